This is an optimization exercise on Yosys and OpenROAD, whose aim is small area, not a production implementation.
RTL that was checked went through simulation tests only; none was proved equivalent to the original.
Order is by start time. A run may have started before the one above it ended, and the first run may already hold edits.
Not every run is shown, and edits may drop behaviour that the tests do not exercise.
Only the layout flow was run in runs 16 and 21; the RTL was not checked for function there.
The clock cells of runs 11 to 23 come from the design's own scripts or RTL, not from TritonCTS.
The flow treats the clock pin as an ideal source. Dropping or thinning the clock tree relies on that and would not hold on a real chip.
No activity file was given, so power comes from the tool's default toggle rates.

[flow/run.sh]
#!/bin/bash
# synth_recipe.tcl (not shown) runs the flow's synth.tcl, then flattens the netlist and writes it again
# the make line also repeats each setting of config.mk as NAME=value (left out here)
make -C /OpenROAD-flow-scripts/flow DESIGN_CONFIG=/design/flow/config.mk WORK_HOME=/design/flow/orfs CLKGATE_MAP_FILE= SYNTH_SCRIPT=/design/flow/synth_recipe.tcl finish
[flow/config.mk]
export PLATFORM = sky130hd
export DESIGN_NAME = user_logic
export DESIGN_NICKNAME = user_logic
export VERILOG_FILES = /design/flow/design.v
export SDC_FILE = /design/flow/constraint.sdc
export NUM_CORES = 4
export LEC_CHECK = 0
export CAP_MARGIN = 20
export CORE_MARGIN = 2
export CORE_UTILIZATION = 40
export SLEW_MARGIN = 20
[flow/design.v]
module user_logic
(
  IR_signal,
  Interrupt,
  Bus2IP_Clk,                      
  Bus2IP_Reset,                    
  Bus2IP_Data,                     
  Bus2IP_BE,                       
  Bus2IP_RdCE,                     
  Bus2IP_WrCE,                     
  IP2Bus_Data,                     
  IP2Bus_RdAck,                    
  IP2Bus_WrAck,                    
  IP2Bus_Error                     
);  
  parameter high = 2'b11;
  parameter low  = 2'b00;
  parameter rise = 2'b01;
  parameter fall = 2'b10;
parameter C_SLV_DWIDTH                   = 32;
parameter C_NUM_REG                      = 3;
input					  IR_signal;
output reg				  Interrupt;
input                                     Bus2IP_Clk;
input                                     Bus2IP_Reset;
input      [0 : C_SLV_DWIDTH-1]           Bus2IP_Data;
input      [0 : C_SLV_DWIDTH/8-1]         Bus2IP_BE;
input      [0 : C_NUM_REG-1]              Bus2IP_RdCE;
input      [0 : C_NUM_REG-1]              Bus2IP_WrCE;
output     [0 : C_SLV_DWIDTH-1]           IP2Bus_Data;
output                                    IP2Bus_RdAck;
output                                    IP2Bus_WrAck;
output                                    IP2Bus_Error;
  reg clk_div_16; 	 
  reg [15:0] clk_div_cnt;  
  wire div_tick;           
  reg input_state;	 
  reg current_state;	 
  reg previous_state;	 
  reg [1:0] state;	 
  reg [11:0] data;	 
  reg [3:0] data_bit;	 
  reg rd_flag;		 
  reg send_flag;	 
  reg start_flag;	 
  integer cnt_low;	 
  reg data_write_flag; 	 
  reg        [0 : C_SLV_DWIDTH-1]           slv_reg0;
  reg        [0 : C_SLV_DWIDTH-1]           slv_reg1;
  reg        [0 : C_SLV_DWIDTH-1]           slv_reg2;
  wire       [0 : 2]                        slv_reg_write_sel;
  wire       [0 : 2]                        slv_reg_read_sel;
  reg        [0 : C_SLV_DWIDTH-1]           slv_ip2bus_data;
  wire                                      slv_read_ack;
  wire                                      slv_write_ack;
  integer                                   byte_index, bit_index;
  always @(posedge Bus2IP_Clk)
  begin
	if(Bus2IP_Reset)  
	begin
		clk_div_16 <= 1'b0;
		clk_div_cnt <= 16'b0;
	end
	else if(clk_div_cnt == 16'd1406)  
	begin
		clk_div_16 <= ~clk_div_16;
		clk_div_cnt <= 16'b0;
	end
	else	 
		clk_div_cnt <= clk_div_cnt + 1'b1;
  end
  assign div_tick = (clk_div_cnt == 16'd1406) && ~clk_div_16;
  always @(posedge Bus2IP_Clk)
  begin
	if(Bus2IP_Reset) 
	begin   
		input_state <= 1'b1;
		current_state <= 1'b1;
		previous_state <= 1'b1;
	end
	else
	begin   
		input_state <= IR_signal; 
		current_state <= input_state;
		previous_state <= current_state;
	end
  end
  always @(posedge Bus2IP_Clk)
  begin
	if(Bus2IP_Reset)
	begin
		state <= high;	 
		rd_flag <= 1'b0;
	end
	else if(~previous_state && ~current_state)  
	begin
		state <= low;
		rd_flag <= 1'b1; 
	end
	else if(previous_state && current_state)    
	begin
		state <= high;
		rd_flag <= 1'b0; 
	end
	else if(~previous_state && current_state)  
	begin
		state <= rise;
		rd_flag <= 1'b0; 
	end
	else if(previous_state && ~current_state)  
	begin
		state <= fall;
		rd_flag <= 1'b1; 
	end
	else 
		state <= state;
  end	
  always @(posedge Bus2IP_Clk)
  begin
	if(Bus2IP_Reset)
	begin
		cnt_low <= 0;
		data_write_flag <= 1'b0;
		data_bit <= 4'b0;
		data <= 12'b0;
		start_flag <= 1'b0;
		send_flag <= 1'b0;
		slv_reg0 <= 32'b0;
		slv_reg1 <= 32'b0;
	end
	else if(div_tick)
	begin
	if(rd_flag)
		cnt_low <= cnt_low + 1;	
	else	
		cnt_low <= 0;
	if(state == low)
		data_write_flag <= 1;  	 
	else if(state == high)
	begin
		if((cnt_low > 62) && (cnt_low < 66))  
		begin
			data_bit <= 4'b0;  	 
			data <= 12'b0;		 
			cnt_low <= 0;		 
			start_flag <= 1; 	 
		end
		if((cnt_low > 30) && (cnt_low < 34) && data_write_flag && start_flag)
		begin    
			data <= {1'b1,data[11:1]};   
			data_bit <= data_bit + 1;    
			data_write_flag <= 0;        
			cnt_low <= 0;                
			send_flag <= 0;              
		end
		if((cnt_low > 14) && (cnt_low < 18) && data_write_flag && start_flag)
		begin    
			data <= {1'b0,data[11:1]};   
			data_bit <= data_bit + 1;    
			data_write_flag <= 0;        
			cnt_low <= 0;                
			send_flag <= 0;              
		end
	end
	if(data_bit == 12 && send_flag == 0)
	begin
		slv_reg0   <= data;
		slv_reg1   <= slv_reg1 + 1'b1;
		send_flag  <= 1;  
		start_flag <= 0; 
	end
	end
  end
  reg [0 : C_SLV_DWIDTH-1] slv_reg1_previous, slv_reg1_current;
  reg interrupt_rst_flag;
  always @(posedge Bus2IP_Clk)
  begin
	if(Bus2IP_Reset)
	begin
		slv_reg1_previous <= 0;
		slv_reg1_current <= 0;
		Interrupt <= 1'b0;
		slv_reg2 <= 32'b0;
	end
        else
	begin
		slv_reg1_current  <= slv_reg1;
		slv_reg1_previous <= slv_reg1_current;
  		if(slv_reg1_previous < slv_reg1_current)  
		begin	
			Interrupt  <= 1'b1;
			slv_reg2 <= 32'h00008000;
		end
		if(slv_reg2 == 32'h10008000)  
		begin
			Interrupt <= 1'b0;
			slv_reg2 <= 32'b0;	
		end
		if ( slv_reg_write_sel == 3'b001 )
		begin
            		for (byte_index=0;byte_index<=(C_SLV_DWIDTH/8)-3;byte_index=byte_index+1 ) 
     	      		  if ( Bus2IP_BE[byte_index] == 1 ) 
                	    for ( bit_index = byte_index*8; bit_index <= byte_index*8+7; bit_index = bit_index+1 )
                  		slv_reg2[bit_index] <= Bus2IP_Data[bit_index];
		end
	end
  end	
  assign
    slv_reg_write_sel = Bus2IP_WrCE[0:2],
    slv_reg_read_sel  = Bus2IP_RdCE[0:2],
    slv_write_ack     = Bus2IP_WrCE[0] || Bus2IP_WrCE[1] || Bus2IP_WrCE[2],
    slv_read_ack      = Bus2IP_RdCE[0] || Bus2IP_RdCE[1] || Bus2IP_RdCE[2];
  always @( slv_reg_read_sel or slv_reg0 or slv_reg1 or slv_reg2 )
    begin: SLAVE_REG_READ_PROC
      case ( slv_reg_read_sel )
        3'b100 : slv_ip2bus_data <= slv_reg0;
        3'b010 : slv_ip2bus_data <= slv_reg1;
        3'b001 : slv_ip2bus_data <= slv_reg2;
        default : slv_ip2bus_data <= 0;
      endcase
    end  
  assign IP2Bus_Data    = slv_ip2bus_data;
  assign IP2Bus_WrAck   = slv_write_ack;
  assign IP2Bus_RdAck   = slv_read_ack;
  assign IP2Bus_Error   = 0;
endmodule
[flow/constraint.sdc]
create_clock -name core_clock -period 10.0 [get_ports {Bus2IP_Clk}]
set_input_delay 2.0000 -clock core_clock [delete_from_list [all_inputs] [get_ports {Bus2IP_Clk}]]
set_output_delay 2.0000 -clock core_clock [all_outputs]
set_load 0.01 [all_outputs]
==> notes.md, run 1 <==
Synth Flop Type dfxtp_1; actual slew at the worst max-slew pin 1.05 ns; worst hold endpoint current_state; Leak 0.00367 µW; Wirelength per Cell 14.2 µm; fillers 2043; CP required 8.00 ns; Port Buffer Count 61; Die Area 22900 µm²; worst slack, placed 3.52 ns; hold path cells 1; flop-to-flop setup slack 6.96 ns; CP arrival 4.49 ns; Non-Filler Instances 1322; synth top area cells dfxtp_1, ha_1, nor2_1; GR Layer Usage met3 2.93%; detailed-route wire length 18.8 mm; min-delay worst type reg -> reg; ANT cells 0; Reg2Reg Capture Point slv_reg1[5]; global route overflow 0; layout overhead on the synthesized area 16.9%; worst setup path category in -> out; setup_tns 0 ns; Routability Congestion 0.775; ANT nets after route 0; outcome complete, no violations; Synth Instances 995; relative slew slack 29.6%; Clock Pin Slew Worst Setup and Hold Paths 0.08 ns; cts hold-fix bufs 0; Inst Count DP 1290; CP bufs+invs 3; first-pass GRT wire length 31.1 mm; initial antenna violation count 0; yosys warns 1; # IOs 81; gr busiest metal met2; Critical Path Fanout Max 20; Synth Register Bits 199; achievable frequency 0.154 GHz; peak supply drop 0.000108 V; Crit. End Element output pin; RSZ-0062 raised after global routing false; most frequent CP cell clkdlybuf4s50_1; Max clock buf depth 2; Final Hold Vio Count 0; CP max stage cell nor3b_2; vias in the first global route 6246; Crit path largest cell delay 0.84 ns; CTS Sinks 199; Worst Clk Skew 0.0163 ns; Core Footprint 21200 µm²; Synth top area share 45.8%; Power Total 1580 µW; Layout Nets 1123; largest net degree at the start of global routing 76; Setup WS post-layout 3.51 ns; total of max-cap violations 0; post-CTS setup buffers 0; CTS resizes 0; DRC Markers 0; detailed router's first-iteration violation count 268; Worst R2R Path Depth 7; Root Buffer clkbuf_16; # setup viols final 0; DIE HEIGHT 151 µm; Final min period 6.49 ns; Yosys top cell by area dfxtp_1; Reg2Reg Launch Point clk_div_cnt[1]; Netlist cell types 56; HPWL after DPL 13.3 mm; met2 Use GR 27.5%; CTS tree yes; M1 GR Usage 23.2%; post-synthesis sequential area ratio 45.8%; via density per instance 5.10; via count 6744; initial core utilization 41.1%; type of origin of the critical path input pin; FP Rows 53; final slew viol count 0; EDFF count, synth 0; GRT Resource Usage Total 17.1%; asr flop ratio synth 0%; die width 151 µm; clk latency of the worst-skew pair 0.44 ns; Largest delay share family, worst path buffers and inverters; CTS H-tree lvls 4; cell area after synthesis 8700 µm²; total CTS buffers 17; fin crit share 64.9%; share of layout cells above drive strength 1 5.25%; Avg Inst Size Synth 8.74 µm²; crit path cell chain clkdlybuf4s50_1 > nor3b_2 > buf_4 > a22o_1 > clkdlybuf4s50_1; pwr dens 156 nW/µm²; min-delay src input_state; first-pass detailed-route iteration total 4
[report_power, final]
part           switching, µW  internal (µW)
Clock                    367            377
Combinational           26.2           16.6
Sequential              3.19            795
[cells by family (layout without fill, tap and decap cells)]
family          count (synthesis)  count (layout)  synth area share (%)
xor+xnor                       67              67                  6.75
mux                             1               1                 0.115
other cells                     1               1                0.0431
flops                         199             199                  45.8
buf+inv                       120             172                  5.42
compound gates                134             134                  11.0
simple gates                  429             429                  24.6
fa+ha+maj                      44              44                  6.33
[metal layers]
layer	wire length, µm	up-vias	part of all wire, %
met2	8730	84	46
li1	-	3503	-
met5	0	-	0
met3	490	20	2.6
met1	9300	3137	49
met4	296	0	1.6
[cells in the final DEF (no fill, tap or decap), types with 17 or more instances in the layout]
master,instances
a22o_1,41
xor2_1,21
clkbuf_16,17
xnor2_1,46
a21oi_1,37
inv_1,74
nor4_1,19
nor2b_1,24
nand2_1,88
ha_1,44
nor3_1,33
nor2_1,136
nand3_1,38
clkdlybuf4s50_1,60
o21ai_0,19
dfxtp_1,199
nand4_1,25
[Yosys cell counts (all sizes together), types with 2 or more instances]
master  number
and3        10
nor2       136
nor3        33
o41ai       14
clkbuf      26
nor3b        7
xor2        21
or3         12
o31ai        2
o211ai       2
o21ai       19
o21ba        2
nor2b       24
a21o         3
nand2       89
a221oi       3
nor4        22
or4b         2
inv         74
nand4       26
buf         20
and2        10
xnor2       46
a32oi        3
a41oi        2
and4         5
a22o        41
nand3       39
or4          2
or2          5
a21oi       37
ha          44
dfxtp      199
[how the worst max path moves through the flow]
stage | startpoint | end | slack [ns] | cells after the start
final | Bus2IP_RdCE[1] | IP2Bus_Data[12] | 3.51 | 5
after global routing | Bus2IP_RdCE[1] | IP2Bus_Data[12] | 3.40 | 5
after CTS | Bus2IP_RdCE[1] | IP2Bus_Data[12] | 3.51 | 5
after detailed placement | Bus2IP_RdCE[1] | IP2Bus_Data[0] | 3.52 | 5
after global placement | Bus2IP_RdCE[1] | IP2Bus_Data[0] | 3.51 | 5
after floorplan | Bus2IP_RdCE[1] | IP2Bus_Data[0] | 4.92 | 3
[cell type report]
type	count	area, µm²	share of cell area [%]
inverter	74	278	2.73
sequential	199	3980	39.2
timing repair buffer	66	646	6.35
tap	275	344	3.38
clock buffer	17	425	4.18
multi-input combinational	676	4260	41.9
clock inverter	15	231	2.28
[state kept, by name, indices dropped and copies added (netlist names), 2 cells and up]
| register | cells |
|---|---|
| clk_div_cnt | 16 |
| cnt_low | 32 |
| data | 12 |
| data_bit | 4 |
| slv_reg0 | 12 |
| slv_reg1 | 32 |
| slv_reg1_current | 32 |
| slv_reg1_previous | 32 |
| slv_reg2 | 17 |
| state | 2 |
[per-stage QoR]
stage / hold slack (ns) / instance area [µm²] / utilization (%)
3_3_place_gp: 0.400 / 9510 / 44.9
3_5_place_dp: 0.402 / 9510 / 45.0
5_1_grt: 0.434 / 10200 / 48.1
4_1_cts: 0.419 / 10200 / 48.1
6_report: 0.418 / 10200 / 48.1
2_1_floorplan: 0.389 / 8700 / -
==> inputs of run 2 (changes only) <==
==> flow/design.v (replaced) <==
module user_logic
(
  IR_signal,
  Interrupt,
  Bus2IP_Clk,
  Bus2IP_Reset,
  Bus2IP_Data,
  Bus2IP_BE,
  Bus2IP_RdCE,
  Bus2IP_WrCE,
  IP2Bus_Data,
  IP2Bus_RdAck,
  IP2Bus_WrAck,
  IP2Bus_Error
);
parameter C_SLV_DWIDTH                   = 32;
parameter C_NUM_REG                      = 3;
input                                     IR_signal;
output                                    Interrupt;
input                                     Bus2IP_Clk;
input                                     Bus2IP_Reset;
input      [0 : C_SLV_DWIDTH-1]           Bus2IP_Data;
input      [0 : C_SLV_DWIDTH/8-1]         Bus2IP_BE;
input      [0 : C_NUM_REG-1]              Bus2IP_RdCE;
input      [0 : C_NUM_REG-1]              Bus2IP_WrCE;
output     [0 : C_SLV_DWIDTH-1]           IP2Bus_Data;
output                                    IP2Bus_RdAck;
output                                    IP2Bus_WrAck;
output                                    IP2Bus_Error;
  localparam [11:0] Y_RST  = 12'b100110100010;
  localparam [11:0] Y_A    = 12'b111011101000;
  localparam [11:0] Y_E    = 12'b000101110111;
  localparam [11:0] M_E    = 12'b111101111011;
  localparam [11:0] Y_T    = 12'b101110111000;
  localparam [11:0] M_T    = 12'b111111011100;
  localparam [11:0] Y_W    = 12'b111011100010;
  localparam [11:0] M_W    = 12'b111101110011;
  reg  [11:0] y;
  wire te = ((y & M_E) == (Y_E & M_E));
  wire tt = ((y & M_T) == (Y_T & M_T));
  wire tw = ((y & M_W) == (Y_W & M_W));
  always @(posedge Bus2IP_Clk)
    if (Bus2IP_Reset)  y <= Y_RST;
    else if (tw)       y <= Y_A;
    else               y <= {y[10:0], y[11] ^ y[10] ^ y[9] ^ y[3]};
  reg ir_d;
  always @(posedge Bus2IP_Clk)
    ir_d <= IR_signal;
  wire lvl_low  = ~ir_d & ~IR_signal;
  wire lvl_high =  ir_d &  IR_signal;
  reg  [6:0]  n1;      
  reg         wflag;   
  reg         sflag;   
  reg  [12:0] sr;      
  reg         pend;    
  wire lo_ok  = ~n1[3] & ~n1[2] & ~(n1[1] & n1[0]);
  wire r_zero = lo_ok & (n1[6:4] == 3'b001);
  wire r_one  = lo_ok & (n1[6:4] == 3'b010);
  wire r_strt = lo_ok & (n1[6:4] == 3'b100);
  wire send   = sflag & sr[0];
  wire dec    = lvl_high & wflag & sflag & (r_zero | r_one);
  wire ld     = lvl_high & r_strt & ~send;
  always @(posedge Bus2IP_Clk)
    if (Bus2IP_Reset) begin
      n1    <= 7'd1;
      wflag <= 1'b0;
      sflag <= 1'b0;
    end else if (te) begin
      if (IR_signal)             n1 <= 7'd1;
      else if (~(n1[6] & n1[5])) n1 <= n1 + 7'd1;
      if (lvl_low)               wflag <= 1'b1;
      else if (dec)              wflag <= 1'b0;
      if (send)                  sflag <= 1'b0;
      else if (ld)               sflag <= 1'b1;
    end
  always @(posedge Bus2IP_Clk)
    if (te & ld)       sr <= 13'h1000;
    else if (te & dec) sr <= {r_one, sr[12:1]};
  reg  [0:11] reg0;
  reg  [31:0] reg1;
  reg  [0:15] reg2_hi;
  reg         irq;
  wire do_send = tt & pend;
  wire set_irq = tw & pend;
  wire clr_irq = irq & (reg2_hi == 16'h1000);
  wire wr2     = (Bus2IP_WrCE == 3'b001);
  always @(posedge Bus2IP_Clk)
    if (Bus2IP_Reset)               pend <= 1'b0;
    else if (te & send)             pend <= 1'b1;
    else if (do_send & (&reg1))     pend <= 1'b0;
    else if (tw)                    pend <= 1'b0;
  always @(posedge Bus2IP_Clk)
    if (Bus2IP_Reset) begin
      reg0 <= 12'b0;
      reg1 <= 32'b0;
    end else if (do_send) begin
      reg0 <= sr[12:1];
      reg1 <= reg1 + 32'd1;
    end
  always @(posedge Bus2IP_Clk)
    if (Bus2IP_Reset) begin
      irq     <= 1'b0;
      reg2_hi <= 16'b0;
    end else begin
      if (clr_irq)      irq <= 1'b0;
      else if (set_irq) irq <= 1'b1;
      if (wr2 & Bus2IP_BE[0])         reg2_hi[0:7]  <= Bus2IP_Data[0:7];
      else if (clr_irq | set_irq)     reg2_hi[0:7]  <= 8'b0;
      if (wr2 & Bus2IP_BE[1])         reg2_hi[8:15] <= Bus2IP_Data[8:15];
      else if (clr_irq | set_irq)     reg2_hi[8:15] <= 8'b0;
    end
  assign Interrupt = irq;
  wire rd0 = (Bus2IP_RdCE == 3'b100);
  wire rd1 = (Bus2IP_RdCE == 3'b010);
  wire rd2 = (Bus2IP_RdCE == 3'b001);
  assign IP2Bus_Data  = ({32{rd0}} & {20'b0, reg0})
                      | ({32{rd1}} & reg1)
                      | ({32{rd2}} & {reg2_hi, irq, 15'b0});
  assign IP2Bus_WrAck = Bus2IP_WrCE[0] | Bus2IP_WrCE[1] | Bus2IP_WrCE[2];
  assign IP2Bus_RdAck = Bus2IP_RdCE[0] | Bus2IP_RdCE[1] | Bus2IP_RdCE[2];
  assign IP2Bus_Error = 1'b0;
endmodule
==> run 2 against run 1 <==
Effect of this change:
- flip-flop and latch count is 102 lower
- largest cell class unchanged
- via count is 37% lower
- clock power fell by 53%
- maximum frequency rose by 4.2%
- still clean on timing, DRC and antenna
- area after synthesis decreased by 47%
- critical path type unchanged
- first-iteration DRC count down 4.1%
- critical endpoint is now IP2Bus_Data[14]
- count of clock-buffer cells in the layout is 8 lower
- sequential power is about 50% lower
- highest routed layer unchanged
- non-clock buffer count increased by 2
- combinational power fell by about 10%
- global-route usage rose by 2.4 points
==> notes.md, run 2 <==
pwr dens 140 nW/µm²; type of origin of the critical path input pin; Wirelength per Cell 16.5 µm; total of max-cap violations 0; CP max stage cell nor3b_2; CTS Sinks 97; cell area after synthesis 4610 µm²; Crit path largest cell delay 0.88 ns; detailed router's first-iteration violation count 257; Core Footprint 11300 µm²; initial antenna violation count 0; CTS tree yes; peak supply drop 0.0000763 V; post-CTS setup buffers 0; most frequent CP cell clkdlybuf4s50_1; Synth Flop Type dfxtp_1; Setup WS post-layout 3.76 ns; Reg2Reg Capture Point reg1[15]; Crit. End Element output pin; met2 routed WL 6.02 mm; most common cell after layout, fill and taps aside dfxtp_1; vias in the first global route 4119; # IOs 81; Synth Instances 544; DRC Markers 0; Max clock buf depth 2; initial core utilization 40.7%; cts hold-fix bufs 0; GRT Resource Usage Total 19.5%; FP Rows 39; CP required 8.00 ns; Final Hold Vio Count 0; largest net degree at the start of global routing 91; first-pass GRT wire length 20.3 mm; Critical Path Sink IP2Bus_Data[14]; biggest regs reg1: 32 flops, reg2_hi: 16 flops, sr: 13 flops; share of layout cells above drive strength 1 7.85%; worst setup path startpoint Bus2IP_RdCE[2]; Die Area 12400 µm²; fin crit share 62.4%; Root Buffer clkbuf_16; CP arrival 4.24 ns; Power Total 783 µW; # setup viols final 0; HPWL after DPL 8.31 mm; Post-synth top cells dfxtp_1, a21oi_1, nor2_1; Reg2Reg Launch Point y[9]; RSZ-0062 raised after global routing false; actual slew at the worst max-slew pin 1.07 ns; worst setup path category in -> out; routed wl met3 364 µm; outcome complete, no violations; die width 111 µm; Avg Inst Size Synth 8.48 µm²; Netlist cell types 52; asr flop ratio synth 0%; post-synthesis sequential area ratio 42.1%; DIE HEIGHT 111 µm; Worst Clk Skew 0.00689 ns; Top reg by flops reg1; global route overflow 0; ANT cells 0; crit path cell chain clkdlybuf4s50_1 > nor3b_2 > a22o_1 > clkdlybuf4s50_1; Clock Pin Slew Worst Setup and Hold Paths 0.06 ns; yosys warns 1; Critical Path Fanout Max 17; Hold Slack 0.444 ns; most frequent cells in the layout dfxtp_1, clkdlybuf4s50_1, a21oi_1; detailed-route wire length 12.0 mm; relative slew slack 28.2%; achievable frequency 0.160 GHz; total CTS buffers 9; Final min period 6.24 ns; EDFF count, synth 0; Layout Nets 629; via count 4227; Leak 0.00186 µW; via density per instance 5.80; top-count cell post-synth dfxtp_1; uppermost routed layer met4; min-delay worst type reg -> reg; number of flip-flops in the largest register 32; Non-Filler Instances 729; clk latency of the worst-skew pair 0.33 ns; Port Buffer Count 61; CTS H-tree lvls 3; CTS resizes 0; Inst Count DP 713; Synth top area share 42.1%; flop-to-flop setup slack 7.34 ns; Yosys top cell by area dfxtp_1; layout overhead on the synthesized area 21.3%; first-pass detailed-route iteration total 4; Synth Register Bits 97; worst slack, placed 3.79 ns; synth top area cells dfxtp_1, a21oi_1, a22o_1; fillers 1130; setup_tns 0 ns; ANT nets after route 0; Worst R2R Path Depth 4; Routability Congestion 0.830; final slew viol count 0; wire length on met1 5.58 mm
run 2: cell types whose count changed in the layout (fill, tap and decap cells not counted), sizes merged, moves of 16 or more:
cell	before	now
dfxtp	199	97
or4	2	18
nor3	33	5
nand3	39	18
xnor2	46	3
nor2	136	39
ha	44	3
nand2	89	38
xor2	21	3
inv	84	15
run 2: where the power goes:
part | internal [µW] | switching (µW)
sequential | 391 | 4.79
combinational | 19.1 | 19.3
clock | 197 | 152
run 2: metal layers:
metal | vias up | GRT usage, %
met5 | - | 0
met4 | 0 | 3.13
met3 | 5 | 3.59
met2 | 73 | 33.6
met1 | 2054 | 26.2
li1 | 2095 | -
run 2: cells by family (layout without fill, tap and decap cells):
family / Yosys count / count (layout) / share of synthesized area [%]
buf+inv: 55 / 97 / 4.72
other cells: 1 / 1 / 0.0813
mux: 12 / 12 / 2.90
simple gates: 229 / 229 / 28.4
xor+xnor: 6 / 6 / 1.14
compound gates: 141 / 141 / 19.9
flops: 97 / 97 / 42.1
fa+ha+maj: 3 / 3 / 0.814
run 2: how the worst min path moves through the flow:
stage / start / slack, ns / end / depth (start not counted)
global placement: y[1] / 0.44 / y[2] / 1
CTS: y[1] / 0.45 / y[2] / 1
global route: y[1] / 0.48 / y[2] / 1
finish: y[1] / 0.44 / y[2] / 1
floorplan: y[1] / 0.42 / y[2] / 1
detailed placement: y[1] / 0.43 / y[2] / 1
run 2: metrics by stage:
stage	util (%)	cell area [µm²]
after floorplan	-	4610
after global placement	46.7	5290
after detailed placement	46.7	5290
after CTS	49.4	5590
after global routing	49.4	5590
final	49.4	5590
run 2: critical path, delay by kind of cell:
kind,cells,cell delay (ns)
buf+inv,2,1.06
simple gates,1,0.88
compound gates,1,0.28
run 2: area by class of cell:
class | count | area [µm²] | share of cell area [%]
multi-input cells | 392 | 2460 | 44.0
flip-flops and latches | 97 | 1940 | 34.7
repair buffers | 68 | 658 | 11.8
clock buffers | 9 | 225 | 4.03
well taps | 143 | 179 | 3.20
clock inverters | 7 | 78.8 | 1.41
inverters | 13 | 48.8 | 0.872
==> inputs of run 3 (changes only) <==
--- a/flow/config.mk
+++ b/flow/config.mk
@@ -5,6 +5,7 @@
 export SDC_FILE = /design/flow/constraint.sdc
 export NUM_CORES = 4
 export LEC_CHECK = 0
+export ABC_AREA = 1
 export CAP_MARGIN = 20
 export CORE_MARGIN = 2
 export CORE_UTILIZATION = 40
==> run 3 against run 2 <==
Effect of this change:
- still clean on timing, DRC and antenna
- first-iteration DRC count up 8.9%
- global-route usage up 0.70 points
- largest cell class unchanged
- register-to-register slack gained 0.75 ns
==> notes.md, run 3 <==
outcome complete, no violations; Clock Pin Slew Worst Setup and Hold Paths 0.06 ns; Core Footprint 12000 µm²; Non-Filler Instances 961; first-pass detailed-route iteration total 6; total CTS buffers 9; CP max stage cell clkdlybuf4s50_1; actual slew at the worst max-slew pin 0.729 ns; relative slew slack 51.3%; post-synthesis sequential area ratio 39.3%; Hold Slack 0.442 ns; Netlist cell types 30; flop-to-flop setup slack 8.09 ns; most common cell after layout, fill and taps aside nand2_1; # IOs 81; cell area after synthesis 4940 µm²; worst setup path category in -> out; worst hold endpoint y[6]; setup_tns 0 ns; final slew viol count 0; top-count cell post-synth nand2_1; GRT Resource Usage Total 20.2%; Routability Congestion 0.886; cts hold-fix bufs 0; crit path cell chain clkdlybuf4s50_1 > nor2_1 > nand2_1 > o22ai_1 > clkdlybuf4s50_1; Power Total 815 µW; die width 115 µm; layout overhead on the synthesized area 20.8%; Reg2Reg Launch Point y[9]; Synth Instances 757; most frequent CP cell clkdlybuf4s50_1; total of max-cap violations 0; biggest regs reg1: 32 flops, reg2_hi: 16 flops, sr: 13 flops; Top reg by flops reg1; CTS H-tree lvls 3; largest net degree at the start of global routing 43; post-CTS setup buffers 0; first-pass GRT wire length 21.5 mm; share of layout cells above drive strength 1 3.81%; Reg2Reg Capture Point reg1[27]; clk latency of the worst-skew pair 0.35 ns; Wirelength per Cell 13.2 µm; Max clock buf depth 2; Root Buffer clkbuf_16; fin crit share 61.2%; global route overflow 0; EDFF count, synth 0; achievable frequency 0.163 GHz; detailed router's first-iteration violation count 280; fillers 1219; via count 4886; Worst R2R Path Depth 7; CTS Sinks 97; Worst Clk Skew 0.00542 ns; CTS tree yes; Final Hold Vio Count 0; ANT cells 0; Avg Inst Size Synth 6.53 µm²; # setup viols final 0; Crit path largest cell delay 0.59 ns; Layout Nets 857; yosys warns 1; FP Rows 40; hold path cells 2; min-delay src y[5]; via density per instance 5.08; type of origin of the critical path input pin; CP arrival 4.12 ns; Leak 0.00235 µW; Synth top area share 39.3%; number of flip-flops in the largest register 32; Inst Count DP 945; Post-synth top cells nand2_1, nor2_1, inv_1; Port Buffer Count 61; DIE HEIGHT 115 µm; ANT nets after route 0; Yosys top cell by area dfxtp_1; Synth Flop Type dfxtp_1; Final min period 6.12 ns; initial core utilization 41.1%; asr flop ratio synth 0%; pwr dens 137 nW/µm²; HPWL after DPL 9.17 mm; Crit. End Element output pin; CTS resizes 0; Die Area 13300 µm²; peak supply drop 0.000109 V; DRC Markers 0; most frequent cells in the layout nand2_1, nor2_1, inv_1; min-delay worst type reg -> reg; RSZ-0062 raised after global routing false; CP required 8.00 ns; detailed-route wire length 12.7 mm; vias in the first global route 4649; Synth Register Bits 97; Critical Path Fanout Max 10; initial antenna violation count 0; synth top area cells dfxtp_1, nand2_1, nor2_1
## run 3: through the flow
stage	cell area, µm²	utilization, %	setup WS (ns)
floorplan	4940	-	5.14
global placement	5650	47.0	3.96
detailed placement	5650	47.0	3.94
CTS	5970	49.7	3.93
global route	5970	49.7	3.75
finish	5970	49.7	3.88
## run 3: worst max path at each step
stage / slack (ns) / start / endpoint
global route: 3.75 / Bus2IP_RdCE[1] / IP2Bus_Data[16]
floorplan: 5.14 / Bus2IP_RdCE[1] / IP2Bus_Data[0]
detailed placement: 3.94 / Bus2IP_RdCE[1] / IP2Bus_Data[1]
global placement: 3.96 / Bus2IP_RdCE[1] / IP2Bus_Data[16]
CTS: 3.93 / Bus2IP_RdCE[1] / IP2Bus_Data[16]
finish: 3.88 / Bus2IP_RdCE[1] / IP2Bus_Data[16]
## run 3: logic make-up after synthesis
logic type      after synthesis  share of synthesized area, %
xor+xnor                      9                          1.60
compound gates              102                          11.0
flops                        97                          39.3
buf+inv                     139                          11.1
fa+ha+maj                     3                         0.760
simple gates                406                          36.1
other cells                   1                        0.0759
## run 3: per-layer routing
layer,global-route usage [%],share of wire [%],vias to the layer above
met5,0,0,-
met4,8.84,2.0,0
met1,25.3,47,2234
li1,-,-,2525
met2,34.1,46,109
met3,3.58,5.0,18
## run 3: area by class of cell
cell class / instances / area, µm² / share of cell area [%]
clock buffers: 12 / 246 / 4.13
clock inverters: 4 / 76.3 / 1.28
inverters: 116 / 435 / 7.30
multi-input cells: 521 / 2450 / 41.1
flip-flops and latches: 97 / 1940 / 32.5
well taps: 147 / 184 / 3.08
repair buffers: 64 / 633 / 10.6
## run 3: worst max-delay path: cells and delay by family
family                 cells  cell delay, ns
AND/OR/NAND/NOR            2            0.75
AO/OA/AOI/OAI              1            0.34
buffers and inverters      2            1.04
## run 3: power breakdown
part           internal, µW  total, µW  switching, µW
logic                  17.9       40.8           22.9
registers               391        396           4.66
clock network           227        378            151
total                   636        815            179
==> inputs of run 4 (changes only) <==
==> flow/flow/run.sh (new file) <==
#!/bin/bash
set -euo pipefail
cd "$(dirname "$0")/.."
bash standard.sh \
  BUFFER_PORTS_ARGS="-buffer_cell sky130_fd_sc_hd__buf_1" \
  CTS_ARGS="-sink_clustering_enable -repair_clock_nets -dont_use_dummy_load -buf_list sky130_fd_sc_hd__clkbuf_8" \
  finish > flow_make.log 2>&1
==> flow/standard.sh (new file) <==
#!/bin/bash
# synth_recipe.tcl (not shown) runs the flow's synth.tcl, then flattens the netlist and writes it again
# the make line also repeats each setting of config.mk as NAME=value (left out here)
make -C /OpenROAD-flow-scripts/flow DESIGN_CONFIG=/design/flow/config.mk WORK_HOME=/design/flow/orfs CLKGATE_MAP_FILE= SYNTH_SCRIPT=/design/flow/synth_recipe.tcl "${@:-finish}"
--- a/flow/config.mk
+++ b/flow/config.mk
@@ -5,7 +5,6 @@
 export SDC_FILE = /design/flow/constraint.sdc
 export NUM_CORES = 4
 export LEC_CHECK = 0
-export ABC_AREA = 1
 export CAP_MARGIN = 20
 export CORE_MARGIN = 2
 export CORE_UTILIZATION = 40
removed: flow/run.sh
==> run 4 against run 3 <==
Effect of this change:
- sequential power is essentially flat
- utilization down 5.2 points
- flip-flop and latch count did not move
- total power fell by 23%
- highest routed layer unchanged
- clock power is 46% lower
- via count shrank 14%
- largest power group unchanged
==> notes.md, run 4 <==
outcome complete, no violations; min-delay worst type reg -> reg; relative slew slack 25.8%; post-synthesis adder-cell area fraction 0.814%; min-delay src sr[2]; Crit. End Element output pin; Post-synth top cells dfxtp_1, a21oi_1, nor2_1; post-synthesis sequential area ratio 42.1%; Synth Area in Compound Gates 19.9%; Clock Pin Slew Worst Setup and Hold Paths 0.09 ns; Synth Register Bits 97; Layout Nets 629; CP max stage cell nor3b_2; actual slew at the worst max-slew pin 1.11 ns; Port Buffer Count 61; top-count cell post-synth dfxtp_1; detailed-route wire length 11.6 mm; share of layout cells above drive strength 1 6.74%; Worst Clk Skew 0.0233 ns; Max clock buf depth 2; Synth Instances 544; # setup viols final 0; global route overflow 0; most common cell after layout, fill and taps aside dfxtp_1; Synth top area share 42.1%; Final Hold Vio Count 0; Hold Slack 0.456 ns; synth top area cells dfxtp_1, a21oi_1, a22o_1; biggest regs reg1: 32 flops, reg2_hi: 16 flops, sr: 13 flops; worst hold endpoint reg0[10]; initial antenna violation count 0; worst setup path category in -> out; Reg2Reg Launch Point y[9]; final slew viol count 0; GRT Resource Usage Total 18.6%; Synth Flop Type dfxtp_1; CP required 8.00 ns; yosys warns 1; initial core utilization 40.7%; Avg Inst Size Synth 8.48 µm²; number of flip-flops in the largest register 32; combinational power share 5.0%; EDFF count, synth 0; fillers 1166; total CTS buffers 9; via count 4180; Core Footprint 11300 µm²; crit path cell chain buf_1 > nor3b_2 > a22o_1 > buf_1; sequential power share 62.8%; cts hold-fix bufs 0; # IOs 81; RSZ-0062 raised after global routing false; CTS resizes 0; first-pass GRT wire length 19.2 mm; die width 111 µm; clk latency of the worst-skew pair 0.37 ns; Yosys top cell by area dfxtp_1; DRC Markers 0; CTS H-tree lvls 3; largest net degree at the start of global routing 91; Largest delay share family, worst path simple AND/OR/NAND/NOR gates; Root Buffer clkbuf_8; ANT cells 0; FP Rows 39; largest family of logic cells by synthesized area simple AND/OR/NAND/NOR gates; Psw 146 µW; Clk pwr share 32.2%; Wirelength per Cell 16.1 µm; post-synthesis simple-gate area fraction 28.4%; hold path cells 2; CP arrival 3.51 ns; peak supply drop 0.0000675 V; most frequent CP cell buf_1; Critical Path Fanout Max 17; Switching Share 23.2%; post-synthesis mux area share 2.90%; achievable frequency 0.181 GHz; post-CTS setup buffers 0; fin crit share 55.1%; ANT nets after route 0; most frequent cells in the layout dfxtp_1, buf_1, a21oi_1; CP bufs+invs 2; pwr dens 125 nW/µm²; asr flop ratio synth 0%; Top reg by flops reg1; setup_tns 0 ns; Die Area 12400 µm²; DIE HEIGHT 111 µm; CTS Sinks 97; detailed router's first-iteration violation count 283; Netlist cell types 52; HPWL after DPL 7.89 mm; Worst R2R Path Depth 4; Final min period 5.51 ns; cell-internal power 484 µW; xor/xnor cell area share of the yosys netlist 1.14%; post-layout util 44.5%; vias in the first global route 3922; CTS tree yes; layout overhead on the synthesized area 9.25%; Routability Congestion 0.793; Reg2Reg Capture Point reg1[17]; type of origin of the critical path input pin; total of max-cap violations 0; first-pass detailed-route iteration total 4; via density per instance 5.79; Crit path largest cell delay 0.91 ns; cell area after synthesis 4610 µm²; flop-to-flop setup slack 7.37 ns; Leak 0.00163 µW
==> run 4: changes by cell type after synthesis, sizes merged, moves of 18 or more <==
cell	before	now
nand2	164	38
inv	115	13
nor2	137	39
nand3	54	18
a22o	0	29
clkbuf	13	37
o22ai	22	0
or4	0	18
==> run 4: logic make-up after synthesis <==
kind of cell | after synthesis
AO/OA/AOI/OAI | 141
XOR/XNOR | 6
adder cells (fa/ha/maj) | 3
buffers and inverters | 55
flip-flops | 97
multiplexers | 12
other | 1
AND/OR/NAND/NOR | 229
==> run 4: power by group through the flow <==
stage                     clock (µW)  sequential, µW  combinational (µW)
final                            203             396                31.6
after global routing             222             397                34.9
after CTS                        208             396                31.6
after detailed placement           0             405                31.4
after global placement             0             405                30.4
after floorplan                    0             403                21.6
==> run 4: layer usage <==
metal  part of all wire, %  up-vias  GRT usage [%]
met4                   1.1        0           5.68
met2                    48       73           31.4
met3                   3.6       10           3.59
met1                    48     2001           24.1
li1                      -     2096              -
met5                     0        -              0
==> run 4: worst max-delay path by stage <==
stage / cells after the start / end / startpoint
5_1_grt: 4 / IP2Bus_Data[15] / Bus2IP_RdCE[2]
4_1_cts: 4 / IP2Bus_Data[14] / Bus2IP_RdCE[2]
3_3_place_gp: 4 / IP2Bus_Data[14] / Bus2IP_RdCE[2]
6_report: 4 / IP2Bus_Data[15] / Bus2IP_RdCE[2]
2_1_floorplan: 3 / IP2Bus_Data[10] / Bus2IP_RdCE[1]
3_5_place_dp: 4 / IP2Bus_Data[14] / Bus2IP_RdCE[2]
==> run 4: final cells by class <==
cell class	instances	area (µm²)	area share, %
flip-flops and latches	97	1940	38.5
inverters	13	48.8	0.968
clock buffers	9	124	2.46
well taps	143	179	3.55
multi-input cells	392	2460	48.9
repair buffers	68	283	5.61
==> run 4: through the flow <==
stage | cell area [µm²] | std cells | setup WS [ns] | power (µW)
floorplan | 4610 | 544 | 4.92 | 425
global placement | 4910 | 713 | 4.57 | 435
detailed placement | 4910 | 713 | 4.55 | 436
CTS | 5040 | 722 | 4.54 | 636
global route | 5040 | 722 | 4.35 | 654
finish | 5040 | 722 | 4.49 | 631
==> run 4: worst reg2reg max path, delay by kind of cell (launching register included) <==
family / cells / cell delay [ns]
DFF: 1 / 0.44
and+or+nand+nor: 3 / 1.70
muxes: 1 / 0.38
==> inputs of run 5 (changes only) <==
==> flow/flow/run.sh (replaced) <==
#!/bin/bash
set -euo pipefail
cd "$(dirname "$0")/.."
bash standard.sh \
  BUFFER_PORTS_ARGS="-buffer_cell sky130_fd_sc_hd__buf_1" \
  CTS_ARGS="-sink_clustering_enable -repair_clock_nets -dont_use_dummy_load -root_buf sky130_fd_sc_hd__clkbuf_8 -buf_list sky130_fd_sc_hd__clkbuf_4" \
  finish > flow_make.log 2>&1
==> run 5 against run 4 <==
Effect of this change:
- total power unchanged
- area after synthesis unchanged
- still clean on timing, DRC and antenna
- highest routed layer unchanged
- count of clock-buffer cells in the layout unchanged
- synthesized cell count unchanged
- sequential power about the same
==> notes.md, run 5 <==
outcome complete, no violations; Worst R2R Path Depth 4; # IOs 81; worst setup path category in -> out; Clock Pin Slew Worst Setup and Hold Paths 0.09 ns; EDFF count, synth 0; detailed-route wire length 11.6 mm; Synth Register Bits 97; layout overhead on the synthesized area 9.25%; most common cell after layout, fill and taps aside dfxtp_1; total CTS buffers 9; total of max-cap violations 0; min-delay worst type reg -> reg; CTS Sinks 97; DRC Markers 0; Root Buffer clkbuf_8; Reg2Reg Capture Point reg1[17]; post-CTS setup buffers 0; Worst Clk Skew 0.0233 ns; Final min period 5.51 ns; actual slew at the worst max-slew pin 1.11 ns; most frequent cells in the layout dfxtp_1, buf_1, a21oi_1; fin crit share 55.1%; DIE HEIGHT 111 µm; # setup viols final 0; top-count cell post-synth dfxtp_1; asr flop ratio synth 0%; relative slew slack 25.8%; largest net degree at the start of global routing 91; Die Area 12400 µm²; Avg Inst Size Synth 8.48 µm²; flop-to-flop setup slack 7.37 ns; fillers 1166; Port Buffer Count 61; die width 111 µm; ANT nets after route 0; cts hold-fix bufs 0; number of flip-flops in the largest register 32; cell area after synthesis 4610 µm²; hold path cells 2; FP Rows 39; Reg2Reg Launch Point y[9]; Critical Path Fanout Max 17; Synth top area share 42.1%; RSZ-0062 raised after global routing false; post-synthesis sequential area ratio 42.1%; ANT cells 0; type of origin of the critical path input pin; Netlist cell types 52; worst hold endpoint reg0[10]; flip-flop and latch area 1940 µm²; Inst Count DP 713; pwr dens 125 nW/µm²; clk latency of the worst-skew pair 0.37 ns; Layout Nets 629; vias in the first global route 3922; Routability Congestion 0.793; CTS resizes 0; Hold Slack 0.456 ns; Wirelength per Cell 16.1 µm; CTS tree yes; first-pass detailed-route iteration total 4; via count 4180; CP arrival 3.51 ns; via density per instance 5.79; final slew viol count 0; detailed router's first-iteration violation count 283; CTS H-tree lvls 3; initial antenna violation count 0; Yosys top cell by area dfxtp_1; Non-Filler Instances 722; HPWL after DPL 7.89 mm; achievable frequency 0.181 GHz; Final Hold Vio Count 0; initial core utilization 40.7%; share of layout cells above drive strength 1 6.74%; global route overflow 0; CP required 8.00 ns; setup_tns 0 ns; Max clock buf depth 2; yosys warns 1; synth top area cells dfxtp_1, a21oi_1, a22o_1; Crit. End Element output pin; min-delay src sr[2]; peak supply drop 0.0000675 V; biggest regs reg1: 32 flops, reg2_hi: 16 flops, sr: 13 flops; Leak 0.00163 µW; Core Footprint 11300 µm²; Synth Flop Type dfxtp_1; Synth Instances 544; Multi-input gate area 2460 µm²; GRT Resource Usage Total 18.6%; Post-synth top cells dfxtp_1, a21oi_1, nor2_1; first-pass GRT wire length 19.2 mm; Top reg by flops reg1
==> run 5: cells by family (layout without fill, tap and decap cells) <==
family                     Yosys count  in the layout  synth area share [%]
DFF                                 97             97                  42.1
xor gates and xnor gates             6              6                  1.14
AOI/OAI and AO/OA                  141            141                  19.9
adders and majority gates            3              3                 0.814
other                                1              1                0.0813
muxes                               12             12                  2.90
and+or+nand+nor                    229            229                  28.4
buffers and inverters               55             90                  4.72
==> run 5: metrics by stage <==
stage                     utilization, %  cell area [µm²]  worst slack, ns  total power (µW)
after floorplan                        -             4610             4.92               425
after global placement              43.4             4910             4.57               435
after detailed placement            43.4             4910             4.55               436
after CTS                           44.5             5040             4.54               636
after global routing                44.5             5040             4.35               654
final                               44.5             5040             4.49               631
==> run 5: layer usage <==
layer / GRT usage (%) / vias to the layer above / share of wire (%)
met5: 0 / - / 0
met4: 5.68 / 0 / 1.1
met3: 3.59 / 10 / 3.6
met2: 31.4 / 73 / 48
met1: 24.1 / 2001 / 48
li1: - / 2096 / -
==> run 5: layout make-up <==
cell class / count / share of cell area [%]
sequential: 97 / 38.5
timing repair buffer: 68 / 5.61
tap: 143 / 3.55
inverter: 13 / 0.968
multi-input combinational: 392 / 48.9
clock buffer: 9 / 2.46
==> run 5: how the worst max path moves through the flow <==
stage	to	startpoint	slack (ns)	cells after the start
final	IP2Bus_Data[15]	Bus2IP_RdCE[2]	4.49	4
after global routing	IP2Bus_Data[15]	Bus2IP_RdCE[2]	4.35	4
after CTS	IP2Bus_Data[14]	Bus2IP_RdCE[2]	4.54	4
after global placement	IP2Bus_Data[14]	Bus2IP_RdCE[2]	4.57	4
after floorplan	IP2Bus_Data[10]	Bus2IP_RdCE[1]	4.92	3
after detailed placement	IP2Bus_Data[14]	Bus2IP_RdCE[2]	4.55	4
==> run 5: critical path, stage by stage <==
cell and delay (ns):
buf_1 0.14, nor3b_2 0.91, a22o_1 0.29, buf_1 0.17
==> run 5: report_power, final <==
group	switching [µW]	internal [µW]
sequential	4.90	391
clock	122	81.0
combinational	19.5	12.1
total	146	484
==> inputs of run 6 (changes only) <==
==> flow/flow/run.sh (replaced) <==
#!/bin/bash
set -euo pipefail
cd "$(dirname "$0")/.."
bash standard.sh \
  BUFFER_PORTS_ARGS="-buffer_cell sky130_fd_sc_hd__buf_1" \
  CTS_ARGS="-sink_clustering_enable -repair_clock_nets -dont_use_dummy_load -sink_clustering_size 50 -sink_clustering_max_diameter 300 -buf_list sky130_fd_sc_hd__clkbuf_8" \
  finish > flow_make.log 2>&1
--- a/flow/config.mk
+++ b/flow/config.mk
@@ -8,4 +8,5 @@
 export CAP_MARGIN = 20
 export CORE_MARGIN = 2
 export CORE_UTILIZATION = 40
+export GPL_TIMING_DRIVEN = 0
 export SLEW_MARGIN = 20
==> run 6 against run 5 <==
Effect of this change:
- still clean
- maximum frequency shrank 5.7%
- flip-flop and latch count is the same
- sequential share of layout area shrank 0.76 points
- synthesized cell count is the same
- utilization grew 0.90 points
- die area is the same
- area after synthesis is the same
- clock power grew 2%
- global-route usage grew 1.9 points
- wire length grew 8.8%
- setup slack lost 0.33 ns
- critical path type unchanged
- largest power group unchanged
- highest routed layer unchanged
==> notes.md, run 6 <==
Die Area 12400 µm²; top-count cell post-synth dfxtp_1; crit path cell chain buf_1 > nor3b_1 > clkbuf_1 > a22o_1 > buf_1; ANT cells 0; worst slack, placed 4.20 ns; CTS Sinks 97; Root Buffer clkbuf_8; Clock Pin Slew Worst Setup and Hold Paths 0.09 ns; fin crit share 58.4%; Max clock buf depth 2; # IOs 81; total CTS buffers 9; most frequent cells in the layout dfxtp_1, buf_1, a21oi_1; pwr dens 124 nW/µm²; Routability Congestion 0.846; Crit path largest cell delay 0.90 ns; Synth Instances 544; CP arrival 3.84 ns; ANT nets after route 0; DRC Markers 0; Core Footprint 11300 µm²; clk latency of the worst-skew pair 0.37 ns; first-pass GRT wire length 20.8 mm; CTS H-tree lvls 3; HPWL after DPL 9.26 mm; Leak 0.00164 µW; CP bufs+invs 3; Synth top area share 42.1%; post-CTS setup buffers 0; Yosys top cell by area dfxtp_1; min-delay worst type reg -> reg; total of max-cap violations 0; CTS resizes 0; final slew viol count 0; number of flip-flops in the largest register 32; biggest regs reg1: 32 flops, reg2_hi: 16 flops, sr: 13 flops; worst setup path category in -> out; final instance area 5140 µm²; global route overflow 0; via count 4414; Top reg by flops reg1; most common cell after layout, fill and taps aside dfxtp_1; first-pass detailed-route iteration total 5; post-synthesis sequential area ratio 42.1%; peak supply drop 0.0000731 V; GRT Resource Usage Total 20.5%; Largest delay share family, worst path simple AND/OR/NAND/NOR gates; Synth Register Bits 97; DIE HEIGHT 111 µm; Layout Nets 663; FP Rows 39; type of origin of the critical path input pin; synth top area cells dfxtp_1, a21oi_1, a22o_1; CP required 8.00 ns; cts hold-fix bufs 0; largest net degree at the start of global routing 15; detailed router's first-iteration violation count 318; Crit. End Element output pin; layout overhead on the synthesized area 11.4%; initial core utilization 40.7%; outcome complete, no violations; relative slew slack 27.1%; # setup viols final 0; cell area after synthesis 4610 µm²; RSZ-0062 raised after global routing false; Final min period 5.84 ns; Post-synth top cells dfxtp_1, a21oi_1, nor2_1; detailed-route wire length 12.6 mm; vias in the first global route 4204; Synth Flop Type dfxtp_1; Avg Inst Size Synth 8.48 µm²; setup_tns 0 ns; Worst Clk Skew 0.0171 ns; Post-DP Area 5020 µm²; EDFF count, synth 0; Final Hold Vio Count 0; via density per instance 5.84; initial antenna violation count 0; CTS tree yes; most frequent CP cell buf_1; Wirelength per Cell 16.7 µm; Setup WS post-layout 4.16 ns; Port Buffer Count 60; fillers 1154; Netlist cell types 52; yosys warns 1; asr flop ratio synth 0%; achievable frequency 0.171 GHz; actual slew at the worst max-slew pin 1.09 ns; Power Total 637 µW; share of layout cells above drive strength 1 5.06%; Critical Path Fanout Max 10; CP max stage cell nor3b_1; die width 111 µm
-- run 6: worst register-to-register path: cells and delay by family, from the launching register on --
| family | cells | cell delay [ns] |
|---|---|---|
| buffers and inverters | 2 | 0.38 |
| adder cells (fa/ha/maj) | 1 | 0.34 |
| AND/OR/NAND/NOR | 4 | 1.28 |
| flip-flops | 1 | 0.47 |
-- run 6: layout make-up --
| type | count | area [µm²] | area share (%) |
|---|---|---|---|
| multi-input combinational | 392 | 2450 | 47.7 |
| sequential | 97 | 1940 | 37.8 |
| timing repair buffer | 60 | 225 | 4.38 |
| buffer | 42 | 169 | 3.29 |
| inverter | 13 | 48.8 | 0.949 |
| tap | 143 | 179 | 3.48 |
| clock buffer | 9 | 124 | 2.41 |
-- run 6: per-layer routing --
metal / GRT usage [%] / wire length, µm
met1: 27.3 / 5920
met2: 33.6 / 5900
met3: 4.57 / 594
met4: 5.93 / 194
met5: 0 / 0
-- run 6: path summary, 6_finish.rpt --
kind / start / end / slack (ns) / cells past startpoint
max: Bus2IP_RdCE[2] / IP2Bus_Data[8] / 4.16 / 5
min: y[1] / y[2] / 0.45 / 1
max reg2reg: reg1[1] / pend / 7.39 / 7
min reg2reg: y[1] / y[2] / 0.45 / 1
-- run 6: where the power goes --
| group | internal [µW] | switching (µW) | leakage, µW |
|---|---|---|---|
| clock | 81.1 | 127 | 0.0000647 |
| combinational | 12.5 | 21.0 | 0.000794 |
| sequential | 391 | 5.00 | 0.000785 |
-- run 6: stage by stage --
| step | hold WS, ns | util (%) | cells |
|---|---|---|---|
| 6_report | 0.447 | 45.4 | 756 |
| 4_1_cts | 0.451 | 45.4 | 756 |
| 3_5_place_dp | 0.444 | 44.3 | 747 |
| 2_1_floorplan | 0.421 | - | 544 |
| 3_3_place_gp | 0.440 | 44.3 | 747 |
| 5_1_grt | 0.478 | 45.4 | 756 |
-- run 6: cells by family after synthesis --
kind of cell,Yosys count,synth area share (%)
multiplexers,12,2.90
AO/OA/AOI/OAI,141,19.9
buffers and inverters,55,4.72
XOR/XNOR,6,1.14
adder cells (fa/ha/maj),3,0.814
other,1,0.0813
AND/OR/NAND/NOR,229,28.4
flip-flops,97,42.1
==> inputs of run 7 (changes only) <==
==> flow/flow/run.sh (replaced) <==
#!/bin/bash
set -euo pipefail
cd "$(dirname "$0")/.."
bash standard.sh \
  BUFFER_PORTS_ARGS="-buffer_cell sky130_fd_sc_hd__buf_1" \
  CTS_ARGS="-sink_clustering_enable -repair_clock_nets -dont_use_dummy_load -sink_clustering_size 35 -sink_clustering_max_diameter 150 -buf_list sky130_fd_sc_hd__clkbuf_8" \
  finish > flow_make.log 2>&1
==> run 7 against run 6 <==
Effect of this change:
- final area unchanged
- maximum frequency unchanged
- combinational power hardly changed
- total power stayed put
- setup slack unchanged
- wire length unchanged
- sequential share of layout area unchanged
- clock skew unchanged
- cell count unchanged
- utilization did not move
- worst hold slack is the same
- clock power hardly changed
- critical path type unchanged
- largest power group unchanged
==> notes.md, run 7 <==
vias in the first global route 4204; initial antenna violation count 0; FP Rows 39; outcome complete, no violations; Routability Congestion 0.846; DRC Markers 0; CTS H-tree lvls 3; Die Area 12400 µm²; peak supply drop 0.0000731 V; actual slew at the worst max-slew pin 1.09 ns; Final Hold Vio Count 0; global route overflow 0; pwr dens 124 nW/µm²; Final min period 5.84 ns; detailed-route wire length 12.6 mm; CTS resizes 0; Clock Pin Slew Worst Setup and Hold Paths 0.09 ns; most frequent cells in the layout dfxtp_1, buf_1, a21oi_1; die width 111 µm; clk latency of the worst-skew pair 0.37 ns; Critical Path Fanout Max 10; initial core utilization 40.7%; total of max-cap violations 0; setup_tns 0 ns; Layout Nets 663; min-delay worst type reg -> reg; synth top area cells dfxtp_1, a21oi_1, a22o_1; Yosys top cell by area dfxtp_1; Leak 0.00164 µW; CP required 8.00 ns; Synth top area share 42.1%; HPWL after DPL 9.26 mm; # IOs 81; final slew viol count 0; worst setup path category in -> out; flop-to-flop setup slack 7.39 ns; cts hold-fix bufs 0; first-pass GRT wire length 20.8 mm; Inst Count DP 747; Root Buffer clkbuf_8; type of origin of the critical path input pin; achievable frequency 0.171 GHz; Worst R2R Path Depth 7; ANT nets after route 0; Netlist cell types 52; asr flop ratio synth 0%; Crit. End Element output pin; biggest regs reg1: 32 flops, reg2_hi: 16 flops, sr: 13 flops; number of flip-flops in the largest register 32; Wirelength per Cell 16.7 µm; largest net degree at the start of global routing 15; EDFF count, synth 0; Synth Register Bits 97; CTS Sinks 97; GRT Resource Usage Total 20.5%; total CTS buffers 9; yosys warns 1; fin crit share 58.4%; hold path cells 1; Synth Flop Type dfxtp_1; DIE HEIGHT 111 µm; post-synthesis sequential area ratio 42.1%; Top reg by flops reg1; RSZ-0062 raised after global routing false; Avg Inst Size Synth 8.48 µm²; first-pass detailed-route iteration total 5; post-CTS setup buffers 0; Max clock buf depth 2; cell area after synthesis 4610 µm²; detailed router's first-iteration violation count 318; via density per instance 5.84; Worst Clk Skew 0.0171 ns; layout overhead on the synthesized area 11.4%; CTS tree yes; Power Total 637 µW; via count 4414; relative slew slack 27.1%; Non-Filler Instances 756; ANT cells 0; CP arrival 3.84 ns; share of layout cells above drive strength 1 5.06%; most common cell after layout, fill and taps aside dfxtp_1; Synth Instances 544; Port Buffer Count 60; top-count cell post-synth dfxtp_1; Core Footprint 11300 µm²; # setup viols final 0; Post-synth top cells dfxtp_1, a21oi_1, nor2_1
## run 7: cell counts after synthesis
No cell type changed its count.
## run 7: cell type report
cell class                 count  area, µm²
sequential                    97       1940
multi-input combinational    392       2450
buffer                        42        169
timing repair buffer          60        225
tap                          143        179
inverter                      13       48.8
clock buffer                   9        124
fill                        1154       6180
## run 7: worst max-delay path, stage by stage
cell and delay (ns):
buf_1 0.13, nor3b_1 0.90, clkbuf_1 0.44, a22o_1 0.22, buf_1 0.16
## run 7: cell families after synthesis
group | count (synthesis) | synth area share (%)
other | 1 | 0.0813
AND/OR/NAND/NOR | 229 | 28.4
adder cells (fa/ha/maj) | 3 | 0.814
AO/OA/AOI/OAI | 141 | 19.9
XOR/XNOR | 6 | 1.14
flip-flops | 97 | 42.1
buffers and inverters | 55 | 4.72
multiplexers | 12 | 2.90
## run 7: power by group
group / switching (µW) / internal (µW) / total, µW
Combinational: 21.0 / 12.5 / 33.4
Sequential: 5.00 / 391 / 396
Clock: 127 / 81.1 / 208
## run 7: worst paths after layout
kind	from	to
hold / removal	y[1]	y[2]
hold reg to reg	y[1]	y[2]
setup / recovery	Bus2IP_RdCE[2]	IP2Bus_Data[8]
setup reg to reg	reg1[1]	pend
## run 7: through the flow
stage               hold slack, ns  setup WS [ns]  util (%)  instance area [µm²]
global route                 0.478           4.02      45.4                 5140
detailed placement           0.444           4.20      44.3                 5020
floorplan                    0.421           4.92         -                 4610
CTS                          0.451           4.19      45.4                 5140
finish                       0.447           4.16      45.4                 5140
global placement             0.440           4.19      44.3                 5020
## run 7: per-layer routing
metal | GRT usage (%) | part of all wire, %
met4 | 5.93 | 1.5
met3 | 4.57 | 4.7
met1 | 27.3 | 47
met5 | 0 | 0
met2 | 33.6 | 47
==> inputs of run 8 (changes only) <==
--- a/flow/design.v
+++ b/flow/design.v
@@ -87,28 +87,37 @@
   always @(posedge Bus2IP_Clk)
     if (Bus2IP_Reset)               pend <= 1'b0;
     else if (te & send)             pend <= 1'b1;
-    else if (do_send & (&reg1))     pend <= 1'b0;
+    else if (r1_c[32])              pend <= 1'b0;
     else if (tw)                    pend <= 1'b0;
+  wire r0_ld   = do_send & ~Bus2IP_Reset;
+  wire r0_hold = ~do_send & ~Bus2IP_Reset;
   always @(posedge Bus2IP_Clk)
-    if (Bus2IP_Reset) begin
-      reg0 <= 12'b0;
-      reg1 <= 32'b0;
-    end else if (do_send) begin
-      reg0 <= sr[12:1];
-      reg1 <= reg1 + 32'd1;
+    reg0 <= ({12{r0_ld}} & sr[12:1]) | ({12{r0_hold}} & reg0);
+  wire [32:0] r1_c;
+  assign r1_c[0] = do_send;
+  genvar gi;
+  generate
+    for (gi = 0; gi < 32; gi = gi + 1) begin : g_r1
+      assign r1_c[gi+1] = r1_c[gi] & reg1[gi];
+      always @(posedge Bus2IP_Clk)
+        reg1[gi] <= ~Bus2IP_Reset & (reg1[gi] ^ r1_c[gi]);
     end
+  endgenerate
   always @(posedge Bus2IP_Clk)
     if (Bus2IP_Reset) begin
       irq     <= 1'b0;
-      reg2_hi <= 16'b0;
     end else begin
       if (clr_irq)      irq <= 1'b0;
       else if (set_irq) irq <= 1'b1;
-      if (wr2 & Bus2IP_BE[0])         reg2_hi[0:7]  <= Bus2IP_Data[0:7];
-      else if (clr_irq | set_irq)     reg2_hi[0:7]  <= 8'b0;
-      if (wr2 & Bus2IP_BE[1])         reg2_hi[8:15] <= Bus2IP_Data[8:15];
-      else if (clr_irq | set_irq)     reg2_hi[8:15] <= 8'b0;
     end
+  wire we_b0   = wr2 & Bus2IP_BE[0] & ~Bus2IP_Reset;
+  wire we_b1   = wr2 & Bus2IP_BE[1] & ~Bus2IP_Reset;
+  wire keep_b0 = ~(wr2 & Bus2IP_BE[0]) & ~(clr_irq | set_irq) & ~Bus2IP_Reset;
+  wire keep_b1 = ~(wr2 & Bus2IP_BE[1]) & ~(clr_irq | set_irq) & ~Bus2IP_Reset;
+  always @(posedge Bus2IP_Clk) begin
+    reg2_hi[0:7]  <= ({8{we_b0}} & Bus2IP_Data[0:7])  | ({8{keep_b0}} & reg2_hi[0:7]);
+    reg2_hi[8:15] <= ({8{we_b1}} & Bus2IP_Data[8:15]) | ({8{keep_b1}} & reg2_hi[8:15]);
+  end
   assign Interrupt = irq;
   wire rd0 = (Bus2IP_RdCE == 3'b100);
   wire rd1 = (Bus2IP_RdCE == 3'b010);
==> flow/flow/run.sh (replaced) <==
#!/bin/bash
set -euo pipefail
cd "$(dirname "$0")/.."
bash standard.sh \
  BUFFER_PORTS_ARGS="-buffer_cell sky130_fd_sc_hd__buf_1" \
  CTS_ARGS="-sink_clustering_enable -repair_clock_nets -dont_use_dummy_load -buf_list sky130_fd_sc_hd__clkbuf_8" \
  finish > flow_make.log 2>&1
--- a/flow/config.mk
+++ b/flow/config.mk
@@ -8,5 +8,4 @@
 export CAP_MARGIN = 20
 export CORE_MARGIN = 2
 export CORE_UTILIZATION = 40
-export GPL_TIMING_DRIVEN = 0
 export SLEW_MARGIN = 20
==> run 8 against run 7 <==
Effect of this change:
- combinational power fell by 11%
- critical path depth rose by 32
- non-clock buffer count fell by 37
- setup slack got worse by 1.4 ns
- worst hold slack improved by 0.014 ns
- sequential share of layout area rose by 4.6 points
- first-iteration DRC count fell by 47%
- utilization rose by 1.2 points
- clock power fell by 5%
- critical path type is now reg -> reg
==> notes.md, run 8 <==
Worst Clk Skew 0.0263 ns; via density per instance 5.22; Die Area 11000 µm²; synth top area cells dfxtp_1, a22o_1, ha_1; most frequent CP cell ha_1; Crit. End Element register; Yosys top cell by area dfxtp_1; Power Total 623 µW; cts hold-fix bufs 0; most frequent cells in the layout dfxtp_1, buf_1, a22o_1; detailed-route wire length 8.10 mm; Crit path largest cell delay 0.41 ns; CTS tree yes; ANT nets after route 0; DRC Markers 0; Synth top area share 47.6%; vias in the first global route 2788; Wirelength per Cell 14.3 µm; post-synthesis sequential area ratio 47.6%; total CTS buffers 9; Routability Congestion 0.790; CP bufs+invs 1; Synth Flop Type dfxtp_1; global route overflow 0; final slew viol count 0; GRT Resource Usage Total 14.9%; detailed router's first-iteration violation count 167; achievable frequency 0.138 GHz; CP required 10.28 ns; Setup WS post-layout 2.76 ns; min-delay worst type reg -> reg; total of max-cap violations 0; CTS resizes 0; worst setup path category reg -> reg; Final Hold Vio Count 0; HPWL after DPL 5.69 mm; cell area after synthesis 4080 µm²; FP Rows 36; worst slack, placed 2.70 ns; layout overhead on the synthesized area 12.2%; first-pass GRT wire length 13.5 mm; ANT cells 0; actual slew at the worst max-slew pin 1.11 ns; peak supply drop 0.0000672 V; Clock Pin Slew Worst Setup and Hold Paths 0.07 ns; Largest delay share family, worst path adder cells; pwr dens 136 nW/µm²; setup_tns 0 ns; Avg Inst Size Synth 10.8 µm²; Netlist cell types 47; Post-synth top cells dfxtp_1, a22o_1, nor2b_1; biggest regs reg1: 32 flops, reg2_hi: 16 flops, sr: 13 flops; CP arrival 7.51 ns; number of flip-flops in the largest register 32; RSZ-0062 raised after global routing false; most common cell after layout, fill and taps aside dfxtp_1; Layout Nets 516; CTS H-tree lvls 3; via count 2963; DIE HEIGHT 105 µm; first-pass detailed-route iteration total 4; # setup viols final 0; top-count cell post-synth dfxtp_1; CTS Sinks 97; Final min period 7.24 ns; asr flop ratio synth 0%; yosys warns 1; Root Buffer clkbuf_8; post-CTS setup buffers 0; Max clock buf depth 2; die width 105 µm; initial antenna violation count 0; Core Footprint 9820 µm²; Leak 0.00189 µW; largest net degree at the start of global routing 67; type of origin of the critical path register; share of layout cells above drive strength 1 6.67%; # IOs 81; outcome complete, no violations; EDFF count, synth 0; CP max stage cell dfxtp_1; Synth Register Bits 97; Critical Path Fanout Max 13; Port Buffer Count 61; relative slew slack 26.1%; initial core utilization 41.5%; Synth Instances 379; clk latency of the worst-skew pair 0.36 ns; fin crit share 72.4%; Top reg by flops reg1
-- run 8: cell types whose count changed after synthesis, moves of 13 or more --
cell      before  now
a21oi_1       51    5
ha_1           3   34
nand2_1       38    7
a22o_1        29   56
clkbuf_1      37   13
nand4_1       28    4
nor2b_1       13   37
o21ai_0       23    3
or4_1         17    1
a22oi_1       15    0
nand3_1       18    3
mux2i_1        1   14
-- run 8: final cells by class --
class	count	area, µm²
Clock buffer	9	124
Fill cell	960	5240
Inverter	6	22.5
Multi-Input combinational cell	258	2060
Sequential cell	97	1940
Tap cell	133	166
Timing Repair Buffer	65	260
-- run 8: worst paths after layout --
kind         cells after the start  slack, ns   end  startpoint
min reg2reg                      2       0.46  y[8]        y[7]
min                              2       0.46  y[8]        y[7]
max reg2reg                     37       2.76  pend        pend
max                             37       2.76  pend        pend
-- run 8: worst reg2reg max path, delay by kind of cell (launching register included) --
| family | cells | cell delay (ns) |
|---|---|---|
| flip-flops | 1 | 0.41 |
| buffers and inverters | 1 | 0.21 |
| AND/OR/NAND/NOR | 3 | 0.30 |
| AO/OA/AOI/OAI | 1 | 0.32 |
| adder cells (fa/ha/maj) | 32 | 5.93 |
-- run 8: per-layer routing --
metal  share of wire (%)  GRT usage [%]
met4                 1.4           5.52
met5                   0              0
met1                  50           20.2
met3                 3.4           2.87
met2                  45           23.6
-- run 8: kinds of logic (layout without fill, tap and decap cells) --
group / Yosys count / in the layout / synth area share (%)
mux: 14 / 14 / 3.44
fa+ha+maj: 34 / 34 / 10.4
flops: 97 / 97 / 47.6
xor+xnor: 4 / 4 / 0.859
compound gates: 74 / 74 / 15.6
buf+inv: 24 / 80 / 2.42
other cells: 1 / 1 / 0.0919
simple gates: 131 / 131 / 19.5
-- run 8: report_power, final --
part           internal, µW  switching (µW)
logic                  11.7            18.0
registers               391            4.70
clock network          81.0             116
total                   484             139
-- run 8: per-stage QoR --
stage          hold slack (ns)  util (%)  cell area (µm²)  std cells
5_1_grt                  0.487      46.6             4580        568
4_1_cts                  0.465      46.6             4570        568
2_1_floorplan            0.432         -             4080        379
3_5_place_dp             0.453      45.3             4450        559
3_3_place_gp             0.456      45.3             4450        559
6_report                 0.462      46.6             4580        568
==> inputs of run 9 (changes only) <==
--- a/flow/config.mk
+++ b/flow/config.mk
@@ -7,5 +7,5 @@
 export LEC_CHECK = 0
 export CAP_MARGIN = 20
 export CORE_MARGIN = 2
-export CORE_UTILIZATION = 40
+export CORE_UTILIZATION = 65
 export SLEW_MARGIN = 20
==> run 9 against run 8 <==
Effect of this change:
- still clean on timing, DRC and antenna
- combinational power about the same
- critical path type unchanged
- non-clock buffer count unchanged
- largest cell class unchanged
- critical path depth down 1
- final area down 1.4%
- sequential share of layout area up 0.62 points
- utilization up 29 points
- synthesized cell count unchanged
- global-route usage up 9.3 points
- register-to-register slack better by 0.11 ns
- clock skew down 0.0046 ns
==> notes.md, run 9 <==
Leak 0.00190 µW; Port Buffer Count 61; total of max-cap violations 0; Wirelength per Cell 15.5 µm; Netlist cell types 47; CTS H-tree lvls 3; fin crit share 71.3%; FP Rows 28; Final Hold Vio Count 0; setup_tns 0 ns; first-pass detailed-route iteration total 4; CP required 10.29 ns; Worst Clk Skew 0.0217 ns; min-delay worst type reg -> reg; RSZ-0062 raised after global routing false; detailed-route wire length 7.93 mm; CTS resizes 0; post-CTS setup buffers 0; Routability Congestion 0.811; yosys warns 1; Max clock buf depth 2; Crit path largest cell delay 0.38 ns; Clock Pin Slew Worst Setup and Hold Paths 0.08 ns; via density per instance 5.78; actual slew at the worst max-slew pin 1.05 ns; Synth Flop Type dfxtp_1; DRC Markers 0; # setup viols final 0; pwr dens 138 nW/µm²; CTS tree yes; HPWL after DPL 5.50 mm; worst setup path category reg -> reg; cts hold-fix bufs 0; EDFF count, synth 0; Synth Instances 379; largest net degree at the start of global routing 67; achievable frequency 0.140 GHz; CP max stage cell dfxtp_1; biggest regs reg1: 32 flops, reg2_hi: 16 flops, sr: 13 flops; number of flip-flops in the largest register 32; most frequent cells in the layout dfxtp_1, buf_1, a22o_1; detailed router's first-iteration violation count 132; global route overflow 0; Core Footprint 5990 µm²; first-pass GRT wire length 13.6 mm; layout overhead on the synthesized area 10.6%; Power Total 621 µW; Root Buffer clkbuf_8; most frequent CP cell ha_1; via count 2949; initial antenna violation count 0; # IOs 81; peak supply drop 0.000113 V; Synth Register Bits 97; top-count cell post-synth dfxtp_1; ANT nets after route 0; initial core utilization 68.1%; Layout Nets 516; synth top area cells dfxtp_1, a22o_1, ha_1; type of origin of the critical path register; final slew viol count 0; cell area after synthesis 4080 µm²; Die Area 6920 µm²; outcome complete, no violations; share of layout cells above drive strength 1 6.67%; GRT Resource Usage Total 24.2%; relative slew slack 29.8%; Avg Inst Size Synth 10.8 µm²; ANT cells 0; asr flop ratio synth 0%; total CTS buffers 9; vias in the first global route 2894; Crit. End Element register; clk latency of the worst-skew pair 0.37 ns; Yosys top cell by area dfxtp_1; CTS Sinks 97; most common cell after layout, fill and taps aside dfxtp_1; post-synthesis sequential area ratio 47.6%; Critical Path Fanout Max 7; DIE HEIGHT 83.2 µm; Top reg by flops reg1; Post-synth top cells dfxtp_1, a22o_1, nor2b_1; CP arrival 7.43 ns; Synth top area share 47.6%; die width 83.2 µm; Final min period 7.13 ns
run 9: path summary, 6_finish.rpt:
path | from | depth (start not counted) | end | slack [ns]
max | y[10] | 36 | pend | 2.87
min | y[7] | 2 | y[8] | 0.47
max reg2reg | y[10] | 36 | pend | 2.87
min reg2reg | y[7] | 2 | y[8] | 0.47
run 9: final cells by class:
class	instances	area (µm²)
fillers	440	1480
well taps	75	93.8
clock buffers	9	124
multi-input cells	258	2070
flip-flops and latches	97	1940
inverters	6	22.5
repair buffers	65	264
run 9: kinds of logic after synthesis:
| group | count (synthesis) | synth area share (%) |
|---|---|---|
| xor+xnor | 4 | 0.859 |
| simple gates | 131 | 19.5 |
| mux | 14 | 3.44 |
| compound gates | 74 | 15.6 |
| other cells | 1 | 0.0919 |
| flops | 97 | 47.6 |
| buf+inv | 24 | 2.42 |
| fa+ha+maj | 34 | 10.4 |
run 9: routing by layer:
layer	part of all wire [%]	wire (µm)	GRT usage [%]	vias up
met2	47	3700	39.2	73
met3	4.6	361	5.86	12
met1	47	3730	32.0	1384
met4	1.7	135	7.75	0
li1	-	-	-	1480
met5	0	0	0	-
run 9: through the flow:
step | instances | setup slack [ns] | instance area (µm²) | hold slack (ns) | utilization, %
final | 510 | 2.87 | 4510 | 0.465 | 75.3
after global routing | 510 | 2.53 | 4510 | 0.488 | 75.3
after CTS | 509 | 2.74 | 4490 | 0.466 | 75.0
after detailed placement | 500 | 2.79 | 4370 | 0.455 | 72.9
after global placement | 500 | 2.92 | 4370 | 0.447 | 72.9
after floorplan | 379 | 3.34 | 4080 | 0.432 | -
run 9: report_power, final:
part           leakage [µW]  internal, µW  switching (µW)
sequential         0.000785           391            4.67
combinational       0.00105          11.6            17.9
clock             0.0000647          80.7             115
run 9: critical path, delay by kind of cell, from the launching register on:
family / cells / cell delay [ns]
fa+ha+maj: 32 / 5.96
simple gates: 3 / 0.39
flops: 1 / 0.38
compound gates: 1 / 0.32
==> inputs of run 10 (changes only) <==
==> flow/flow/run.sh (replaced) <==
#!/bin/bash
set -euo pipefail
cd "$(dirname "$0")/.."
bash standard.sh \
  BUFFER_PORTS_ARGS="-buffer_cell sky130_fd_sc_hd__buf_1" \
  CTS_ARGS="-sink_clustering_enable -repair_clock_nets -dont_use_dummy_load -buf_list sky130_fd_sc_hd__clkbuf_8" \
  REMOVE_ABC_BUFFERS=1 RECOVER_POWER=100 \
  finish > flow_make.log 2>&1
--- a/flow/config.mk
+++ b/flow/config.mk
@@ -8,4 +8,5 @@
 export CAP_MARGIN = 20
 export CORE_MARGIN = 2
 export CORE_UTILIZATION = 65
+export GPL_TIMING_DRIVEN = 0
 export SLEW_MARGIN = 20
==> run 10 against run 9 <==
Effect of this change:
- wire length is 1.3% lower
- utilization fell by 0.52 points
- critical path type unchanged
- clock power barely moved
- sequential share of layout area grew 0.30 points
- sequential power is essentially flat
- final area shrank 0.69%
- now fails the layout checks on capacitance limit, slew limit
==> notes.md, run 10 <==
outcome failed layout checks; SO Viols capacitance limit, slew limit; Crit path largest cell delay 1.28 ns; Final Hold Vio Count 0; top-count cell post-synth dfxtp_1; Synth Instances 379; CTS H-tree lvls 3; CP arrival 7.72 ns; number of flip-flops in the largest register 32; worst slack, placed 2.79 ns; min-delay src y[7]; worst hold endpoint y[8]; first-pass detailed-route iteration total 4; wire length on met1 3.65 mm; cell area after synthesis 4080 µm²; Root Buffer clkbuf_8; CP max stage cell nor4_1; CP bufs+invs 1; via density per instance 5.93; Port Buffer Count 61; largest net degree at the start of global routing 38; global route overflow 0; peak supply drop 0.000122 V; ANT nets after route 0; Largest delay share family, worst path adder cells; share of layout cells above drive strength 1 5.49%; Netlist cell types 47; EDFF count, synth 0; hold path cells 2; via count 3034; vias in the first global route 2951; Final min period 7.56 ns; Top reg by flops reg1; fillers 478; Multi-input gate area 2040 µm²; Switching Share 22.0%; Post-synth top cells dfxtp_1, a22o_1, nor2b_1; type of origin of the critical path register; Synth Register Bits 97; DRC Markers 0; min-delay worst type reg -> reg; DIE HEIGHT 83.2 µm; routed wl met3 462 µm; Yosys top cell by area dfxtp_1; Routability Congestion 0.827; die width 83.2 µm; fin crit share 75.6%; Reg2Reg Capture Point pend; detailed-route wire length 7.82 mm; Clock Pin Slew Worst Setup and Hold Paths 0.08 ns; Wirelength per Cell 15.3 µm; CP required 10.17 ns; Crit. End Element register; most frequent cells in the layout dfxtp_1, buf_1, a22o_1; FP Rows 28; Leak 0.00187 µW; initial antenna violation count 0; initial core utilization 68.1%; clk latency of the worst-skew pair 0.35 ns; Critical Path Fanout Max 8; # setup viols final 0; flop-to-flop setup slack 2.44 ns; Max clock buf depth 2; # IOs 81; most common cell after layout, fill and taps aside dfxtp_1; synth top area cells dfxtp_1, a22o_1, ha_1; Synth top area share 47.6%; Synth Flop Type dfxtp_1; achievable frequency 0.132 GHz; actual slew at the worst max-slew pin 1.94 ns; sequential power share 63.9%; asr flop ratio synth 0%; layout overhead on the synthesized area 9.85%; combinational power share 4.7%; CTS Sinks 97; CTS resizes 0; detailed router's first-iteration violation count 107; uppermost routed layer met4; relative slew slack -30.9%; GRT Resource Usage Total 23.5%; first-pass GRT wire length 13.4 mm; worst setup path category reg -> reg; HPWL after DPL 5.64 mm; RSZ-0062 raised after global routing false; total of max-cap violations 3; ANT cells 0; final slew viol count 59; cell-internal power 484 µW; Core Footprint 5990 µm²; Setup WS post-layout 2.44 ns; Avg Inst Size Synth 10.8 µm²; total CTS buffers 9; most frequent CP cell ha_1; Worst Clk Skew 0.0234 ns; post-CTS setup buffers 0; Worst R2R Path Depth 37; CTS tree yes; Reg2Reg Launch Point pend; setup_tns 0 ns; Psw 136 µW; flip-flop and latch area 1940 µm²; yosys warns 1; met2 routed WL 3.58 mm; biggest regs reg1: 32 flops, reg2_hi: 16 flops, sr: 13 flops; Clk pwr share 31.4%; cts hold-fix bufs 0; pwr dens 138 nW/µm²; Hold Slack 0.474 ns; Die Area 6920 µm²; Layout Nets 518; post-synthesis sequential area ratio 47.6%; post-layout util 74.8%
## run 10: power by group through the flow
stage,Combinational (µW),Sequential (µW),Clock (µW)
after CTS,31.0,396,200
final,29.0,396,195
after global routing,32.5,397,212
after global placement,27.3,405,0
after floorplan,15.7,403,0
after detailed placement,30.8,405,0
## run 10: cell type report
type	instances	share of cell area, %
well taps	75	2.09
clock buffers	9	2.76
flip-flops and latches	97	43.3
inverters	6	0.503
repair buffers	67	5.86
multi-input cells	258	45.4
## run 10: how the worst max path moves through the flow
stage | endpoint | start | depth (start not counted) | slack, ns
floorplan | pend | y[9] | 36 | 3.42
global placement | reg1[31] | pend | 35 | 2.58
detailed placement | pend | y[10] | 37 | 2.79
CTS | pend | y[10] | 37 | 2.73
global route | pend | pend | 37 | 1.83
finish | pend | pend | 37 | 2.44
## run 10: worst min-delay path, cell delays in order, from the launching register on
cell      delay, ns
dfxtp_1        0.32
inv_1          0.05
o21bai_1       0.06
## run 10: per-layer routing
layer | vias up | global-route usage (%)
li1 | 1491 | -
met1 | 1431 | 31.2
met2 | 97 | 37.5
met3 | 15 | 5.57
met4 | 0 | 8.64
met5 | - | 0
## run 10: logic make-up after synthesis
family                     share of synthesized area [%]
adders and majority gates                           10.4
muxes                                               3.44
buffers and inverters                               2.42
DFF                                                 47.6
and+or+nand+nor                                     19.5
AOI/OAI and AO/OA                                   15.6
other                                             0.0919
xor gates and xnor gates                           0.859
## run 10: through the flow
stage / std cells / area (µm²) / total power (µW)
6_report: 512 / 4480 / 620
5_1_grt: 512 / 4480 / 642
4_1_cts: 512 / 4550 / 627
3_5_place_dp: 503 / 4420 / 436
3_3_place_gp: 497 / 4330 / 432
2_1_floorplan: 361 / 4000 / 419
==> inputs of run 11 (changes only) <==
==> flow/flow/run.sh (replaced) <==
#!/bin/bash
# The standard layout (standard synthesis unchanged) with three changes:
#  * port buffers are buf_1 instead of the default clkdlybuf4s50_1;
#  * the clock tree is rebuilt after CTS by clock_tree.tcl (POST_CTS hook):
#    CLK_NBUF buffers of type CLK_BUF_CELL, each fed from the clock port;
#  * CTS itself inserts no dummy loads.
# The full make output goes to flow_make.log in the work folder; ORFS's own
# per-step logs are under orfs/logs.
set -euo pipefail
cd "$(dirname "$0")/.."
export CLK_NBUF=3
export CLK_BUF_CELL=sky130_fd_sc_hd__clkbuf_16
bash standard.sh \
  BUFFER_PORTS_ARGS="-buffer_cell sky130_fd_sc_hd__buf_1" \
  CTS_ARGS="-sink_clustering_enable -repair_clock_nets -dont_use_dummy_load -buf_list sky130_fd_sc_hd__clkbuf_8" \
  POST_CTS_TCL="$(pwd)/flow/clock_tree.tcl" \
  finish > flow_make.log 2>&1
==> flow/flow/clock_tree.tcl (new file) <==
set nbuf [expr {[info exists ::env(CLK_NBUF)] ? $::env(CLK_NBUF) : 4}]
set bcell [expr {[info exists ::env(CLK_BUF_CELL)] ? $::env(CLK_BUF_CELL) : "sky130_fd_sc_hd__clkbuf_8"}]
set block [ord::get_db_block]
set clkport [$block findBTerm Bus2IP_Clk]
set clknet [$clkport getNet]
# walk the tree from the port: collect buffers and sinks
set sinks {}
set bufs {}
set todo [list $clknet]
while {[llength $todo]} {
  set net [lindex $todo 0]; set todo [lrange $todo 1 end]
  foreach it [$net getITerms] {
    set inst [$it getInst]
    if {![$it isInputSignal] && [$it getIoType] ne "INPUT"} { continue }
    set m [[$inst getMaster] getName]
    if {[string match "*clkbuf*" $m] || [string match "*clkinv*" $m]} {
      lappend bufs $inst
      lappend todo [[$inst findITerm X] getNet]
    } else {
      lappend sinks $it
    }
  }
}
foreach b $bufs {
  set on [[$b findITerm X] getNet]
  foreach it [$b getITerms] { if {[$it getNet] ne "NULL"} { $it disconnect } }
  odb::dbInst_destroy $b
  if {$on ne "NULL" && $on ne $clknet && [llength [$on getITerms]] == 0} { odb::dbNet_destroy $on }
}
foreach it $sinks { if {[$it getNet] ne "NULL"} { $it disconnect } }
# k-means on sink locations
set pts {}
foreach it $sinks {
  set bb [[$it getInst] getBBox]
  lappend pts [list [expr {([$bb xMin]+[$bb xMax])/2.0}] [expr {([$bb yMin]+[$bb yMax])/2.0}]]
}
set n [llength $pts]
set cents {}
set sorted [lsort -real -index 0 $pts]
for {set k 0} {$k < $nbuf} {incr k} { lappend cents [lindex $sorted [expr {int(($k+0.5)*$n/$nbuf)}]] }
for {set iter 0} {$iter < 50} {incr iter} {
  # balanced assignment: each buffer takes at most cap sinks; the sinks with
  # the most to lose from a second choice pick first
  set cap [expr {($n + $nbuf - 1) / $nbuf}]
  set order {}
  set i 0
  foreach p $pts {
    set ds {}
    for {set k 0} {$k < $nbuf} {incr k} {
      set c [lindex $cents $k]
      lappend ds [expr {abs([lindex $p 0]-[lindex $c 0]) + abs([lindex $p 1]-[lindex $c 1])}]
    }
    set sd [lsort -real $ds]
    lappend order [list $i [expr {[lindex $sd 1] - [lindex $sd 0]}] $ds]
    incr i
  }
  set asg [lrepeat $n 0]
  set used [lrepeat $nbuf 0]
  foreach o [lsort -real -decreasing -index 1 $order] {
    set ds [lindex $o 2]
    set best -1; set bd 1e30
    for {set k 0} {$k < $nbuf} {incr k} {
      if {[lindex $used $k] < $cap && [lindex $ds $k] < $bd} { set bd [lindex $ds $k]; set best $k }
    }
    lset asg [lindex $o 0] $best
    lset used $best [expr {[lindex $used $best] + 1}]
  }
  set nc {}
  for {set k 0} {$k < $nbuf} {incr k} {
    set sx 0; set sy 0; set cnt 0
    foreach p $pts a $asg { if {$a == $k} { set sx [expr {$sx+[lindex $p 0]}]; set sy [expr {$sy+[lindex $p 1]}]; incr cnt } }
    if {$cnt} { lappend nc [list [expr {$sx/$cnt}] [expr {$sy/$cnt}]] } else { lappend nc [lindex $cents $k] }
  }
  set cents $nc
}
set master [[ord::get_db] findMaster $bcell]
for {set k 0} {$k < $nbuf} {incr k} {
  set b [odb::dbInst_create $block $master "clkbuf_leaf_$k"]
  set c [lindex $cents $k]
  $b setLocation [expr {int([lindex $c 0])}] [expr {int([lindex $c 1])}]
  $b setPlacementStatus PLACED
  set net [odb::dbNet_create $block "clknet_leaf_$k"]
  $net setSigType CLOCK
  [$b findITerm A] connect $clknet
  [$b findITerm X] connect $net
  set cnt 0
  foreach it $sinks a $asg { if {$a == $k} { $it connect $net; incr cnt } }
  puts "clk4: buffer $k ($bcell) drives $cnt sinks"
}
puts "clk4: removed [llength $bufs] CTS buffers, [llength $sinks] sinks"
detailed_placement
check_placement -verbose
--- a/flow/config.mk
+++ b/flow/config.mk
@@ -8,5 +8,4 @@
 export CAP_MARGIN = 20
 export CORE_MARGIN = 2
 export CORE_UTILIZATION = 65
-export GPL_TIMING_DRIVEN = 0
 export SLEW_MARGIN = 20
==> run 11 against run 10 <==
Effect of this change:
- now clean on timing, DRC and antenna
- cell count down 1.6%
- register-to-register slack better by 0.37 ns
- synthesized cell count unchanged
- clock power down 23%
- global-route usage down 0.43 points
- combinational power up 2%
- area after synthesis unchanged
- clock skew down 0.011 ns
- largest cell class unchanged
- highest routed layer unchanged
==> notes.md, run 11 <==
ANT nets after route 0; Crit. End Element register; synth top area cells dfxtp_1, a22o_1, ha_1; Synth Register Bits 97; Port Buffer Count 61; most common cell after layout, fill and taps aside dfxtp_1; first-pass detailed-route iteration total 4; Psw 117 µW; largest net degree at the start of global routing 67; GRT Resource Usage Total 23.1%; share of layout cells above drive strength 1 5.36%; vias in the first global route 2860; number of flip-flops in the largest register 32; RSZ-0062 raised after global routing false; CP max stage cell dfxtp_1; via density per instance 5.84; DRC Markers 0; actual slew at the worst max-slew pin 1.08 ns; peak supply drop 0.000165 V; Reg2Reg Launch Point y[10]; worst setup path category reg -> reg; Avg Inst Size Synth 10.8 µm²; Routability Congestion 0.811; cell-internal power 459 µW; min-delay worst type reg -> reg; worst slack, placed 2.79 ns; Power Total 576 µW; Top reg by flops reg1; combinational power share 5.1%; Layout Nets 519; Synth Flop Type dfxtp_1; detailed router's first-iteration violation count 149; yosys warns 1; Switching Share 20.3%; Synth top area share 47.6%; worst hold endpoint y[8]; hold path cells 2; # IOs 81; DIE HEIGHT 83.2 µm; setup_tns 0 ns; relative slew slack 27.4%; sequential power share 68.8%; most frequent CP cell ha_1; post-synthesis sequential area ratio 47.6%; Critical Path Fanout Max 9; detailed-route wire length 7.93 mm; cell area after synthesis 4080 µm²; final instance area 4460 µm²; Core Footprint 5990 µm²; fin crit share 71.9%; Final Hold Vio Count 0; die width 83.2 µm; total of max-cap violations 0; Crit path largest cell delay 0.39 ns; # setup viols final 0; first-pass GRT wire length 13.4 mm; min-delay src y[7]; final slew viol count 0; flip-flop and latch area 1940 µm²; achievable frequency 0.139 GHz; Reg2Reg Capture Point pend; Multi-input gate area 2070 µm²; Die Area 6920 µm²; Wirelength per Cell 15.7 µm; global route overflow 0; biggest regs reg1: 32 flops, reg2_hi: 16 flops, sr: 13 flops; Yosys top cell by area dfxtp_1; most frequent cells in the layout dfxtp_1, buf_1, a22o_1; pwr dens 129 nW/µm²; CP required 10.11 ns; Worst R2R Path Depth 36; Worst Clk Skew 0.0127 ns; flop-to-flop setup slack 2.81 ns; FP Rows 28; Leak 0.00187 µW; Synth Instances 379; Clock Pin Slew Worst Setup and Hold Paths 0.12 ns; Post-synth top cells dfxtp_1, a22o_1, nor2b_1; top-count cell post-synth dfxtp_1; ANT cells 0; Setup WS post-layout 2.81 ns; Netlist cell types 47; clk latency of the worst-skew pair 0.18 ns; layout overhead on the synthesized area 9.42%; Post-DP Area 4370 µm²; CP arrival 7.30 ns; initial antenna violation count 0; HPWL after DPL 5.50 mm; post-layout util 74.5%; EDFF count, synth 0; CTS Sinks 97; Final min period 7.19 ns; via count 2942; outcome complete, no violations; asr flop ratio synth 0%; type of origin of the critical path register; Clk pwr share 26.1%; fillers 442; initial core utilization 68.1%
[run 11: per-layer routing]
metal  part of all wire (%)  vias to the layer above  track usage [%]
li1                       -                     1478                -
met1                     46                     1393             31.2
met2                     49                       66             40.3
met3                    4.5                        5             3.08
met4                   0.66                        0             3.43
met5                      0                        -                0
[run 11: cell type report]
class | instances | share of cell area (%)
plain buffers | 3 | 1.68
inverters | 6 | 0.505
well taps | 75 | 2.10
flip-flops and latches | 97 | 43.5
repair buffers | 65 | 5.92
multi-input cells | 258 | 46.3
[run 11: how the worst max path moves through the flow]
stage | to | startpoint | cells after the start | slack (ns)
after global placement | pend | y[10] | 36 | 2.92
after detailed placement | pend | y[6] | 36 | 2.79
final | pend | y[10] | 36 | 2.81
after global routing | pend | y[6] | 36 | 2.49
after floorplan | pend | y[9] | 37 | 3.34
[run 11: worst max-delay path: cells and delay by family (launching register included)]
family          cells  cell delay, ns
simple gates        3            0.41
compound gates      1            0.33
flops               1            0.39
fa+ha+maj          32            5.98
[run 11: metrics by stage]
step | hold WS [ns] | instances
detailed placement | 0.455 | 500
floorplan | 0.432 | 379
global route | 0.497 | 504
global placement | 0.447 | 500
finish | 0.470 | 504
[run 11: cells by family after synthesis]
| group | Yosys count | share of synthesized area, % |
|---|---|---|
| and+or+nand+nor | 131 | 19.5 |
| DFF | 97 | 47.6 |
| AOI/OAI and AO/OA | 74 | 15.6 |
| adders and majority gates | 34 | 10.4 |
| buffers and inverters | 24 | 2.42 |
| muxes | 14 | 3.44 |
| xor gates and xnor gates | 4 | 0.859 |
| other | 1 | 0.0919 |
[run 11: power groups by stage]
stage	registers, µW	logic (µW)	clock network (µW)
floorplan	403	19.8	0
global placement	405	28.5	0
detailed placement	405	28.8	0
global route	397	32.8	167
finish	396	29.5	151
==> inputs of run 12 (changes only) <==
--- a/flow/design.v
+++ b/flow/design.v
@@ -73,9 +73,14 @@
       if (send)                  sflag <= 1'b0;
       else if (ld)               sflag <= 1'b1;
     end
+  wire sr_ld   = te & ld;
+  wire sr_sh   = te & dec;
+  wire sr_hold = ~(sr_ld | sr_sh);
+  wire [12:0] sr_d;
+  ul_ao22 u_sr [11:0] (.a(sr_sh), .b(sr[12:1]), .c(sr_hold), .d(sr[11:0]), .y(sr_d[11:0]));
+  assign sr_d[12] = (sr_sh & r_one) | (sr_hold & sr[12]) | sr_ld;
   always @(posedge Bus2IP_Clk)
-    if (te & ld)       sr <= 13'h1000;
-    else if (te & dec) sr <= {r_one, sr[12:1]};
+    sr <= sr_d;
   reg  [0:11] reg0;
   reg  [31:0] reg1;
   reg  [0:15] reg2_hi;
@@ -91,16 +96,19 @@
     else if (tw)                    pend <= 1'b0;
   wire r0_ld   = do_send & ~Bus2IP_Reset;
   wire r0_hold = ~do_send & ~Bus2IP_Reset;
+  wire [0:11] reg0_d;
+  ul_ao22 u_r0 [0:11] (.a(r0_ld), .b(sr[12:1]), .c(r0_hold), .d(reg0), .y(reg0_d));
   always @(posedge Bus2IP_Clk)
-    reg0 <= ({12{r0_ld}} & sr[12:1]) | ({12{r0_hold}} & reg0);
+    reg0 <= reg0_d;
   wire [32:0] r1_c;
   assign r1_c[0] = do_send;
   genvar gi;
   generate
     for (gi = 0; gi < 32; gi = gi + 1) begin : g_r1
-      assign r1_c[gi+1] = r1_c[gi] & reg1[gi];
+      wire d;
+      ul_cnt_bit u_c (.q(reg1[gi]), .ci(r1_c[gi]), .rst(Bus2IP_Reset), .d(d), .co(r1_c[gi+1]));
       always @(posedge Bus2IP_Clk)
-        reg1[gi] <= ~Bus2IP_Reset & (reg1[gi] ^ r1_c[gi]);
+        reg1[gi] <= d;
     end
   endgenerate
   always @(posedge Bus2IP_Clk)
@@ -114,10 +122,11 @@
   wire we_b1   = wr2 & Bus2IP_BE[1] & ~Bus2IP_Reset;
   wire keep_b0 = ~(wr2 & Bus2IP_BE[0]) & ~(clr_irq | set_irq) & ~Bus2IP_Reset;
   wire keep_b1 = ~(wr2 & Bus2IP_BE[1]) & ~(clr_irq | set_irq) & ~Bus2IP_Reset;
-  always @(posedge Bus2IP_Clk) begin
-    reg2_hi[0:7]  <= ({8{we_b0}} & Bus2IP_Data[0:7])  | ({8{keep_b0}} & reg2_hi[0:7]);
-    reg2_hi[8:15] <= ({8{we_b1}} & Bus2IP_Data[8:15]) | ({8{keep_b1}} & reg2_hi[8:15]);
-  end
+  wire [0:15] reg2_d;
+  ul_ao22 u_r2a [0:7] (.a(we_b0), .b(Bus2IP_Data[0:7]),  .c(keep_b0), .d(reg2_hi[0:7]),  .y(reg2_d[0:7]));
+  ul_ao22 u_r2b [0:7] (.a(we_b1), .b(Bus2IP_Data[8:15]), .c(keep_b1), .d(reg2_hi[8:15]), .y(reg2_d[8:15]));
+  always @(posedge Bus2IP_Clk)
+    reg2_hi <= reg2_d;
   assign Interrupt = irq;
   wire rd0 = (Bus2IP_RdCE == 3'b100);
   wire rd1 = (Bus2IP_RdCE == 3'b010);
@@ -129,3 +138,10 @@
   assign IP2Bus_RdAck = Bus2IP_RdCE[0] | Bus2IP_RdCE[1] | Bus2IP_RdCE[2];
   assign IP2Bus_Error = 1'b0;
 endmodule
+module ul_ao22 (input a, input b, input c, input d, output y);
+  assign y = (a & b) | (c & d);
+endmodule
+module ul_cnt_bit (input q, input ci, input rst, output d, output co);
+  assign d  = ~rst & (q ^ ci);
+  assign co = q & ci;
+endmodule
==> run 12 against run 11 <==
Effect of this change:
- global-route usage decreased by 1.0 points
- synthesized cell count decreased by 1.1%
- total power decreased by 0.56%
- cell count decreased by 1.4%
- utilization decreased by 1.2 points
- setup slack got worse by 0.62 ns
- first-iteration DRC count decreased by 24%
- sequential share of layout area increased by 0.99 points
- largest cell class unchanged
==> notes.md, run 12 <==
Avg Inst Size Synth 10.7 µm²; DIE HEIGHT 82.5 µm; Worst Clk Skew 0.00792 ns; # setup viols final 0; first-pass GRT wire length 11.8 mm; min-delay worst type reg -> reg; detailed-route wire length 7.64 mm; met2 Use GR 37.6%; DRC Markers 0; Critical Path Fanout Max 13; gr busiest metal met2; Die Area 6810 µm²; Hold Slack 0.471 ns; Synth Flop Type dfxtp_1; Final Hold Vio Count 0; Switching Share 20.1%; Final min period 7.81 ns; most frequent CP cell ha_1; type of origin of the critical path register; pwr dens 131 nW/µm²; yosys warns 1; Core Footprint 5960 µm²; Non-Filler Instances 497; Layout Nets 512; Inst Count DP 494; EDFF count, synth 0; Top reg by flops reg1; # IOs 81; die width 82.5 µm; top-count cell post-synth dfxtp_1; GRT Resource Usage Total 22.1%; first-pass detailed-route iteration total 4; vias in the first global route 2591; via count 2930; CTS Sinks 97; relative slew slack 25.0%; Port Buffer Count 61; most common cell after layout, fill and taps aside dfxtp_1; peak supply drop 0.000155 V; ANT cells 0; Psw 115 µW; CP required 10.11 ns; global route overflow 0; Routability Congestion 0.794; total of max-cap violations 0; RSZ-0062 raised after global routing false; setup_tns 0 ns; Yosys top cell by area dfxtp_1; fin crit share 78.1%; FP Rows 28; detailed router's first-iteration violation count 113; Crit path largest cell delay 0.38 ns; final slew viol count 0; Wirelength per Cell 15.4 µm; CP max stage cell dfxtp_1; M1 GR Usage 29.1%; asr flop ratio synth 0%; number of flip-flops in the largest register 32; most frequent cells in the layout dfxtp_1, buf_1, a22o_1; HPWL after DPL 5.39 mm; combinational power share 4.9%; share of layout cells above drive strength 1 3.55%; layout overhead on the synthesized area 8.86%; Clk pwr share 26.1%; Clock Pin Slew Worst Setup and Hold Paths 0.11 ns; Post-synth top cells dfxtp_1, a22o_1, ha_1, nor2b_1, nor2_1; worst setup path category reg -> reg; post-synthesis sequential area ratio 48.4%; Netlist cell types 46; initial antenna violation count 0; Synth Instances 375; actual slew at the worst max-slew pin 1.12 ns; synth top area cells dfxtp_1, a22o_1, ha_1; achievable frequency 0.128 GHz; flip-flop and latch area 1940 µm²; Leak 0.00181 µW; fillers 453; clk latency of the worst-skew pair 0.17 ns; Synth Register Bits 97; initial core utilization 67.3%; Crit. End Element register; via density per instance 5.90; outcome complete, no violations; Synth top area share 48.4%; largest net degree at the start of global routing 67; Multi-input gate area 1970 µm²; sequential power share 69.0%; biggest regs reg1: 32 flops, reg2_hi: 16 flops, sr: 13 flops; GR Layer Usage met3 4.46%; CP arrival 7.91 ns; cell area after synthesis 4010 µm²; cell-internal power 458 µW; ANT nets after route 0
[run 12: cell types whose count changed in the layout (fill, tap and decap cells not counted), sizes merged, moves of 3 or more]
cell | previous run | this run
nor2 | 27 | 20
a21oi | 5 | 9
nand4 | 4 | 1
nor2b | 37 | 34
o21ai | 3 | 6
or4 | 1 | 4
[run 12: worst max-delay path: cells and delay by family, from the launching register on]
kind / cells / cell delay, ns
and+or+nand+nor: 3 / 0.58
buffers and inverters: 1 / 0.21
DFF: 1 / 0.38
adders and majority gates: 32 / 6.43
AOI/OAI and AO/OA: 1 / 0.13
[run 12: power groups by stage]
| stage | logic, µW | registers, µW | clock network [µW] |
|---|---|---|---|
| after floorplan | 18.2 | 403 | 0 |
| after global placement | 26.9 | 404 | 0 |
| after detailed placement | 27.6 | 404 | 0 |
| after global routing | 30.8 | 396 | 164 |
| final | 27.9 | 395 | 150 |
[run 12: cell families after synthesis]
family,share of synthesized area [%]
adders and majority gates,10.6
muxes,3.00
other,0.0935
AOI/OAI and AO/OA,16.1
DFF,48.4
and+or+nand+nor,18.2
xor gates and xnor gates,0.656
buffers and inverters,2.87
[run 12: per-layer routing]
| layer | vias up | share of wire, % |
|---|---|---|
| met5 | - | 0 |
| met4 | 0 | 0.97 |
| met3 | 8 | 4.4 |
| met2 | 62 | 47 |
| met1 | 1390 | 48 |
| li1 | 1470 | - |
[run 12: final cells by class]
cell class	count	area share [%]
Buffer	3	1.72
Inverter	6	0.516
Multi-Input combinational cell	251	45.2
Sequential cell	97	44.5
Tap cell	75	2.15
Timing Repair Buffer	65	5.96
[run 12: path summary, 6_finish.rpt]
kind | start | to | slack [ns] | depth (start not counted)
min | wflag | wflag | 0.47 | 2
max reg2reg | y[10] | pend | 2.19 | 37
min reg2reg | wflag | wflag | 0.47 | 2
max | y[10] | pend | 2.19 | 37
[run 12: per-stage QoR]
| stage | power [µW] | util (%) | setup slack [ns] | instance area (µm²) |
|---|---|---|---|---|
| after floorplan | 421 | - | 2.71 | 4010 |
| after global placement | 431 | 72.0 | 2.22 | 4290 |
| after detailed placement | 432 | 72.0 | 2.19 | 4290 |
| after global routing | 591 | 73.3 | 1.79 | 4360 |
| final | 573 | 73.3 | 2.19 | 4360 |
==> inputs of run 13 (changes only) <==
--- a/flow/flow/clock_tree.tcl
+++ b/flow/flow/clock_tree.tcl
@@ -1,4 +1,5 @@
 set nbuf [expr {[info exists ::env(CLK_NBUF)] ? $::env(CLK_NBUF) : 4}]
+set balance [expr {[info exists ::env(CLK_BALANCE)] ? $::env(CLK_BALANCE) : 1}]
 set bcell [expr {[info exists ::env(CLK_BUF_CELL)] ? $::env(CLK_BUF_CELL) : "sky130_fd_sc_hd__clkbuf_8"}]
 set block [ord::get_db_block]
 set clkport [$block findBTerm Bus2IP_Clk]
@@ -41,7 +42,7 @@
 for {set iter 0} {$iter < 50} {incr iter} {
   # balanced assignment: each buffer takes at most cap sinks; the sinks with
   # the most to lose from a second choice pick first
-  set cap [expr {($n + $nbuf - 1) / $nbuf}]
+  set cap [expr {$balance ? ($n + $nbuf - 1) / $nbuf : $n}]
   set order {}
   set i 0
   foreach p $pts {
--- a/flow/config.mk
+++ b/flow/config.mk
@@ -7,5 +7,5 @@
 export LEC_CHECK = 0
 export CAP_MARGIN = 20
 export CORE_MARGIN = 2
-export CORE_UTILIZATION = 65
+export CORE_UTILIZATION = 80
 export SLEW_MARGIN = 20
==> run 13 against run 12 <==
Effect of this change:
- largest cell class unchanged
- synthesized cell count is the same
- area after synthesis is the same
- register-to-register slack lost 0.33 ns
- sequential share of layout area grew 0.10 points
- first-iteration DRC count grew 120%
- global-route usage grew 14 points
- final area shrank 0.23%
- still clean
- total power grew 0.33%
- die area shrank 18%
==> notes.md, run 13 <==
outcome complete, no violations; RSZ-0062 raised after global routing false; actual slew at the worst max-slew pin 1.05 ns; routed wl met3 682 µm; CTS Sinks 97; EDFF count, synth 0; yosys warns 1; Final Hold Vio Count 0; Worst Clk Skew 0.0169 ns; type of origin of the critical path register; most frequent cells in the layout dfxtp_1, buf_1, a22o_1; via density per instance 6.77; Routability Congestion 0.821; Yosys top cell by area dfxtp_1; # IOs 81; uppermost routed layer met4; Synth Instances 375; most frequent CP cell ha_1; setup_tns 0 ns; initial core utilization 83.8%; fillers 189; min-delay worst type reg -> reg; final slew viol count 0; Synth top area share 48.4%; global route overflow 0; Multi-input gate area 1970 µm²; DIE HEIGHT 74.8 µm; Netlist cell types 46; largest net degree at the start of global routing 67; clk latency of the worst-skew pair 0.18 ns; share of layout cells above drive strength 1 3.55%; ANT cells 0; cell area after synthesis 4010 µm²; Synth Register Bits 97; Final min period 8.14 ns; Post-synth top cells dfxtp_1, a22o_1, ha_1, nor2b_1, nor2_1; Hold Slack 0.480 ns; min-delay src y[0]; worst setup path startpoint y[10]; initial antenna violation count 0; fin crit share 81.4%; wire length on met1 3.82 mm; achievable frequency 0.123 GHz; Wirelength per Cell 20.8 µm; total of max-cap violations 0; asr flop ratio synth 0%; die width 74.8 µm; Synth Flop Type dfxtp_1; worst setup path category reg -> reg; Crit. End Element register; # setup viols final 0; Port Buffer Count 61; CP max stage cell dfxtp_1; peak supply drop 0.000154 V; first-pass detailed-route iteration total 5; Top reg by flops reg1; HPWL after DPL 6.50 mm; Clock Pin Slew Worst Setup and Hold Paths 0.11 ns; Critical Path Fanout Max 13; via count 3311; Reg2Reg Launch Point y[10]; Layout Nets 512; GRT Resource Usage Total 36.3%; pwr dens 132 nW/µm²; CP arrival 8.24 ns; number of flip-flops in the largest register 32; vias in the first global route 3168; detailed router's first-iteration violation count 252; top-count cell post-synth dfxtp_1; layout overhead on the synthesized area 8.61%; Crit path largest cell delay 0.39 ns; synth top area cells dfxtp_1, a22o_1, ha_1; biggest regs reg1: 32 flops, reg2_hi: 16 flops, sr: 13 flops; Core Footprint 4790 µm²; first-pass GRT wire length 15.3 mm; FP Rows 25; most common cell after layout, fill and taps aside dfxtp_1; Leak 0.00181 µW; met2 routed WL 5.19 mm; DRC Markers 0; Die Area 5590 µm²; detailed-route wire length 10.2 mm; post-synthesis sequential area ratio 48.4%; flip-flop and latch area 1940 µm²; relative slew slack 30.0%; Avg Inst Size Synth 10.7 µm²; ANT nets after route 0; CP required 10.10 ns
## run 13: power breakdown
| part | switching, µW | internal, µW |
|---|---|---|
| sequential | 4.22 | 392 |
| combinational | 19.2 | 10.3 |
| clock | 93.6 | 56.1 |
## run 13: critical path: cells and delay by family, from the launching register on
| family | cells | cell delay (ns) |
|---|---|---|
| fa+ha+maj | 32 | 6.65 |
| simple gates | 3 | 0.65 |
| flops | 1 | 0.39 |
| buf+inv | 1 | 0.22 |
| compound gates | 1 | 0.17 |
## run 13: per-stage QoR
step / utilization [%] / power (µW) / cells / cell area [µm²] / setup WS (ns)
after floorplan: - / 421 / 375 / 4010 / 2.71
after detailed placement: 89.4 / 432 / 486 / 4280 / 2.08
after global routing: 91.0 / 588 / 489 / 4350 / 1.61
final: 91.0 / 575 / 489 / 4350 / 1.86
after global placement: 89.4 / 430 / 486 / 4280 / 2.33
## run 13: cell type report
cell class / instances / area share (%)
multi-input combinational: 251 / 45.3
buffer: 3 / 1.72
timing repair buffer: 65 / 5.98
tap: 67 / 1.93
sequential: 97 / 44.6
inverter: 6 / 0.517
## run 13: cells by family (layout without fill, tap and decap cells)
| logic type | after synthesis | in the layout | share of synthesized area [%] |
|---|---|---|---|
| xor+xnor | 3 | 3 | 0.656 |
| compound gates | 81 | 81 | 16.1 |
| simple gates | 120 | 120 | 18.2 |
| flops | 97 | 97 | 48.4 |
| buf+inv | 27 | 74 | 2.87 |
| mux | 12 | 12 | 3.00 |
| fa+ha+maj | 34 | 34 | 10.6 |
| other cells | 1 | 1 | 0.0935 |
## run 13: per-layer routing
layer | global-route usage, % | vias to the layer above
met5 | 0 | -
met4 | 15.5 | 0
met3 | 5.22 | 60
met2 | 65.7 | 203
met1 | 43.1 | 1581
li1 | - | 1467
## run 13: worst paths after layout
kind / cells after the start / slack [ns] / to
worst max-delay path: 37 / 1.86 / pend
worst min-delay path: 1 / 0.48 / y[1]
worst max register to register: 37 / 1.86 / pend
worst min register to register: 1 / 0.48 / y[1]
==> inputs of run 14 (changes only) <==
==> flow/config.mk (replaced) <==
export PLATFORM = sky130hd
export DESIGN_NAME = user_logic
export DESIGN_NICKNAME = user_logic
export VERILOG_FILES = /design/flow/design.v
export SDC_FILE = /design/flow/constraint.sdc
export NUM_CORES = 4
export LEC_CHECK = 0
export CAP_MARGIN = 0
export CORE_MARGIN = 2
export CORE_UTILIZATION = 65
export SLEW_MARGIN = 0
==> run 14 against run 13 <==
Effect of this change:
- largest power group unchanged
- total power decreased by 0.33%
- setup slack better by 0.33 ns
- utilization shrank 18 points
==> notes.md, run 14 <==
Worst R2R Path Depth 37; ANT nets after route 0; cell area after synthesis 4010 µm²; Avg Inst Size Synth 10.7 µm²; via count 2930; Die Area 6810 µm²; DRC Markers 0; global route overflow 0; Port Buffer Count 61; first-pass GRT wire length 11.8 mm; Final Hold Vio Count 0; die width 82.5 µm; # IOs 81; Critical Path Fanout Max 13; clk latency of the worst-skew pair 0.17 ns; most common cell after layout, fill and taps aside dfxtp_1; fillers 453; relative slew slack 25.0%; CP required 10.11 ns; total of max-cap violations 0; CP arrival 7.91 ns; Final min period 7.81 ns; fin crit share 78.1%; post-synthesis sequential area ratio 48.4%; pwr dens 131 nW/µm²; Post-synth top cells dfxtp_1, a22o_1, ha_1, nor2b_1, nor2_1; worst setup path category reg -> reg; Routability Congestion 0.794; Crit. End Element register; share of layout cells above drive strength 1 3.55%; achievable frequency 0.128 GHz; detailed-route wire length 7.64 mm; Yosys top cell by area dfxtp_1; Clock Pin Slew Worst Setup and Hold Paths 0.11 ns; Leak 0.00181 µW; Hold Slack 0.471 ns; Reg2Reg Capture Point pend; initial antenna violation count 0; # setup viols final 0; initial core utilization 67.3%; most frequent cells in the layout dfxtp_1, buf_1, a22o_1; type of origin of the critical path register; Core Footprint 5960 µm²; largest net degree at the start of global routing 67; final slew viol count 0; synth top area cells dfxtp_1, a22o_1, ha_1; min-delay worst type reg -> reg; first-pass detailed-route iteration total 4; peak supply drop 0.000155 V; number of flip-flops in the largest register 32; ANT cells 0; via density per instance 5.90; Synth Register Bits 97; Worst Clk Skew 0.00792 ns; yosys warns 1; RSZ-0062 raised after global routing false; GRT Resource Usage Total 22.1%; most frequent CP cell ha_1; worst hold endpoint wflag; Synth Flop Type dfxtp_1; top-count cell post-synth dfxtp_1; min-delay src wflag; CP max stage cell dfxtp_1; EDFF count, synth 0; Layout Nets 512; detailed router's first-iteration violation count 113; CTS Sinks 97; actual slew at the worst max-slew pin 1.12 ns; vias in the first global route 2591; Netlist cell types 46; Synth top area share 48.4%; asr flop ratio synth 0%; biggest regs reg1: 32 flops, reg2_hi: 16 flops, sr: 13 flops; layout overhead on the synthesized area 8.86%; Reg2Reg Launch Point y[10]; HPWL after DPL 5.39 mm; Synth Instances 375; setup_tns 0 ns; hold path cells 2; flop-to-flop setup slack 2.19 ns; Power Total 573 µW; DIE HEIGHT 82.5 µm; Crit path largest cell delay 0.38 ns; FP Rows 28; outcome complete, no violations; Top reg by flops reg1; Wirelength per Cell 15.4 µm
==> run 14: where the power goes <==
| group | leakage, µW | switching [µW] | internal, µW |
|---|---|---|---|
| Combinational | 0.000990 | 17.6 | 10.3 |
| Clock | 0.0000370 | 93.8 | 56.1 |
| Sequential | 0.000786 | 3.82 | 392 |
==> run 14: logic make-up after synthesis <==
family	share of synthesized area (%)
AND/OR/NAND/NOR	18.2
flip-flops	48.4
AO/OA/AOI/OAI	16.1
adder cells (fa/ha/maj)	10.6
buffers and inverters	2.87
multiplexers	3.00
XOR/XNOR	0.656
other	0.0935
==> run 14: worst max-delay path by stage <==
stage | start | end | slack [ns] | depth (start not counted)
after detailed placement | y[10] | pend | 2.19 | 37
after global routing | y[8] | pend | 1.79 | 37
after floorplan | y[10] | pend | 2.71 | 37
final | y[10] | pend | 2.19 | 37
after global placement | y[10] | pend | 2.22 | 37
==> run 14: cell type report <==
| class | count | area, µm² | area share, % |
|---|---|---|---|
| multi-input combinational | 251 | 1970 | 45.2 |
| sequential | 97 | 1940 | 44.5 |
| timing repair buffer | 65 | 260 | 5.96 |
| tap | 75 | 93.8 | 2.15 |
| buffer | 3 | 75.1 | 1.72 |
| inverter | 6 | 22.5 | 0.516 |
==> run 14: through the flow <==
step           setup WS (ns)  utilization, %  instance area, µm²  std cells
2_1_floorplan           2.71               -                4010        375
3_3_place_gp            2.22            72.0                4290        494
3_5_place_dp            2.19            72.0                4290        494
5_1_grt                 1.79            73.3                4360        497
6_report                2.19            73.3                4360        497
==> run 14: worst max-delay path, delay by kind of cell (launching register included) <==
family | cells | cell delay (ns)
fa+ha+maj | 32 | 6.43
flops | 1 | 0.38
compound gates | 1 | 0.13
buf+inv | 1 | 0.21
simple gates | 3 | 0.58
==> run 14: metal layers <==
metal,global-route usage (%),up-vias,part of all wire (%),wire length (µm)
li1,-,1470,-,-
met1,29.1,1390,48,3660
met2,37.6,62,47,3570
met3,4.46,8,4.4,336
met4,4.43,0,0.97,74
met5,0,-,0,0
==> inputs of run 15 (changes only) <==
--- a/flow/flow/run.sh
+++ b/flow/flow/run.sh
@@ -13,5 +13,6 @@
 bash standard.sh \
   BUFFER_PORTS_ARGS="-buffer_cell sky130_fd_sc_hd__buf_1" \
   CTS_ARGS="-sink_clustering_enable -repair_clock_nets -dont_use_dummy_load -buf_list sky130_fd_sc_hd__clkbuf_8" \
+  REMOVE_ABC_BUFFERS=1 \
   POST_CTS_TCL="$(pwd)/flow/clock_tree.tcl" \
   finish > flow_make.log 2>&1
--- a/flow/config.mk
+++ b/flow/config.mk
@@ -5,7 +5,8 @@
 export SDC_FILE = /design/flow/constraint.sdc
 export NUM_CORES = 4
 export LEC_CHECK = 0
-export CAP_MARGIN = 0
+export CAP_MARGIN = 20
 export CORE_MARGIN = 2
 export CORE_UTILIZATION = 65
-export SLEW_MARGIN = 0
+export GPL_TIMING_DRIVEN = 0
+export SLEW_MARGIN = 20
==> run 15 against run 14 <==
Effect of this change:
- highest routed layer unchanged
- critical path depth unchanged
- clock skew increased by 0.0028 ns
- area after synthesis did not move
- total power decreased by 0.21%
- clock power barely moved
- worst hold slack worse by 0.0012 ns
- first-iteration DRC count grew 62%
- critical path type unchanged
- utilization up 0.61 points
==> notes.md, run 15 <==
outcome complete, no violations; Synth top area share 48.4%; DIE HEIGHT 82.5 µm; FP Rows 28; Crit path largest cell delay 0.37 ns; global route overflow 0; initial antenna violation count 0; EDFF count, synth 0; Final min period 7.79 ns; number of flip-flops in the largest register 32; Synth Register Bits 97; largest net degree at the start of global routing 37; ANT nets after route 0; layout overhead on the synthesized area 9.77%; share of layout cells above drive strength 1 4.25%; Layout Nets 514; most frequent CP cell ha_1; Leak 0.00183 µW; post-synthesis sequential area ratio 48.4%; detailed router's first-iteration violation count 183; setup_tns 0 ns; CP bufs+invs 1; cell area after synthesis 4010 µm²; asr flop ratio synth 0%; RSZ-0062 raised after global routing false; final slew viol count 0; Setup WS post-layout 2.21 ns; Avg Inst Size Synth 10.7 µm²; Critical Path Fanout Max 7; worst setup path category reg -> reg; Core Footprint 5960 µm²; die width 82.5 µm; Final Hold Vio Count 0; achievable frequency 0.128 GHz; actual slew at the worst max-slew pin 0.938 ns; clk latency of the worst-skew pair 0.17 ns; hold path cells 1; initial core utilization 67.3%; Post-DP Area 4330 µm²; min-delay worst type reg -> reg; CP arrival 7.90 ns; via density per instance 5.87; HPWL after DPL 5.60 mm; first-pass GRT wire length 12.2 mm; WP depth 37; Yosys top cell by area dfxtp_1; synth top area cells dfxtp_1, a22o_1, ha_1; # setup viols final 0; DRC Markers 0; fillers 463; relative slew slack 37.0%; Netlist cell types 46; first-pass detailed-route iteration total 4; Wirelength per Cell 15.3 µm; fin crit share 77.9%; Clock Pin Slew Worst Setup and Hold Paths 0.11 ns; Largest delay share family, worst path adder cells; Port Buffer Count 61; vias in the first global route 2582; Routability Congestion 0.814; CP max stage cell dfxtp_1; via count 2931; Top reg by flops reg1; Worst Clk Skew 0.0107 ns; top-count cell post-synth dfxtp_1; Synth Flop Type dfxtp_1; Hold Slack 0.470 ns; Post-synth top cells dfxtp_1, a22o_1, ha_1, nor2b_1, nor2_1; pwr dens 130 nW/µm²; peak supply drop 0.000142 V; ANT cells 0; Crit. End Element register; biggest regs reg1: 32 flops, reg2_hi: 16 flops, sr: 13 flops; worst slack, placed 2.24 ns; final instance area 4400 µm²; GRT Resource Usage Total 22.7%; # IOs 81; most common cell after layout, fill and taps aside dfxtp_1; Die Area 6810 µm²; CP required 10.12 ns; Synth Instances 375; CTS Sinks 97; type of origin of the critical path register; most frequent cells in the layout dfxtp_1, buf_1, a22o_1; total of max-cap violations 0; detailed-route wire length 7.61 mm; yosys warns 1; Worst R2R Path Depth 37
run 15: cell counts after synthesis:
No cell type changed its count.
run 15: metal layers:
layer / share of wire, % / track usage, %
met5: 0 / 0
met3: 5.1 / 3.70
met2: 47 / 36.9
met1: 47 / 32.1
met4: 1.0 / 4.43
run 15: per-stage QoR:
step	power [µW]	instances	utilization, %
after global routing	593	499	73.9
final	572	499	73.9
after floorplan	417	354	-
after detailed placement	433	496	72.6
after global placement	430	490	71.2
run 15: layout make-up:
type	count	area, µm²	area share [%]
Multi-Input combinational cell	251	1980	44.9
Buffer	3	75.1	1.71
Tap cell	75	93.8	2.13
Inverter	6	22.5	0.512
Sequential cell	97	1940	44.1
Timing Repair Buffer	67	292	6.62
run 15: power by group:
| group | leakage [µW] | internal, µW | switching (µW) |
|---|---|---|---|
| clock | 0.0000370 | 56.0 | 91.5 |
| sequential | 0.000786 | 392 | 3.62 |
| combinational | 0.00101 | 11.3 | 18.0 |
| total | 0.00183 | 459 | 113 |
run 15: worst reg2reg max path: cells and delay by family (launching register included):
kind / cells / cell delay, ns
adder cells (fa/ha/maj): 32 / 6.40
AND/OR/NAND/NOR: 3 / 0.63
flip-flops: 1 / 0.37
buffers and inverters: 1 / 0.17
AO/OA/AOI/OAI: 1 / 0.15
run 15: kinds of logic (layout without fill, tap and decap cells):
family,count (synthesis),in the layout,synth area share (%)
AOI/OAI and AO/OA,81,81,16.1
xor gates and xnor gates,3,3,0.656
adders and majority gates,34,34,10.6
buffers and inverters,27,76,2.87
DFF,97,97,48.4
muxes,12,12,3.00
other,1,1,0.0935
and+or+nand+nor,120,120,18.2
run 15: worst paths after layout:
check	from	end	slack, ns
max	y[10]	pend	2.21
min	y[5]	y[6]	0.47
max reg2reg	y[10]	pend	2.21
min reg2reg	y[5]	y[6]	0.47
==> inputs of run 16 (changes only) <==
--- a/flow/design.v
+++ b/flow/design.v
@@ -105,10 +105,9 @@
   genvar gi;
   generate
     for (gi = 0; gi < 32; gi = gi + 1) begin : g_r1
-      wire d;
-      ul_cnt_bit u_c (.q(reg1[gi]), .ci(r1_c[gi]), .rst(Bus2IP_Reset), .d(d), .co(r1_c[gi+1]));
+      assign r1_c[gi+1] = r1_c[gi] & reg1[gi];
       always @(posedge Bus2IP_Clk)
-        reg1[gi] <= d;
+        reg1[gi] <= ~Bus2IP_Reset & (reg1[gi] ^ r1_c[gi]);
     end
   endgenerate
   always @(posedge Bus2IP_Clk)
--- a/flow/flow/run.sh
+++ b/flow/flow/run.sh
@@ -13,6 +13,5 @@
 bash standard.sh \
   BUFFER_PORTS_ARGS="-buffer_cell sky130_fd_sc_hd__buf_1" \
   CTS_ARGS="-sink_clustering_enable -repair_clock_nets -dont_use_dummy_load -buf_list sky130_fd_sc_hd__clkbuf_8" \
-  REMOVE_ABC_BUFFERS=1 \
   POST_CTS_TCL="$(pwd)/flow/clock_tree.tcl" \
   finish > flow_make.log 2>&1
--- a/flow/config.mk
+++ b/flow/config.mk
@@ -8,5 +8,5 @@
 export CAP_MARGIN = 20
 export CORE_MARGIN = 2
 export CORE_UTILIZATION = 65
-export GPL_TIMING_DRIVEN = 0
 export SLEW_MARGIN = 20
+export SYNTH_HIERARCHICAL = 1
==> run 16 against run 15 <==
Effect of this change:
- maximum frequency is 13% higher
- wire length rose by 2.5%
- clock skew is 0.0039 ns higher
- setup slack gained 0.87 ns
- total power increased by 0.56%
- final area shrank 1.9%
- critical endpoint unchanged
- global-route usage grew 0.45 points
- first-iteration DRC count down 27%
- highest routed layer unchanged
- synthesized cell count decreased by 2.4%
==> notes.md, run 16 <==
Port Buffer Count 61; vias in the first global route 2625; total of max-cap violations 0; CTS Sinks 97; Power Total 575 µW; CP max stage cell dfxtp_1; biggest regs reg1: 32 flops, reg2_hi: 16 flops, sr: 13 flops; post-synthesis sequential area ratio 49.3%; Non-Filler Instances 495; number of flip-flops in the largest register 32; Reg2Reg Capture Point pend; Setup WS post-layout 3.08 ns; ANT cells 0; EDFF count, synth 0; top-count cell post-synth dfxtp_1; initial core utilization 66.9%; die width 81.9 µm; DIE HEIGHT 81.9 µm; peak supply drop 0.000153 V; # IOs 81; Netlist cell types 41; Inst Count DP 492; first-pass GRT wire length 12.2 mm; yosys warns 7; setup_tns 0 ns; most common cell after layout, fill and taps aside dfxtp_1; Synth Register Bits 97; Reg2Reg Launch Point y[9]; post-synthesis adder-cell area fraction 10.8%; post-layout util 73.4%; Worst Clk Skew 0.0146 ns; Final Hold Vio Count 0; worst setup path category reg -> reg; outcome complete, no violations; GRT Resource Usage Total 23.2%; layout overhead on the synthesized area 9.59%; post-synthesis mux area share 0%; Critical Path Fanout Max 5; synth top area cells dfxtp_1, a22o_1, ha_1; Final min period 6.92 ns; Clock Pin Slew Worst Setup and Hold Paths 0.12 ns; via count 2982; type of origin of the critical path register; Worst R2R Path Depth 36; min-delay worst type reg -> reg; xor/xnor cell area share of the yosys netlist 0.889%; largest net degree at the start of global routing 49; CP arrival 7.05 ns; most frequent CP cell ha_1; first-pass detailed-route iteration total 4; CP required 10.14 ns; most frequent cells in the layout dfxtp_1, a22o_1, buf_1; via density per instance 6.02; Crit. End Element register; # setup viols final 0; final slew viol count 0; global route overflow 0; Synth Flop Type dfxtp_1; Leak 0.00182 µW; cell area after synthesis 3940 µm²; worst slack, placed 3.09 ns; Wirelength per Cell 15.8 µm; Yosys top cell by area dfxtp_1; initial antenna violation count 0; asr flop ratio synth 0%; Synth Instances 366; FP Rows 28; RSZ-0062 raised after global routing false; Synth Area in Compound Gates 18.7%; Top reg by flops reg1; flip-flop and latch area 1940 µm²; Die Area 6700 µm²; share of layout cells above drive strength 1 3.33%; min-delay src wflag; Crit path largest cell delay 0.37 ns; Multi-input gate area 1930 µm²; ANT nets after route 0; DRC Markers 0; clk latency of the worst-skew pair 0.18 ns; worst hold endpoint wflag; hold path cells 2; post-synthesis simple-gate area fraction 18.2%; HPWL after DPL 5.60 mm; largest family of logic cells by synthesized area compound AO/OA/AOI/OAI gates; actual slew at the worst max-slew pin 1.02 ns; fillers 445; detailed router's first-iteration violation count 134; Avg Inst Size Synth 10.8 µm²; fin crit share 69.2%; Layout Nets 510; Core Footprint 5890 µm²; Routability Congestion 0.868; Synth top area share 49.3%; Post-synth top cells dfxtp_1, a22o_1, nor2b_1; pwr dens 133 nW/µm²; detailed-route wire length 7.80 mm; flop-to-flop setup slack 3.08 ns; relative slew slack 31.5%; achievable frequency 0.145 GHz
run 16: worst max-delay path by stage:
stage | from | to | cells after the start
after floorplan | y[9] | pend | 36
after global placement | y[9] | pend | 36
final | y[9] | pend | 36
after global routing | y[8] | pend | 36
after detailed placement | y[9] | pend | 36
run 16: Yosys stat by module, one instance, submodules excluded:
module	cell area (µm²)	cells	flops+latches
user_logic	3590	326	97
ul_ao22	8.76	1	0
run 16: where the power goes:
part           total (µW)  internal, µW  switching (µW)
clock network         151          56.1            94.8
registers             396           392            4.56
logic                28.0          10.7            17.4
total                 575           458             117
run 16: per-layer routing:
metal	vias up	GRT usage [%]	wire length, µm
li1	1463	-	-
met1	1453	29.9	3640
met2	59	41.5	3790
met3	7	3.08	306
met4	0	4.67	59
met5	-	0	0
run 16: kinds of logic (layout without fill, tap and decap cells):
logic type                 count (synthesis)  after routing
and+or+nand+nor                          119            119
DFF                                       97             97
adders and majority gates                 34             34
buffers and inverters                     20             74
xor gates and xnor gates                   4              4
other                                      1              1
AOI/OAI and AO/OA                         91             91
run 16: layout make-up:
class	count	area share (%)
Timing Repair Buffer	64	5.85
Sequential cell	97	45.0
Tap cell	75	2.17
Buffer	3	1.74
Multi-Input combinational cell	249	44.7
Inverter	7	0.609
run 16: stage by stage:
step	cell area [µm²]	hold WS (ns)
5_1_grt	4320	0.497
2_1_floorplan	3940	0.423
3_3_place_gp	4240	0.452
3_5_place_dp	4240	0.458
6_report	4320	0.477
run 16: worst max-delay path: cells and delay by family (launching register included):
| family | cells | cell delay (ns) |
|---|---|---|
| AND/OR/NAND/NOR | 3 | 0.41 |
| adder cells (fa/ha/maj) | 32 | 5.92 |
| AO/OA/AOI/OAI | 1 | 0.14 |
| flip-flops | 1 | 0.37 |
==> inputs of run 17 (changes only) <==
--- a/flow/design.v
+++ b/flow/design.v
@@ -85,6 +85,7 @@
   reg  [31:0] reg1;
   reg  [0:15] reg2_hi;
   reg         irq;
+  wire [32:0] r1_c;    
   wire do_send = tt & pend;
   wire set_irq = tw & pend;
   wire clr_irq = irq & (reg2_hi == 16'h1000);
@@ -100,7 +101,6 @@
   ul_ao22 u_r0 [0:11] (.a(r0_ld), .b(sr[12:1]), .c(r0_hold), .d(reg0), .y(reg0_d));
   always @(posedge Bus2IP_Clk)
     reg0 <= reg0_d;
-  wire [32:0] r1_c;
   assign r1_c[0] = do_send;
   genvar gi;
   generate
@@ -140,7 +140,3 @@
 module ul_ao22 (input a, input b, input c, input d, output y);
   assign y = (a & b) | (c & d);
 endmodule
-module ul_cnt_bit (input q, input ci, input rst, output d, output co);
-  assign d  = ~rst & (q ^ ci);
-  assign co = q & ci;
-endmodule
==> run 17 against run 16 <==
Effect of this change:
- critical path type unchanged
- largest cell class unchanged
- setup slack unchanged
- still clean on timing, DRC and antenna
- total power unchanged
- sequential share of layout area unchanged
- utilization unchanged
- die area unchanged
- highest routed layer unchanged
- first-iteration DRC count unchanged
- maximum frequency unchanged
==> notes.md, run 17 <==
biggest regs reg1: 32 flops, reg2_hi: 16 flops, sr: 13 flops; share of layout cells above drive strength 1 3.33%; Hold Slack 0.477 ns; most frequent cells in the layout dfxtp_1, a22o_1, buf_1; Synth Instances 366; post-synthesis sequential area ratio 49.3%; initial core utilization 66.9%; Crit. End Element register; most common cell after layout, fill and taps aside dfxtp_1; cell area after synthesis 3940 µm²; Die Area 6700 µm²; DRC Markers 0; initial antenna violation count 0; post-synthesis simple-gate area fraction 18.2%; Worst Clk Skew 0.0146 ns; first-pass detailed-route iteration total 4; largest family of logic cells by synthesized area compound AO/OA/AOI/OAI gates; Synth Area in Compound Gates 18.7%; via density per instance 6.02; worst setup path category reg -> reg; peak supply drop 0.000153 V; Routability Congestion 0.868; ANT nets after route 0; type of origin of the critical path register; Wirelength per Cell 15.8 µm; achievable frequency 0.145 GHz; top-count cell post-synth dfxtp_1; setup_tns 0 ns; final slew viol count 0; ANT cells 0; CP max stage cell dfxtp_1; yosys warns 7; pwr dens 133 nW/µm²; fillers 445; CP arrival 7.05 ns; Avg Inst Size Synth 10.8 µm²; post-synthesis mux area share 0%; Final min period 6.92 ns; Top reg by flops reg1; HPWL after DPL 5.60 mm; Synth Register Bits 97; most frequent CP cell ha_1; # IOs 81; relative slew slack 31.5%; Final Hold Vio Count 0; Leak 0.00182 µW; GRT Resource Usage Total 23.2%; CTS Sinks 97; Post-synth top cells dfxtp_1, a22o_1, nor2b_1; layout overhead on the synthesized area 9.59%; Multi-input gate area 1930 µm²; die width 81.9 µm; synth top area cells dfxtp_1, a22o_1, ha_1; DIE HEIGHT 81.9 µm; via count 2982; Clock Pin Slew Worst Setup and Hold Paths 0.12 ns; min-delay worst type reg -> reg; Netlist cell types 41; actual slew at the worst max-slew pin 1.02 ns; Crit path largest cell delay 0.37 ns; post-synthesis adder-cell area fraction 10.8%; outcome complete, no violations; Yosys top cell by area dfxtp_1; Critical Path Fanout Max 5; Layout Nets 510; FP Rows 28; first-pass GRT wire length 12.2 mm; Synth top area share 49.3%; Synth Flop Type dfxtp_1; detailed-route wire length 7.80 mm; vias in the first global route 2625; largest net degree at the start of global routing 49; Core Footprint 5890 µm²; fin crit share 69.2%; flip-flop and latch area 1940 µm²; asr flop ratio synth 0%; CP required 10.14 ns; Port Buffer Count 61; detailed router's first-iteration violation count 134; RSZ-0062 raised after global routing false; EDFF count, synth 0; global route overflow 0; clk latency of the worst-skew pair 0.18 ns; total of max-cap violations 0; number of flip-flops in the largest register 32; # setup viols final 0; xor/xnor cell area share of the yosys netlist 0.889%; flop-to-flop setup slack 3.08 ns
## run 17: cell counts in the layout (fill, tap and decap cells not counted)
No cell type changed its count.
## run 17: path summary, 6_finish.rpt
| path | start | end | depth (start not counted) |
|---|---|---|---|
| min | wflag | wflag | 2 |
| max reg2reg | y[9] | pend | 36 |
| min reg2reg | wflag | wflag | 2 |
| max | y[9] | pend | 36 |
## run 17: power breakdown
group          leakage (µW)  switching [µW]  internal, µW
clock network     0.0000370            94.8          56.1
logic              0.000997            17.4          10.7
registers          0.000785            4.56           392
total               0.00182             117           458
## run 17: logic make-up (layout without fill, tap and decap cells)
group | Yosys count | after routing
xor+xnor | 4 | 4
other cells | 1 | 1
buf+inv | 20 | 74
compound gates | 91 | 91
fa+ha+maj | 34 | 34
flops | 97 | 97
simple gates | 119 | 119
## run 17: Yosys stat by module (local to each module, per instance)
module | area (µm²) | cells inside | flip-flops and latches
user_logic | 3590 | 326 | 97
ul_ao22 | 8.76 | 1 | 0
## run 17: routing by layer
layer | vias to the layer above | GRT usage [%] | part of all wire [%]
met5 | - | 0 | 0
met4 | 0 | 4.67 | 0.76
met3 | 7 | 3.08 | 3.9
met2 | 59 | 41.5 | 49
met1 | 1453 | 29.9 | 47
li1 | 1463 | - | -
## run 17: layout make-up
class                      instances  area share (%)
buffer                             3            1.74
inverter                           7           0.609
multi-input combinational        249            44.7
sequential                        97            45.0
tap                               75            2.17
timing repair buffer              64            5.85
## run 17: worst max-delay path, delay by kind of cell (launching register included)
kind / cells / cell delay (ns)
AOI/OAI and AO/OA: 1 / 0.14
DFF: 1 / 0.37
and+or+nand+nor: 3 / 0.41
adders and majority gates: 32 / 5.92
## run 17: metrics by stage
step / util (%) / power, µW / instances / setup WS (ns) / area [µm²]
after floorplan: - / 422 / 366 / 3.65 / 3940
after global placement: 72.1 / 432 / 492 / 3.16 / 4240
after detailed placement: 72.1 / 433 / 492 / 3.09 / 4240
after global routing: 73.4 / 590 / 495 / 2.65 / 4320
final: 73.4 / 575 / 495 / 3.08 / 4320
==> inputs of run 18 (changes only) <==
--- a/flow/design.v
+++ b/flow/design.v
@@ -62,17 +62,28 @@
   wire ld     = lvl_high & r_strt & ~send;
   always @(posedge Bus2IP_Clk)
     if (Bus2IP_Reset) begin
-      n1    <= 7'd1;
       wflag <= 1'b0;
       sflag <= 1'b0;
     end else if (te) begin
-      if (IR_signal)             n1 <= 7'd1;
-      else if (~(n1[6] & n1[5])) n1 <= n1 + 7'd1;
       if (lvl_low)               wflag <= 1'b1;
       else if (dec)              wflag <= 1'b0;
       if (send)                  sflag <= 1'b0;
       else if (ld)               sflag <= 1'b1;
     end
+  wire       n1_clr = Bus2IP_Reset | (te & IR_signal);
+  wire [7:0] n1_c;
+  assign n1_c[0] = te & ~(n1[6] & n1[5]);
+  genvar ni;
+  generate
+    for (ni = 0; ni < 7; ni = ni + 1) begin : g_n1
+      assign n1_c[ni+1] = n1_c[ni] & n1[ni];
+      if (ni == 0) begin : b0
+        always @(posedge Bus2IP_Clk) n1[ni] <= n1_clr | (n1[ni] ^ n1_c[ni]);
+      end else begin : bn
+        always @(posedge Bus2IP_Clk) n1[ni] <= ~n1_clr & (n1[ni] ^ n1_c[ni]);
+      end
+    end
+  endgenerate
   wire sr_ld   = te & ld;
   wire sr_sh   = te & dec;
   wire sr_hold = ~(sr_ld | sr_sh);
==> run 18 against run 17 <==
Effect of this change:
- via count shrank 7.1%
- final area is 0.49% lower
- highest routed layer unchanged
- register-to-register slack got worse by 0.05 ns
- combinational power about the same
==> notes.md, run 18 <==
Synth top area share 49.8%; Psw 115 µW; flip-flop and latch area 1940 µm²; Routability Congestion 0.732; cell area after synthesis 3900 µm²; ANT nets after route 0; cell-internal power 458 µW; most common cell after layout, fill and taps aside dfxtp_1; CTS Sinks 97; RSZ-0062 raised after global routing false; vias in the first global route 2510; detailed router's first-iteration violation count 112; Port Buffer Count 61; fillers 438; fin crit share 69.6%; Wirelength per Cell 15.4 µm; Power Total 573 µW; setup_tns 0 ns; Final Hold Vio Count 0; ANT cells 0; Final min period 6.96 ns; Layout Nets 496; most frequent CP cell ha_1; post-synthesis sequential area ratio 49.8%; Post-synth top cells dfxtp_1, a22o_1, ha_1; Critical Path Fanout Max 3; Synth Instances 345; min-delay worst type reg -> reg; Top reg by flops reg1; Clock Pin Slew Worst Setup and Hold Paths 0.12 ns; Synth Register Bits 97; GRT Resource Usage Total 22.2%; combinational power share 4.9%; Multi-input gate area 1910 µm²; detailed-route wire length 7.31 mm; Netlist cell types 44; clk latency of the worst-skew pair 0.17 ns; achievable frequency 0.144 GHz; Yosys top cell by area dfxtp_1; DRC Markers 0; Worst Clk Skew 0.00914 ns; total of max-cap violations 0; outcome complete, no violations; via density per instance 5.82; Hold Slack 0.454 ns; asr flop ratio synth 0%; Die Area 6640 µm²; worst setup path category reg -> reg; via count 2770; # setup viols final 0; synth top area cells dfxtp_1, a22o_1, ha_1; type of origin of the critical path register; Crit path largest cell delay 0.35 ns; DIE HEIGHT 81.5 µm; layout overhead on the synthesized area 10.1%; top-count cell post-synth dfxtp_1; Clk pwr share 26.1%; Avg Inst Size Synth 11.3 µm²; share of layout cells above drive strength 1 3.99%; largest net degree at the start of global routing 51; actual slew at the worst max-slew pin 1.06 ns; initial antenna violation count 0; global route overflow 0; # IOs 81; post-layout util 73.4%; relative slew slack 29.3%; first-pass GRT wire length 11.6 mm; CP required 10.10 ns; Largest delay share family, worst path adder cells; final slew viol count 0; CP arrival 7.07 ns; Crit. End Element register; pwr dens 133 nW/µm²; CP max stage cell dfxtp_1; peak supply drop 0.000137 V; Switching Share 20.1%; CP bufs+invs 1; initial core utilization 66.7%; FP Rows 28; first-pass detailed-route iteration total 4; Reg2Reg Launch Point y[10]; sequential power share 69.0%; Leak 0.00189 µW; min-delay src y[7]; Core Footprint 5850 µm²; Synth Flop Type dfxtp_1; worst setup path startpoint y[10]; number of flip-flops in the largest register 32; die width 81.5 µm; HPWL after DPL 5.20 mm; biggest regs reg1: 32 flops, reg2_hi: 16 flops, sr: 13 flops; EDFF count, synth 0; most frequent cells in the layout dfxtp_1, a22o_1, buf_1; yosys warns 7
[run 18: power by group through the flow]
stage | Clock, µW | Sequential, µW | Combinational [µW]
3_3_place_gp | 0 | 404 | 27.3
2_1_floorplan | 0 | 403 | 18.3
5_1_grt | 163 | 397 | 31.2
6_report | 150 | 396 | 27.9
3_5_place_dp | 0 | 404 | 27.9
[run 18: logic make-up (layout without fill, tap and decap cells)]
| kind of cell | count (synthesis) | count (layout) | synth area share, % |
|---|---|---|---|
| simple gates | 101 | 101 | 16.1 |
| xor+xnor | 4 | 4 | 0.898 |
| flops | 97 | 97 | 49.8 |
| buf+inv | 18 | 74 | 1.89 |
| fa+ha+maj | 39 | 39 | 12.5 |
| compound gates | 85 | 85 | 18.8 |
| other cells | 1 | 1 | 0.0961 |
[run 18: final timing paths]
kind	to	slack, ns	cells past startpoint
max	pend	3.04	37
max reg2reg	pend	3.04	37
min reg2reg	y[8]	0.45	2
min	y[8]	0.45	2
[run 18: metrics by stage]
| stage | setup WS (ns) | instance area, µm² | std cells |
|---|---|---|---|
| final | 3.04 | 4300 | 476 |
| after floorplan | 3.67 | 3900 | 345 |
| after global placement | 3.18 | 4210 | 473 |
| after global routing | 2.69 | 4300 | 476 |
| after detailed placement | 3.11 | 4210 | 473 |
[run 18: worst min-delay path: cells and delay by family, from the launching register on]
kind	cells	cell delay [ns]
simple gates	2	0.09
flops	1	0.33
[run 18: modules after synthesis, one instance, submodules excluded]
module	cell area, µm²	times used
ul_ao22	8.76	40
user_logic	3550	1
[run 18: per-layer routing]
| layer | track usage [%] | share of wire (%) | vias to the layer above |
|---|---|---|---|
| met5 | 0 | 0 | - |
| met4 | 5.25 | 1.4 | 0 |
| met3 | 2.64 | 4.4 | 10 |
| met2 | 39.5 | 48 | 71 |
| met1 | 28.8 | 47 | 1295 |
| li1 | - | - | 1394 |
[run 18: cell type report]
class                   instances  area share [%]
flip-flops and latches         97            45.2
multi-input cells             230            44.4
repair buffers                 64            5.88
well taps                      75            2.18
plain buffers                   3            1.75
inverters                       7           0.612
==> inputs of run 19 (changes only) <==
==> flow/flow/run.sh (replaced) <==
#!/bin/bash
# The standard layout (standard synthesis unchanged) with three changes:
#  * port buffers are buf_1 instead of the default clkdlybuf4s50_1;
#  * the clock tree is rebuilt after CTS by clock_tree.tcl (POST_CTS hook):
#    one inverter (CLK_ROOT_INV) on the clock port feeding CLK_NBUF
#    inverters (CLK_BUF_CELL), each driving one group of flip-flops;
#  * CTS itself inserts no dummy loads.
# The full make output goes to flow_make.log in the work folder; ORFS's own
# per-step logs are under orfs/logs.
set -euo pipefail
cd "$(dirname "$0")/.."
export CLK_NBUF=3
export CLK_BUF_CELL=sky130_fd_sc_hd__inv_12
export CLK_ROOT_INV=sky130_fd_sc_hd__inv_4
bash standard.sh \
  BUFFER_PORTS_ARGS="-buffer_cell sky130_fd_sc_hd__buf_1" \
  CTS_ARGS="-sink_clustering_enable -repair_clock_nets -dont_use_dummy_load -buf_list sky130_fd_sc_hd__clkbuf_8" \
  POST_CTS_TCL="$(pwd)/flow/clock_tree.tcl" \
  finish > flow_make.log 2>&1
--- a/flow/flow/clock_tree.tcl
+++ b/flow/flow/clock_tree.tcl
@@ -2,6 +2,8 @@
 set balance [expr {[info exists ::env(CLK_BALANCE)] ? $::env(CLK_BALANCE) : 1}]
 set bcell [expr {[info exists ::env(CLK_BUF_CELL)] ? $::env(CLK_BUF_CELL) : "sky130_fd_sc_hd__clkbuf_8"}]
 set block [ord::get_db_block]
+proc uniq_inst {n} { set b [ord::get_db_block]; while {[$b findInst $n] ne "NULL"} { append n "_r" }; return $n }
+proc uniq_net {n} { set b [ord::get_db_block]; while {[$b findNet $n] ne "NULL"} { append n "_r" }; return $n }
 set clkport [$block findBTerm Bus2IP_Clk]
 set clknet [$clkport getNet]
 # walk the tree from the port: collect buffers and sinks
@@ -75,15 +77,31 @@
   set cents $nc
 }
 set master [[ord::get_db] findMaster $bcell]
+set feed $clknet
+if {[info exists ::env(CLK_ROOT_INV)] && $::env(CLK_ROOT_INV) ne ""} {
+  # an inverter pair: one inverter at the centre of the sinks feeds the
+  # leaf inverters, so the sinks see the clock's own polarity
+  set sx 0; set sy 0
+  foreach c $cents { set sx [expr {$sx + [lindex $c 0]}]; set sy [expr {$sy + [lindex $c 1]}] }
+  set r [odb::dbInst_create $block [[ord::get_db] findMaster $::env(CLK_ROOT_INV)] [uniq_inst "clkinv_root"]]
+  $r setLocation [expr {int($sx/$nbuf)}] [expr {int($sy/$nbuf)}]
+  $r setPlacementStatus PLACED
+  set feed [odb::dbNet_create $block [uniq_net "clknet_root_n"]]
+  $feed setSigType CLOCK
+  [$r findITerm A] connect $clknet
+  [$r findITerm Y] connect $feed
+}
 for {set k 0} {$k < $nbuf} {incr k} {
-  set b [odb::dbInst_create $block $master "clkbuf_leaf_$k"]
+  set b [odb::dbInst_create $block $master [uniq_inst "clkbuf_leaf_$k"]]
   set c [lindex $cents $k]
   $b setLocation [expr {int([lindex $c 0])}] [expr {int([lindex $c 1])}]
   $b setPlacementStatus PLACED
-  set net [odb::dbNet_create $block "clknet_leaf_$k"]
+  set net [odb::dbNet_create $block [uniq_net "clknet_leaf_$k"]]
   $net setSigType CLOCK
-  [$b findITerm A] connect $clknet
-  [$b findITerm X] connect $net
+  [$b findITerm A] connect $feed
+  set out [$b findITerm X]
+  if {$out eq "NULL"} { set out [$b findITerm Y] }
+  $out connect $net
   set cnt 0
   foreach it $sinks a $asg { if {$a == $k} { $it connect $net; incr cnt } }
   puts "clk4: buffer $k ($bcell) drives $cnt sinks"
==> run 19 against run 18 <==
Effect of this change:
- sequential power about the same
- worst hold slack worse by 0.00091 ns
- clock skew up 0.0022 ns
- synthesized cell count unchanged
- first-iteration DRC count down 0.89%
- die area unchanged
- final area down 0.47%
- cell count up 0.21%
- wire length down 0.45%
- critical path type unchanged
==> notes.md, run 19 <==
fin crit share 69.5%; clk latency of the worst-skew pair 0.23 ns; Setup WS post-layout 3.05 ns; Critical Path Sink pend; DIE HEIGHT 81.5 µm; pwr dens 132 nW/µm²; worst setup path category reg -> reg; Final min period 6.95 ns; ANT cells 0; worst slack, placed 3.11 ns; Worst Clk Skew 0.0113 ns; Leak 0.00188 µW; first-pass detailed-route iteration total 4; CP arrival 7.10 ns; Core Footprint 5850 µm²; Reg2Reg Capture Point pend; die width 81.5 µm; setup_tns 0 ns; CP required 10.16 ns; ANT nets after route 0; FP Rows 28; CP max stage cell dfxtp_1; post-layout util 73.1%; Synth top area share 49.8%; final slew viol count 0; cell area after synthesis 3900 µm²; Reg2Reg Launch Point y[10]; yosys warns 7; detailed-route wire length 7.28 mm; actual slew at the worst max-slew pin 1.04 ns; layout overhead on the synthesized area 9.59%; worst setup path startpoint y[10]; DRC Markers 0; biggest regs reg1: 32 flops, reg2_hi: 16 flops, sr: 13 flops; RSZ-0062 raised after global routing false; via count 2773; min-delay worst type reg -> reg; Clock Pin Slew Worst Setup and Hold Paths 0.11 ns; Yosys top cell by area dfxtp_1; detailed router's first-iteration violation count 111; # IOs 81; Netlist cell types 44; Synth Flop Type dfxtp_1; achievable frequency 0.144 GHz; largest net degree at the start of global routing 51; Avg Inst Size Synth 11.3 µm²; total of max-cap violations 0; Top reg by flops reg1; peak supply drop 0.0000991 V; CTS Sinks 97; Power Total 564 µW; top-count cell post-synth dfxtp_1; global route overflow 0; initial antenna violation count 0; flop-to-flop setup slack 3.05 ns; Layout Nets 497; Crit. End Element register; first-pass GRT wire length 11.6 mm; most common cell after layout, fill and taps aside dfxtp_1; Worst R2R Path Depth 37; initial core utilization 66.7%; synth top area cells dfxtp_1, a22o_1, ha_1; Synth Instances 345; Wirelength per Cell 15.3 µm; post-synthesis sequential area ratio 49.8%; gr busiest metal met2; Die Area 6640 µm²; most frequent CP cell ha_1; Port Buffer Count 61; # setup viols final 0; Critical Path Fanout Max 3; via density per instance 5.81; vias in the first global route 2544; EDFF count, synth 0; Routability Congestion 0.732; outcome complete, no violations; most frequent cells in the layout dfxtp_1, a22o_1, buf_1; share of layout cells above drive strength 1 4.23%; GR Layer Usage met3 2.20%; met2 Use GR 39.0%; asr flop ratio synth 0%; Post-synth top cells dfxtp_1, a22o_1, ha_1; M1 GR Usage 28.8%; type of origin of the critical path register; Crit path largest cell delay 0.35 ns; number of flip-flops in the largest register 32; Final Hold Vio Count 0; GRT Resource Usage Total 21.9%; Synth Register Bits 97; relative slew slack 30.1%; HPWL after DPL 5.20 mm
## run 19: layout make-up
type / count / area, µm²
sequential: 97 / 1940
multi-input combinational: 230 / 1910
fill: 438 / 1570
timing repair buffer: 64 / 253
tap: 75 / 93.8
inverter: 11 / 81.3
## run 19: worst min path at each step
stage                     start    to  slack, ns  cells past startpoint
after detailed placement   y[7]  y[8]       0.44                      2
after floorplan            y[7]  y[8]       0.42                      2
after global routing       y[7]  y[8]       0.50                      2
final                      y[7]  y[8]       0.45                      2
after global placement     y[7]  y[8]       0.43                      2
## run 19: cells by family after synthesis
group                      after synthesis  synth area share [%]
AOI/OAI and AO/OA                       85                  18.8
xor gates and xnor gates                 4                 0.898
other                                    1                0.0961
buffers and inverters                   18                  1.89
DFF                                     97                  49.8
adders and majority gates               39                  12.5
and+or+nand+nor                        101                  16.1
## run 19: report_power, final
part / switching (µW) / internal (µW) / total [µW]
Combinational: 17.3 / 10.6 / 27.9
Clock: 123 / 17.6 / 140
Sequential: 4.19 / 392 / 396
## run 19: per-module statistics from Yosys, one instance, submodules excluded
module,cells inside,times used,cell area (µm²)
user_logic,305,1,3550
ul_ao22,1,40,8.76
## run 19: critical path, delay by kind of cell (launching register included)
family	cells	cell delay, ns
fa+ha+maj	32	5.91
flops	1	0.35
compound gates	1	0.14
buf+inv	1	0.08
simple gates	3	0.41
## run 19: routing by layer
layer / up-vias / wire length [µm]
li1: 1390 / -
met1: 1308 / 3350
met2: 64 / 3490
met3: 11 / 322
met4: 0 / 110
met5: - / 0
## run 19: per-stage QoR
step / hold slack (ns) / cells / area [µm²]
after floorplan: 0.423 / 345 / 3900
after detailed placement: 0.437 / 473 / 4210
after global routing: 0.499 / 477 / 4280
final: 0.454 / 477 / 4280
after global placement: 0.431 / 473 / 4210
==> inputs of run 20 (changes only) <==
==> flow/flow/run.sh (replaced) <==
#!/bin/bash
# The standard layout (standard synthesis unchanged) with these changes:
#  * port buffers are buf_1 instead of the default clkdlybuf4s50_1;
#  * the clock tree is rebuilt after CTS by clock_tree.tcl (POST_CTS hook):
#    one inverter (CLK_ROOT_INV) on the clock port feeding CLK_NBUF
#    inverters (CLK_BUF_CELL), each driving one group of flip-flops;
#  * CTS itself inserts no dummy loads;
#  * after CTS, downsize.tcl swaps gates that synthesis upsized to smaller
#    cells of the same function where slew, load and timing allow.
# The full make output goes to flow_make.log in the work folder; ORFS's own
# per-step logs are under orfs/logs.
set -euo pipefail
cd "$(dirname "$0")/.."
export CLK_NBUF=3
export CLK_BUF_CELL=sky130_fd_sc_hd__inv_12
export CLK_ROOT_INV=sky130_fd_sc_hd__inv_4
bash standard.sh \
  BUFFER_PORTS_ARGS="-buffer_cell sky130_fd_sc_hd__buf_1" \
  CTS_ARGS="-sink_clustering_enable -repair_clock_nets -dont_use_dummy_load -buf_list sky130_fd_sc_hd__clkbuf_8" \
  POST_CTS_TCL="$(pwd)/flow/post_cts.tcl" \
  finish > flow_make.log 2>&1
==> flow/flow/downsize.tcl (new file) <==
# Gate sizing after CTS: synthesis (ABC) upsizes some gates on its own
# critical paths. For each logic cell with a drive strength above 1, try the
# smaller cells of the same function (_0, _1, _2), smallest first, and keep
# a swap only if, with placement parasitics, there is no max-slew or
# max-capacitance violation, the cell's own output slew stays under 0.6 ns,
# setup slack stays over 1 ns and hold slack over 0.1 ns. Flip-flops, the
# clock tree and inverters are left alone.
set block [ord::get_db_block]
set db [ord::get_db]
set swapped 0
set tried 0
estimate_parasitics -placement
foreach inst [$block getInsts] {
  set m [[$inst getMaster] getName]
  if {![regexp {^sky130_fd_sc_hd__(.*)_([0-9]+)$} $m -> fn drv]} { continue }
  if {$drv <= 1} { continue }
  if {[regexp {^(dfxtp|clkinv|inv|conb|tap|fill|decap|dlygate|clkdly)} $fn]} { continue }
  set on_clock 0
  foreach it [$inst getITerms] {
    set n [$it getNet]
    if {$n ne "NULL" && [$n getSigType] eq "CLOCK"} { set on_clock 1 }
  }
  if {$on_clock} { continue }
  set cands {}
  foreach d {0 1 2} {
    if {$d < $drv && [$db findMaster "sky130_fd_sc_hd__${fn}_$d"] ne "NULL"} {
      lappend cands "sky130_fd_sc_hd__${fn}_$d"
    }
  }
  if {![llength $cands]} { continue }
  incr tried
  foreach c $cands {
    set old [$inst getMaster]
    $inst swapMaster [$db findMaster $c]
    estimate_parasitics -placement
    set ok 1
    if {[sta::max_slew_violation_count] > 0 || [sta::max_capacitance_violation_count] > 0} { set ok 0 }
    if {$ok && ([sta::worst_slack_cmd max] < 1.0e-9 || [sta::worst_slack_cmd min] < 0.1e-9)} { set ok 0 }
    if {$ok} {
      foreach it [$inst getITerms] {
        if {![$it isOutputSignal]} { continue }
        set pin [get_pins "[$inst getName]/[[$it getMTerm] getName]"]
        foreach prop {slew_max_rise slew_max_fall} {
          if {[get_property $pin $prop] > 0.6} { set ok 0 }
        }
      }
    }
    if {$ok} { incr swapped; puts "downsize: [$inst getName] $m -> $c"; break }
    $inst swapMaster $old
  }
}
estimate_parasitics -placement
puts "downsize: tried $tried, swapped $swapped"
==> flow/flow/post_cts.tcl (new file) <==
# POST_CTS hook: rebuild the clock tree, then size gates down where it is safe.
set flow_dir [file dirname [file normalize [info script]]]
source [file join $flow_dir clock_tree.tcl]
source [file join $flow_dir downsize.tcl]
==> run 20 against run 19 <==
Effect of this change:
- still clean on timing, DRC and antenna
- maximum frequency is 0.15% lower
- flip-flop and latch count stayed put
- first-iteration DRC count is 19% lower
- wire length hardly changed
- total power is 0.20% lower
- clock skew is 0.0021 ns lower
- area after synthesis stayed put
- critical path type unchanged
==> notes.md, run 20 <==
total of max-cap violations 0; most frequent cells in the layout dfxtp_1, a22o_1, buf_1; min-delay worst type reg -> reg; HPWL after DPL 5.20 mm; die width 81.5 µm; Synth Area in Compound Gates 18.8%; Die Area 6640 µm²; Yosys top cell by area dfxtp_1; first-pass GRT wire length 11.6 mm; xor/xnor cell area share of the yosys netlist 0.898%; worst hold endpoint y[8]; combinational power share 4.7%; post-synthesis mux area share 0%; asr flop ratio synth 0%; Reg2Reg Launch Point y[10]; Worst Clk Skew 0.00921 ns; relative slew slack 30.3%; vias in the first global route 2543; Final min period 6.96 ns; Non-Filler Instances 477; most frequent CP cell ha_1; Clk pwr share 24.9%; Post-synth top cells dfxtp_1, a22o_1, ha_1; DRC Markers 0; Synth Flop Type dfxtp_1; Synth Register Bits 97; Netlist cell types 44; detailed router's first-iteration violation count 90; share of layout cells above drive strength 1 2.49%; Worst R2R Path Depth 37; via count 2773; Inst Count DP 473; # setup viols final 0; Layout Nets 497; Crit path largest cell delay 0.35 ns; largest net degree at the start of global routing 51; min-delay src y[7]; fillers 443; biggest regs reg1: 32 flops, reg2_hi: 16 flops, sr: 13 flops; via density per instance 5.81; Critical Path Fanout Max 3; Psw 144 µW; cell-internal power 419 µW; CTS Sinks 97; top-count cell post-synth dfxtp_1; Final Hold Vio Count 0; ANT nets after route 0; post-synthesis sequential area ratio 49.8%; DIE HEIGHT 81.5 µm; initial antenna violation count 0; Switching Share 25.5%; Power Total 563 µW; fin crit share 69.6%; CP max stage cell dfxtp_1; largest family of logic cells by synthesized area compound AO/OA/AOI/OAI gates; clk latency of the worst-skew pair 0.23 ns; achievable frequency 0.144 GHz; cell area after synthesis 3900 µm²; sequential power share 70.3%; Synth Instances 345; Leak 0.00186 µW; Routability Congestion 0.732; detailed-route wire length 7.28 mm; FP Rows 28; Crit. End Element register; number of flip-flops in the largest register 32; ANT cells 0; outcome complete, no violations; post-synthesis simple-gate area fraction 16.1%; setup_tns 0 ns; Port Buffer Count 61; Wirelength per Cell 15.3 µm; # IOs 81; synth top area cells dfxtp_1, a22o_1, ha_1; pwr dens 133 nW/µm²; Synth top area share 49.8%; CP arrival 7.11 ns; post-synthesis adder-cell area fraction 12.5%; first-pass detailed-route iteration total 4; Top reg by flops reg1; RSZ-0062 raised after global routing false; GRT Resource Usage Total 22.0%; type of origin of the critical path register; actual slew at the worst max-slew pin 1.04 ns; Avg Inst Size Synth 11.3 µm²; global route overflow 0; worst setup path category reg -> reg; peak supply drop 0.0000980 V; CP required 10.16 ns; layout overhead on the synthesized area 8.75%; final slew viol count 0; hold path cells 2; most common cell after layout, fill and taps aside dfxtp_1; Clock Pin Slew Worst Setup and Hold Paths 0.11 ns; initial core utilization 66.7%; EDFF count, synth 0; yosys warns 7; Reg2Reg Capture Point pend; Core Footprint 5850 µm²; flop-to-flop setup slack 3.04 ns
## run 20: worst max-delay path, delay by kind of cell, from the launching register on
family | cells | cell delay (ns)
adder cells (fa/ha/maj) | 32 | 5.92
AND/OR/NAND/NOR | 3 | 0.41
flip-flops | 1 | 0.35
AO/OA/AOI/OAI | 1 | 0.14
buffers and inverters | 1 | 0.08
## run 20: layer usage
metal	vias up	wire length (µm)	track usage [%]
li1	1396	-	-
met1	1300	3400	29.3
met2	66	3480	39.0
met3	11	295	2.20
met4	0	110	4.75
met5	-	0	0
## run 20: per-module statistics from Yosys (local to each module, per instance)
module / copies in the design / cells / flops+latches
ul_ao22: 40 / 1 / 0
user_logic: 1 / 305 / 97
## run 20: how the worst max path moves through the flow
stage / endpoint / startpoint / slack (ns) / depth (start not counted)
5_1_grt: pend / y[10] / 2.69 / 37
6_report: pend / y[10] / 3.04 / 37
3_5_place_dp: pend / y[6] / 3.11 / 36
2_1_floorplan: reg1[31] / y[6] / 3.67 / 35
3_3_place_gp: pend / y[6] / 3.18 / 36
## run 20: layout make-up
cell class / count / area (µm²) / area share (%)
Timing Repair Buffer: 64 / 249 / 5.87
Inverter: 11 / 81.3 / 1.92
Sequential cell: 97 / 1940 / 45.8
Multi-Input combinational cell: 230 / 1880 / 44.3
Tap cell: 75 / 93.8 / 2.21
## run 20: cells by family after synthesis
family | Yosys count
AO/OA/AOI/OAI | 85
other | 1
AND/OR/NAND/NOR | 101
flip-flops | 97
adder cells (fa/ha/maj) | 39
buffers and inverters | 18
XOR/XNOR | 4
## run 20: metrics by stage
stage                     hold slack [ns]  worst slack, ns  area, µm²  utilization (%)
final                               0.455             3.04       4240             72.5
after global routing                0.499             2.69       4240             72.5
after detailed placement            0.437             3.11       4210             72.0
after global placement              0.431             3.18       4210             72.0
after floorplan                     0.423             3.67       3900                -
## run 20: power groups by stage
stage / clock network [µW] / registers, µW / logic [µW]
2_1_floorplan: 0 / 403 / 18.3
3_3_place_gp: 0 / 404 / 27.3
3_5_place_dp: 0 / 404 / 27.9
5_1_grt: 155 / 397 / 29.9
6_report: 140 / 396 / 26.7
==> inputs of run 21 (changes only) <==
--- a/flow/design.v
+++ b/flow/design.v
@@ -60,16 +60,10 @@
   wire send   = sflag & sr[0];
   wire dec    = lvl_high & wflag & sflag & (r_zero | r_one);
   wire ld     = lvl_high & r_strt & ~send;
-  always @(posedge Bus2IP_Clk)
-    if (Bus2IP_Reset) begin
-      wflag <= 1'b0;
-      sflag <= 1'b0;
-    end else if (te) begin
-      if (lvl_low)               wflag <= 1'b1;
-      else if (dec)              wflag <= 1'b0;
-      if (send)                  sflag <= 1'b0;
-      else if (ld)               sflag <= 1'b1;
-    end
+  always @(posedge Bus2IP_Clk) begin
+    wflag <= ~Bus2IP_Reset & ((te & lvl_low) | (wflag & ~(te & dec)));
+    sflag <= ~Bus2IP_Reset & ~(te & send) & (sflag | (te & ld));
+  end
   wire       n1_clr = Bus2IP_Reset | (te & IR_signal);
   wire [7:0] n1_c;
   assign n1_c[0] = te & ~(n1[6] & n1[5]);
==> run 21 against run 20 <==
Effect of this change:
- utilization increased by 0.33 points
- flip-flop and latch count unchanged
- still clean on timing, DRC and antenna
- wire length increased by 0.91%
- sequential share of layout area increased by 0.068 points
- via count increased by 0.18%
- maximum frequency decreased by 3.1%
- critical path type unchanged
- die area decreased by 0.94%
- sequential power about the same
- setup slack got worse by 0.23 ns
==> notes.md, run 21 <==
CP arrival 7.34 ns; ANT nets after route 0; EDFF count, synth 0; post-synthesis simple-gate area fraction 16.3%; Clock Pin Slew Worst Setup and Hold Paths 0.11 ns; Wirelength per Cell 15.4 µm; Worst Clk Skew 0.00731 ns; xor/xnor cell area share of the yosys netlist 0.907%; relative slew slack 29.1%; min-delay worst type reg -> reg; Top reg by flops reg1; Synth Instances 345; Die Area 6580 µm²; biggest regs reg1: 32 flops, reg2_hi: 16 flops, sr: 13 flops; CTS Sinks 97; min-delay src y[5]; Synth top area share 50.3%; post-synthesis mux area share 0%; Core Footprint 5820 µm²; Setup WS post-layout 2.82 ns; worst slack, placed 2.81 ns; Final Hold Vio Count 0; top-count cell post-synth dfxtp_1; Critical Path Sink pend; Switching Share 25.5%; most common cell after layout, fill and taps aside dfxtp_1; Port Buffer Count 61; worst setup path category reg -> reg; DRC Markers 0; global route overflow 0; fin crit share 71.8%; Worst R2R Path Depth 36; Post-synth top cells dfxtp_1, a22o_1, ha_1; Psw 143 µW; type of origin of the critical path register; fillers 458; post-synthesis sequential area ratio 50.3%; Synth Flop Type dfxtp_1; Routability Congestion 0.793; actual slew at the worst max-slew pin 1.06 ns; CP required 10.16 ns; first-pass GRT wire length 11.3 mm; synth top area cells dfxtp_1, a22o_1, ha_1; initial core utilization 66.4%; Avg Inst Size Synth 11.2 µm²; post-synthesis adder-cell area fraction 12.6%; Clk pwr share 24.9%; share of layout cells above drive strength 1 2.24%; RSZ-0062 raised after global routing false; Synth Area in Compound Gates 18.0%; CP max stage cell dfxtp_1; most frequent CP cell ha_1; Power Total 562 µW; Yosys top cell by area dfxtp_1; asr flop ratio synth 0%; total of max-cap violations 0; most frequent cells in the layout dfxtp_1, a22o_1, buf_1; number of flip-flops in the largest register 32; cell area after synthesis 3860 µm²; pwr dens 133 nW/µm²; HPWL after DPL 5.24 mm; FP Rows 28; GRT Resource Usage Total 21.6%; Crit. End Element register; Netlist cell types 35; Synth Register Bits 97; final slew viol count 0; Reg2Reg Launch Point y[6]; sequential power share 70.4%; largest family of logic cells by synthesized area compound AO/OA/AOI/OAI gates; detailed router's first-iteration violation count 114; clk latency of the worst-skew pair 0.23 ns; DIE HEIGHT 81.1 µm; via count 2778; Reg2Reg Capture Point pend; Final min period 7.18 ns; ANT cells 0; achievable frequency 0.139 GHz; Crit path largest cell delay 0.37 ns; # setup viols final 0; post-layout util 72.9%; yosys warns 7; flop-to-flop setup slack 2.82 ns; Layout Nets 497; largest net degree at the start of global routing 51; # IOs 81; cell-internal power 419 µW; setup_tns 0 ns; layout overhead on the synthesized area 9.68%; detailed-route wire length 7.35 mm; vias in the first global route 2423; combinational power share 4.7%; outcome complete, no violations; worst setup path startpoint y[6]; via density per instance 5.82; Leak 0.00184 µW; Critical Path Fanout Max 3; first-pass detailed-route iteration total 4; peak supply drop 0.000116 V; initial antenna violation count 0; die width 81.1 µm
==> run 21: layout make-up <==
| cell class | instances | area (µm²) | area share (%) |
|---|---|---|---|
| Inverter | 10 | 77.6 | 1.83 |
| Sequential cell | 97 | 1940 | 45.8 |
| Timing Repair Buffer | 65 | 253 | 5.96 |
| Multi-Input combinational cell | 230 | 1870 | 44.2 |
| Tap cell | 75 | 93.8 | 2.21 |
==> run 21: critical path, delay by kind of cell, from the launching register on <==
family | cells | cell delay, ns
fa+ha+maj | 32 | 5.92
simple gates | 3 | 0.68
flops | 1 | 0.37
compound gates | 1 | 0.15
==> run 21: worst min-delay path by stage <==
stage / endpoint / cells after the start / slack [ns]
finish: y[6] / 1 / 0.48
global route: y[2] / 1 / 0.50
detailed placement: y[2] / 1 / 0.45
global placement: y[11] / 2 / 0.45
floorplan: y[2] / 1 / 0.43
==> run 21: power by group through the flow <==
stage                     sequential (µW)  clock (µW)  combinational [µW]
after floorplan                       403           0                16.8
after global placement                404           0                25.6
after detailed placement              404           0                26.4
after global routing                  397         158                29.1
final                                 396         140                26.2
==> run 21: logic make-up (layout without fill, tap and decap cells) <==
group / count (synthesis) / count (layout)
xor+xnor: 4 / 4
compound gates: 84 / 84
flops: 97 / 97
simple gates: 102 / 102
other cells: 1 / 1
buf+inv: 18 / 75
fa+ha+maj: 39 / 39
==> run 21: per-stage QoR <==
stage,hold WS (ns),cell area [µm²],instances
floorplan,0.429,3860,345
global placement,0.450,4180,473
detailed placement,0.449,4180,473
global route,0.502,4240,477
finish,0.478,4240,477
==> run 21: metal layers <==
layer,vias up,GRT usage (%),wire (µm),share of wire [%]
met5,-,0,0,0
li1,1393,-,-,-
met3,5,2.44,354,4.8
met1,1312,28.4,3380,46
met4,0,3.05,62,0.84
met2,68,39.1,3560,48
==> run 21: Yosys stat by module (local to each module, per instance) <==
module | times used | cell area, µm² | cells
user_logic | 1 | 3510 | 305
ul_ao22 | 40 | 8.76 | 1
==> inputs of run 22 (changes only) <==
--- a/flow/design.v
+++ b/flow/design.v
@@ -27,14 +27,14 @@
 output                                    IP2Bus_RdAck;
 output                                    IP2Bus_WrAck;
 output                                    IP2Bus_Error;
-  localparam [11:0] Y_RST  = 12'b100110100010;
-  localparam [11:0] Y_A    = 12'b111011101000;
-  localparam [11:0] Y_E    = 12'b000101110111;
-  localparam [11:0] M_E    = 12'b111101111011;
-  localparam [11:0] Y_T    = 12'b101110111000;
-  localparam [11:0] M_T    = 12'b111111011100;
-  localparam [11:0] Y_W    = 12'b111011100010;
-  localparam [11:0] M_W    = 12'b111101110011;
+  localparam [11:0] Y_RST  = 12'b111010000101;
+  localparam [11:0] Y_A    = 12'b110010001000;
+  localparam [11:0] Y_E    = 12'b000010000100;
+  localparam [11:0] M_E    = 12'b111100110111;
+  localparam [11:0] Y_T    = 12'b010000100000;
+  localparam [11:0] M_T    = 12'b100110111111;
+  localparam [11:0] Y_W    = 12'b000010000001;
+  localparam [11:0] M_W    = 12'b011001111111;
   reg  [11:0] y;
   wire te = ((y & M_E) == (Y_E & M_E));
   wire tt = ((y & M_T) == (Y_T & M_T));
@@ -42,7 +42,7 @@
   always @(posedge Bus2IP_Clk)
     if (Bus2IP_Reset)  y <= Y_RST;
     else if (tw)       y <= Y_A;
-    else               y <= {y[10:0], y[11] ^ y[10] ^ y[9] ^ y[3]};
+    else               y <= {y[10:0], y[11] ^ y[0]};
   reg ir_d;
   always @(posedge Bus2IP_Clk)
     ir_d <= IR_signal;
==> run 22 against run 21 <==
Effect of this change:
- sequential power hardly changed
- maximum frequency is 0.28% higher
- area after synthesis is 0.62% lower
- sequential share of layout area is 0.53 points higher
- global-route usage is 1.7 points higher
- setup slack better by 0.020 ns
- synthesized cell count is 1.2% lower
- register-to-register slack better by 0.02 ns
- clock power hardly changed
- via count is 0.36% lower
- flip-flop and latch count stayed put
- critical path type unchanged
- largest cell class unchanged
==> notes.md, run 22 <==
outcome complete, no violations; CP max stage cell dfxtp_1; initial antenna violation count 0; largest family of logic cells by synthesized area compound AO/OA/AOI/OAI gates; final slew viol count 0; CP bufs+invs 0; post-synthesis adder-cell area fraction 12.4%; ANT cells 0; Layout Nets 491; die width 80.9 µm; HPWL after DPL 5.23 mm; Core Footprint 5610 µm²; xor/xnor cell area share of the yosys netlist 0.684%; fillers 426; post-synthesis simple-gate area fraction 16.3%; Netlist cell types 40; Non-Filler Instances 469; most frequent cells in the layout dfxtp_1, a22o_1, buf_1; achievable frequency 0.140 GHz; fin crit share 71.6%; detailed router's first-iteration violation count 98; most frequent CP cell ha_1; Post-synth top cells dfxtp_1, a22o_1, ha_1; first-pass detailed-route iteration total 4; # IOs 81; post-synthesis sequential area ratio 50.6%; cell area after synthesis 3840 µm²; Avg Inst Size Synth 11.3 µm²; Worst Clk Skew 0.0152 ns; top-count cell post-synth dfxtp_1; vias in the first global route 2615; Synth top area share 50.6%; Synth Flop Type dfxtp_1; yosys warns 7; min-delay worst type reg -> reg; total of max-cap violations 0; via count 2768; most common cell after layout, fill and taps aside dfxtp_1; actual slew at the worst max-slew pin 1.08 ns; global route overflow 0; clk latency of the worst-skew pair 0.23 ns; # setup viols final 0; Post-DP Area 4150 µm²; Yosys top cell by area dfxtp_1; Clock Pin Slew Worst Setup and Hold Paths 0.11 ns; DRC Markers 0; CP arrival 7.30 ns; Hold Slack 0.454 ns; RSZ-0062 raised after global routing false; biggest regs reg1: 32 flops, reg2_hi: 16 flops, sr: 13 flops; Final min period 7.16 ns; asr flop ratio synth 0%; type of origin of the critical path register; Synth Register Bits 97; first-pass GRT wire length 12.2 mm; detailed-route wire length 7.38 mm; Synth Area in Compound Gates 18.3%; Die Area 6540 µm²; via density per instance 5.90; Critical Path Fanout Max 5; relative slew slack 27.6%; synth top area cells dfxtp_1, a22o_1, ha_1; final instance area 4190 µm²; initial core utilization 68.5%; setup_tns 0 ns; post-synthesis mux area share 0%; share of layout cells above drive strength 1 2.52%; Power Total 559 µW; Inst Count DP 465; CTS Sinks 97; Final Hold Vio Count 0; Leak 0.00183 µW; Largest delay share family, worst path adder cells; Crit. End Element register; EDFF count, synth 0; GRT Resource Usage Total 23.3%; peak supply drop 0.000113 V; largest net degree at the start of global routing 48; layout overhead on the synthesized area 9.09%; Port Buffer Count 61; number of flip-flops in the largest register 32; Crit path largest cell delay 0.43 ns; DIE HEIGHT 80.9 µm; Top reg by flops reg1; ANT nets after route 0; FP Rows 27; Routability Congestion 0.811; CP required 10.14 ns; pwr dens 134 nW/µm²; worst setup path category reg -> reg; Wirelength per Cell 15.7 µm; Synth Instances 341
-- run 22: cell families after synthesis --
kind of cell / after synthesis
adder cells (fa/ha/maj): 38
buffers and inverters: 16
other: 1
flip-flops: 97
AO/OA/AOI/OAI: 84
XOR/XNOR: 3
AND/OR/NAND/NOR: 102
-- run 22: per-module statistics from Yosys (local to each module, per instance) --
module,cells,flip-flops and latches
user_logic,301,97
ul_ao22,1,0
-- run 22: cell type report --
type / instances / area (µm²) / area share, %
Inverter: 9 / 73.8 / 1.76
Tap cell: 72 / 90.1 / 2.15
Sequential cell: 97 / 1940 / 46.4
Timing Repair Buffer: 63 / 241 / 5.76
Multi-Input combinational cell: 228 / 1840 / 44.0
-- run 22: final timing paths --
check,start,endpoint,slack [ns],cells after the start
setup / recovery,y[0],pend,2.84,37
hold / removal,y[8],y[9],0.45,2
setup reg to reg,y[0],pend,2.84,37
hold reg to reg,y[8],y[9],0.45,2
-- run 22: worst reg2reg max path: cells and delay by family (launching register included) --
kind / cells / cell delay, ns
AOI/OAI and AO/OA: 1 / 0.17
adders and majority gates: 32 / 5.93
DFF: 1 / 0.43
and+or+nand+nor: 4 / 0.54
-- run 22: stage by stage --
step | util, % | setup slack [ns]
finish | 74.7 | 2.84
global placement | 74.0 | 3.04
floorplan | - | 3.57
detailed placement | 74.0 | 2.89
global route | 74.7 | 2.48
-- run 22: routing by layer --
metal  GRT usage, %  vias up  routed length, µm
met5              0        -                  0
met4           3.73        0                 60
met3           2.44        6                352
met2           41.2       68               3570
met1           31.5     1318               3390
li1               -     1376                  -
-- run 22: power breakdown --
group | internal, µW | total, µW | switching, µW
sequential | 391 | 395 | 3.97
combinational | 8.06 | 24.3 | 16.2
clock | 17.5 | 140 | 123
==> inputs of run 23 (changes only) <==
--- a/flow/design.v
+++ b/flow/design.v
@@ -52,12 +52,13 @@
   reg         wflag;   
   reg         sflag;   
   reg  [12:0] sr;      
-  reg         pend;    
   wire lo_ok  = ~n1[3] & ~n1[2] & ~(n1[1] & n1[0]);
   wire r_zero = lo_ok & (n1[6:4] == 3'b001);
   wire r_one  = lo_ok & (n1[6:4] == 3'b010);
   wire r_strt = lo_ok & (n1[6:4] == 3'b100);
   wire send   = sflag & sr[0];
+  wire pend   = ~sflag & sr[0];    
+  wire [32:0] r1_c;                
   wire dec    = lvl_high & wflag & sflag & (r_zero | r_one);
   wire ld     = lvl_high & r_strt & ~send;
   always @(posedge Bus2IP_Clk) begin
@@ -82,7 +83,10 @@
   wire sr_sh   = te & dec;
   wire sr_hold = ~(sr_ld | sr_sh);
   wire [12:0] sr_d;
-  ul_ao22 u_sr [11:0] (.a(sr_sh), .b(sr[12:1]), .c(sr_hold), .d(sr[11:0]), .y(sr_d[11:0]));
+  wire [11:0] sr_m;
+  ul_ao22 u_sr [11:0] (.a(sr_sh), .b(sr[12:1]), .c(sr_hold), .d(sr[11:0]), .y(sr_m));
+  assign sr_d[11:1] = sr_m[11:1];
+  assign sr_d[0]  = sr_m[0] & ~Bus2IP_Reset & ~(pend & (tw | r1_c[32]));
   assign sr_d[12] = (sr_sh & r_one) | (sr_hold & sr[12]) | sr_ld;
   always @(posedge Bus2IP_Clk)
     sr <= sr_d;
@@ -90,16 +94,10 @@
   reg  [31:0] reg1;
   reg  [0:15] reg2_hi;
   reg         irq;
-  wire [32:0] r1_c;    
   wire do_send = tt & pend;
   wire set_irq = tw & pend;
   wire clr_irq = irq & (reg2_hi == 16'h1000);
   wire wr2     = (Bus2IP_WrCE == 3'b001);
-  always @(posedge Bus2IP_Clk)
-    if (Bus2IP_Reset)               pend <= 1'b0;
-    else if (te & send)             pend <= 1'b1;
-    else if (r1_c[32])              pend <= 1'b0;
-    else if (tw)                    pend <= 1'b0;
   wire r0_ld   = do_send & ~Bus2IP_Reset;
   wire r0_hold = ~do_send & ~Bus2IP_Reset;
   wire [0:11] reg0_d;
==> run 23 against run 22 <==
Effect of this change:
- still clean on timing, DRC and antenna
- critical path depth is the same
- die area fell by 0.47%
- area after synthesis decreased by 0.49%
- via count decreased by 3.7%
- global-route usage fell by 0.16 points
- sequential share of layout area grew 0.25 points
- critical path type unchanged
- highest routed layer unchanged
==> notes.md, run 23 <==
Netlist cell types 38; asr flop ratio synth 0%; vias in the first global route 2577; detailed router's first-iteration violation count 104; flop-to-flop setup slack 2.94 ns; EDFF count, synth 0; final slew viol count 0; flip-flop and latch area 1920 µm²; synth top area cells dfxtp_1, a22o_1, ha_1; Multi-input gate area 1800 µm²; min-delay src y[6]; post-synthesis adder-cell area fraction 12.4%; setup_tns 0 ns; biggest regs reg1: 32 flops, reg2_hi: 16 flops, sr: 13 flops; total of max-cap violations 0; Post-synth top cells dfxtp_1, a22o_1, ha_1, nor2b_1; ANT cells 0; peak supply drop 0.000124 V; pwr dens 135 nW/µm²; Synth Instances 332; initial core utilization 68.1%; share of layout cells above drive strength 1 1.80%; # IOs 81; post-synthesis mux area share 0%; Reg2Reg Capture Point sr[0]; Crit path largest cell delay 0.40 ns; fin crit share 70.6%; Final min period 7.06 ns; largest net degree at the start of global routing 46; Setup WS post-layout 2.94 ns; first-pass detailed-route iteration total 4; layout overhead on the synthesized area 7.92%; # setup viols final 0; achievable frequency 0.142 GHz; CP required 10.17 ns; largest family of logic cells by synthesized area compound AO/OA/AOI/OAI gates; Core Footprint 5610 µm²; post-synthesis sequential area ratio 50.3%; HPWL after DPL 5.25 mm; DIE HEIGHT 80.7 µm; min-delay worst type reg -> reg; Synth top area share 50.3%; most frequent cells in the layout dfxtp_1, a22o_1, buf_1; xor/xnor cell area share of the yosys netlist 0.688%; Worst Clk Skew 0.0158 ns; clk latency of the worst-skew pair 0.23 ns; worst setup path category reg -> reg; DRC Markers 0; Layout Nets 483; fillers 450; Reg2Reg Launch Point y[0]; uppermost routed layer met4; routed wl met3 275 µm; yosys warns 7; Synth Flop Type dfxtp_1; Final Hold Vio Count 0; RSZ-0062 raised after global routing false; most common cell after layout, fill and taps aside dfxtp_1; via density per instance 5.78; worst slack, placed 2.86 ns; Synth Area in Compound Gates 18.1%; met2 routed WL 3.32 mm; number of flip-flops in the largest register 32; Yosys top cell by area dfxtp_1; post-synthesis simple-gate area fraction 16.8%; ANT nets after route 0; CTS Sinks 96; cell area after synthesis 3820 µm²; wire length on met1 3.47 mm; Wirelength per Cell 15.5 µm; Critical Path Fanout Max 4; Clock Pin Slew Worst Setup and Hold Paths 0.11 ns; hold path cells 1; Routability Congestion 0.792; first-pass GRT wire length 12.1 mm; relative slew slack 28.0%; Leak 0.00183 µW; detailed-route wire length 7.14 mm; most frequent CP cell ha_1; outcome complete, no violations; worst hold endpoint y[7]; Hold Slack 0.457 ns; initial antenna violation count 0; Die Area 6510 µm²; top-count cell post-synth dfxtp_1; GRT Resource Usage Total 23.2%; actual slew at the worst max-slew pin 1.07 ns; FP Rows 27; Avg Inst Size Synth 11.5 µm²; Power Total 556 µW; Synth Register Bits 96; global route overflow 0; CP arrival 7.23 ns; CP max stage cell dfxtp_1; Crit. End Element register; Top reg by flops reg1; Worst R2R Path Depth 37; Port Buffer Count 61; type of origin of the critical path register; die width 80.7 µm; via count 2665
[run 23: cell count changes after synthesis, moves of 2 or more]
cell / delta
a21oi_1: -5
and3_1: +4
nand2_1: -4
nand2b_1: -3
or3_1: +3
and4bb_2: +2
inv_1: -2
nand3b_1: -2
nor2b_1: +2
nor3b_1: +2
[run 23: cell families after synthesis]
group,after synthesis
other,1
adder cells (fa/ha/maj),38
AO/OA/AOI/OAI,80
buffers and inverters,14
AND/OR/NAND/NOR,100
flip-flops,96
XOR/XNOR,3
[run 23: per-module statistics from Yosys, one instance, submodules excluded]
module | cells inside | flip-flops and latches | cell area (µm²)
user_logic | 292 | 96 | 3470
ul_ao22 | 1 | 0 | 8.76
[run 23: per-stage QoR]
step / utilization [%] / cell area (µm²) / cells
after floorplan: - / 3820 / 332
after global placement: 73.5 / 4120 / 457
after detailed placement: 73.5 / 4120 / 457
after global routing: 73.5 / 4120 / 461
final: 73.5 / 4120 / 461
[run 23: final cells by class]
cell class                 count  area share [%]
sequential                    96            46.6
multi-input combinational    222            43.7
timing repair buffer          64            5.89
tap                           72            2.18
inverter                       7            1.61
[run 23: where the power goes]
group | switching, µW | internal, µW
sequential | 3.62 | 387
combinational | 14.7 | 7.90
clock | 125 | 17.6
total | 143 | 413
[run 23: metal layers]
metal,vias to the layer above,global-route usage (%)
met1,1264,31.6
met4,0,4.41
met3,6,3.48
li1,1347,-
met2,48,39.3
met5,-,0
[run 23: how the worst max path moves through the flow]
stage,depth (start not counted),start,endpoint,slack [ns]
2_1_floorplan,36,y[0],reg1[31],3.44
3_3_place_gp,37,y[0],sr[0],2.90
3_5_place_dp,37,y[0],sr[0],2.86
5_1_grt,37,y[0],sr[0],2.59
6_report,37,y[0],sr[0],2.94
[run 23: worst max-delay path: cells and delay by family (launching register included)]
family | cells | cell delay, ns
adder cells (fa/ha/maj) | 32 | 5.91
AND/OR/NAND/NOR | 4 | 0.56
flip-flops | 1 | 0.40
AO/OA/AOI/OAI | 1 | 0.16

-- what the ideal ports hide --
How much do the figures lean on ideal ports? The routed layouts below were timed once more, with nothing changed but the port constraints.
Step 1 sets driving cells, clkbuf_16 on the clock port and buf_2 on the other inputs (assumed; they add their load-dependent delay and slew).
Step 2 times the ports against the registers' clock, not the clock port: input delays grow and output delays shrink by t, the midpoint of the rising clock arrivals with the driver on.
Three values: ideal ports, drivers, drivers and shift; two values: the first two.
run | shift t [ns] | setup slack, ns | worst hold slack (ns) | worst setup path at the end | worst register clock-pin slew, ns
run 1 | 0.480 | 3.505 / 3.470 / 3.470 | 0.418 / 0.418 / 0.418 | input to output | 0.09 / 0.09
run 2 | 0.366 | 3.764 / 3.733 / 3.733 | 0.444 / 0.444 / 0.444 | input to output | 0.07 / 0.07
run 3 | 0.384 | 3.876 / 3.852 / 3.852 | 0.442 / 0.442 / 0.442 | input to output | 0.07 / 0.07
run 4 | 0.390 | 4.490 / 4.468 / 4.468 | 0.456 / 0.456 / 0.456 | input to output | 0.10 / 0.10
run 5 | 0.390 | 4.490 / 4.468 / 4.468 | 0.456 / 0.456 / 0.456 | input to output | 0.10 / 0.10
run 6 | 0.394 | 4.156 / 4.132 / 4.132 | 0.447 / 0.447 / 0.447 | input to output | 0.09 / 0.09
run 7 | 0.394 | 4.156 / 4.132 / 4.132 | 0.447 / 0.447 / 0.447 | input to output | 0.09 / 0.09
run 8 | 0.375 | 2.761 / 2.761 / 2.761 | 0.462 / 0.462 / 0.462 | register to register | 0.10 / 0.10
run 9 | 0.384 | 2.867 / 2.867 / 2.867 | 0.465 / 0.465 / 0.465 | register to register | 0.09 / 0.09
run 10 | 0.373 | 2.445 / 2.445 / 2.445 | 0.474 / 0.474 / 0.474 | register to register | 0.09 / 0.09
run 11 | 0.231 | 2.813 / 2.813 / 2.813 | 0.470 / 0.470 / 0.470 | register to register | 0.12 / 0.12
run 12 | 0.232 | 2.191 / 2.191 / 2.191 | 0.471 / 0.471 / 0.471 | register to register | 0.11 / 0.11
run 13 | 0.230 | 1.861 / 1.861 / 1.861 | 0.480 / 0.480 / 0.480 | register to register | 0.12 / 0.12
run 14 | 0.232 | 2.191 / 2.191 / 2.191 | 0.471 / 0.471 / 0.471 | register to register | 0.11 / 0.11
run 15 | 0.232 | 2.214 / 2.214 / 2.214 | 0.470 / 0.470 / 0.470 | register to register | 0.11 / 0.11
run 16 | 0.230 | 3.084 / 3.084 / 3.084 | 0.477 / 0.477 / 0.477 | register to register | 0.12 / 0.12
run 17 | 0.230 | 3.084 / 3.084 / 3.084 | 0.477 / 0.477 / 0.477 | register to register | 0.12 / 0.12
run 18 | 0.230 | 3.036 / 3.036 / 3.036 | 0.454 / 0.454 / 0.454 | register to register | 0.12 / 0.12
run 19 | 0.256 | 3.054 / 3.054 / 3.054 | 0.454 / 0.454 / 0.454 | register to register | 0.11 / 0.11
run 20 | 0.257 | 3.044 / 3.044 / 3.044 | 0.455 / 0.455 / 0.455 | register to register | 0.11 / 0.11
run 21 | 0.259 | 2.818 / 2.818 / 2.818 | 0.478 / 0.478 / 0.478 | register to register | 0.11 / 0.11
run 22 | 0.260 | 2.838 / 2.838 / 2.838 | 0.454 / 0.454 / 0.454 | register to register | 0.12 / 0.12
run 23 | 0.259 | 2.943 / 2.943 / 2.943 | 0.457 / 0.457 / 0.457 | register to register | 0.12 / 0.12
The setup slack of run 1, which loses most, moves by -0.035 ns with the drivers and by -0.035 ns with both steps.
